From an optimization exercise on the open Yosys and OpenROAD flow, aimed at small area; shortcuts taken in it are not production practice. Where RTL was checked, it was by simulation tests only, not by an equivalence proof against the original. Order is by start time. A run may have started before the one above it ended, and the first run may already hold edits. Some runs may be left out. An edit can pass the tests and still lose a function that they never use. Function not checked in run 3: the RTL went through the layout flow alone. Power and IR drop assume default switching activity.

===== flow/run.sh =====
#!/bin/bash
# synth_recipe.tcl (not shown) runs the flow's synth.tcl, then flattens the netlist and writes it again
# the make line also repeats each setting of config.mk as NAME=value (left out here)
make -C /OpenROAD-flow-scripts/flow DESIGN_CONFIG=/design/flow/config.mk WORK_HOME=/design/flow/orfs CLKGATE_MAP_FILE= SYNTH_SCRIPT=/design/flow/synth_recipe.tcl finish

===== flow/config.mk =====
export PLATFORM = sky130hd
export DESIGN_NAME = cpu
export DESIGN_NICKNAME = cpu
export VERILOG_FILES = /design/flow/design.v
export SDC_FILE = /design/flow/constraint.sdc
export NUM_CORES = 4
export LEC_CHECK = 0
export CAP_MARGIN = 20
export CORE_MARGIN = 2
export CORE_UTILIZATION = 40
export SLEW_MARGIN = 20

===== flow/constraint.sdc =====
create_clock -name core_clock -period 20.0 [get_ports {clk}]
set_input_delay 4.0000 -clock core_clock [delete_from_list [all_inputs] [get_ports {clk}]]
set_output_delay 4.0000 -clock core_clock [all_outputs]
set_load 0.01 [all_outputs]

===== flow/design.v =====
module Registrador (
  input  wire        Clk,
  input  wire        Reset,
  input  wire        Load,
  input  wire [31:0] Entrada,
  output reg  [31:0] Saida
);
  always @(posedge Clk) begin
    if (Reset)
      Saida <= 32'b0;
    else if (Load)
      Saida <= Entrada;
  end
endmodule
module Instr_Reg (
  input  wire        Clk,
  input  wire        Reset,
  input  wire        Load_ir,
  input  wire [31:0] Entrada,
  output reg  [5:0]  Instr31_26,
  output reg  [4:0]  Instr25_21,
  output reg  [4:0]  Instr20_16,
  output reg  [15:0] Instr15_0
);
  always @(posedge Clk) begin
    if (Reset) begin
      Instr31_26 <= 6'b0;
      Instr25_21 <= 5'b0;
      Instr20_16 <= 5'b0;
      Instr15_0  <= 16'b0;
    end else if (Load_ir) begin
      Instr31_26 <= Entrada[31:26];
      Instr25_21 <= Entrada[25:21];
      Instr20_16 <= Entrada[20:16];
      Instr15_0  <= Entrada[15:0];
    end
  end
endmodule
module Banco_reg (
  input  wire        Clk,
  input  wire        Reset,
  input  wire        RegWrite,
  input  wire [4:0]  ReadReg1,
  input  wire [4:0]  ReadReg2,
  input  wire [4:0]  WriteReg,
  input  wire [31:0] WriteData,
  output wire [31:0] ReadData1,
  output wire [31:0] ReadData2
);
  reg [31:0] Cluster [0:31];
  integer i;
  assign ReadData1 = Cluster[ReadReg1];
  assign ReadData2 = Cluster[ReadReg2];
  always @(posedge Clk) begin
    if (Reset) begin
      for (i = 0; i < 32; i = i + 1)
        Cluster[i] <= 32'b0;
    end else if (RegWrite) begin
      Cluster[WriteReg] <= WriteData;
    end
  end
endmodule
module RegDesloc (
  input  wire        Clk,
  input  wire        Reset,
  input  wire [2:0]  Shift,
  input  wire [4:0]  N,
  input  wire [31:0] Entrada,
  output wire [31:0] Saida
);
  reg [31:0] temp;
  reg [4:0]  n_shift;
  assign Saida = temp;
  always @(posedge Clk) begin
    if (Reset) begin
      temp <= 32'b0;
    end else begin
      case (Shift)
        3'b001: begin
          temp    <= Entrada;
          n_shift <= N;
        end
        3'b010: temp <= temp << n_shift;
        3'b011: temp <= temp >> n_shift;
        3'b100: temp <= $signed(temp) >>> n_shift;
        3'b101: temp <= (temp >> n_shift) | (temp << (6'd32 - {1'b0, n_shift}));
        3'b110: temp <= (temp << n_shift) | (temp >> (6'd32 - {1'b0, n_shift}));
        default: temp <= temp;
      endcase
    end
  end
endmodule
module ula32 (
  input  wire [31:0] A,
  input  wire [31:0] B,
  input  wire [2:0]  Seletor,
  output wire [31:0] S,
  output wire        Overflow,
  output wire        Negativo,
  output wire        z,
  output wire        Igual,
  output wire        Maior,
  output wire        Menor
);
  reg  [31:0] s_temp;
  reg  [31:0] novo_B;
  wire [31:0] soma_temp;
  wire [31:0] carry_temp;
  wire        igual_temp;
  wire        overflow_temp;
  always @(*) begin
    case (Seletor)
      3'b000:  s_temp = A;
      3'b001:  s_temp = soma_temp;
      3'b010:  s_temp = soma_temp;
      3'b011:  s_temp = A & B;
      3'b110:  s_temp = A ^ B;
      3'b101:  s_temp = ~A;
      3'b100:  s_temp = soma_temp;
      default: s_temp = 32'b0;
    endcase
  end
  always @(*) begin
    case (Seletor)
      3'b001:  novo_B = B;
      3'b100:  novo_B = 32'd1;
      default: novo_B = ~B;
    endcase
  end
  assign S        = s_temp;
  assign Negativo = s_temp[31];
  assign z        = (s_temp == 32'b0);
  assign soma_temp[0]  = A[0] ^ novo_B[0] ^ Seletor[1];
  assign carry_temp[0] = (Seletor[1] & (A[0] | novo_B[0])) | (A[0] & novo_B[0]);
  genvar k;
  generate
    for (k = 1; k < 32; k = k + 1) begin : rc
      assign soma_temp[k]  = A[k] ^ novo_B[k] ^ carry_temp[k-1];
      assign carry_temp[k] = (carry_temp[k-1] & (A[k] | novo_B[k])) | (A[k] & novo_B[k]);
    end
  endgenerate
  assign overflow_temp = carry_temp[31] ^ carry_temp[30];
  assign Overflow      = overflow_temp;
  assign igual_temp = (soma_temp == 32'b0) ? ~overflow_temp : 1'b0;
  assign Igual      = igual_temp;
  assign Maior      = ((~soma_temp[31] & ~overflow_temp) | (overflow_temp & ~A[31])) & ~igual_temp;
  assign Menor      = (soma_temp[31] & ~overflow_temp) | (overflow_temp & A[31]);
endmodule
module mult(
    input wire [31:0] q,
    input wire [31:0] m,
    input wire clk,
    input wire start,
    input wire reset,
    output reg [31:0] hi,
    output reg [31:0] lo
);
    reg [31:0] a;
    reg regqcomparativo;
    reg [31:0] multiplicando;
    reg [31:0] multiplicador;
    reg [5:0] contador;
    reg status;
    reg [31:0] hi_v;
    reg [31:0] lo_v;
    always @ (posedge clk)
            begin
        hi_v = hi; lo_v = lo;
                if (reset == 1'b1) begin
                status = 1'b0;
                end
                if (start == 1'b1) begin
                a = 32'b0;
                regqcomparativo = 1'b0;
                multiplicando = q;
                multiplicador = m;
                contador = 6'd32;
                hi_v = 32'b0;
                lo_v = 32'b0;
                status = 1'b1;
                end
                if (reset == 1'b1 && status == 1'b1)begin
                    a = 32'b0;
                    regqcomparativo = 1'b0;
                    multiplicando = q;
                    multiplicador = m;
                    contador = 6'd32;
                    hi_v = 32'b0;
                    lo_v = 32'b0;
                end
                else if (contador != 0 && status == 1'b1) begin
                if (multiplicando[0] == 1'b1 && regqcomparativo == 1'b0)  
                begin
                    a = a - multiplicador;
                end
                else if (multiplicando[0] == 1'b0 && regqcomparativo == 1'b1)  
                begin
                    a = a+multiplicador;
                end
                {a, multiplicando, regqcomparativo} = {a, multiplicando, regqcomparativo} >> 1'b1;
                if(a[30] == 1'b1)begin
                    a[31] = 1'b1;
                end
                contador = contador - 1'b1;
            if (contador == 6'b0) begin
                hi_v = a;
                lo_v = multiplicando;
                status = 1'b0;
            end
        end
        hi <= hi_v; lo <= lo_v;
    end
endmodule
module div(
    input wire [31:0] b,
    input wire [31:0] q,
    input wire clk,
    input wire start,
    input wire reset,
    output reg divzero,
    output reg [31:0] hi,
    output reg [31:0] lo
);
    reg [31:0] a;
    reg [31:0] divisor;
    reg [31:0] dividendo;
    reg [5:0] contador;
    reg status;
    reg sinalDivisor;
    reg sinalDividendo;
    reg divzero_v;
    reg [31:0] hi_v;
    reg [31:0] lo_v;
    always @(posedge clk) begin
        divzero_v = divzero; hi_v = hi; lo_v = lo;
        if (reset == 1'b1) begin
          status = 1'b0;
          divzero_v = 1'b0;
        end
        if (divzero_v == 1'b1) begin
          status = 1'b0;
          divzero_v = 1'b0;
        end
        if (start == 1'b1) begin
                a = 32'b0;
                dividendo = q;
                divisor = b;
                contador = 6'd32;
                hi_v = 32'b0;
                lo_v = 32'b0;
                status = 1'b1;
                divzero_v = 1'b0;
                sinalDivisor = divisor[31];   
                sinalDividendo = dividendo[31]; 
                if (divisor[31] == 1'b1) begin
                  divisor = ~(divisor) + 1'b1;
                end
                if (dividendo[31] == 1'b1) begin
                  dividendo = ~(dividendo) + 1'b1;
                end
        end
        if (reset == 1'b1 && status == 1'b1)begin
                    a = 32'b0;
                    dividendo = q;
                    divisor = b;
                    contador = 6'd32;
                    hi_v = 32'b0;
                    lo_v = 32'b0;
                    divzero_v = 1'b0;
                    sinalDivisor = divisor[31];   
                    sinalDividendo = dividendo[31]; 
        end
        else if (contador != 0 && status == 1'b1) begin
            if(divisor == 32'b0) begin
                divzero_v = 1'b1;
                contador = 6'b0;
            end
            else begin
            {a,dividendo} = {a, dividendo} << 1'b1;
            a = a - divisor;
            if (a[31] == 1'b1)begin
                a = a + divisor;
            end
            else begin
                dividendo[0] = 1'b1;
            end
            contador = contador - 1'b1;
            end
        end
        if (contador == 6'b0 && divzero_v == 1'b0 && status == 1'b1) begin
          if (sinalDividendo == 1'b1) begin
            dividendo = ~dividendo + 1'b1;
          end
          if (sinalDivisor == 1'b1) begin
            dividendo = ~dividendo + 1'b1;
          end
                hi_v = a;
                lo_v = dividendo;
                status = 1'b0;
        end
        divzero <= divzero_v; hi <= hi_v; lo <= lo_v;
    end
endmodule
module load_size_control(
    input wire [1:0] load_size,
    input wire [31:0] load_input,
    output wire [23:0] out
);
    assign out = (load_size == 2'b00) ? load_input [7:0]:
                 (load_size == 2'b01) ? load_input [15:0]:
                 (load_size == 2'b10) ? load_input [31:16]:
                 load_input [31:8];
endmodule
module store_size_control(
  input wire store_size,  
  input wire [31:0] store_input,  
  input wire [23:0] byte_junction_input,  
  output wire [31:0] out  
);
  assign out = (store_size == 0) ? {{byte_junction_input}, {store_input[7:0]}} :
               {{byte_junction_input[15:0]}, store_input[15:0]};
endmodule
module mux_HILO (
  input HiLoSrc,
  input wire [31:0] inFromDiv,
  input wire [31:0] inFromMult,
  output wire [31:0] out
);
  assign out = (HiLoSrc == 0) ? inFromDiv : inFromMult;
endmodule
module mux_IorD (
  input wire [2:0] IorD,
  input wire [31:0] inFromPC,
  input wire [31:0] inFromALU,
  output wire [31:0] out
);
  assign out = (IorD == 0) ? 253 :
               (IorD == 1) ? 254 :
               (IorD == 2) ? 255 :
               (IorD == 3) ? inFromPC :
               inFromALU;
endmodule
module mux_PcSrc (
  input wire [1:0] sel,
  input wire [31:0] inFromALU, 
  input wire [31:0] inFromShiftL2,
  input wire [31:0] inFromLoadSizeControl,
  input wire [31:0] inFromEPC,
  output wire [31:0] out
);
  assign out =  (sel == 0) ? inFromALU :
                (sel == 1) ? inFromShiftL2:
                (sel == 2) ? inFromLoadSizeControl:
                inFromEPC;
endmodule
module mux_SRInput (
  input wire SrInputSrc,
  input wire [31:0] inFromB,
  input wire [31:0] inFromA,
  output wire [31:0] out
);
  assign out = (SrInputSrc == 0) ? inFromB : inFromA;
endmodule
module mux_SRN (
  input wire [1:0] SrNSrc,
  input wire [4:0] inFromShamt,
  input wire [4:0] inFromMem,
  input wire [4:0] inFromA,
  input wire [4:0] inFromB,
  output wire [4:0] out
);
  assign out =  (SrNSrc == 0) ? inFromShamt:
                (SrNSrc == 1) ? inFromMem:
                (SrNSrc == 2) ? inFromA:
                inFromB;
endmodule
module mux_conSrc (
  input wire [1:0] conSrc,
  input wire equalTo,
  input wire notEqualTo,
  input wire lessThanOrEq,
  input wire moreThan,
  output wire out
);
  assign out =  (conSrc == 0) ? equalTo :
                (conSrc == 1) ? notEqualTo:
                (conSrc == 2) ? lessThanOrEq:
                moreThan;
endmodule
module mux_ulaA (
  input wire sel,
  input wire [31:0] inFromPC,
  input wire [31:0] inFromReg,
  output wire [31:0] out
);
  assign out = (sel == 0) ? inFromPC : inFromReg;
endmodule
module mux_ulaB (
  input wire [1:0] sel,
  input wire [31:0] inFromReg,
  input wire [31:0] inFromSignExt,
  input wire [31:0] inFromShiftL2,
  output wire [31:0] out
);
  assign out =  (sel == 0) ? inFromReg :
                (sel == 1) ? 4:
                (sel == 2) ? inFromSignExt:
                inFromShiftL2;
endmodule
module mux_wrDataReg (
  input wire [3:0] sel,
  input wire [31:0] inFromAluResult,
  input wire [31:0] inFromMemData,
  input wire [31:0] inFromHI,
  input wire [31:0] inFromLO,
  input wire [31:0] inFromLoadSizeCtrl,
  input wire [31:0] inFromShiftReg,
  input wire [31:0] inFromB,
  input wire [31:0] inFromShift16,
  input wire [31:0] inFromA,
  input wire [31:0] inFromExtend,
  output wire [31:0] out
);
  assign out =  (sel == 0)  ? inFromAluResult:    
                (sel == 1)  ? inFromMemData:      
                (sel == 2)  ? inFromHI:           
                (sel == 3)  ? inFromLO:           
                (sel == 4)  ? 227:                 
                (sel == 5)  ? inFromLoadSizeCtrl: 
                (sel == 6)  ? inFromShiftReg:     
                (sel == 7)  ? inFromB:            
                (sel == 8)  ? inFromShift16:      
                (sel == 9)  ? inFromA:
                inFromExtend;
endmodule
module mux_wrReg (
  input wire [2:0] sel,
  input wire [4:0] inFromRT,
  input wire [4:0] inFromRD,
  input wire [4:0] inFromRS,
  output wire [4:0] out
);
  assign out =  (sel == 0) ? inFromRT :
                (sel == 1) ? inFromRD:
                (sel == 2) ? 31:
                (sel == 3) ? 29:
                inFromRS;
endmodule
module mux_writeDataMemSrc (
  input wire WriteDataSrc,
  input wire [31:0] inFromB,
  input wire [31:0] inFromStoreSizeControl,
  output wire [31:0] out
);
  assign out = (WriteDataSrc == 0) ? inFromB : inFromStoreSizeControl;
endmodule
module shift_16 (
  input wire [15:0] in,
  output wire [31:0] out
);
  assign out = {in, {16{1'b0}}};
endmodule
module shift_left_2(
    input wire [31:0] in,
    output wire [31:0] out
);
    assign out = in << 2;  
endmodule
module sign_extend (
  input wire [15:0] in,
  output wire [31:0] out
);
  assign out = (in[15]) ? {{16{1'b1}}, in} : {{16{1'b0}}, in};
endmodule
module control_unit (
  input wire clk,
  input wire reset,
  input wire Overflow,  
  input wire Negativo,  
  input wire Zero,   
  input wire Igual,  
  input wire Maior,  
  input wire Menor,  
  input wire invalid_opcode,
  input wire divzero,
  input wire [5:0] OPCODE,
  input wire [5:0] FUNCT,
  input wire conSrc_out,
    output reg PC_write,
    output reg A_write,
    output reg B_write,
    output reg EPC_write,
    output reg HI_write,
    output reg LO_write,
    output reg FlagRegWrite,
    output reg IRWrite,
    output reg RegWrite,
    output reg MemWrite,
    output reg [2:0] ShiftOP,
    output reg [2:0] Seletor,
    output reg mult_start,
    output reg div_start,
    output reg [1:0] load_size,
    output reg store_size,
    output reg writeCondition,
      output reg seletor_ulaA,
      output reg [1:0] seletor_ulaB,
      output reg [2:0] RegDst,
      output reg [3:0] MemtoReg,
      output reg SrInputSrc,
      output reg [1:0] SrNSrc,
      output reg SrctoMem,   
      output reg [2:0] IorD,
      output reg [1:0] PCSource,
      output reg [1:0] conSrc,
      output reg HiLoSrc,
  output reg reset_out
);
  reg [5:0] STATE;
  reg [5:0] COUNTER;
  reg CAN_OVERFLOW;
  parameter ST_r = 6'b0;
  parameter ST_add   = 6'b000110;
  parameter ST_and   = 6'b000111;
  parameter ST_div   = 6'b001000;
  parameter ST_mult  = 6'b001001;
  parameter ST_jr    = 6'b001010;
  parameter ST_mfhi  = 6'b001011;
  parameter ST_mflo  = 6'b001100;
  parameter ST_sll   = 6'b001101;
  parameter ST_sllv  = 6'b001110;
  parameter ST_slt   = 6'b001111;
  parameter ST_sra   = 6'b010000;
  parameter ST_srav  = 6'b010001;
  parameter ST_srl   = 6'b010010;
  parameter ST_sub   = 6'b010011;
  parameter ST_break = 6'b010100;
  parameter ST_rte   = 6'b010101;
  parameter ST_xchg  = 6'b010110;
  parameter ST_addi  = 6'b010111;
  parameter ST_addiu = 6'b011000;
  parameter ST_beq   = 6'b011001;
  parameter ST_bne   = 6'b011010;
  parameter ST_ble   = 6'b011011;
  parameter ST_bgt   = 6'b011100;
  parameter ST_sram  = 6'b011101;
  parameter ST_lb    = 6'b011110;
  parameter ST_lh    = 6'b011111;
  parameter ST_lui   = 6'b100000;
  parameter ST_lw    = 6'b100001;
  parameter ST_sb    = 6'b100010;
  parameter ST_sh    = 6'b100011;
  parameter ST_slti  = 6'b100100;
  parameter ST_sw    = 6'b100101;
  parameter ST_j = 6'b100110;
  parameter ST_jal = 6'b100111;
  parameter opcode_r = 6'b000000;
  parameter funct_add   = 6'b100000;
  parameter funct_and   = 6'b100100;
  parameter funct_div   = 6'b011010;
  parameter funct_mult  = 6'b011000;
  parameter funct_jr    = 6'b001000;
  parameter funct_mfhi  = 6'b010000;
  parameter funct_mflo  = 6'b010010;
  parameter funct_sll   = 6'b000000;
  parameter funct_sllv  = 6'b000100;
  parameter funct_slt   = 6'b101010;
  parameter funct_sra   = 6'b000011;
  parameter funct_srav  = 6'b000111;
  parameter funct_srl   = 6'b000010;
  parameter funct_sub   = 6'b100010;
  parameter funct_break = 6'b001101;
  parameter funct_rte   = 6'b010011;
  parameter funct_xchg  = 6'b000101;
  parameter opcode_addi  = 6'b001000;
  parameter opcode_addiu = 6'b001001; 
  parameter opcode_beq   = 6'b000100; 
  parameter opcode_bne   = 6'b000101; 
  parameter opcode_ble   = 6'b000110; 
  parameter opcode_bgt   = 6'b000111; 
  parameter opcode_sram  = 6'b000001; 
  parameter opcode_lb    = 6'b100000; 
  parameter opcode_lh    = 6'b100001; 
  parameter opcode_lui   = 6'b001111; 
  parameter opcode_lw    = 6'b100011; 
  parameter opcode_sb    = 6'b101000; 
  parameter opcode_sh    = 6'b101001; 
  parameter opcode_slti  = 6'b001010; 
  parameter opcode_sw    = 6'b101011; 
  parameter opcode_j = 6'b000010;
  parameter opcode_jal = 6'b000011;
  parameter ST_reset = 6'b111111;
  parameter ST_fetch = 6'b000001;
  parameter ST_decode = 6'b000010;     
  parameter ST_shift_end = 6'b101100;
  parameter ST_conditional_branch = 6'b101101;
  parameter ST_calculateOverflow = 6'b101110;
  parameter ST_invalid_opcode = 6'b000011;
  parameter ST_overflow = 6'b000100;
  parameter ST_divzero = 6'b000101;
  always @ (posedge clk) begin
    if (reset == 1'b1 || reset_out == 1'b1) begin
      if (reset == 1'b1 || STATE != ST_reset) begin     
        STATE = ST_reset;
        PC_write <= 0;    
        writeCondition <= 0;
        A_write <= 0;     
        B_write <= 0;     
        EPC_write <= 0;   
        HI_write <= 0;    
        LO_write <= 0;    
        FlagRegWrite <= 0;
        IRWrite <= 0;     
        RegWrite <= 0;    
        MemWrite <= 0;    
        ShiftOP <= 0;     
        Seletor <= 0;     
        mult_start <= 0; 
        div_start <= 0;  
        load_size <= 0;
        store_size <= 0;
        seletor_ulaA <= 0;
        seletor_ulaB <= 0;
        RegDst <= 0;   
        MemtoReg <= 0; 
        SrInputSrc <= 0;
        SrNSrc <= 0;
        SrctoMem <= 0;
        IorD <= 0;     
        PCSource <= 0; 
        conSrc <= 0;   
        HiLoSrc <= 0;
        reset_out <= 1;
        COUNTER = 0;
      end else begin       
        STATE = ST_fetch;
        PC_write <= 0;    
        writeCondition <= 0;
        A_write <= 0;     
        B_write <= 0;     
        EPC_write <= 0;   
        HI_write <= 0;    
        LO_write <= 0;    
        FlagRegWrite <= 0;
        IRWrite <= 0;     
        RegWrite <= 1'b1;    
        MemWrite <= 0;    
        ShiftOP <= 0;     
        Seletor <= 0;     
        mult_start <= 0; 
        div_start <= 0;  
        load_size <= 0;
        store_size <= 0;
        seletor_ulaA <= 0;
        seletor_ulaB <= 0;
        RegDst <= 3'b011;   
        MemtoReg <= 4'b0100; 
        SrInputSrc <= 0;
        SrNSrc <= 0;
        SrctoMem <= 0;
        IorD <= 0;     
        PCSource <= 0; 
        conSrc <= 0;   
        HiLoSrc <= 0;
        reset_out <= 0;  
        COUNTER = 0;
      end
    end
    else begin
      case (STATE)
        ST_fetch: begin
          if(COUNTER <= 6'b000001) begin  
            STATE = ST_fetch;  
            PC_write <= 1'b0;    
            writeCondition <= 0;
            A_write <= 1'b0;     
            B_write <= 1'b0;     
            EPC_write <= 1'b0;   
            HI_write <= 1'b0;    
            LO_write <= 1'b0;    
            FlagRegWrite <= 1'b0;
            IRWrite <= 1'b0;     
            RegWrite <= 1'b0;    
            MemWrite <= 1'b0;  
            ShiftOP <= 0;     
            Seletor <= 3'b000;     
            mult_start <= 1'b0; 
            div_start <= 1'b0;  
            load_size <= 2'b0;
            store_size <= 1'b0;
            seletor_ulaA <= 1'b0;
            seletor_ulaB <= 2'b0;
            RegDst <= 4'b0;   
            MemtoReg <= 4'b0; 
            SrInputSrc <= 1'b0;
            SrNSrc <= 3'b0;
            SrctoMem <= 0;
            IorD <= 3'b011;  
            PCSource <= 2'b0; 
            conSrc <= 0;   
            HiLoSrc <= 1'b0;
            reset_out <= 1'b0;  
            COUNTER = COUNTER + 1;
          end else if(COUNTER == 6'b000010)begin
            STATE = ST_fetch;
            PCSource <= 2'b00;  
            seletor_ulaA <= 1'b0;  
            seletor_ulaB <= 2'b01;  
            Seletor <= 3'b001;  
            PC_write <= 1'b1;  
            IRWrite <= 1'b1;  
            COUNTER = COUNTER + 1;
            CAN_OVERFLOW = 0;
          end
          else if(COUNTER == 6'b000011) begin
            STATE = ST_fetch;
            IRWrite <= 1'b0;  
            PC_write <= 1'b0;  
            A_write <= 1'b1;  
            B_write <= 1'b1;  
            COUNTER = COUNTER + 1;
          end
        else if(COUNTER == 6'b000100)begin
            A_write <= 1'b0;  
            B_write <= 1'b0;  
            COUNTER = 6'b0;
            case(OPCODE)
              opcode_r: begin
                case(FUNCT)
                  funct_add: begin
                    STATE = ST_add;
                  end
                  funct_and: begin
                    STATE = ST_and;
                  end
                  funct_div: begin
                    STATE = ST_div;
                  end
                  funct_mult: begin
                    STATE = ST_mult;
                  end
                  funct_jr: begin
                    STATE = ST_jr;
                  end
                  funct_mfhi: begin
                    STATE = ST_mfhi;
                  end
                  funct_mflo: begin
                    STATE = ST_mflo;
                  end
                  funct_sll: begin
                    STATE = ST_sll;
                  end
                  funct_sllv: begin
                    STATE = ST_sllv;
                  end
                  funct_slt: begin
                    STATE = ST_slt;
                  end
                  funct_sra: begin
                    STATE = ST_sra;
                  end
                  funct_srav: begin
                    STATE = ST_srav;
                  end
                  funct_srl: begin
                    STATE = ST_srl;
                  end
                  funct_sub: begin
                    STATE = ST_sub;
                  end
                  funct_break: begin
                    STATE = ST_break;
                  end
                  funct_rte: begin
                    STATE = ST_rte;
                  end
                  funct_xchg: begin
                    STATE = ST_xchg;
                  end
                  default: begin
                    STATE = ST_invalid_opcode;
                  end
                endcase
              end
            opcode_addi: begin
              STATE = ST_addi;
            end
            opcode_addiu: begin
              STATE = ST_addiu;
            end
            opcode_beq: begin
              STATE = ST_conditional_branch;
            end
            opcode_bne: begin
              STATE = ST_conditional_branch;
            end
            opcode_ble: begin
              STATE = ST_conditional_branch;
            end
            opcode_bgt: begin
              STATE = ST_conditional_branch;
            end
            opcode_sram: begin
              STATE = ST_sram;
            end
            opcode_lb: begin
              STATE = ST_lb;
            end
            opcode_lh: begin
              STATE = ST_lh;
            end
            opcode_lui: begin
              STATE = ST_lui;
            end
            opcode_lw: begin
              STATE = ST_lw;
            end
            opcode_sb: begin
              STATE = ST_sb;
            end
            opcode_sh: begin
              STATE = ST_sh;
            end
            opcode_slti: begin
              STATE = ST_slti;
            end
            opcode_sw: begin
              STATE = ST_sw;
            end
            opcode_j: begin
              STATE = ST_j;
            end
            opcode_jal: begin
              STATE = ST_jal;
            end
            default: begin
              STATE = ST_invalid_opcode;
            end
          endcase
          end
        end
        ST_add: begin
          PC_write <= 1'b0;  
          A_write <= 1'b0;     
          B_write <= 1'b0;     
          EPC_write <= 1'b0;   
          HI_write <= 1'b0;    
          LO_write <= 1'b0;    
          FlagRegWrite <= 1'b0;
          IRWrite <= 1'b0;     
          RegWrite <= 1'b1;   
          MemWrite <= 1'b0;   
          ShiftOP <= 0;     
          Seletor <= 3'b001;  
          mult_start <= 1'b0; 
          div_start <= 1'b0;  
          load_size <= 2'b0;
          store_size <= 1'b0;
          seletor_ulaA <= 1'b1;  
          seletor_ulaB <= 2'b00;  
          RegDst <= 3'b001;  
          MemtoReg <= 4'b0;  
          SrInputSrc <= 1'b0;
          SrNSrc <= 3'b0;
          SrctoMem <= 0;
          IorD <= 3'b000; 
          PCSource <= 2'b00;
          conSrc <= 0;   
          HiLoSrc <= 1'b0;
          reset_out <= 1'b0; 
          STATE = ST_calculateOverflow;
        end
        ST_and: begin
          PC_write <= 1'b0;    
          A_write <= 1'b0;     
          B_write <= 1'b0;     
          EPC_write <= 1'b0;   
          HI_write <= 1'b0;    
          LO_write <= 1'b0;    
          FlagRegWrite <= 1'b0;
          IRWrite <= 1'b0;     
          RegWrite <= 1'b1;  
          MemWrite <= 1'b0;   
          ShiftOP <= 0;     
          Seletor <= 3'b011;   
          mult_start <= 1'b0; 
          div_start <= 1'b0;  
          load_size <= 2'b0;
          store_size <= 1'b0;
          seletor_ulaA <= 1'b1;  
          seletor_ulaB <= 2'b00;  
          RegDst <= 3'b001;  
          MemtoReg <= 4'b0;  
          SrInputSrc <= 1'b0;
          SrNSrc <= 3'b0;
          SrctoMem <= 0;
          IorD <= 3'b000; 
          PCSource <= 2'b00;
          conSrc <= 0;   
          HiLoSrc <= 1'b0;
          reset_out <= 1'b0; 
          STATE = ST_fetch;
        end
        ST_div: begin
          if (COUNTER == 0) begin
            STATE = ST_div;
            PC_write <= 1'b0;
            A_write <= 1'b0;     
            B_write <= 1'b0;     
            EPC_write <= 1'b0;   
            HI_write <= 1'b0;    
            LO_write <= 1'b0;    
            FlagRegWrite <= 1'b0;
            IRWrite <= 1'b0;     
            RegWrite <= 1'b0;
            MemWrite <= 1'b0;   
            ShiftOP <= 0;     
            Seletor <= 3'b0;     
            mult_start <= 1'b0; 
            div_start <= 1'b1;   
            load_size <= 2'b0;
            store_size <= 1'b0;
            seletor_ulaA <= 1'b0;
            seletor_ulaB <= 2'b0;
            RegDst <= 3'b000;
            MemtoReg <= 4'b0; 
            SrInputSrc <= 1'b0;
            SrNSrc <= 3'b0;
            SrctoMem <= 0;
            IorD <= 3'b000; 
            PCSource <= 2'b01;
            conSrc <= 0;   
            HiLoSrc <= 1'b0;
            reset_out <= 1'b0; 
            COUNTER = COUNTER + 1;
          end else if (COUNTER < 32) begin
            STATE = ST_div;
            div_start <= 1'b0;   
            COUNTER = COUNTER + 1;
            if (divzero == 1) begin
              STATE = ST_divzero;
              COUNTER = 0;
            end
          end else begin
            STATE = ST_fetch;
            HiLoSrc <= 1'b0;
            HI_write <= 1'b1;
            LO_write <= 1'b1;
            COUNTER = 0;
          end
        end
        ST_mult: begin
          if (COUNTER == 0) begin
            STATE = ST_mult;
            PC_write <= 1'b0;
            A_write <= 1'b0;     
            B_write <= 1'b0;     
            EPC_write <= 1'b0;   
            HI_write <= 1'b0;    
            LO_write <= 1'b0;    
            FlagRegWrite <= 1'b0;
            IRWrite <= 1'b0;     
            RegWrite <= 1'b0;
            MemWrite <= 1'b0;   
            ShiftOP <= 0;     
            Seletor <= 3'b0;     
            mult_start <= 1'b1;  
            div_start <= 1'b0;  
            load_size <= 2'b0;
            store_size <= 1'b0;
            seletor_ulaA <= 1'b0;
            seletor_ulaB <= 2'b0;
            RegDst <= 3'b000;
            MemtoReg <= 4'b0; 
            SrInputSrc <= 1'b0;
            SrNSrc <= 3'b0;
            SrctoMem <= 0;
            IorD <= 3'b000; 
            PCSource <= 2'b00;
            conSrc <= 0;   
            HiLoSrc <= 1'b1;
            reset_out <= 1'b0; 
            COUNTER = COUNTER + 1;
          end else if (COUNTER < 32) begin
            STATE = ST_mult;
            mult_start <= 1'b0;  
            COUNTER = COUNTER + 1;
          end else begin
            STATE = ST_fetch;
            HiLoSrc <= 1'b1;
            HI_write <= 1'b1;
            LO_write <= 1'b1;
            COUNTER = 0;
          end
        end
        ST_jr: begin
          STATE = ST_fetch;
          PC_write <= 1'b1;      
          A_write <= 1'b0;     
          B_write <= 1'b0;     
          EPC_write <= 1'b0;   
          HI_write <= 1'b0;    
          LO_write <= 1'b0;    
          FlagRegWrite <= 1'b0;
          IRWrite <= 1'b0;     
          RegWrite <= 1'b0;    
          MemWrite <= 1'b0;
          ShiftOP <= 0;     
          Seletor <= 3'b000;       
          mult_start <= 1'b0; 
          div_start <= 1'b0;  
          load_size <= 2'b0;
          store_size <= 1'b0;
          seletor_ulaA <= 1'b1;   
          seletor_ulaB <= 2'b0;
          RegDst <= 4'b0;   
          MemtoReg <= 4'b0; 
          SrInputSrc <= 1'b0;
          SrNSrc <= 3'b0;
          SrctoMem <= 0;
          IorD <= 3'b011; 
          PCSource <= 2'b00;     
          conSrc <= 0;   
          HiLoSrc <= 1'b0;
          reset_out <= 1'b0;
        end
        ST_mfhi: begin
          PC_write <= 1'b0;    
          A_write <= 1'b0;     
          B_write <= 1'b0;     
          EPC_write <= 1'b0;   
          HI_write <= 1'b0;    
          LO_write <= 1'b0;    
          FlagRegWrite <= 1'b0;
          IRWrite <= 1'b0;     
          RegWrite <= 1'b1;  
          MemWrite <= 1'b0;   
          ShiftOP <= 0;     
          Seletor <= 3'b0;     
          mult_start <= 1'b0; 
          div_start <= 1'b0;  
          load_size <= 2'b0;
          store_size <= 1'b0;
          seletor_ulaA <= 1'b0;
          seletor_ulaB <= 2'b0;
          RegDst <= 3'b001;  
          MemtoReg <= 4'b0010;  
          SrInputSrc <= 1'b0;
          SrNSrc <= 3'b0;
          SrctoMem <= 0;
          IorD <= 3'b000; 
          PCSource <= 2'b0; 
          conSrc <= 0;   
          HiLoSrc <= 1'b0;
          reset_out <= 1'b0; 
          STATE = ST_fetch;
        end
        ST_mflo: begin
          PC_write <= 1'b0;   
          A_write <= 1'b0;     
          B_write <= 1'b0;     
          EPC_write <= 1'b0;   
          HI_write <= 1'b0;    
          LO_write <= 1'b0;    
          FlagRegWrite <= 1'b0;
          IRWrite <= 1'b0;     
          RegWrite <= 1'b1;  
          MemWrite <= 1'b0;   
          ShiftOP <= 0;     
          Seletor <= 3'b0;     
          mult_start <= 1'b0; 
          div_start <= 1'b0;  
          load_size <= 2'b0;
          store_size <= 1'b0;
          seletor_ulaA <= 1'b0;
          seletor_ulaB <= 2'b0;
          RegDst <= 3'b001;  
          MemtoReg <= 4'b0011;  
          SrInputSrc <= 1'b0;
          SrNSrc <= 3'b0;
          SrctoMem <= 0;
          IorD <= 3'b000; 
          PCSource <= 2'b00; 
          conSrc <= 0;   
          HiLoSrc <= 1'b0;
          reset_out <= 1'b0; 
          STATE = ST_fetch;
        end
        ST_sll: begin
        if(COUNTER == 6'b0)begin
          PC_write <= 1'b0;   
          A_write <= 1'b0;     
          B_write <= 1'b0;     
          EPC_write <= 1'b0;   
          HI_write <= 1'b0;    
          LO_write <= 1'b0;    
          FlagRegWrite <= 1'b0;
          IRWrite <= 1'b0;     
          RegWrite <= 1'b0; 
          MemWrite <= 1'b0;   
          ShiftOP <= 3'b001;  
          Seletor <= 3'b0;     
          mult_start <= 1'b0; 
          div_start <= 1'b0;  
          load_size <= 2'b0;
          store_size <= 1'b0;
          seletor_ulaA <= 1'b0;
          seletor_ulaB <= 2'b0;
          RegDst <= 3'b000;
          MemtoReg <= 4'b0000;
          SrInputSrc <= 1'b0;  
          SrNSrc <= 3'b000;  
          SrctoMem <= 0;
          IorD <= 3'b000; 
          PCSource <= 2'b00; 
          conSrc <= 0;   
          HiLoSrc <= 1'b0;
          reset_out <= 1'b0; 
          STATE = ST_sll;
          COUNTER = COUNTER + 1;
        end
        else begin
          PC_write <= 1'b0;   
          A_write <= 1'b0;     
          B_write <= 1'b0;     
          EPC_write <= 1'b0;   
          HI_write <= 1'b0;    
          LO_write <= 1'b0;    
          FlagRegWrite <= 1'b0;
          IRWrite <= 1'b0;     
          RegWrite <= 1'b0; 
          MemWrite <= 1'b0;   
          ShiftOP <= 3'b010;  
          Seletor <= 3'b0;     
          mult_start <= 1'b0; 
          div_start <= 1'b0;  
          load_size <= 2'b0;
          store_size <= 1'b0;
          seletor_ulaA <= 1'b0;
          seletor_ulaB <= 2'b0;
          RegDst <= 3'b000;
          MemtoReg <= 4'b0000;
          SrInputSrc <= 1'b0;
          SrNSrc <= 3'b000;
          SrctoMem <= 0;
          IorD <= 3'b000; 
          PCSource <= 2'b00; 
          conSrc <= 0;   
          HiLoSrc <= 1'b0;
          reset_out <= 1'b0; 
          STATE = ST_shift_end;      
        end
      end
        ST_sllv: begin
        if(COUNTER == 6'b0)begin
          PC_write <= 1'b0;   
          A_write <= 1'b0;     
          B_write <= 1'b0;     
          EPC_write <= 1'b0;   
          HI_write <= 1'b0;    
          LO_write <= 1'b0;    
          FlagRegWrite <= 1'b0;
          IRWrite <= 1'b0;     
          RegWrite <= 1'b0; 
          MemWrite <= 1'b0;   
          ShiftOP <= 3'b001;  
          Seletor <= 3'b0;     
          mult_start <= 1'b0; 
          div_start <= 1'b0;  
          load_size <= 2'b0;
          store_size <= 1'b0;
          seletor_ulaA <= 1'b0;
          seletor_ulaB <= 2'b0;
          RegDst <= 3'b000;
          MemtoReg <= 4'b0000;
          SrInputSrc <= 1'b1;  
          SrNSrc <= 3'b011;  
          SrctoMem <= 0;
          IorD <= 3'b000; 
          PCSource <= 2'b00; 
          conSrc <= 0;   
          HiLoSrc <= 1'b0;
          reset_out <= 1'b0; 
          STATE = ST_sllv;
          COUNTER = COUNTER + 1;
        end
        else begin
          PC_write <= 1'b0;   
          A_write <= 1'b0;     
          B_write <= 1'b0;     
          EPC_write <= 1'b0;   
          HI_write <= 1'b0;    
          LO_write <= 1'b0;    
          FlagRegWrite <= 1'b0;
          IRWrite <= 1'b0;     
          RegWrite <= 1'b0; 
          MemWrite <= 1'b0;   
          ShiftOP <= 3'b010;  
          Seletor <= 3'b0;     
          mult_start <= 1'b0; 
          div_start <= 1'b0;  
          load_size <= 2'b0;
          store_size <= 1'b0;
          seletor_ulaA <= 1'b0;
          seletor_ulaB <= 2'b0;
          RegDst <= 3'b000;
          MemtoReg <= 4'b0000;
          SrInputSrc <= 1'b0;
          SrNSrc <= 3'b000;
          SrctoMem <= 0;
          IorD <= 3'b000; 
          PCSource <= 2'b00; 
          conSrc <= 0;   
          HiLoSrc <= 1'b0;
          reset_out <= 1'b0; 
          STATE = ST_shift_end;      
        end
      end 
        ST_slt: begin
          PC_write <= 1'b0;    
          A_write <= 1'b0;     
          B_write <= 1'b0;     
          EPC_write <= 1'b0;   
          HI_write <= 1'b0;    
          LO_write <= 1'b0;    
          FlagRegWrite <= 1'b0;
          IRWrite <= 1'b0;     
          RegWrite <= 1'b1;  
          MemWrite <= 1'b0;   
          ShiftOP <= 0;     
          Seletor <= 3'b111;  
          mult_start <= 1'b0; 
          div_start <= 1'b0;  
          load_size <= 2'b0;
          store_size <= 1'b0;
          seletor_ulaA <= 1'b1;  
          seletor_ulaB <= 2'b00;  
          RegDst <= 3'b001;  
          MemtoReg <= 4'b1010;  
          SrInputSrc <= 1'b0;
          SrNSrc <= 3'b0;
          SrctoMem <= 0;
          IorD <= 3'b000; 
          PCSource <= 2'b00;
          conSrc <= 0;   
          HiLoSrc <= 1'b0;
          reset_out <= 1'b0; 
          STATE = ST_fetch;
        end
        ST_sra: begin
        if(COUNTER == 6'b0)begin
          PC_write <= 1'b0;   
          A_write <= 1'b0;     
          B_write <= 1'b0;     
          EPC_write <= 1'b0;   
          HI_write <= 1'b0;    
          LO_write <= 1'b0;    
          FlagRegWrite <= 1'b0;
          IRWrite <= 1'b0;     
          RegWrite <= 1'b0; 
          MemWrite <= 1'b0;   
          ShiftOP <= 3'b001;  
          Seletor <= 3'b0;     
          mult_start <= 1'b0; 
          div_start <= 1'b0;  
          load_size <= 2'b0;
          store_size <= 1'b0;
          seletor_ulaA <= 1'b0;
          seletor_ulaB <= 2'b0;
          RegDst <= 3'b000;
          MemtoReg <= 4'b0000;
          SrInputSrc <= 1'b0;  
          SrNSrc <= 3'b000;  
          SrctoMem <= 0;
          IorD <= 3'b000; 
          PCSource <= 2'b00; 
          conSrc <= 0;   
          HiLoSrc <= 1'b0;
          reset_out <= 1'b0; 
          STATE = ST_sra;
          COUNTER = COUNTER + 1;
        end
        else begin
          PC_write <= 1'b0;   
          A_write <= 1'b0;     
          B_write <= 1'b0;     
          EPC_write <= 1'b0;   
          HI_write <= 1'b0;    
          LO_write <= 1'b0;    
          FlagRegWrite <= 1'b0;
          IRWrite <= 1'b0;     
          RegWrite <= 1'b0; 
          MemWrite <= 1'b0;   
          ShiftOP <= 3'b100;  
          Seletor <= 3'b0;     
          mult_start <= 1'b0; 
          div_start <= 1'b0;  
          load_size <= 2'b0;
          store_size <= 1'b0;
          seletor_ulaA <= 1'b0;
          seletor_ulaB <= 2'b0;
          RegDst <= 3'b000;
          MemtoReg <= 4'b0000;
          SrInputSrc <= 1'b0;
          SrNSrc <= 3'b000;
          SrctoMem <= 0;
          IorD <= 3'b000; 
          PCSource <= 2'b00; 
          conSrc <= 0;   
          HiLoSrc <= 1'b0;
          reset_out <= 1'b0; 
          STATE = ST_shift_end;      
        end
      end
        ST_srav: begin
        if(COUNTER == 6'b0)begin
          PC_write <= 1'b0;   
          A_write <= 1'b0;     
          B_write <= 1'b0;     
          EPC_write <= 1'b0;   
          HI_write <= 1'b0;    
          LO_write <= 1'b0;    
          FlagRegWrite <= 1'b0;
          IRWrite <= 1'b0;     
          RegWrite <= 1'b0; 
          MemWrite <= 1'b0;   
          ShiftOP <= 3'b001;  
          Seletor <= 3'b0;     
          mult_start <= 1'b0; 
          div_start <= 1'b0;  
          load_size <= 2'b0;
          store_size <= 1'b0;
          seletor_ulaA <= 1'b0;
          seletor_ulaB <= 2'b0;
          RegDst <= 3'b000;
          MemtoReg <= 4'b0000;
          SrInputSrc <= 1'b1;  
          SrNSrc <= 3'b011;  
          SrctoMem <= 0;
          IorD <= 3'b000; 
          PCSource <= 2'b00; 
          conSrc <= 0;   
          HiLoSrc <= 1'b0;
          reset_out <= 1'b0; 
          STATE = ST_srav;
          COUNTER = COUNTER + 1;
        end
        else begin
          PC_write <= 1'b0;   
          A_write <= 1'b0;     
          B_write <= 1'b0;     
          EPC_write <= 1'b0;   
          HI_write <= 1'b0;    
          LO_write <= 1'b0;    
          FlagRegWrite <= 1'b0;
          IRWrite <= 1'b0;     
          RegWrite <= 1'b0; 
          MemWrite <= 1'b0;   
          ShiftOP <= 3'b100;  
          Seletor <= 3'b0;     
          mult_start <= 1'b0; 
          div_start <= 1'b0;  
          load_size <= 2'b0;
          store_size <= 1'b0;
          seletor_ulaA <= 1'b0;
          seletor_ulaB <= 2'b0;
          RegDst <= 3'b000;
          MemtoReg <= 4'b0000;
          SrInputSrc <= 1'b0;
          SrNSrc <= 3'b000;
          SrctoMem <= 0;
          IorD <= 3'b000; 
          PCSource <= 2'b00; 
          conSrc <= 0;   
          HiLoSrc <= 1'b0;
          reset_out <= 1'b0; 
          STATE = ST_shift_end;      
        end
      end
        ST_srl: begin
        if(COUNTER == 6'b0)begin
          PC_write <= 1'b0;   
          A_write <= 1'b0;     
          B_write <= 1'b0;     
          EPC_write <= 1'b0;   
          HI_write <= 1'b0;    
          LO_write <= 1'b0;    
          FlagRegWrite <= 1'b0;
          IRWrite <= 1'b0;     
          RegWrite <= 1'b0; 
          MemWrite <= 1'b0;   
          ShiftOP <= 3'b001;  
          Seletor <= 3'b0;     
          mult_start <= 1'b0; 
          div_start <= 1'b0;  
          load_size <= 2'b0;
          store_size <= 1'b0;
          seletor_ulaA <= 1'b0;
          seletor_ulaB <= 2'b0;
          RegDst <= 3'b000;
          MemtoReg <= 4'b0000;
          SrInputSrc <= 1'b0;  
          SrNSrc <= 3'b000;  
          SrctoMem <= 0;
          IorD <= 3'b000; 
          PCSource <= 2'b00; 
          conSrc <= 0;   
          HiLoSrc <= 1'b0;
          reset_out <= 1'b0; 
          STATE = ST_srl;
          COUNTER = COUNTER + 1;
        end
        else begin
          PC_write <= 1'b0;   
          A_write <= 1'b0;     
          B_write <= 1'b0;     
          EPC_write <= 1'b0;   
          HI_write <= 1'b0;    
          LO_write <= 1'b0;    
          FlagRegWrite <= 1'b0;
          IRWrite <= 1'b0;     
          RegWrite <= 1'b0; 
          MemWrite <= 1'b0;   
          ShiftOP <= 3'b011;  
          Seletor <= 3'b0;     
          mult_start <= 1'b0; 
          div_start <= 1'b0;  
          load_size <= 2'b0;
          store_size <= 1'b0;
          seletor_ulaA <= 1'b0;
          seletor_ulaB <= 2'b0;
          RegDst <= 3'b000;
          MemtoReg <= 4'b0000;
          SrInputSrc <= 1'b0;
          SrNSrc <= 3'b000;
          SrctoMem <= 0;
          IorD <= 3'b000; 
          PCSource <= 2'b00; 
          conSrc <= 0;   
          HiLoSrc <= 1'b0;
          reset_out <= 1'b0; 
          STATE = ST_shift_end;      
        end
      end
        ST_shift_end: begin
          PC_write <= 1'b0;   
          A_write <= 1'b0;     
          B_write <= 1'b0;     
          EPC_write <= 1'b0;   
          HI_write <= 1'b0;    
          LO_write <= 1'b0;    
          FlagRegWrite <= 1'b0;
          IRWrite <= 1'b0;     
          RegWrite <= 1'b1;   
          MemWrite <= 1'b0;   
          ShiftOP <= 0;     
          Seletor <= 3'b0;     
          mult_start <= 1'b0; 
          div_start <= 1'b0;  
          load_size <= 2'b0;
          store_size <= 1'b0;
          seletor_ulaA <= 1'b0;
          seletor_ulaB <= 2'b0;
          RegDst <= 3'b001;  
          MemtoReg <= 4'b0110;  
          SrInputSrc <= 1'b0;
          SrNSrc <= 3'b0;
          SrctoMem <= 0;
          IorD <= 3'b000; 
          PCSource <= 2'b00; 
          conSrc <= 0;   
          HiLoSrc <= 1'b0;
          reset_out <= 1'b0; 
          STATE = ST_fetch;
          COUNTER = 0;
      end
        ST_sub: begin
          PC_write <= 1'b0;  
          A_write <= 1'b0;     
          B_write <= 1'b0;     
          EPC_write <= 1'b0;   
          HI_write <= 1'b0;    
          LO_write <= 1'b0;    
          FlagRegWrite <= 1'b0;
          IRWrite <= 1'b0;     
          RegWrite <= 1'b1;   
          MemWrite <= 1'b0;   
          ShiftOP <= 0;     
          Seletor <= 3'b010;  
          mult_start <= 1'b0; 
          div_start <= 1'b0;  
          load_size <= 2'b0;
          store_size <= 1'b0;
          seletor_ulaA <= 1'b1;  
          seletor_ulaB <= 2'b00;  
          RegDst <= 3'b001;  
          MemtoReg <= 4'b0000;  
          SrInputSrc <= 1'b0;
          SrNSrc <= 3'b0;
          SrctoMem <= 0;
          IorD <= 3'b000; 
          PCSource <= 2'b00;
          conSrc <= 0;   
          HiLoSrc <= 1'b0;
          reset_out <= 1'b0; 
          STATE = ST_calculateOverflow;
        end
        ST_break: begin
          STATE = ST_fetch;
          PC_write <= 1'b1;      
          A_write <= 1'b0;     
          B_write <= 1'b0;     
          EPC_write <= 1'b0;   
          HI_write <= 1'b0;    
          LO_write <= 1'b0;    
          FlagRegWrite <= 1'b0;
          IRWrite <= 1'b0;     
          RegWrite <= 1'b0;    
          MemWrite <= 1'b0;
          ShiftOP <= 0;     
          Seletor <= 3'b010;     
          mult_start <= 1'b0; 
          div_start <= 1'b0;  
          load_size <= 2'b0;
          store_size <= 1'b0;
          seletor_ulaA <= 1'b0;  
          seletor_ulaB <= 2'b01; 
          RegDst <= 4'b0;   
          MemtoReg <= 4'b0; 
          SrInputSrc <= 1'b0;
          SrNSrc <= 3'b0;
          SrctoMem <= 0;
          IorD <= 3'b011; 
          PCSource <= 2'b0;      
          conSrc <= 0;   
          HiLoSrc <= 1'b0;
          reset_out <= 1'b0;
        end
        ST_rte: begin
          STATE = ST_fetch;
          PC_write <= 1'b1;      
          A_write <= 1'b0;     
          B_write <= 1'b0;     
          EPC_write <= 1'b0;   
          HI_write <= 1'b0;    
          LO_write <= 1'b0;    
          FlagRegWrite <= 1'b0;
          IRWrite <= 1'b0;     
          RegWrite <= 1'b0;    
          MemWrite <= 1'b0;
          ShiftOP <= 0;     
          Seletor <= 3'b000;
          mult_start <= 1'b0; 
          div_start <= 1'b0;  
          load_size <= 2'b0;
          store_size <= 1'b0;
          seletor_ulaA <= 1'b0;
          seletor_ulaB <= 2'b0;
          RegDst <= 4'b0;   
          MemtoReg <= 4'b0; 
          SrInputSrc <= 1'b0;
          SrNSrc <= 3'b0;
          SrctoMem <= 0;
          IorD <= 3'b011; 
          PCSource <= 2'b11;      
          conSrc <= 0;   
          HiLoSrc <= 1'b0;
          reset_out <= 1'b0;
        end
        ST_xchg: begin
          if (COUNTER == 1'b0)begin
            PC_write <= 1'b0;   
            A_write <= 1'b0;     
            B_write <= 1'b0;     
            EPC_write <= 1'b0;   
            HI_write <= 1'b0;    
            LO_write <= 1'b0;    
            FlagRegWrite <= 1'b0;
            IRWrite <= 1'b0;     
            RegWrite <= 1'b1;   
            MemWrite <= 1'b0;   
            ShiftOP <= 0;     
            Seletor <= 3'b0;     
            mult_start <= 1'b0; 
            div_start <= 1'b0;  
            load_size <= 2'b0;
            store_size <= 1'b0;
            seletor_ulaA <= 1'b0;
            seletor_ulaB <= 2'b0;
            RegDst <= 3'b000;  
            MemtoReg <= 4'b1001;  
            SrInputSrc <= 1'b0;
            SrNSrc <= 3'b0;
            SrctoMem <= 0;
            IorD <= 3'b000; 
            PCSource <= 2'b00;
            conSrc <= 0;   
            HiLoSrc <= 1'b0;
            reset_out <= 1'b0;
            COUNTER = COUNTER + 1;
            STATE = ST_xchg; 
          end else if (COUNTER == 1'b1) begin
            STATE = ST_fetch;
            RegDst <= 3'b100;  
            MemtoReg <= 4'b0111;  
            RegWrite <= 1'b1;   
            COUNTER = 0;
          end
        end
        ST_addi: begin
          PC_write <= 1'b0;  
          A_write <= 1'b0;     
          B_write <= 1'b0;     
          EPC_write <= 1'b0;   
          HI_write <= 1'b0;    
          LO_write <= 1'b0;    
          FlagRegWrite <= 1'b0;
          IRWrite <= 1'b0;     
          RegWrite <= 1'b1;   
          MemWrite <= 1'b0;   
          ShiftOP <= 0;     
          Seletor <= 3'b001;  
          mult_start <= 1'b0; 
          div_start <= 1'b0;  
          load_size <= 2'b0;
          store_size <= 1'b0;
          seletor_ulaA <= 1'b1;  
          seletor_ulaB <= 2'b10;  
          RegDst <= 3'b000;  
          MemtoReg <= 4'b0000;  
          SrInputSrc <= 1'b0;
          SrNSrc <= 3'b0;
          SrctoMem <= 0;
          IorD <= 3'b000; 
          PCSource <= 2'b00;
          conSrc <= 0;   
          HiLoSrc <= 1'b0;
          reset_out <= 1'b0; 
          STATE = ST_calculateOverflow;
        end
        ST_addiu: begin
          PC_write <= 1'b0;    
          A_write <= 1'b0;     
          B_write <= 1'b0;     
          EPC_write <= 1'b0;   
          HI_write <= 1'b0;    
          LO_write <= 1'b0;    
          FlagRegWrite <= 1'b0;
          IRWrite <= 1'b0;     
          RegWrite <= 1'b1;  
          MemWrite <= 1'b0;   
          ShiftOP <= 0;     
          Seletor <= 3'b001;  
          mult_start <= 1'b0; 
          div_start <= 1'b0;  
          load_size <= 2'b0;
          store_size <= 1'b0;
          seletor_ulaA <= 1'b1;  
          seletor_ulaB <= 2'b10; 
          RegDst <= 3'b000;  
          MemtoReg <= 4'b0;  
          SrInputSrc <= 1'b0;
          SrNSrc <= 3'b0;
          SrctoMem <= 0;
          IorD <= 3'b000; 
          PCSource <= 2'b00;
          conSrc <= 0;   
          HiLoSrc <= 1'b0;
          reset_out <= 1'b0; 
          STATE = ST_fetch;
        end
        ST_beq: begin
          PC_write <= 1'b0;  
          writeCondition <= 1;
          A_write <= 1'b0;     
          B_write <= 1'b0;     
          EPC_write <= 1'b0;   
          HI_write <= 1'b0;    
          LO_write <= 1'b0;    
          FlagRegWrite <= 1'b0;  
          IRWrite <= 1'b0;     
          RegWrite <= 1'b0; 
          MemWrite <= 1'b0;   
          ShiftOP <= 0;     
          Seletor <= 3'b001;  
          mult_start <= 1'b0; 
          div_start <= 1'b0;  
          load_size <= 2'b0;
          store_size <= 1'b0;
          seletor_ulaA <= 1'b0;  
          seletor_ulaB <= 2'b11;  
          RegDst <= 3'b000;
          MemtoReg <= 4'b0;
          SrInputSrc <= 1'b0;
          SrNSrc <= 3'b0;
          SrctoMem <= 0;
          IorD <= 3'b000; 
          PCSource <= 2'b00;  
          conSrc <= 2'b00;  
          HiLoSrc <= 1'b0;
          reset_out <= 1'b0; 
          STATE = ST_fetch;        
        end
        ST_bne: begin
          PC_write <= 0;  
          writeCondition <= 1;
          A_write <= 1'b0;     
          B_write <= 1'b0;     
          EPC_write <= 1'b0;   
          HI_write <= 1'b0;    
          LO_write <= 1'b0;    
          FlagRegWrite <= 1'b0;  
          IRWrite <= 1'b0;     
          RegWrite <= 1'b0; 
          MemWrite <= 1'b0;   
          ShiftOP <= 0;     
          Seletor <= 3'b001;  
          mult_start <= 1'b0; 
          div_start <= 1'b0;  
          load_size <= 2'b0;
          store_size <= 1'b0;
          seletor_ulaA <= 1'b0;  
          seletor_ulaB <= 2'b11;  
          RegDst <= 3'b000;
          MemtoReg <= 4'b0;
          SrInputSrc <= 1'b0;
          SrNSrc <= 3'b0;
          SrctoMem <= 0;
          IorD <= 3'b000; 
          PCSource <= 2'b00;  
          conSrc <= 2'b01;  
          HiLoSrc <= 1'b0;
          reset_out <= 1'b0; 
          STATE = ST_fetch;
        end
        ST_ble: begin
          PC_write <= 0;  
          writeCondition <= 1;
          A_write <= 1'b0;     
          B_write <= 1'b0;     
          EPC_write <= 1'b0;   
          HI_write <= 1'b0;    
          LO_write <= 1'b0;    
          FlagRegWrite <= 1'b0;  
          IRWrite <= 1'b0;     
          RegWrite <= 1'b0; 
          MemWrite <= 1'b0;   
          ShiftOP <= 0;     
          Seletor <= 3'b001;  
          mult_start <= 1'b0; 
          div_start <= 1'b0;  
          load_size <= 2'b0;
          store_size <= 1'b0;
          seletor_ulaA <= 1'b0;  
          seletor_ulaB <= 2'b11;  
          RegDst <= 3'b000;
          MemtoReg <= 4'b0;
          SrInputSrc <= 1'b0;
          SrNSrc <= 3'b0;
          SrctoMem <= 0;
          IorD <= 3'b000; 
          PCSource <= 2'b00;  
          conSrc <= 2'b10;  
          HiLoSrc <= 1'b0;
          reset_out <= 1'b0; 
          STATE = ST_fetch;
        end
        ST_bgt:begin
          PC_write <= 0;  
          writeCondition <= 1;
          A_write <= 1'b0;     
          B_write <= 1'b0;     
          EPC_write <= 1'b0;   
          HI_write <= 1'b0;    
          LO_write <= 1'b0;    
          FlagRegWrite <= 1'b0;  
          IRWrite <= 1'b0;     
          RegWrite <= 1'b0; 
          MemWrite <= 1'b0;   
          ShiftOP <= 0;     
          Seletor <= 3'b001;  
          mult_start <= 1'b0; 
          div_start <= 1'b0;  
          load_size <= 2'b0;
          store_size <= 1'b0;
          seletor_ulaA <= 1'b0;  
          seletor_ulaB <= 2'b11;  
          RegDst <= 3'b000;
          MemtoReg <= 4'b0;
          SrInputSrc <= 1'b0;
          SrNSrc <= 3'b0;
          SrctoMem <= 0;
          IorD <= 3'b000; 
          PCSource <= 2'b00;  
          conSrc <= 2'b11;  
          HiLoSrc <= 1'b0;
          reset_out <= 1'b0; 
          STATE = ST_fetch;    
        end
        ST_sram: begin
          if (COUNTER <= 1'b1)begin
            PC_write <= 1'b0;   
            A_write <= 1'b0;     
            B_write <= 1'b0;     
            EPC_write <= 1'b0;   
            HI_write <= 1'b0;    
            LO_write <= 1'b0;    
            FlagRegWrite <= 1'b0;
            IRWrite <= 1'b0;     
            RegWrite <= 1'b0;  
            MemWrite <= 1'b0;
            ShiftOP <= 0;     
            Seletor <= 3'b001;  
            mult_start <= 1'b0; 
            div_start <= 1'b0;  
            load_size <= 2'b0;
            store_size <= 1'b0;
            seletor_ulaA <= 1'b1;  
            seletor_ulaB <= 2'b10;  
            RegDst <= 3'b000;
            MemtoReg <= 4'b0000;
            SrInputSrc <= 1'b0;
            SrNSrc <= 3'b0;
            SrctoMem <= 0;
            IorD <= 3'b100;  
            PCSource <= 2'b00;
            conSrc <= 0;   
            HiLoSrc <= 1'b0;
            reset_out <= 1'b0;
            COUNTER = COUNTER + 1;
            STATE = ST_sram; 
          end else if (COUNTER == 2'b10) begin
            STATE = ST_sram;
            SrNSrc <= 3'b001;  
            SrInputSrc <= 1'b0;  
            ShiftOP <= 3'b001;  
            COUNTER = COUNTER + 1;
          end else if (COUNTER == 2'b11) begin
            STATE = ST_sram;
            ShiftOP <= 3'b100;  
            COUNTER = COUNTER + 1;
          end else if (COUNTER == 3'b100) begin
            STATE = ST_fetch;
            MemtoReg <= 3'b110;  
            RegDst <= 1'b0;  
            RegWrite <= 1'b1;  
            COUNTER = 0;
          end
        end
        ST_lb: begin
          if (COUNTER <= 1'b1)begin
            PC_write <= 1'b0;   
            A_write <= 1'b0;     
            B_write <= 1'b0;     
            EPC_write <= 1'b0;   
            HI_write <= 1'b0;    
            LO_write <= 1'b0;    
            FlagRegWrite <= 1'b0;
            IRWrite <= 1'b0;     
            RegWrite <= 1'b0;  
            MemWrite <= 1'b0;  
            ShiftOP <= 0;     
            Seletor <= 3'b001;  
            mult_start <= 1'b0; 
            div_start <= 1'b0;  
            load_size <= 2'b0;
            store_size <= 1'b0;
            seletor_ulaA <= 1'b1;  
            seletor_ulaB <= 2'b10;  
            RegDst <= 3'b000;
            MemtoReg <= 4'b0000;
            SrInputSrc <= 1'b0;
            SrNSrc <= 3'b0;
            SrctoMem <= 0;
            IorD <= 3'b100;  
            PCSource <= 2'b00;
            conSrc <= 0;   
            HiLoSrc <= 1'b0;
            reset_out <= 1'b0;
            COUNTER = COUNTER + 1;
            STATE = ST_lb; 
          end else if (COUNTER == 2'b10) begin
            STATE = ST_fetch;
            RegWrite <= 1'b1;   
            MemtoReg <= 4'b0101;  
            load_size <= 2'b00;  
            RegDst <= 1'b0;  
            COUNTER = 0;
          end
        end
        ST_lh: begin
          if (COUNTER <= 1'b1)begin
            PC_write <= 1'b0;   
            A_write <= 1'b0;     
            B_write <= 1'b0;     
            EPC_write <= 1'b0;   
            HI_write <= 1'b0;    
            LO_write <= 1'b0;    
            FlagRegWrite <= 1'b0;
            IRWrite <= 1'b0;     
            RegWrite <= 1'b0;  
            MemWrite <= 1'b0;  
            ShiftOP <= 0;     
            Seletor <= 3'b001;  
            mult_start <= 1'b0; 
            div_start <= 1'b0;  
            load_size <= 2'b0;
            store_size <= 1'b0;
            seletor_ulaA <= 1'b1;  
            seletor_ulaB <= 2'b10;  
            RegDst <= 3'b000;
            MemtoReg <= 4'b0000;
            SrInputSrc <= 1'b0;
            SrNSrc <= 3'b0;
            SrctoMem <= 0;
            IorD <= 3'b100;  
            PCSource <= 2'b00;
            conSrc <= 0;   
            HiLoSrc <= 1'b0;
            reset_out <= 1'b0;
            COUNTER = COUNTER + 1;
            STATE = ST_lh; 
          end else if (COUNTER == 2'b10) begin
            STATE = ST_fetch;
            RegWrite <= 1'b1;   
            MemtoReg <= 4'b0101;  
            load_size <= 2'b01;  
            RegDst <= 1'b0;  
            COUNTER = 0;
          end
        end
        ST_lui: begin
          PC_write <= 1'b0;   
          A_write <= 1'b0;     
          B_write <= 1'b0;     
          EPC_write <= 1'b0;   
          HI_write <= 1'b0;    
          LO_write <= 1'b0;    
          FlagRegWrite <= 1'b0;
          IRWrite <= 1'b0;     
          RegWrite <= 1'b1;     
          MemWrite <= 1'b0;   
          ShiftOP <= 0;     
          Seletor <= 3'b0;     
          mult_start <= 1'b0; 
          div_start <= 1'b0;  
          load_size <= 2'b0;
          store_size <= 1'b0;
          seletor_ulaA <= 1'b0;
          seletor_ulaB <= 2'b0;
          RegDst <= 3'b000; 
          MemtoReg <= 4'b1000;  
          SrInputSrc <= 1'b0;
          SrNSrc <= 3'b0;
          SrctoMem <= 0;
          IorD <= 3'b000; 
          PCSource <= 2'b00; 
          conSrc <= 0;   
          HiLoSrc <= 1'b0;
          reset_out <= 1'b0; 
          STATE = ST_fetch;
        end
        ST_lw: begin
          if (COUNTER <= 1'b1)begin
            PC_write <= 1'b0;   
            A_write <= 1'b0;     
            B_write <= 1'b0;     
            EPC_write <= 1'b0;   
            HI_write <= 1'b0;    
            LO_write <= 1'b0;    
            FlagRegWrite <= 1'b0;
            IRWrite <= 1'b0;     
            RegWrite <= 1'b0;  
            MemWrite <= 1'b0;  
            ShiftOP <= 0;     
            Seletor <= 3'b001;  
            mult_start <= 1'b0; 
            div_start <= 1'b0;  
            load_size <= 2'b0;
            store_size <= 1'b0;
            seletor_ulaA <= 1'b1;  
            seletor_ulaB <= 2'b10;  
            RegDst <= 3'b000;
            MemtoReg <= 4'b0000;
            SrInputSrc <= 1'b0;
            SrNSrc <= 3'b0;
            SrctoMem <= 0;
            IorD <= 3'b100;  
            PCSource <= 2'b00;
            conSrc <= 0;   
            HiLoSrc <= 1'b0;
            reset_out <= 1'b0;
            COUNTER = COUNTER + 1;
            STATE = ST_lw; 
          end else if (COUNTER == 2'b10) begin
            STATE = ST_fetch;
            RegWrite <= 1'b1;   
            MemtoReg <= 4'b0001;  
            RegDst <= 1'b0;  
            COUNTER = 0;
          end
        end
        ST_sb: begin
          if (COUNTER <= 1'b1)begin
            PC_write <= 1'b0;   
            A_write <= 1'b0;     
            B_write <= 1'b0;     
            EPC_write <= 1'b0;   
            HI_write <= 1'b0;    
            LO_write <= 1'b0;    
            FlagRegWrite <= 1'b0;
            IRWrite <= 1'b0;     
            RegWrite <= 1'b0;  
            MemWrite <= 1'b0;  
            ShiftOP <= 0;     
            Seletor <= 3'b001;  
            mult_start <= 1'b0; 
            div_start <= 1'b0;  
            load_size <= 2'b0;
            store_size <= 1'b0;
            seletor_ulaA <= 1'b1;  
            seletor_ulaB <= 2'b10;  
            RegDst <= 3'b000;
            MemtoReg <= 4'b0000;
            SrInputSrc <= 1'b0;
            SrNSrc <= 3'b0;
            SrctoMem <= 0;
            IorD <= 3'b100;  
            PCSource <= 2'b00;
            conSrc <= 0;   
            HiLoSrc <= 1'b0;
            reset_out <= 1'b0;
            COUNTER = COUNTER + 1;
            STATE = ST_sb; 
          end else if (COUNTER == 2'b10) begin
            STATE = ST_fetch;
            load_size <= 2'b11;  
            store_size <= 1'b0;  
            SrctoMem <= 1'b1;  
            MemWrite <= 1'b1;  
            COUNTER = 0;
          end
        end
        ST_sh: begin
          if (COUNTER <= 1'b1)begin
            PC_write <= 1'b0;   
            A_write <= 1'b0;     
            B_write <= 1'b0;     
            EPC_write <= 1'b0;   
            HI_write <= 1'b0;    
            LO_write <= 1'b0;    
            FlagRegWrite <= 1'b0;
            IRWrite <= 1'b0;     
            RegWrite <= 1'b0;  
            MemWrite <= 1'b0;  
            ShiftOP <= 0;     
            Seletor <= 3'b001;  
            mult_start <= 1'b0; 
            div_start <= 1'b0;  
            load_size <= 2'b0;
            store_size <= 1'b0;
            seletor_ulaA <= 1'b1;  
            seletor_ulaB <= 2'b10;  
            RegDst <= 3'b000;
            MemtoReg <= 4'b0000;
            SrInputSrc <= 1'b0;
            SrNSrc <= 3'b0;
            SrctoMem <= 0;
            IorD <= 3'b100;  
            PCSource <= 2'b00;
            conSrc <= 0;   
            HiLoSrc <= 1'b0;
            reset_out <= 1'b0;
            COUNTER = COUNTER + 1;
            STATE = ST_sh; 
          end else if (COUNTER == 2'b10) begin
            STATE = ST_fetch;
            load_size <= 2'b10;  
            store_size <= 1'b1;  
            SrctoMem <= 1'b1;  
            MemWrite <= 1'b1;  
            COUNTER = 0;
          end
        end
        ST_slti: begin
          PC_write <= 1'b0;    
          A_write <= 1'b0;     
          B_write <= 1'b0;     
          EPC_write <= 1'b0;   
          HI_write <= 1'b0;    
          LO_write <= 1'b0;    
          FlagRegWrite <= 1'b0;
          IRWrite <= 1'b0;     
          RegWrite <= 1'b1; 
          MemWrite <= 1'b0;   
          ShiftOP <= 0;     
          Seletor <= 3'b111;  
          mult_start <= 1'b0; 
          div_start <= 1'b0;  
          load_size <= 2'b0;
          store_size <= 1'b0;
          seletor_ulaA <= 1'b1;  
          seletor_ulaB <= 2'b10;  
          RegDst <= 3'b000;  
          MemtoReg <= 4'b1010;  
          SrInputSrc <= 1'b0;
          SrNSrc <= 3'b0;
          SrctoMem <= 0;
          IorD <= 3'b000; 
          PCSource <= 2'b00;
          conSrc <= 0;   
          HiLoSrc <= 1'b0;
          reset_out <= 1'b0; 
          STATE = ST_fetch;
        end
        ST_sw: begin
          STATE = ST_fetch;
          PC_write <= 1'b0;
          A_write <= 1'b0;     
          B_write <= 1'b0;     
          EPC_write <= 1'b0;   
          HI_write <= 1'b0;    
          LO_write <= 1'b0;    
          FlagRegWrite <= 1'b0;
          IRWrite <= 1'b0;     
          RegWrite <= 1'b0;    
          MemWrite <= 1'b1;        
          ShiftOP <= 0;     
          Seletor <= 3'b001;       
          mult_start <= 1'b0; 
          div_start <= 1'b0;  
          load_size <= 2'b0;
          store_size <= 1'b0;
          seletor_ulaA <= 1'b1;   
          seletor_ulaB <= 2'b10;   
          RegDst <= 4'b0;   
          MemtoReg <= 4'b0; 
          SrInputSrc <= 1'b0;
          SrNSrc <= 3'b0;
          SrctoMem <= 0;         
          IorD <= 3'b100;        
          PCSource <= 2'b00;
          conSrc <= 0;
          HiLoSrc <= 1'b0;
          reset_out <= 1'b0;
        end
        ST_j: begin 
          PC_write <= 1'b1;   
          A_write <= 1'b0;     
          B_write <= 1'b0;     
          EPC_write <= 1'b0;   
          HI_write <= 1'b0;    
          LO_write <= 1'b0;    
          FlagRegWrite <= 1'b0;
          IRWrite <= 1'b0;     
          RegWrite <= 1'b0;  
          MemWrite <= 1'b0;   
          ShiftOP <= 0;     
          Seletor <= 3'b0;     
          mult_start <= 1'b0; 
          div_start <= 1'b0;  
          load_size <= 2'b0;
          store_size <= 1'b0;
          seletor_ulaA <= 1'b0;
          seletor_ulaB <= 2'b0;
          RegDst <= 3'b0;
          MemtoReg <= 4'b0; 
          SrInputSrc <= 1'b0;
          SrNSrc <= 3'b0;
          SrctoMem <= 0;
          IorD <= 3'b000; 
          PCSource <= 2'b01;   
          conSrc <= 0;   
          HiLoSrc <= 1'b0;
          reset_out <= 1'b0; 
          STATE = ST_fetch;
        end
        ST_jal: begin
          PC_write <= 1'b1;  
          A_write <= 1'b0;     
          B_write <= 1'b0;     
          EPC_write <= 1'b0;   
          HI_write <= 1'b0;    
          LO_write <= 1'b0;    
          FlagRegWrite <= 1'b0;
          IRWrite <= 1'b0;     
          RegWrite <= 1'b1;   
          MemWrite <= 1'b0;   
          ShiftOP <= 0;     
          Seletor <= 3'b0;     
          mult_start <= 1'b0; 
          div_start <= 1'b0;  
          load_size <= 2'b0;
          store_size <= 1'b0;
          seletor_ulaA <= 1'b0;
          seletor_ulaB <= 2'b0;
          RegDst <= 3'b010;  
          MemtoReg <= 4'b0; 
          SrInputSrc <= 1'b0;
          SrNSrc <= 3'b0;
          SrctoMem <= 0;
          IorD <= 3'b000; 
          PCSource <= 2'b01;  
          conSrc <= 0;   
          HiLoSrc <= 1'b0;
          reset_out <= 1'b0; 
          STATE = ST_fetch;
        end
        ST_conditional_branch: begin
          PC_write <= 1'b0;    
          A_write <= 1'b0;     
          B_write <= 1'b0;     
          EPC_write <= 1'b0;   
          HI_write <= 1'b0;    
          LO_write <= 1'b0;    
          FlagRegWrite <= 1'b1;  
          IRWrite <= 1'b0;     
          RegWrite <= 1'b0; 
          MemWrite <= 1'b0;   
          ShiftOP <= 0;     
          Seletor <= 3'b111;  
          mult_start <= 1'b0; 
          div_start <= 1'b0;  
          load_size <= 2'b0;
          store_size <= 1'b0;
          seletor_ulaA <= 1'b1;  
          seletor_ulaB <= 2'b00;  
          RegDst <= 3'b000;
          MemtoReg <= 4'b0;
          SrInputSrc <= 1'b0;
          SrNSrc <= 3'b0;
          SrctoMem <= 0;
          IorD <= 3'b000; 
          PCSource <= 2'b00;
          conSrc <= 0;   
          HiLoSrc <= 1'b0;
          reset_out <= 1'b0;
          case(OPCODE)
            opcode_beq: begin
              STATE = ST_beq;
            end
            opcode_bne: begin
              STATE = ST_bne;
            end
            opcode_ble: begin
              STATE = ST_ble;
            end
            opcode_bgt:begin
              STATE = ST_bgt;
            end
          endcase
        end
        ST_invalid_opcode: begin
          if (COUNTER < 6'b000010) begin
            STATE = ST_invalid_opcode;  
            PC_write <= 1'b0;    
            A_write <= 1'b0;     
            B_write <= 1'b0;     
            EPC_write <= 1'b1;     
            HI_write <= 1'b0;    
            LO_write <= 1'b0;    
            FlagRegWrite <= 1'b0;
            IRWrite <= 1'b0;     
            RegWrite <= 1'b0;    
            MemWrite <= 1'b0;      
            ShiftOP <= 0;     
            Seletor <= 3'b010;     
            mult_start <= 1'b0; 
            div_start <= 1'b0;  
            load_size <= 2'b0;
            store_size <= 1'b0;
            seletor_ulaA <= 1'b0;  
            seletor_ulaB <= 2'b01; 
            RegDst <= 4'b0;   
            MemtoReg <= 4'b0; 
            SrInputSrc <= 1'b0;
            SrNSrc <= 3'b0;
            SrctoMem <= 0;
            IorD <= 3'b000;        
            PCSource <= 2'b0; 
            conSrc <= 0;   
            HiLoSrc <= 1'b0;
            reset_out <= 1'b0;
            COUNTER = COUNTER + 1;
          end else begin
            STATE = ST_fetch;  
            PC_write <= 1'b1;      
            A_write <= 1'b0;     
            B_write <= 1'b0;     
            EPC_write <= 1'b0;
            HI_write <= 1'b0;    
            LO_write <= 1'b0;    
            FlagRegWrite <= 1'b0;
            IRWrite <= 1'b0;     
            RegWrite <= 1'b0;    
            MemWrite <= 1'b0;
            ShiftOP <= 0;     
            Seletor <= 3'b000;
            mult_start <= 1'b0; 
            div_start <= 1'b0;  
            load_size <= 2'b0;     
            store_size <= 1'b0;
            seletor_ulaA <= 1'b0;
            seletor_ulaB <= 2'b01;
            RegDst <= 4'b0;   
            MemtoReg <= 4'b0; 
            SrInputSrc <= 1'b0;
            SrNSrc <= 3'b0;
            SrctoMem <= 0;
            IorD <= 3'b000;
            PCSource <= 2'b10;     
            conSrc <= 0;   
            HiLoSrc <= 1'b0;
            reset_out <= 1'b0;
            COUNTER = 0;
          end
        end
        ST_overflow: begin
          if (COUNTER < 6'b000010) begin
            STATE = ST_overflow;  
            PC_write <= 1'b0;    
            A_write <= 1'b0;     
            B_write <= 1'b0;     
            EPC_write <= 1'b1;     
            HI_write <= 1'b0;    
            LO_write <= 1'b0;    
            FlagRegWrite <= 1'b0;
            IRWrite <= 1'b0;     
            RegWrite <= 1'b0;    
            MemWrite <= 1'b0;      
            ShiftOP <= 0;     
            Seletor <= 3'b010;     
            mult_start <= 1'b0; 
            div_start <= 1'b0;  
            load_size <= 2'b0;
            store_size <= 1'b0;
            seletor_ulaA <= 1'b0;  
            seletor_ulaB <= 2'b01; 
            RegDst <= 4'b0;   
            MemtoReg <= 4'b0; 
            SrInputSrc <= 1'b0;
            SrNSrc <= 3'b0;
            SrctoMem <= 0;
            IorD <= 3'b001;        
            PCSource <= 2'b0; 
            conSrc <= 0;   
            HiLoSrc <= 1'b0;
            reset_out <= 1'b0;
            COUNTER = COUNTER + 1;
          end else begin
            STATE = ST_fetch;  
            PC_write <= 1'b1;      
            A_write <= 1'b0;     
            B_write <= 1'b0;     
            EPC_write <= 1'b0;
            HI_write <= 1'b0;    
            LO_write <= 1'b0;    
            FlagRegWrite <= 1'b0;
            IRWrite <= 1'b0;     
            RegWrite <= 1'b0;    
            MemWrite <= 1'b0;
            ShiftOP <= 0;     
            Seletor <= 3'b000;
            mult_start <= 1'b0; 
            div_start <= 1'b0;  
            load_size <= 2'b0;     
            store_size <= 1'b0;
            seletor_ulaA <= 1'b0;
            seletor_ulaB <= 2'b01;
            RegDst <= 4'b0;   
            MemtoReg <= 4'b0; 
            SrInputSrc <= 1'b0;
            SrNSrc <= 3'b0;
            SrctoMem <= 0;
            IorD <= 3'b000;
            PCSource <= 2'b10;     
            conSrc <= 0;   
            HiLoSrc <= 1'b0;
            reset_out <= 1'b0;
            COUNTER = 0;
          end
        end
        ST_divzero: begin
          if (COUNTER < 6'b000010) begin
            STATE = ST_divzero;  
            PC_write <= 1'b0;    
            A_write <= 1'b0;     
            B_write <= 1'b0;     
            EPC_write <= 1'b1;     
            HI_write <= 1'b0;    
            LO_write <= 1'b0;    
            FlagRegWrite <= 1'b0;
            IRWrite <= 1'b0;     
            RegWrite <= 1'b0;    
            MemWrite <= 1'b0;      
            ShiftOP <= 0;     
            Seletor <= 3'b010;     
            mult_start <= 1'b0; 
            div_start <= 1'b0;  
            load_size <= 2'b0;
            store_size <= 1'b0;
            seletor_ulaA <= 1'b0;  
            seletor_ulaB <= 2'b01; 
            RegDst <= 4'b0;   
            MemtoReg <= 4'b0; 
            SrInputSrc <= 1'b0;
            SrNSrc <= 3'b0;
            SrctoMem <= 0;
            IorD <= 3'b010;        
            PCSource <= 2'b0; 
            conSrc <= 0;   
            HiLoSrc <= 1'b0;
            reset_out <= 1'b0;
            COUNTER = COUNTER + 1;
          end else begin
            STATE = ST_fetch;  
            PC_write <= 1'b1;      
            A_write <= 1'b0;     
            B_write <= 1'b0;     
            EPC_write <= 1'b0;
            HI_write <= 1'b0;    
            LO_write <= 1'b0;    
            FlagRegWrite <= 1'b0;
            IRWrite <= 1'b0;     
            RegWrite <= 1'b0;    
            MemWrite <= 1'b0;
            ShiftOP <= 0;     
            Seletor <= 3'b000;
            mult_start <= 1'b0; 
            div_start <= 1'b0;  
            load_size <= 2'b0;     
            store_size <= 1'b0;
            seletor_ulaA <= 1'b0;
            seletor_ulaB <= 2'b01;
            RegDst <= 4'b0;   
            MemtoReg <= 4'b0; 
            SrInputSrc <= 1'b0;
            SrNSrc <= 3'b0;
            SrctoMem <= 0;
            IorD <= 3'b000;
            PCSource <= 2'b10;     
            conSrc <= 0;   
            HiLoSrc <= 1'b0;
            reset_out <= 1'b0;
            COUNTER = 0;
          end
        end
        ST_calculateOverflow: begin
          if (Overflow == 1'b1) begin
            STATE = ST_overflow;
          end
          else begin
            STATE = ST_fetch;
          end
        end
      endcase
    end
  end
endmodule
module cpu (
  input wire clk,
  input wire reset,
  input wire [31:0] mem_rdata,
  output wire [31:0] mem_addr,
  output wire [31:0] mem_wdata,
  output wire mem_we
);
  wire reset_out;
  wire rst;
  assign rst = reset | reset_out;
  wire invalid_opcode;
  assign invalid_opcode = 1'b0;
  wire [31:0] PC_in;
  wire [31:0] PC_out;
  wire [31:0] A_in;
  wire [31:0] A_out;
  wire [31:0] B_in;
  wire [31:0] B_out;
  wire [31:0] EPC_in;
  wire [31:0] EPC_out;
  wire [31:0] HI_in;
  wire [31:0] HI_out;
  wire [31:0] LO_in;
  wire [31:0] LO_out;
  wire [31:0] FLAG_REG_in;     
  wire [31:0] FLAG_REG_out;
  wire [31:0] IR_in;
  wire [5:0] IR_opcode;
  wire [4:0] IR_rs;
  wire [4:0] IR_rt;
  wire [15:0] IR_im;       
  wire [4:0] ReadReg1;
  wire [4:0] ReadReg2;
  wire [4:0] WriteReg;
  wire [31:0] WriteDataReg;
  wire [31:0] ReadData1;
  wire [31:0] ReadData2;
  wire [31:0] Address;
  wire [31:0] WriteDataMem;
  wire [31:0] MemData;
  wire [4:0] SRN;
  wire [31:0] SRInput;
  wire [31:0] SROut;
  wire [31:0] ula_A_in;
  wire [31:0] ula_B_in;
  wire [31:0] ULA_out;
  wire [31:0] sign_extend_out;
  wire [31:0] shift_left_2_mux_ula_b_out;
  wire [31:0] shift_left_2_IR_out;
  wire [31:0] shift_16_out;
  wire [23:0] load_size_control_out;
  wire [31:0] store_size_control_out;
  wire conSrc_out;
  wire [31:0] mult_hi_out;
  wire [31:0] mult_lo_out;
  wire [31:0] div_hi_out;
  wire [31:0] div_lo_out;
  wire PC_write;
  wire A_write;
  wire B_write;
  wire EPC_write;
  wire HI_write;
  wire LO_write;
  wire FlagRegWrite;
  wire IRWrite;
  wire RegWrite;
  wire MemWrite;
  wire [2:0] ShiftOP;
  wire [2:0] Seletor;
  wire mult_start;
  wire div_start;
  wire seletor_ulaA;
  wire [1:0] seletor_ulaB;
  wire [2:0] RegDst;
  wire [3:0] MemtoReg;
  wire SrInputSrc;
  wire [1:0] SrNSrc;
  wire [1:0] load_size;
  wire store_size;
  wire SrctoMem;   
  wire [2:0] IorD;
  wire [1:0] PCSource;
  wire [1:0] conSrc;
  wire HiLoSrc;
  wire writeCondition;
  wire Overflow;  
  wire Negativo;  
  wire Zero;   
  wire Igual;  
  wire Maior;  
  wire Menor;  
  wire divzero;  
    Registrador PC_(
      clk,
      rst,
      PC_write | (writeCondition & conSrc_out),
      PC_in,
      PC_out
    );
    Registrador A_(
      clk,
      rst,
      A_write,
      A_in,
      A_out
    );
    Registrador B_(
      clk,
      rst,
      B_write,
      B_in,
      B_out
    );
    Registrador EPC_(
      clk,
      rst,
      EPC_write,
      ULA_out,
      EPC_out
    );
    Registrador HI_(
      clk,
      rst,
      HI_write,
      HI_in,
      HI_out
    );
    Registrador LO_(
      clk,
      rst,
      LO_write,
      LO_in,
      LO_out
    );
    Registrador FLAG_REG_(
      clk,
      rst,
      FlagRegWrite,
      {29'b0, Igual, Menor, Maior},
      FLAG_REG_out
    );
    Instr_Reg IR_(
      clk,
      rst,
      IRWrite,
      MemData,
      IR_opcode,
      IR_rs,
      IR_rt,
      IR_im
    );
    Banco_reg BANCO_REG_(
      clk,
      rst,
      RegWrite,
      IR_rs,
      IR_rt,
      WriteReg,
      WriteDataReg,
      A_in,
      B_in
    );
    RegDesloc SR_(
      clk,
      rst,
      ShiftOP,
      SRN,
      SRInput,
      SROut
    );
  assign mem_addr = Address;
  assign mem_wdata = WriteDataMem;
  assign mem_we = MemWrite;
  assign MemData = mem_rdata;
  ula32 ULA_(
    ula_A_in,
    ula_B_in,
    Seletor,
    ULA_out,
    Overflow,
    Negativo,
    Zero,
    Igual,
    Maior,
    Menor
  );
    mux_ulaA MUX_ULA_A_(
      seletor_ulaA,
      PC_out,
      A_out,
      ula_A_in
    );
    mux_ulaB MUX_ULA_B_(
      seletor_ulaB,
      B_out,
      sign_extend_out,
      shift_left_2_mux_ula_b_out,
      ula_B_in
    );
    mux_wrReg MUX_WRREG_(
      RegDst,
      IR_rt,
      IR_im[15:11],
      IR_rs,
      WriteReg
    );
    mux_wrDataReg MUX_WRDATADATAREG_(
      MemtoReg,
      ULA_out,
      MemData,
      HI_out,
      LO_out,
      {{8'b0}, load_size_control_out},
      SROut,
      B_out,
      shift_16_out,
      A_out,
      {{31'b0}, {Menor}},
      WriteDataReg
    );
    mux_writeDataMemSrc MUX_WRITEDATAMEMSRC_(
      SrctoMem,
      B_out,
      store_size_control_out,
      WriteDataMem
    );
    mux_SRInput MUX_SRINPUT_(
      SrInputSrc,
      B_out,
      A_out,
      SRInput
    );
    mux_SRN MUX_SRN_(
      SrNSrc,
      IR_im[10:6],
      MemData[4:0],
      A_out[4:0],
      B_out[4:0],
      SRN
    );
    mux_IorD MUX_IORD_(
      IorD,
      PC_out,
      ULA_out,
      Address
    );
    mux_PcSrc MUX_PCSRC_(
      PCSource,
      ULA_out,
      {{PC_out[31:28]}, {shift_left_2_IR_out[27:0]}},
      {{8'b0}, load_size_control_out},
      EPC_out,
      PC_in
    );
    mux_conSrc MUX_CONSRC_(
      conSrc,
      FLAG_REG_out[2],
      ~FLAG_REG_out[2],
      FLAG_REG_out[2] | FLAG_REG_out[1],
      FLAG_REG_out[0],
      conSrc_out
    );
    mux_HILO MUX_HI_(
      HiLoSrc,
      div_hi_out,
      mult_hi_out,
      HI_in
    );
    mux_HILO MUX_LO_(
      HiLoSrc,
      div_lo_out,
      mult_lo_out,
      LO_in
    );
  sign_extend SIGN_EXTEND_(
    IR_im,
    sign_extend_out
  );
  shift_left_2 SHIFT_LEFT_2_MUX_ULA_B_(
    sign_extend_out,
    shift_left_2_mux_ula_b_out
  );
  shift_left_2 SHIFT_LEFT_2_IR_(
    {6'b0, IR_rs, IR_rt, IR_im},
    shift_left_2_IR_out
  );
  shift_16 SHIFT_16_(
    IR_im,
    shift_16_out
  );
  load_size_control LOAD_SIZE_CONTROL_(
    load_size,
    MemData,
    load_size_control_out
  );
  store_size_control STORE_SIZE_CONTROL_(
    store_size,
    B_out,
    load_size_control_out,
    store_size_control_out
  );
  mult MULT_(
    A_out,
    B_out,
    clk,
    mult_start,
    rst,
    mult_hi_out,
    mult_lo_out
  );
  div DIV_(
    B_out,
    A_out,
    clk,
    div_start,
    rst,
    divzero,
    div_hi_out,
    div_lo_out
  );
  control_unit CTRL_UNIT_(
    .clk(clk),
    .reset(reset),
    .Overflow(Overflow),  
    .Negativo(Negativo),  
    .Zero(Zero),   
    .Igual(Igual),  
    .Maior(Maior),  
    .Menor(Menor),  
    .invalid_opcode(invalid_opcode),
    .divzero(divzero),
    .OPCODE(IR_opcode),
    .FUNCT(IR_im[5:0]),
    .conSrc_out(conSrc_out),
    .PC_write(PC_write),     
    .A_write(A_write),      
    .B_write(B_write),      
    .EPC_write(EPC_write),    
    .HI_write(HI_write),     
    .LO_write(LO_write),     
    .FlagRegWrite(FlagRegWrite), 
    .IRWrite(IRWrite),      
    .RegWrite(RegWrite),
    .MemWrite(MemWrite),
    .ShiftOP(ShiftOP),
    .Seletor(Seletor),
    .mult_start(mult_start), 
    .div_start(div_start),  
    .load_size(load_size),
    .store_size(store_size),
    .writeCondition(writeCondition),
    .seletor_ulaA(seletor_ulaA),
    .seletor_ulaB(seletor_ulaB),
    .RegDst(RegDst),   
    .MemtoReg(MemtoReg), 
    .SrInputSrc(SrInputSrc),
    .SrNSrc(SrNSrc),
    .SrctoMem(SrctoMem),
    .IorD(IorD),     
    .PCSource(PCSource), 
    .conSrc(conSrc),   
    .HiLoSrc(HiLoSrc),
   .reset_out(reset_out) 
  );
endmodule

==> results of run 1 <==
-- Yosys cell counts, types with 62 or more instances --
master    number  area (um^2)
mux4_2       685        15430
buf_1        151        566.8
a21o_1        89        668.1
a211oi_1     250         1877
ha_1         175         2190
xor2_1        76        665.6
a21oi_1      689         3448
nor2_1      2002         7515
a22o_1        62        543.0
o22ai_1       79        494.2
a31oi_1       89        556.8
mux2_2        94         1059
a22oi_1      115        863.3
clkbuf_1     813         3052
mux2i_1      447         4474
nand2_1      763         2864
dfxtp_1      578        11570
nand3_1      132        660.6
o21ai_0      468         2342
xnor2_1      100        875.8
inv_1        186        698.2
edfxtp_1    1108        33270
nor2b_1      141        882.1
nor3_1       121        605.6
-- flip-flops by register name, indices dropped and copies added (netlist names), 16 cells and up, named ones only --
name / cells
MULT_.hi: 32
HI_.Saida: 32
IR_.Instr15_0: 16
PC_.Saida: 32
DIV_.divisor: 32
EPC_.Saida: 32
DIV_.hi: 32
DIV_.a: 32
DIV_.lo: 32
MULT_.multiplicador: 32
SR_.temp: 32
B_.Saida: 32
MULT_.multiplicando: 32
MULT_.lo: 32
A_.Saida: 32
BANCO_REG_.Cluster: 1024
MULT_.a: 32
DIV_.dividendo: 32
LO_.Saida: 32
-- layout make-up --
| type | count | area [um^2] |
|---|---|---|
| diodes | 17 | 42.54 |
| clock buffers | 244 | 5266 |
| clock inverters | 114 | 1149 |
| fillers | 24491 | 145100 |
| inverters | 192 | 723.2 |
| multi-input cells | 7496 | 56390 |
| flip-flops and latches | 1686 | 44910 |
| well taps | 3515 | 4398 |
| repair buffers | 461 | 3806 |
-- logic make-up after synthesis --
kind of cell               count (synthesis)
adders and majority gates                211
AOI/OAI and AO/OA                       2352
DFF                                     1686
muxes                                   1227
xor gates and xnor gates                 176
and+or+nand+nor                         3530
buffers and inverters                   1183
-- what timing repair did --
item,in CTS,in global routing
gates resized for setup,0,2
endpoints found under the hold margin,0,0
endpoints found under the setup margin,0,1
-- worst max-delay path: cells and delay by family, from the launching register on --
family	cells	cell delay (ns)
mux	2	0.25
buf+inv	4	0.80
fa+ha+maj	32	11.93
simple gates	3	0.44
compound gates	5	0.92
flops	1	0.42
-- layer usage --
layer / part of all wire [%] / vias to the layer above / track usage (%) / routed length (um)
met5: 0.030 / - / 0 / 138
met4: 7.4 / 20 / 21.39 / 34330
met3: 11 / 1318 / 8.801 / 53230
met2: 44 / 5930 / 51.70 / 203300
met1: 37 / 44819 / 43.52 / 174000
li1: - / 37863 / - / -
-- power groups by stage --
stage                     combinational (mW)  sequential (mW)  clock (mW)
after detailed placement                6.48             4.86           0
after CTS                               6.51             4.79        3.67
after global routing                    7.19             4.87        3.80
after floorplan                         4.52             4.73           0
final                                   6.71             4.79        3.64
after global placement                  6.40             4.80           0
-- path summary, 6_finish.rpt --
| check | startpoint | to | slack (ns) | cells after the start |
|---|---|---|---|---|
| min | CTRL_UNIT_.IRWrite$_SDFFE_PN0P_ | CTRL_UNIT_.IRWrite$_SDFFE_PN0P_ | 0.45 | 2 |
| max reg2reg | IR_.Instr15_0[0]$_SDFFE_PN0P_ | BANCO_REG_.Cluster[24][0]$_SDFFCE_PN0P_ | 4.69 | 52 |
| min reg2reg | CTRL_UNIT_.IRWrite$_SDFFE_PN0P_ | CTRL_UNIT_.IRWrite$_SDFFE_PN0P_ | 0.45 | 2 |
| max | IR_.Instr15_0[0]$_SDFFE_PN0P_ | mem_addr[31] | 0.39 | 46 |
-- through the flow --
step	total power [mW]	worst slack, ns	util (%)
6_report	15.15	0.3853	44.57
5_1_grt	15.85	-0.002753	44.56
4_1_cts	14.97	0.1839	44.50
3_5_place_dp	11.34	1.167	42.05
3_3_place_gp	11.20	1.027	42.05
2_1_floorplan	9.246	2.355	-
==> run_results.csv, run 1 <==
group,metric,value,unit
detailed_routing,drtIter0Drc,12824,
power,leakage,41.04,nW
logic_synthesis,yosys.area_share.simple,14.35,%
logic_synthesis,synth_cell_type_count,107,
clock_tree,ctsHtreeMaxLevel,4,
critical_path,path_max_fanout,5,
power,p_switching,6.264,mW
power,swShare,41.36,%
detailed_routing,num_vias,89950,
critical_path,crit_path_max_incr_delay,0.56,ns
detailed_routing,wl_per_cell,33.88,um
power,max-vdd-ir-drop,0.1295,mV
sta,timing.hold.ws,0.4549,ns
critical_path,cp.arrival,15.61,ns
sta,slew_viol_final,0,
power,power_frac_seq,31.6,%
finish,final_common_cell,"nor2_1",
clock_tree,ctsRootBufferMaster,"clkbuf_16",
logic_synthesis,yosysSeqAreaShare,42.70,%
sta,finalHoldViolCount,0,
logic_synthesis,synth-edff-count,1108,
detailed_routing,dr.pass1.iters,8,
logic_synthesis,ys.flop_type,"edfxtp_1",
sta,fin_crit_sh,98.07,%
detailed_routing,ant_nets,0,
die,dieArea,266700,um^2
grt,antenna_found_initial,37,
logic_synthesis,syn_area_per_cell,10.13,um^2
critical_path,worstPathRequired,16.00,ns
clock_tree,cts.sinks,1686,
clock_tree,clock_latency,0.88,ns
finish,final_area,116700,um^2
placed_design,place_inst,13346,
sta,finalSetupViolCount,0,
logic_synthesis,yosysWarnings,8,
grt,grt_max_degree,108,
logic_synthesis,synth.mux.area_fraction,19.97,%
clock_tree,cts_setup_buffers,0,
finish,area_growth_syn_to_layout,11.09,%
logic_synthesis,synth_top_family_by_area,"multiplexers",
die,core.rowCount,188,
grt,grt_pass1_wl,650.1,mm
logic_synthesis,async_flop_share,0,%
critical_path,cp_slowest_cell,"clkdlybuf4s50_1",
power,power.internal,8.882,mW
placed_design,gp_congestion,1.012,
critical_path,path_class,"reg2out",
finish,final_cell_mix,"1,988 x nor2_1, 1,108 x edfxtp_1, 694 x nand2_1, 685 x mux4_2, 675 x a21oi_1",
critical_path,cp_common_cell,"fa_1",
sta,period_needed,19.61,ns
detailed_routing,vias_per_cell,6.554,
grt,grt_usage,34.14,%
die,die_x,516.4,um
power,p_clk_share,24.1,%
die,core-area,261800,um^2
die,ios,99,
logic_synthesis,synthAdderAreaFrac,2.771,%
finish,drive_gt1_share,16.46,%
clock_tree,tritoncts,"built",
clock_tree,path_clk_slew,0.06,ns
logic_synthesis,synth_seq_cells,1686,
flow_run,max-cap-violations,0,
sta,fmax,50.98,MHz
grt,grt.overflow.total,0,
finish,fin_nets,10273,
logic_synthesis,synthXorXnorAreaFrac,1.468,%
sta,setup_tns,0,ns
placed_design,hpwlAfterDp,312.8,mm
status,status,"timing/DRC/antenna clean",
die,initial_core_util,40.12,%
critical_path,critPathLaunchType,"flip-flop",
finish,fin_cells,13725,
grt,grt_pass1_vias,86311,
critical_path,endpoint_kind,"output pin",
sta,finClkSkew,0.07701,ns
detailed_routing,drc,0,
power,p_per_area,129.8,nW/um^2
clock_tree,cts_hold_buf,0,
detailed_routing,totalWireLength,465.0,mm
clock_tree,cts_made_buffers,191,
placed_design,place_area,110100,um^2
sta,tightest_slew,1.167,ns
logic_synthesis,syn-cell-area,105000,um^2
placed_design,port-buffer-count,98,
min_path,hold_path_class,"reg2reg",
die,die_h,516.4,um
logic_synthesis,syn_nets,10610,
clock_tree,clk_path_buf_depth,3,
logic_synthesis,synth_compound_area_share,14.44,%
sta,max-slew-margin-rel,19.98,%
power,p_comb_share,44.3,%
logic_synthesis,syn_inst,10365,
==> run 2: changes to the inputs <==
==> flow/design.v (replaced) <==
module cpu (
  input  wire        clk,
  input  wire        reset,
  input  wire [31:0] mem_rdata,
  output wire [31:0] mem_addr,
  output wire [31:0] mem_wdata,
  output wire        mem_we
);
  localparam [4:0]
    S_RST  = 5'd0,  S_RST2 = 5'd1,
    S_F1   = 5'd2,  S_F2   = 5'd3,  S_F3  = 5'd4,  S_F4  = 5'd5,
    S_I0   = 5'd6,
    S_AD1  = 5'd7,  S_AD2  = 5'd8,  S_PREX = 5'd9,
    S_EXA  = 5'd10, S_EXB  = 5'd11, S_EXC = 5'd12,
    S_W1   = 5'd13, S_P1   = 5'd14,
    S_XC1  = 5'd15, S_XC2  = 5'd16,
    S_SH1  = 5'd17, S_SH2  = 5'd18, S_SH3 = 5'd19,
    S_MD   = 5'd20, S_MDL  = 5'd21,
    S_CB1  = 5'd22, S_CB2  = 5'd23,
    S_L1   = 5'd24, S_L2   = 5'd25, S_L3  = 5'd26,
    S_SW1  = 5'd27, S_SR4  = 5'd28, S_SR5 = 5'd29;
  reg  [4:0]  state;
  reg  [4:0]  cnt;
  reg  [1:0]  exv;        
  reg         taken;      
  reg         bq;         
  reg  [31:0] PC, EPC, IR, B, HI, LO;
  wire rst = reset | (state == S_RST);
  wire [5:0] op = IR[31:26];
  wire [5:0] fn = IR[5:0];
  wire [4:0] rs = IR[25:21];
  wire [4:0] rt = IR[20:16];
  wire [4:0] rd = IR[15:11];
  wire       r  = (op == 6'h00);
  wire i_add   = r & (fn == 6'h20);
  wire i_and   = r & (fn == 6'h24);
  wire i_div   = r & (fn == 6'h1a);
  wire i_mult  = r & (fn == 6'h18);
  wire i_jr    = r & (fn == 6'h08);
  wire i_mfhi  = r & (fn == 6'h10);
  wire i_mflo  = r & (fn == 6'h12);
  wire i_sll   = r & (fn == 6'h00);
  wire i_sllv  = r & (fn == 6'h04);
  wire i_slt   = r & (fn == 6'h2a);
  wire i_sra   = r & (fn == 6'h03);
  wire i_srav  = r & (fn == 6'h07);
  wire i_srl   = r & (fn == 6'h02);
  wire i_sub   = r & (fn == 6'h22);
  wire i_break = r & (fn == 6'h0d);
  wire i_rte   = r & (fn == 6'h13);
  wire i_xchg  = r & (fn == 6'h05);
  wire i_addi  = (op == 6'h08);
  wire i_addiu = (op == 6'h09);
  wire i_br    = (op[5:2] == 4'b0001);           
  wire i_sram  = (op == 6'h01);
  wire i_lb    = (op == 6'h20);
  wire i_lh    = (op == 6'h21);
  wire i_lui   = (op == 6'h0f);
  wire i_lw    = (op == 6'h23);
  wire i_sb    = (op == 6'h28);
  wire i_sh    = (op == 6'h29);
  wire i_slti  = (op == 6'h0a);
  wire i_sw    = (op == 6'h2b);
  wire i_j     = (op == 6'h02);
  wire i_jal   = (op == 6'h03);
  wire d_ad  = i_add | i_sub | i_addi;
  wire d_w1  = i_and | i_slt | i_mfhi | i_mflo | i_addiu | i_slti | i_lui | i_j | i_jal;
  wire d_md  = i_div | i_mult;
  wire d_p1  = i_jr | i_break | i_rte;
  wire d_sh  = i_sll | i_sllv | i_sra | i_srav | i_srl;
  wire d_mem = i_sram | i_lb | i_lh | i_lw | i_sb | i_sh;
  reg  [31:0] rf [0:31];
  wire [4:0]  raddr = (state == S_F4) ? rt : rs;
  reg  [31:0] A;
  integer ri;
  always @(*) begin
    A = 32'b0;
    for (ri = 0; ri < 32; ri = ri + 1)
      A = A | (rf[ri] & {32{raddr == ri}});
  end
  wire is_div = fn[1];                  
  wire sA = A[31];
  wire sB = B[31];
  wire b_zero = (B == 32'b0);
  wire md_en  = ~(is_div & b_zero);
  wire booth_sub = LO[0] & ~bq;
  wire booth_add = ~LO[0] & bq;
  reg  [2:0] asel;    
  reg  [2:0] bsel;    
  reg        inv, cin, andop, b227;
  wire [31:0] sext  = {{16{IR[15]}}, IR[15:0]};
  reg  [31:0] ain, bin;
  always @(*) begin
    case (asel)
      3'd1:    ain = A;
      3'd2:    ain = PC;
      3'd3:    ain = HI;
      3'd4:    ain = {HI[30:0], LO[31] ^ sA};
      default: ain = 32'b0;
    endcase
    case (bsel)
      3'd1:    bin = B;
      3'd2:    bin = 32'd4;
      3'd3:    bin = sext;
      3'd4:    bin = {sext[29:0], 2'b00};
      3'd5:    bin = LO;
      3'd6:    bin = HI;
      3'd7:    bin = {IR[15:0], 16'b0};
      default: bin = {24'b0, b227, b227, b227, 3'b000, b227, b227};
    endcase
  end
  wire [31:0] bx  = bin ^ {32{inv}};
  wire [31:0] sum = ain + bx + {31'b0, cin};
  wire [31:0] alu = andop ? (ain & bin) : sum;
  wire ov = (ain[31] == bx[31]) & (sum[31] != ain[31]);
  wire lt = sum[31] ^ ov;
  wire eq = (sum == 32'b0);
  always @(*) begin
    asel = 3'd1; bsel = 3'd3; inv = 1'b0; cin = 1'b0; andop = 1'b0; b227 = 1'b0;
    case (state)
      S_F1, S_F2, S_F3, S_F4, S_EXA, S_EXB: begin
        asel = 3'd2; bsel = 3'd2;
        inv = (state == S_EXA) | (state == S_EXB);
        cin = inv;
      end
      S_I0: begin
        bsel = 3'd0; inv = i_div & sA;
      end
      S_AD1: begin
        bsel = r ? 3'd1 : 3'd3; inv = r & fn[1]; cin = r & fn[1];
      end
      S_W1: begin
        if (i_and | i_slt) bsel = 3'd1;
        if (i_slt | i_slti) begin inv = 1'b1; cin = 1'b1; end
        andop = i_and;
        if (i_jal) begin asel = 3'd2; bsel = 3'd0; end
        if (i_mfhi) begin asel = 3'd0; bsel = 3'd6; end
        if (i_mflo) begin asel = 3'd0; bsel = 3'd5; end
        if (i_lui)  begin asel = 3'd0; bsel = 3'd7; end
      end
      S_P1: begin
        if (i_break) begin asel = 3'd2; bsel = 3'd2; inv = 1'b1; cin = 1'b1; end
        else bsel = 3'd0;
      end
      S_XC1: bsel = 3'd0;
      S_XC2: begin asel = 3'd0; bsel = 3'd1; end
      S_MD: begin
        if (is_div) begin
          asel = 3'd4; bsel = 3'd1; inv = ~sB; cin = ~sB;
        end else begin
          asel = 3'd3; bsel = (booth_sub | booth_add) ? 3'd1 : 3'd0;
          inv = booth_sub; cin = booth_sub;
        end
      end
      S_MDL: begin
        asel = 3'd0; bsel = 3'd5; inv = is_div & (sA ^ sB); cin = inv;
      end
      S_CB1: begin bsel = 3'd1; inv = 1'b1; cin = 1'b1; end
      S_CB2: begin asel = 3'd2; bsel = 3'd4; end
      S_RST2: begin asel = 3'd0; bsel = 3'd0; b227 = 1'b1; end
      default: ;
    endcase
  end
  wire        sh_v   = (state == S_SH3) & fn[2];        
  wire [31:0] sh_src = sh_v ? A : B;
  wire [4:0]  sh_amt = (state == S_SR5) ? mem_rdata[4:0] : (fn[2] ? B[4:0] : IR[10:6]);
  wire        sh_left  = (state == S_SH3) & ~fn[1];
  wire        sh_arith = (state == S_SR5) | fn[0];
  reg  [31:0] sh_x, sh_out;
  wire [31:0] sh_y;
  integer k;
  always @(*) begin
    for (k = 0; k < 32; k = k + 1)
      sh_x[k] = sh_left ? sh_src[31-k] : sh_src[k];
  end
  assign sh_y = $signed({sh_arith & ~sh_left & sh_src[31], sh_x}) >>> sh_amt;
  always @(*) begin
    for (k = 0; k < 32; k = k + 1)
      sh_out[k] = sh_left ? sh_y[31-k] : sh_y[k];
  end
  wire w1_write = (state == S_W1) & ~i_j;
  wire ld_write = (state == S_L3) & ~op[3] & op[5];       
  wire rf_we = (state == S_RST2) | (state == S_AD1) | w1_write | (state == S_XC1) |
               (state == S_XC2) | (state == S_SH3) | ld_write | (state == S_SR5);
  wire [4:0] waddr = (state == S_RST2) ? 5'd29 :
                     ((state == S_W1) & i_jal) ? 5'd31 :
                     (state == S_XC2) ? rs :
                     (r & (state != S_XC1)) ? rd : rt;
  wire [31:0] ld_data = {op[1] ? mem_rdata[31:16] : 16'b0,
                         op[0] ? mem_rdata[15:8]  : 8'b0,
                         mem_rdata[7:0]};
  wire [31:0] wdata = ((state == S_SH3) | (state == S_SR5)) ? sh_out :
                      (state == S_L3) ? ld_data :
                      ((state == S_W1) & (i_slt | i_slti)) ? {31'b0, lt} :
                      alu;
  wire [31:0] wdata_r = wdata & {32{~rst}};
  integer i;
  always @(posedge clk) begin
    for (i = 0; i < 32; i = i + 1)
      if (rst | (rf_we & (waddr == i)))
        rf[i] <= wdata_r;
  end
  wire addr_pc  = (state == S_F1) | (state == S_F2) | (state == S_F3) | (state == S_F4) |
                  (state == S_I0) | (state == S_P1);
  wire addr_alu = (state == S_L1) | (state == S_L2) | (state == S_L3) | (state == S_SW1) |
                  (state == S_SR4) | (state == S_SR5);
  wire exab = (state == S_EXA) | (state == S_EXB);
  assign mem_addr = addr_pc  ? PC :
                    addr_alu ? alu :
                    {24'b0, 6'b111111, exab ? exv : 2'b01};
  assign mem_we = (state == S_SW1) | ((state == S_L3) & op[3]);
  assign mem_wdata = {(state == S_SW1) ? B[31:16] : mem_rdata[31:16],
                      ((state == S_SW1) | op[0]) ? B[15:8] : mem_rdata[15:8],
                      B[7:0]};
  always @(posedge clk) begin
    if (state == S_F3) IR <= mem_rdata;
    if (state == S_F4) B  <= A;
    if (state == S_CB1)
      taken <= (op[1:0] == 2'b00) ? eq :
               (op[1:0] == 2'b01) ? ~eq :
               (op[1:0] == 2'b10) ? (eq | lt) : (~eq & ~lt);
  end
  always @(posedge clk) begin
    if (rst) begin
      PC <= 32'b0;
    end else begin
      case (state)
        S_F3: PC <= alu;
        S_P1: PC <= i_rte ? EPC : alu;
        S_W1: if (i_j | i_jal) PC <= {PC[31:28], IR[25:0], 2'b00};
        S_CB2: if (taken) PC <= alu;
        S_EXC: PC <= {24'b0, mem_rdata[7:0]};
        default: ;
      endcase
    end
  end
  always @(posedge clk) begin
    if (rst) EPC <= 32'b0;
    else if (state == S_EXA) EPC <= alu;
  end
  always @(posedge clk) begin
    if (rst) begin
      HI <= 32'b0;
      LO <= 32'b0;
    end else begin
      if (state == S_I0 && d_md && md_en) begin
        HI <= 32'b0;
        LO <= alu;
      end
      if (state == S_MD && md_en) begin
        if (is_div) begin
          HI <= sum[31] ? ain : sum;
          LO <= {LO[30:0], ~sum[31]};
        end else begin
          HI <= {sum[31], sum[31:1]};
          LO <= {sum[0], LO[31:1]};
        end
      end
      if (state == S_MDL) LO <= alu;
    end
  end
  always @(posedge clk) begin
    if (state == S_I0) bq <= 1'b0;
    else if (state == S_MD) bq <= LO[0];
  end
  always @(posedge clk) begin
    if (reset) begin
      state <= S_RST;
    end else begin
      case (state)
        S_RST:  state <= S_RST2;
        S_RST2: state <= S_F1;
        S_F1:   state <= S_F2;
        S_F2:   state <= S_F3;
        S_F3:   state <= S_F4;
        S_F4:   state <= S_I0;
        S_I0: begin
          cnt <= 5'd0;
          if (d_ad)       state <= S_AD1;
          else if (d_w1)  state <= S_W1;
          else if (d_md)  state <= S_MD;
          else if (d_p1)  state <= S_P1;
          else if (d_sh)  state <= S_SH1;
          else if (i_xchg) state <= S_XC1;
          else if (i_br)  state <= S_CB1;
          else if (d_mem) state <= S_L1;
          else if (i_sw)  state <= S_SW1;
          else begin
            state <= S_EXA;
            exv <= 2'b01;
          end
        end
        S_AD1: begin
          if (ov) begin
            state <= S_PREX;
            exv <= 2'b10;
          end else
            state <= S_AD2;
        end
        S_AD2:  state <= S_F1;
        S_PREX: state <= S_EXA;
        S_EXA:  state <= S_EXB;
        S_EXB:  state <= S_EXC;
        S_EXC:  state <= S_F1;
        S_W1:   state <= S_F1;
        S_P1:   state <= S_F1;
        S_XC1:  state <= S_XC2;
        S_XC2:  state <= S_F1;
        S_SH1:  state <= S_SH2;
        S_SH2:  state <= S_SH3;
        S_SH3:  state <= S_F1;
        S_MD: begin
          cnt <= cnt + 5'd1;
          if (cnt == 5'd1 && is_div && b_zero) begin
            state <= S_PREX;
            exv <= 2'b11;
          end else if (cnt == 5'd31)
            state <= S_MDL;
        end
        S_MDL:  state <= S_F1;
        S_CB1:  state <= S_CB2;
        S_CB2:  state <= S_F1;
        S_L1:   state <= S_L2;
        S_L2:   state <= S_L3;
        S_L3:   state <= op[5] ? S_F1 : S_SR4;
        S_SW1:  state <= S_F1;
        S_SR4:  state <= S_SR5;
        S_SR5:  state <= S_F1;
        default: state <= S_RST;
      endcase
    end
  end
endmodule
==> run_results.csv, run 2 <==
group,metric,value,unit
sta,tightest_slew,1.280,ns
sta,finClkSkew,0.05145,ns
logic_synthesis,yosysWarnings,2,
critical_path,crit_start,"state[0]$_SDFFE_PP0P_",
logic_synthesis,synth-edff-count,1096,
logic_synthesis,async_flop_share,0,%
sta,max-slew-margin-rel,14.43,%
detailed_routing,totalWireLength,263.7,mm
grt,grt_pass1_vias,46659,
logic_synthesis,ys.flop_type,"edfxtp_1",
critical_path,path_max_fanout,54,
logic_synthesis,yosys-top-cells-count,"1,096 x edfxtp_1, 804 x o21ai_0, 390 x nand2_1",
critical_path,cp_common_cell,"buf_4",
logic_synthesis,syn_inst,5397,
min_path,worstHoldStart,"bq$_SDFFE_PP0P_",
clock_tree,clock_latency,0.79,ns
finish,final_common_cell,"edfxtp_1",
sta,slew_viol_final,0,
sta,rsz0062_at_grt,"false",
sta,fmax,61.00,MHz
min_path,worstHoldPathCells,2,
detailed_routing,num_vias,51334,
clock_tree,tritoncts,"built",
clock_tree,clk_path_buf_depth,3,
critical_path,cp_slowest_cell,"a2111oi_0",
critical_path,r2r-start,"state[0]$_SDFFE_PP0P_",
critical_path,crit_buf_inv,5,
status,status,"timing/DRC/antenna clean",
detailed_routing,dr.pass1.iters,7,
critical_path,critPathLaunchType,"flip-flop",
clock_tree,ctsRootBufferMaster,"clkbuf_16",
critical_path,cp.arrival,12.39,ns
finish,drive_gt1_share,13.05,%
die,die_x,392.8,um
die,dieArea,154300,um^2
placed_design,gp_congestion,1.043,
sta,period_needed,16.39,ns
logic_synthesis,synth_cell_type_count,108,
clock_tree,ctsHtreeMaxLevel,4,
logic_synthesis,synth_seq_cells,1230,
clock_tree,cts_made_buffers,134,
logic_synthesis,syn_nets,5469,
logic_synthesis,synth.most_common_cell,"edfxtp_1",
placed_design,place_area,65080,um^2
clock_tree,cts.sinks,1230,
logic_synthesis,syn_area_per_cell,11.21,um^2
logic_synthesis,synth_top_area_share,54.42,%
detailed_routing,wl_per_cell,34.97,um
die,ios,99,
grt,grt.overflow.total,0,
grt,grt_pass1_wl,365.7,mm
placed_design,pre_cts_ws,4.767,ns
logic_synthesis,yosysSeqAreaShare,58.86,%
power,leakage,24.18,nW
critical_path,crit_path_max_incr_delay,0.86,ns
finish,area_growth_syn_to_layout,14.81,%
critical_path,r2r.worst_path.cells,37,
flow_run,max-cap-violations,0,
grt,antenna_found_initial,17,
sta,setup_tns,0,ns
logic_synthesis,syn-cell-area,60470,um^2
critical_path,endpoint_kind,"output pin",
min_path,min_to,"bq$_SDFFE_PP0P_",
detailed_routing,drtIter0Drc,8628,
min_path,hold_path_class,"reg2reg",
critical_path,critical_path.top_delay_family,"compound AO/OA/AOI/OAI gates",
critical_path,rr_endpoint,"taken$_DFFE_PP_",
clock_tree,cts_resized,0,
die,core.rowCount,142,
die,die_h,392.8,um
grt,grt_max_degree,76,
finish,final_cell_mix,"1,096 x edfxtp_1, 770 x o21ai_0, 390 x nand2_1, 334 x nor2_1, 315 x a21oi_1",
sta,finalHoldViolCount,0,
logic_synthesis,synth_area_leaders,"edfxtp_1 54%, o21ai_0 6.7%, dfxtp_1 4.4%",
power,max-vdd-ir-drop,0.08865,mV
logic_synthesis,yosysTopAreaCell,"edfxtp_1",
power,fin_total_pwr,7.169,mW
clock_tree,cts_hold_buf,0,
sta,fin_crit_sh,81.97,%
grt,grt_usage,33.35,%
die,initial_core_util,40.33,%
critical_path,worstPathRequired,16.00,ns
die,core-area,150000,um^2
finish,largest_register,"rf",
sta,setup_ws,3.605,ns
placed_design,port-buffer-count,98,
critical_path,r2r_slack,5.63,ns
power,p_per_area,103.2,nW/um^2
clock_tree,path_clk_slew,0.06,ns
finish,fin_cells,7541,
sta,finalSetupViolCount,0,
finish,fin_nets,5492,
detailed_routing,vias_per_cell,6.807,
placed_design,hpwlAfterDp,170.3,mm
finish,final_area,69430,um^2
placed_design,place_inst,7300,
clock_tree,cts_setup_buffers,0,
finish,largest_reg_flops,1024,
detailed_routing,ant_nets,0,
detailed_routing,drc,0,
critical_path,worst-path-stages,29,
critical_path,path_class,"reg2out",
run 2: cell types whose count changed after synthesis, sizes merged, moves of 330 or more:
| cell | delta |
|---|---|
| a21oi | -355 |
| clkbuf | -464 |
| dfxtp | -444 |
| nor2 | -1663 |
| mux2i | -330 |
| o21ai | +333 |
| mux4 | -684 |
| nand2 | -373 |
run 2: area by class of cell:
cell class	count	area [um^2]
antenna	7	17.52
clock buffer	173	3656
clock inverter	61	658.1
fill	13611	80520
inverter	65	244.0
multi-input combinational	3644	23900
sequential	1230	35600
tap	2016	2522
timing repair buffer	345	2835
run 2: cells by family (layout without fill, tap and decap cells):
group,Yosys count,after routing,synth area share [%]
compound gates,2082,2082,22.15
flops,1230,1230,58.86
xor+xnor,70,70,1.014
simple gates,1266,1266,10.31
mux,188,188,3.281
fa+ha+maj,38,38,0.8235
other cells,0,7,0
buf+inv,523,644,3.555
run 2: metal layers:
metal | vias up | track usage [%] | routed length, um
met5 | - | 0 | 64
met4 | 8 | 22.04 | 20670
met3 | 776 | 8.774 | 34630
met2 | 4115 | 48.33 | 110900
met1 | 25317 | 43.88 | 97470
li1 | 21118 | - | -
run 2: where the power goes:
group          total, mW  internal, mW  switching [mW]  leakage [nW]
registers           3.45          3.33           0.115          13.1
logic               1.24         0.306           0.935          8.97
clock network       2.48          1.42            1.06          2.11
total               7.17          5.06            2.11          24.2
run 2: worst max path at each step:
stage          slack [ns]           end
2_1_floorplan        8.66  mem_addr[31]
3_3_place_gp         4.73  mem_addr[31]
3_5_place_dp         4.77  mem_addr[31]
4_1_cts              3.88  mem_addr[31]
5_1_grt              3.43  mem_addr[31]
6_report             3.61  mem_addr[31]
run 2: metrics by stage:
stage | util (%) | hold WS (ns)
2_1_floorplan | - | 0.4332
4_1_cts | 46.28 | 0.4625
5_1_grt | 46.29 | 0.4950
3_5_place_dp | 43.40 | 0.4529
3_3_place_gp | 43.38 | 0.4415
6_report | 46.30 | 0.4606
run 2: tightest hold or removal path: cells and delay by family (launching register included):
kind / cells / cell delay (ns)
simple gates: 1 / 0.05
flops: 1 / 0.31
compound gates: 1 / 0.06
==> run 3: changes to the inputs <==
--- a/flow/design.v
+++ b/flow/design.v
@@ -19,5 +19,5 @@
     S_CB1  = 5'd22, S_CB2  = 5'd23,
     S_L1   = 5'd24, S_L2   = 5'd25, S_L3  = 5'd26,
-    S_SW1  = 5'd27, S_SR4  = 5'd28, S_SR5 = 5'd29;
+    S_SW1  = 5'd27, S_SR4  = 5'd28, S_SR5 = 5'd29, S_F1S = 5'd30;
   reg  [4:0]  state;
   reg  [4:0]  cnt;
@@ -71,5 +71,6 @@
   wire d_mem = i_sram | i_lb | i_lh | i_lw | i_sb | i_sh;
   reg  [31:0] rf [0:31];
-  wire [4:0]  raddr = (state == S_F4) ? rt : rs;
+  wire        i_shv = i_sllv | i_srav;
+  wire [4:0]  raddr = (((state == S_F4) & ~i_shv) | ((state == S_SH3) & i_shv)) ? rt : rs;
   reg  [31:0] A;
   integer ri;
@@ -100,10 +101,9 @@
     endcase
     case (bsel)
-      3'd1:    bin = B;
+      3'd1:    bin = Bsh;
       3'd2:    bin = 32'd4;
       3'd3:    bin = sext;
       3'd4:    bin = {sext[29:0], 2'b00};
       3'd5:    bin = LO;
-      3'd6:    bin = HI;
       3'd7:    bin = {IR[15:0], 16'b0};
       default: bin = {24'b0, b227, b227, b227, 3'b000, b227, b227};
@@ -135,5 +135,5 @@
         andop = i_and;
         if (i_jal) begin asel = 3'd2; bsel = 3'd0; end
-        if (i_mfhi) begin asel = 3'd0; bsel = 3'd6; end
+        if (i_mfhi) begin asel = 3'd3; bsel = 3'd0; end
         if (i_mflo) begin asel = 3'd0; bsel = 3'd5; end
         if (i_lui)  begin asel = 3'd0; bsel = 3'd7; end
@@ -159,28 +159,30 @@
       S_CB2: begin asel = 3'd2; bsel = 3'd4; end
       S_RST2: begin asel = 3'd0; bsel = 3'd0; b227 = 1'b1; end
+      S_SH3, S_F1S: begin asel = 3'd0; bsel = 3'd1; end
       default: ;
     endcase
   end
-  wire        sh_v   = (state == S_SH3) & fn[2];        
-  wire [31:0] sh_src = sh_v ? A : B;
-  wire [4:0]  sh_amt = (state == S_SR5) ? mem_rdata[4:0] : (fn[2] ? B[4:0] : IR[10:6]);
+  wire        sh_on    = (state == S_SH3) | (state == S_F1S);
+  wire [4:0]  sh_amt   = ~sh_on ? 5'd0 :
+                         (state == S_F1S) ? mem_rdata[4:0] :
+                         fn[2] ? A[4:0] : IR[10:6];
   wire        sh_left  = (state == S_SH3) & ~fn[1];
-  wire        sh_arith = (state == S_SR5) | fn[0];
-  reg  [31:0] sh_x, sh_out;
-  wire [31:0] sh_y;
+  wire        sh_fill  = ((state == S_F1S) | fn[0]) & ~sh_left & B[31];
+  wire [4:0]  rot = sh_left ? (5'd0 - sh_amt) : sh_amt;
+  wire [31:0] r0 = rot[0] ? {B[0], B[31:1]} : B;
+  wire [31:0] r1 = rot[1] ? {r0[1:0], r0[31:2]} : r0;
+  wire [31:0] r2 = rot[2] ? {r1[3:0], r1[31:4]} : r1;
+  wire [31:0] r3 = rot[3] ? {r2[7:0], r2[31:8]} : r2;
+  wire [31:0] r4 = rot[4] ? {r3[15:0], r3[31:16]} : r3;
+  reg  [31:0] Bsh;
   integer k;
   always @(*) begin
     for (k = 0; k < 32; k = k + 1)
-      sh_x[k] = sh_left ? sh_src[31-k] : sh_src[k];
-  end
-  assign sh_y = $signed({sh_arith & ~sh_left & sh_src[31], sh_x}) >>> sh_amt;
-  always @(*) begin
-    for (k = 0; k < 32; k = k + 1)
-      sh_out[k] = sh_left ? sh_y[31-k] : sh_y[k];
+      Bsh[k] = (sh_left ? (k >= sh_amt) : ({1'b0, sh_amt} <= 6'd31 - k)) ? r4[k] : sh_fill;
   end
   wire w1_write = (state == S_W1) & ~i_j;
   wire ld_write = (state == S_L3) & ~op[3] & op[5];       
   wire rf_we = (state == S_RST2) | (state == S_AD1) | w1_write | (state == S_XC1) |
-               (state == S_XC2) | (state == S_SH3) | ld_write | (state == S_SR5);
+               (state == S_XC2) | (state == S_SH3) | ld_write | (state == S_F1S);
   wire [4:0] waddr = (state == S_RST2) ? 5'd29 :
                      ((state == S_W1) & i_jal) ? 5'd31 :
@@ -190,6 +192,5 @@
                          op[0] ? mem_rdata[15:8]  : 8'b0,
                          mem_rdata[7:0]};
-  wire [31:0] wdata = ((state == S_SH3) | (state == S_SR5)) ? sh_out :
-                      (state == S_L3) ? ld_data :
+  wire [31:0] wdata = (state == S_L3) ? ld_data :
                       ((state == S_W1) & (i_slt | i_slti)) ? {31'b0, lt} :
                       alu;
@@ -201,5 +202,5 @@
         rf[i] <= wdata_r;
   end
-  wire addr_pc  = (state == S_F1) | (state == S_F2) | (state == S_F3) | (state == S_F4) |
+  wire addr_pc  = (state == S_F1) | (state == S_F1S) | (state == S_F2) | (state == S_F3) | (state == S_F4) |
                   (state == S_I0) | (state == S_P1);
   wire addr_alu = (state == S_L1) | (state == S_L2) | (state == S_L3) | (state == S_SW1) |
@@ -326,5 +327,6 @@
         S_SW1:  state <= S_F1;
         S_SR4:  state <= S_SR5;
-        S_SR5:  state <= S_F1;
+        S_SR5:  state <= S_F1S;
+        S_F1S:  state <= S_F2;
         default: state <= S_RST;
       endcase
--- a/flow/config.mk
+++ b/flow/config.mk
@@ -6,6 +6,7 @@
 export NUM_CORES = 4
 export LEC_CHECK = 0
-export CAP_MARGIN = 20
+export CAP_MARGIN = 0
 export CORE_MARGIN = 2
-export CORE_UTILIZATION = 40
-export SLEW_MARGIN = 20
+export CORE_UTILIZATION = 70
+export GPL_TIMING_DRIVEN = 0
+export SLEW_MARGIN = 0
==> run_results.csv, run 3 <==
group,metric,value,unit
die,core.rowCount,105,
logic_synthesis,synth_area_leaders,"edfxtp_1 57%, dfxtp_1 4.6%, mux2i_1 3.6%",
placed_design,port-buffer-count,97,
die,die_h,291.9,um
logic_synthesis,synth.most_common_cell,"edfxtp_1",
logic_synthesis,yosysSeqAreaShare,61.36,%
grt,grt.overflow.total,5,
clock_tree,ctsRootBufferMaster,"clkbuf_16",
grt,grt_usage,74.24,%
clock_tree,cts.sinks,1230,
die,die_x,291.9,um
placed_design,gp_congestion,1.193,
logic_synthesis,syn-cell-area,58010,um^2
logic_synthesis,synth_seq_cells,1230,
clock_tree,cts_made_buffers,113,
die,initial_core_util,70.65,%
grt,grt_pass1_vias,58481,
grt,grt_pass1_wl,440.0,mm
status,status,"aborted with a tool error",
clock_tree,ctsHtreeMaxLevel,3,
placed_design,place_inst,6031,
status,tool.error,"[ERROR GRT-0116] Global routing finished with congestion. Check the congestion regions in the DRC Viewer.",
logic_synthesis,synth-edff-count,1096,
logic_synthesis,synth_cell_type_count,113,
grt,grt_max_degree,42,
logic_synthesis,syn_nets,4873,
logic_synthesis,yosysTopAreaCell,"edfxtp_1",
logic_synthesis,yosys-top-cells-count,"1,096 x edfxtp_1, 426 x nand2_1, 275 x o21ai_0",
logic_synthesis,syn_inst,4795,
placed_design,pre_cts_ws,-0.7849,ns
logic_synthesis,ys.flop_type,"edfxtp_1",
placed_design,hpwlAfterDp,189.1,mm
clock_tree,clk_path_buf_depth,3,
logic_synthesis,yosysWarnings,2,
logic_synthesis,syn_area_per_cell,12.10,um^2
die,ios,99,
logic_synthesis,synth_top_area_share,56.73,%
status,lastStage,"global routing (5_1_grt)",
logic_synthesis,async_flop_share,0,%
[run 3: cell types whose count changed after synthesis, moves of 71 or more]
cell	change
nand3_1	+71
a222oi_1	+89
a21oi_1	-82
a22oi_1	+139
mux2i_1	+94
o21a_1	-89
o21ai_0	-529
clkbuf_1	-89
nor2_1	-95
[run 3: through the flow]
stage	hold WS, ns	cell area, um^2	utilization, %
floorplan	0.4363	58010	-
global placement	0.4450	60320	73.47
CTS	0.4662	65800	80.13
detailed placement	0.4555	62100	75.63
[run 3: cell families after synthesis]
kind of cell	after synthesis	share of synthesized area [%]
compound gates	1544	18.80
simple gates	1247	10.41
flops	1230	61.36
buf+inv	409	2.957
mux	254	4.475
xor+xnor	66	0.9964
fa+ha+maj	45	1.005
[run 3: worst max path at each step]
| stage | from | endpoint | depth (start not counted) |
|---|---|---|---|
| floorplan | mem_rdata[0] | mem_addr[31] | 37 |
| global placement | mem_rdata[0] | mem_addr[31] | 39 |
| detailed placement | mem_rdata[0] | mem_addr[31] | 39 |
| CTS | mem_rdata[0] | mem_addr[31] | 39 |
[run 3: power groups by stage]
stage	sequential, mW	combinational, mW	clock, mW
after floorplan	3.80	0.743	0
after global placement	3.87	1.35	0
after detailed placement	3.90	1.53	0
after CTS	3.94	1.60	2.23
[run 3: layer usage]
metal	GRT overflow	GRT usage (%)
met1	0	75.97
met2	2	88.53
met3	0	61.21
met4	3	69.59
met5	0	34.26
[run 3: repair_timing]
| item | in CTS |
|---|---|
| pin swaps | 1 |
| setup endpoints to repair | 4 |
| gates resized for setup | 8 |
| buffers inserted | 1 |
| hold buffers | 0 |
==> run 4: changes to the inputs <==
--- a/flow/design.v
+++ b/flow/design.v
@@ -72,5 +72,10 @@
   reg  [31:0] rf [0:31];
   wire        i_shv = i_sllv | i_srav;
-  wire [4:0]  raddr = (((state == S_F4) & ~i_shv) | ((state == S_SH3) & i_shv)) ? rt : rs;
+  wire        nx_shv = (mem_rdata[31:26] == 6'h00) &
+                       ((mem_rdata[5:0] == 6'h04) | (mem_rdata[5:0] == 6'h07));
+  reg         rd_rt;
+  always @(posedge clk)
+    rd_rt <= (state == S_F3) ? ~nx_shv : ((state == S_I0) & i_shv);
+  wire [4:0]  raddr = rd_rt ? rt : rs;
   reg  [31:0] A;
   integer ri;
@@ -163,11 +168,22 @@
     endcase
   end
-  wire        sh_on    = (state == S_SH3) | (state == S_F1S);
-  wire [4:0]  sh_amt   = ~sh_on ? 5'd0 :
-                         (state == S_F1S) ? mem_rdata[4:0] :
-                         fn[2] ? A[4:0] : IR[10:6];
+  reg  [4:0]  samt, srot;
+  wire [4:0]  n_sh = fn[2] ? A[4:0] : IR[10:6];
+  always @(posedge clk) begin
+    if (rst | (state == S_SH3) | (state == S_F1S)) begin
+      samt <= 5'd0;
+      srot <= 5'd0;
+    end else if (state == S_SH1) begin
+      samt <= n_sh;
+      srot <= fn[1] ? n_sh : (5'd0 - n_sh);
+    end else if (state == S_SR5) begin
+      samt <= mem_rdata[4:0];
+      srot <= mem_rdata[4:0];
+    end
+  end
+  wire [4:0]  sh_amt   = samt;
   wire        sh_left  = (state == S_SH3) & ~fn[1];
   wire        sh_fill  = ((state == S_F1S) | fn[0]) & ~sh_left & B[31];
-  wire [4:0]  rot = sh_left ? (5'd0 - sh_amt) : sh_amt;
+  wire [4:0]  rot = srot;
   wire [31:0] r0 = rot[0] ? {B[0], B[31:1]} : B;
   wire [31:0] r1 = rot[1] ? {r0[1:0], r0[31:2]} : r0;
==> flow/flow/run.sh (new file) <==
#!/bin/bash
# Own layout flow: the standard ORFS flow (standard.sh) with these changes to how the
# layout is made:
#  1. after the standard synthesis, its combinational cells are mapped again (for area, then
#     buffered and sized by ABC for the clock period) by
#     Yosys/ABC (flow/resyn.tcl); the flip-flops, their names and cell types are kept
#  2. CTS with larger sink clusters and without dummy loads
#  3. the port buffers are sky130_fd_sc_hd__buf_1
#  4. a fanout limit of 16 for the placement repair (flow/pre_resize.tcl)
# Each tool's full output goes to its own log in this folder (ORFS steps: orfs/logs/).
set -euo pipefail
PLAT=${FLOW_PLATFORM:-sky130hd}
TOP=${FLOW_TOP:-cpu}
R=orfs/results/$PLAT/cpu/base
LIB=$FLOW_HOME/platforms/$PLAT/lib/sky130_fd_sc_hd__tt_025C_1v80.lib
export CTS_ARGS="-sink_clustering_enable -repair_clock_nets -dont_use_dummy_load -sink_clustering_size 20 -sink_clustering_max_diameter 100"
export BUFFER_PORTS_ARGS="-buffer_cell sky130_fd_sc_hd__buf_1"
export PRE_RESIZE_TCL="$PWD/flow/pre_resize.tcl"

# 1. standard synthesis
bash standard.sh "$PWD/$R/1_2_yosys.v" > make_synth.log 2>&1
cp "$R/1_2_yosys.v" standard_1_2_yosys.v

# 2. area re-mapping of the combinational logic
printf "set_driving_cell sky130_fd_sc_hd__buf_1\nset_load 5\n" > abc.constr
python3 flow/genmodels.py "$LIB" cell_models.v > genmodels.log 2>&1
DONT_USE=$(python3 - "$FLOW_HOME/platforms/$PLAT/config.mk" <<'PY'
import re, sys
t = open(sys.argv[1]).read()
i = t.index('DONT_USE_CELLS')
print(' '.join(re.findall(r'sky130_fd_sc_hd__\w+', t[i:t.index('\n#', i)])))
PY
)
YOSYS=$(command -v yosys || echo "$FLOW_HOME/../tools/install/yosys/bin/yosys")
RESYN_LIB="$LIB" RESYN_DONT_USE="$DONT_USE" RESYN_MODELS=cell_models.v \
RESYN_IN=standard_1_2_yosys.v RESYN_TOP="$TOP" RESYN_STAT=resyn_stat.txt RESYN_OUT=resyn_1_2_yosys.v \
RESYN_ABC="+strash;&get -n;&deepsyn -T 60;&dch -f;&nf -R 1000;&put;topo;stime -c;buffer -c -N 16;upsize -c;dnsize -c;" \
RESYN_ABC_EXTRA="-D 20000 -constr $PWD/abc.constr" \
  "$YOSYS" -c flow/resyn.tcl > resyn.log 2>&1
cp resyn_1_2_yosys.v "$R/1_2_yosys.v"
touch "$R/1_2_yosys.v"

# 3. the rest of the standard flow, from the re-mapped netlist
bash standard.sh > make_finish.log 2>&1
==> flow/flow/genmodels.py (new file) <==
#!/usr/bin/env python3
"""Write Verilog models of the single-output combinational cells of a liberty file.
usage: genmodels.py LIB OUT.v"""
import re, sys
lib = open(sys.argv[1]).read()
out = []
def conv(f):
    f = f.replace('!', '~').replace('+', '|').replace('*', '&')
    f = re.sub(r'\)\s*\(', ') & (', f)
    # implicit AND by space between operands: "A B" -> "A & B"
    f = re.sub(r'([A-Za-z0-9_\)])\s+(?=[A-Za-z0-9_\(~])', r'\1 & ', f)
    return f
for m in re.finditer(r'\n\s*cell\s*\(\s*"?(\w+)"?\s*\)\s*\{', lib):
    name = m.group(1)
    start = m.end()
    depth = 1; i = start
    while depth:
        c = lib[i]
        if c == '{': depth += 1
        elif c == '}': depth -= 1
        i += 1
    body = lib[start:i]
    if re.search(r'\b(ff|latch|statetable)\s*\(', body):
        continue
    pins = re.findall(r'\n\s*pin\s*\(\s*"?(\w+)"?\s*\)\s*\{(.*?)\n\s{8}\}', body, re.S)
    if not pins:
        continue
    ins, outs = [], []
    for pn, pb in pins:
        d = re.search(r'direction\s*:\s*"?(\w+)"?', pb)
        if not d: continue
        if d.group(1) == 'input': ins.append(pn)
        elif d.group(1) == 'output':
            f = re.search(r'function\s*:\s*"([^"]*)"', pb)
            outs.append((pn, f.group(1) if f else None))
    if len(outs) != 1 or outs[0][1] is None:
        continue
    on, f = outs[0]
    ports = ', '.join(['input ' + p for p in ins] + ['output ' + on])
    out.append(f'module {name}({ports});\n  assign {on} = {conv(f)};\nendmodule\n')
open(sys.argv[2], 'w').write('\n'.join(out))
print(len(out), 'models')
==> flow/flow/pre_resize.tcl (new file) <==
# Before the placement repair (repair_design): a fanout limit, so that the long high-fanout
# nets (the register file's write enables and data) are split into small buffer trees.
set_max_fanout 16 [current_design]
==> flow/flow/resyn.tcl (new file) <==
# Re-map the combinational logic of the standard synthesis netlist for area.
# The flip-flops (and the ha/fa and tie cells) are kept as they are, with their names;
# every other cell is read as its function and mapped again by ABC.
yosys -import
set lib $::env(RESYN_LIB)
set du {}
foreach c $::env(RESYN_DONT_USE) { lappend du -dont_use $c }
read_verilog $::env(RESYN_MODELS)
read_liberty -lib -ignore_redef $lib
read_verilog $::env(RESYN_IN)
hierarchy -check -top $::env(RESYN_TOP)
flatten
opt -purge
techmap
opt -fast
abc -liberty $lib {*}$du -script $::env(RESYN_ABC) {*}$::env(RESYN_ABC_EXTRA)
setundef -zero
splitnets
opt_clean -purge
hilomap -singleton -hicell sky130_fd_sc_hd__conb_1 HI -locell sky130_fd_sc_hd__conb_1 LO
insbuf -buf sky130_fd_sc_hd__buf_4 A X
tee -o $::env(RESYN_STAT) stat -liberty $lib
write_verilog -noattr -nohex -nodec $::env(RESYN_OUT)
==> flow/standard.sh (new file) <==
#!/bin/bash
# synth_recipe.tcl (not shown) runs the flow's synth.tcl, then flattens the netlist and writes it again
# the make line also repeats each setting of config.mk as NAME=value (left out here)
make -C /OpenROAD-flow-scripts/flow DESIGN_CONFIG=/design/flow/config.mk WORK_HOME=/design/flow/orfs CLKGATE_MAP_FILE= SYNTH_SCRIPT=/design/flow/synth_recipe.tcl "${@:-finish}"
--- a/flow/config.mk
+++ b/flow/config.mk
@@ -6,7 +6,8 @@
 export NUM_CORES = 4
 export LEC_CHECK = 0
-export CAP_MARGIN = 0
+export CAP_MARGIN = 10
 export CORE_MARGIN = 2
-export CORE_UTILIZATION = 70
+export CORE_UTILIZATION = 60
 export GPL_TIMING_DRIVEN = 0
-export SLEW_MARGIN = 0
+export SETUP_SLACK_MARGIN = 1.0
+export SLEW_MARGIN = 10
removed: flow/run.sh
==> run_results.csv, run 4 <==
group,metric,value,unit
status,status,"complete, but fails checks",
status,so_faults,"max-capacitance violations, max-slew violations",
grt,grt.overflow.total,0,
clock_tree,cts_resized,0,
placed_design,port-buffer-count,97,
power,p_switching,2.359,mW
clock_tree,cts_made_buffers,74,
power,leakage,20.80,nW
finish,drive_gt1_share,6.946,%
die,die_x,297.4,um
critical_path,path_max_fanout,16,
logic_synthesis,syn-cell-area,51640,um^2
logic_synthesis,syn_area_per_cell,13.64,um^2
critical_path,r2r.worst_path.cells,63,
clock_tree,clock_latency,0.76,ns
critical_path,cp_slowest_cell,"o21ai_0",
finish,nFillCells,5455,
sta,slew_viol_final,84,
power,power.internal,4.659,mW
finish,final_common_cell,"edfxtp_1",
placed_design,place_inst,5270,
power,max-vdd-ir-drop,0.1083,mV
critical_path,r2r_slack,3.26,ns
clock_tree,tritoncts,"built",
finish,largest_reg_flops,1024,
sta,finClkSkew,0.1427,ns
die,ios,99,
detailed_routing,drtIter0Drc,10510,
detailed_routing,num_vias,44611,
power,p_comb_share,21.6,%
finish,area_growth_syn_to_layout,12.63,%
finish,fin_cells,5362,
min_path,min_to,"EPC[20]$_SDFFE_PP0P_",
placed_design,hpwlAfterDp,158.9,mm
finish,largest_register,"rf",
min_path,worstHoldStart,"EPC[20]$_SDFFE_PP0P_",
die,core-area,85280,um^2
logic_synthesis,syn_inst,3786,
sta,max-slew-margin-rel,-7.191,%
finish,final_cell_mix,"1,096 x edfxtp_1, 429 x nand2_1, 287 x a222oi_1, 244 x nor2_1, 200 x o21ai_0",
placed_design,gp_congestion,1.043,
critical_path,critPathLaunchType,"flip-flop",
grt,grt_usage,52.46,%
power,p_clk_share,22.3,%
die,initial_core_util,60.56,%
logic_synthesis,syn_nets,3859,
min_path,hold_path_class,"reg2reg",
grt,grt_pass1_wl,325.2,mm
critical_path,rr_endpoint,"taken$_DFFE_PP_",
flow_run,max-cap-violations,7,
die,core.rowCount,107,
detailed_routing,ant_nets,0,
die,dieArea,88440,um^2
grt,grt_pass1_vias,41836,
sta,fin_crit_sh,93.69,%
detailed_routing,dr.pass1.iters,14,
die,die_h,297.4,um
sta,period_needed,18.74,ns
critical_path,worstPathRequired,16.00,ns
power,power_frac_seq,56.1,%
sta,finalHoldViolCount,0,
sta,rsz0062_at_grt,"false",
critical_path,path_class,"reg2out",
clock_tree,ctsHtreeMaxLevel,3,
critical_path,crit_path_max_incr_delay,0.93,ns
critical_path,cp_common_cell,"o21bai_1",
detailed_routing,vias_per_cell,8.320,
power,swShare,33.62,%
logic_synthesis,yosysWarnings,2,
sta,tightest_slew,1.608,ns
clock_tree,clk_path_buf_depth,3,
critical_path,crit_buf_inv,4,
clock_tree,ctsRootBufferMaster,"clkbuf_16",
clock_tree,path_clk_slew,0.10,ns
clock_tree,cts_hold_buf,0,
critical_path,r2r-start,"IR[22]$_DFFE_PP_",
power,p_per_area,120.7,nW/um^2
grt,antenna_found_initial,14,
critical_path,cp.arrival,14.74,ns
sta,setup_tns,0,ns
min_path,worstHoldPathCells,2,
sta,finalSetupViolCount,0,
grt,grt_max_degree,21,
critical_path,critical_path.top_delay_family,"compound AO/OA/AOI/OAI gates",
critical_path,endpoint_kind,"output pin",
clock_tree,cts.sinks,1240,
sta,fmax,53.37,MHz
clock_tree,cts_setup_buffers,0,
detailed_routing,drc,0,
detailed_routing,totalWireLength,240.5,mm
detailed_routing,wl_per_cell,44.86,um
finish,fin_nets,4279,
[run 4: area by class of cell]
class | count | area, um^2 | area share, %
diodes | 14 | 35.03 | 0.06023
plain buffers | 157 | 649.4 | 1.116
clock buffers | 74 | 1852 | 3.184
inverters | 50 | 187.7 | 0.3227
multi-input cells | 2339 | 15090 | 25.94
flip-flops and latches | 1240 | 35790 | 61.54
well taps | 1144 | 1431 | 2.461
repair buffers | 344 | 3128 | 5.378
[run 4: worst min-delay path: stages, from the launching register on]
cell	delay (ns)
dfxtp_1	0.33
nand2_1	0.05
o21ai_0	0.06
[run 4: worst max-delay path by stage]
stage / slack, ns / cells after the start / from / to
floorplan: 6.41 / 55 / rd_rt$_DFF_P_ / mem_addr[31]
global placement: 2.58 / 55 / IR[22]$_DFFE_PP_ / mem_addr[31]
detailed placement: 2.80 / 57 / rd_rt$_DFF_P_ / mem_addr[31]
CTS: 2.07 / 55 / IR[22]$_DFFE_PP_ / mem_addr[31]
global route: 1.06 / 55 / IR[22]$_DFFE_PP_ / mem_addr[31]
finish: 1.26 / 55 / IR[22]$_DFFE_PP_ / mem_addr[31]
[run 4: stage by stage]
stage | power, mW | setup WS (ns) | area [um^2] | utilization (%) | hold WS [ns]
after CTS | 6.757 | 2.072 | 58070 | 68.09 | 0.4569
after global routing | 7.025 | 1.062 | 58140 | 68.17 | 0.4779
after global placement | 4.990 | 2.581 | 53440 | 62.66 | 0.4293
final | 7.018 | 1.262 | 58170 | 68.21 | 0.4583
after floorplan | 4.425 | 6.413 | 51640 | - | 0.4196
after detailed placement | 5.251 | 2.803 | 56210 | 65.92 | 0.4401
[run 4: power groups by stage]
stage / Sequential [mW] / Combinational [mW] / Clock [mW]
detailed placement: 3.90 / 1.35 / 0
global placement: 3.88 / 1.11 / 0
global route: 3.96 / 1.49 / 1.58
CTS: 3.89 / 1.38 / 1.49
finish: 3.94 / 1.51 / 1.57
floorplan: 3.82 / 0.604 / 0
[run 4: per-layer routing]
layer	vias up	GRT usage, %	part of all wire (%)
met5	-	0.4329	0.089
met4	12	46.38	13
met3	1802	20.59	17
met2	5778	78.37	42
met1	20701	58.44	28
li1	16318	-	-
==> run 5: changes to the inputs <==
--- a/flow/flow/run.sh
+++ b/flow/flow/run.sh
@@ -5,5 +5,5 @@
 #     buffered and sized by ABC for the clock period) by
 #     Yosys/ABC (flow/resyn.tcl); the flip-flops, their names and cell types are kept
-#  2. CTS with larger sink clusters and without dummy loads
+#  2. CTS without dummy loads
 #  3. the port buffers are sky130_fd_sc_hd__buf_1
 #  4. a fanout limit of 16 for the placement repair (flow/pre_resize.tcl)
@@ -14,5 +14,5 @@
 R=orfs/results/$PLAT/cpu/base
 LIB=$FLOW_HOME/platforms/$PLAT/lib/sky130_fd_sc_hd__tt_025C_1v80.lib
-export CTS_ARGS="-sink_clustering_enable -repair_clock_nets -dont_use_dummy_load -sink_clustering_size 20 -sink_clustering_max_diameter 100"
+export CTS_ARGS="-sink_clustering_enable -repair_clock_nets -dont_use_dummy_load"
 export BUFFER_PORTS_ARGS="-buffer_cell sky130_fd_sc_hd__buf_1"
 export PRE_RESIZE_TCL="$PWD/flow/pre_resize.tcl"
==> flow/config.mk (replaced) <==
export PLATFORM = sky130hd
export DESIGN_NAME = cpu
export DESIGN_NICKNAME = cpu
export VERILOG_FILES = /design/flow/design.v
export SDC_FILE = /design/flow/constraint.sdc
export NUM_CORES = 4
export LEC_CHECK = 0
export CAP_MARGIN = 15
export CORE_MARGIN = 2
export CORE_UTILIZATION = 55
export GPL_TIMING_DRIVEN = 0
export SETUP_SLACK_MARGIN = 1.5
export SLEW_MARGIN = 15
==> run_results.csv, run 5 <==
group,metric,value,unit
sta,fin_crit_sh,90.51,%
critical_path,cp_common_cell,"o21bai_1",
power,power.internal,4.864,mW
finish,largest_register,"rf",
sta,tightest_slew,1.390,ns
detailed_routing,drtIter0Drc,11073,
critical_path,path_class,"reg2out",
sta,finalHoldViolCount,0,
min_path,hold_path_class,"reg2reg",
clock_tree,ctsRootBufferMaster,"clkbuf_16",
status,status,"timing/DRC/antenna clean",
placed_design,pre_cts_ws,2.543,ns
detailed_routing,vias_per_cell,8.068,
grt,grt_pass1_vias,40801,
grt,grt.overflow.total,0,
power,p_switching,2.158,mW
critical_path,path_max_fanout,16,
critical_path,endpoint_kind,"output pin",
clock_tree,clk_path_buf_depth,3,
die,core-area,93470,um^2
grt,antenna_found_initial,23,
sta,setup_tns,0,ns
logic_synthesis,syn_nets,3893,
placed_design,gp_congestion,1.015,
logic_synthesis,yosysWarnings,2,
die,initial_core_util,55.57,%
finish,final_cell_mix,"1,096 x edfxtp_1, 396 x nand2_1, 257 x nor2_1, 232 x a222oi_1, 153 x a22oi_1",
sta,slew_viol_final,0,
clock_tree,cts_made_buffers,118,
clock_tree,clock_latency,0.76,ns
grt,grt_usage,50.15,%
die,dieArea,96910,um^2
finish,utilization,62.70,%
finish,drive_gt1_share,9.233,%
finish,largest_reg_flops,1024,
critical_path,endpoint,"mem_addr[31]",
sta,timing.hold.ws,0.4128,ns
critical_path,crit_start,"rd_rt$_DFF_P_",
critical_path,r2r.worst_path.cells,63,
sta,max-slew-margin-rel,6.371,%
grt,grt_pass1_wl,333.8,mm
critical_path,cp_slowest_cell,"clkdlybuf4s15_1",
flow_run,max-cap-violations,0,
die,die_h,311.3,um
power,swShare,30.73,%
logic_synthesis,syn_inst,3820,
die,ios,99,
critical_path,r2r_slack,3.39,ns
power,p_clk_share,27.5,%
logic_synthesis,syn-cell-area,51940,um^2
critical_path,crit_path_max_incr_delay,0.75,ns
placed_design,port-buffer-count,97,
sta,finalSetupViolCount,0,
critical_path,critPathLaunchType,"flip-flop",
power,leakage,21.28,nW
finish,fin_nets,4288,
finish,area_growth_syn_to_layout,12.83,%
logic_synthesis,syn_area_per_cell,13.60,um^2
clock_tree,tritoncts,"built",
detailed_routing,num_vias,44183,
clock_tree,path_clk_slew,0.06,ns
sta,period_needed,18.10,ns
critical_path,r2r-start,"rd_rt$_DFF_P_",
critical_path,rr_endpoint,"taken$_DFFE_PP_",
sta,setup_ws,1.897,ns
placed_design,hpwlAfterDp,168.8,mm
power,p_comb_share,18.8,%
clock_tree,cts.sinks,1240,
detailed_routing,ant_nets,0,
critical_path,worstPathRequired,16.00,ns
die,die_x,311.3,um
power,p_per_area,119.8,nW/um^2
detailed_routing,drc,0,
grt,grt_max_degree,19,
power,max-vdd-ir-drop,0.1164,mV
sta,finClkSkew,0.1173,ns
detailed_routing,wl_per_cell,45.38,um
detailed_routing,totalWireLength,248.5,mm
finish,final_common_cell,"edfxtp_1",
die,core.rowCount,112,
critical_path,cp.arrival,14.10,ns
sta,fmax,55.24,MHz
power,power_frac_seq,53.7,%
clock_tree,ctsHtreeMaxLevel,3,
detailed_routing,dr.pass1.iters,13,
sta,rsz0062_at_grt,"false",
==> run 5: cell count changes in the layout (fill, tap and decap cells not counted), moves of 23 or more <==
cell | previous run | this run
buf_2 | 35 | 117
a22oi_1 | 122 | 153
a221o_1 | 12 | 35
buf_8 | 55 | 6
nand2_1 | 429 | 396
or4_1 | 5 | 34
a222oi_1 | 287 | 232
clkbuf_16 | 74 | 118
clkdlybuf4s50_1 | 130 | 68
o21ai_0 | 200 | 141
buf_1 | 156 | 127
==> run 5: timing repair <==
| action | 4_1_cts | 5_1_grt |
|---|---|---|
| setup buffers | 0 | 0 |
| endpoints found under the setup margin | 0 | 3 |
| hold endpoints to repair | 0 | 0 |
| gates resized for setup | 0 | 18 |
| hold buffers | 0 | 0 |
==> run 5: critical path, delay by kind of cell, from the launching register on <==
family	cells	cell delay (ns)
xor gates and xnor gates	2	0.32
DFF	1	0.33
adders and majority gates	2	0.79
AOI/OAI and AO/OA	36	7.20
buffers and inverters	8	3.57
and+or+nand+nor	5	1.16
==> run 5: cell type report <==
class,count,area [um^2]
buffer,160,735.7
timing repair buffer,275,1894
fill,6834,34860
inverter,70,262.8
multi-input combinational,2350,15370
sequential,1240,35790
clock buffer,118,2953
antenna,9,22.52
tap,1254,1569
==> run 5: layer usage <==
metal  global-route usage [%]  vias up  part of all wire (%)
li1                         -    16374                     -
met3                    22.40     1291                    19
met4                    32.69       16                   8.7
met1                    66.12    21224                    33
met5                        0        -                 0.049
met2                    66.81     5278                    39
==> run 5: metrics by stage <==
| stage | cell area, um^2 | total power [mW] | instances |
|---|---|---|---|
| detailed placement | 55560 | 4.985 | 5347 |
| floorplan | 51940 | 4.277 | 3820 |
| global placement | 53870 | 4.847 | 5171 |
| CTS | 58510 | 6.857 | 5465 |
| finish | 58610 | 7.022 | 5476 |
| global route | 58580 | 7.074 | 5468 |
==> run 5: worst min path at each step <==
stage | startpoint | to | slack [ns] | cells past startpoint
6_report | LO[24]$_SDFFE_PP0P_ | LO[23]$_SDFFE_PP0P_ | 0.41 | 2
5_1_grt | LO[24]$_SDFFE_PP0P_ | LO[23]$_SDFFE_PP0P_ | 0.42 | 2
4_1_cts | LO[24]$_SDFFE_PP0P_ | LO[23]$_SDFFE_PP0P_ | 0.41 | 2
3_5_place_dp | EPC[18]$_SDFFE_PP0P_ | EPC[18]$_SDFFE_PP0P_ | 0.44 | 2
3_3_place_gp | EPC[7]$_SDFFE_PP0P_ | EPC[7]$_SDFFE_PP0P_ | 0.44 | 2
2_1_floorplan | EPC[12]$_SDFFE_PP0P_ | EPC[12]$_SDFFE_PP0P_ | 0.43 | 2
==> run 5: power by group through the flow <==
| stage | registers, mW | logic [mW] | clock network, mW |
|---|---|---|---|
| final | 3.77 | 1.32 | 1.93 |
| after global routing | 3.80 | 1.29 | 1.98 |
| after CTS | 3.76 | 1.20 | 1.90 |
| after detailed placement | 3.79 | 1.19 | 0 |
| after global placement | 3.81 | 1.04 | 0 |
| after floorplan | 3.74 | 0.541 | 0 |
==> run 6: changes to the inputs <==
--- a/flow/flow/run.sh
+++ b/flow/flow/run.sh
@@ -5,5 +5,5 @@
 #     buffered and sized by ABC for the clock period) by
 #     Yosys/ABC (flow/resyn.tcl); the flip-flops, their names and cell types are kept
-#  2. CTS without dummy loads
+#  2. CTS with larger sink clusters and without dummy loads
 #  3. the port buffers are sky130_fd_sc_hd__buf_1
 #  4. a fanout limit of 16 for the placement repair (flow/pre_resize.tcl)
@@ -14,5 +14,5 @@
 R=orfs/results/$PLAT/cpu/base
 LIB=$FLOW_HOME/platforms/$PLAT/lib/sky130_fd_sc_hd__tt_025C_1v80.lib
-export CTS_ARGS="-sink_clustering_enable -repair_clock_nets -dont_use_dummy_load"
+export CTS_ARGS="-sink_clustering_enable -repair_clock_nets -dont_use_dummy_load -sink_clustering_size 20 -sink_clustering_max_diameter 100"
 export BUFFER_PORTS_ARGS="-buffer_cell sky130_fd_sc_hd__buf_1"
 export PRE_RESIZE_TCL="$PWD/flow/pre_resize.tcl"
--- a/flow/config.mk
+++ b/flow/config.mk
@@ -6,8 +6,8 @@
 export NUM_CORES = 4
 export LEC_CHECK = 0
-export CAP_MARGIN = 15
+export CAP_MARGIN = 30
 export CORE_MARGIN = 2
 export CORE_UTILIZATION = 55
 export GPL_TIMING_DRIVEN = 0
-export SETUP_SLACK_MARGIN = 1.5
-export SLEW_MARGIN = 15
+export SETUP_SLACK_MARGIN = 1.0
+export SLEW_MARGIN = 30
==> run_results.csv, run 6 <==
group,metric,value,unit
status,status,"timing/DRC/antenna clean",
clock_tree,clk_path_buf_depth,3,
flow_run,max-cap-violations,0,
die,die_h,310.8,um
finish,final_common_cell,"edfxtp_1",
finish,area_growth_syn_to_layout,11.26,%
logic_synthesis,yosysWarnings,2,
min_path,min_to,"HI[18]$_SDFFE_PP0P_",
detailed_routing,ant_nets,0,
sta,finalHoldViolCount,0,
critical_path,r2r-start,"IR[23]$_DFFE_PP_",
clock_tree,cts_hold_buf,0,
placed_design,pre_cts_ws,3.004,ns
die,core-area,93330,um^2
grt,grt.overflow.total,0,
die,core.rowCount,112,
clock_tree,ctsRootBufferMaster,"clkbuf_16",
detailed_routing,dr.pass1.iters,13,
grt,grt_pass1_vias,38468,
placed_design,port-buffer-count,97,
sta,tightest_slew,1.128,ns
min_path,worstHoldPathCells,2,
die,ios,99,
placed_design,gp_congestion,1.033,
grt,grt_usage,44.26,%
critical_path,path_max_fanout,16,
critical_path,cp.arrival,14.02,ns
finish,utilization,61.73,%
detailed_routing,num_vias,40904,
power,fin_total_pwr,6.591,mW
finish,nFillCells,7010,
finish,fin_nets,4238,
sta,fmax,55.49,MHz
power,max-vdd-ir-drop,0.1020,mV
die,initial_core_util,55.48,%
detailed_routing,drtIter0Drc,8527,
clock_tree,cts_setup_buffers,0,
sta,finalSetupViolCount,0,
sta,rsz0062_at_grt,"false",
min_path,worstHoldStart,"HI[18]$_SDFFE_PP0P_",
finish,drive_gt1_share,9.272,%
critical_path,cp_slowest_cell,"edfxtp_1",
sta,fin_crit_sh,90.11,%
critical_path,r2r.worst_path.cells,65,
clock_tree,ctsHtreeMaxLevel,3,
die,die_x,310.8,um
power,leakage,20.84,nW
finish,largest_register,"rf",
clock_tree,cts_resized,0,
finish,final_area,57610,um^2
min_path,hold_path_class,"reg2reg",
detailed_routing,vias_per_cell,7.539,
placed_design,place_area,55660,um^2
placed_design,hpwlAfterDp,152.8,mm
critical_path,critPathLaunchType,"flip-flop",
sta,finClkSkew,0.07845,ns
finish,largest_reg_flops,1024,
detailed_routing,drc,0,
sta,setup_tns,0,ns
sta,period_needed,18.02,ns
critical_path,worstPathRequired,16.00,ns
critical_path,path_class,"reg2out",
detailed_routing,totalWireLength,218.7,mm
critical_path,endpoint_kind,"output pin",
grt,antenna_found_initial,15,
finish,final_cell_mix,"1,096 x edfxtp_1, 433 x nand2_1, 274 x a222oi_1, 223 x nor2_1, 144 x dfxtp_1",
clock_tree,cts.sinks,1240,
logic_synthesis,syn_area_per_cell,13.68,um^2
clock_tree,cts_made_buffers,75,
grt,grt_max_degree,21,
logic_synthesis,syn_nets,3857,
grt,grt_pass1_wl,299.4,mm
critical_path,r2r_slack,3.29,ns
sta,max-slew-margin-rel,24.21,%
detailed_routing,wl_per_cell,40.31,um
critical_path,crit_path_max_incr_delay,0.79,ns
sta,slew_viol_final,0,
critical_path,rr_endpoint,"taken$_DFFE_PP_",
clock_tree,path_clk_slew,0.09,ns
logic_synthesis,syn_inst,3784,
die,dieArea,96610,um^2
power,p_per_area,114.4,nW/um^2
logic_synthesis,syn-cell-area,51780,um^2
clock_tree,tritoncts,"built",
sta,setup_ws,1.977,ns
clock_tree,clock_latency,0.70,ns
run 6: worst max path at each step:
stage / from / to / slack [ns] / depth (start not counted)
floorplan: IR[28]$_DFFE_PP_ / mem_addr[31] / 6.69 / 48
global placement: IR[23]$_DFFE_PP_ / mem_addr[30] / 2.53 / 52
detailed placement: IR[28]$_DFFE_PP_ / mem_addr[31] / 3.00 / 51
CTS: IR[28]$_DFFE_PP_ / mem_addr[31] / 2.24 / 51
global route: state[3]$_SDFFE_PP0P_ / mem_addr[31] / 1.54 / 51
finish: IR[23]$_DFFE_PP_ / mem_addr[30] / 1.98 / 54
run 6: worst max-delay path, delay by kind of cell, from the launching register on:
kind                       cells  cell delay (ns)
and+or+nand+nor                9             1.61
xor gates and xnor gates       3             0.94
buffers and inverters          8             2.55
AOI/OAI and AO/OA             33             7.07
DFF                            1             0.79
adders and majority gates      1             0.34
run 6: per-stage QoR:
stage,instances,hold slack [ns]
after CTS,5415,0.4596
after global routing,5419,0.4787
after floorplan,3784,0.4160
final,5426,0.4596
after global placement,5135,0.4333
after detailed placement,5340,0.4385
run 6: cell type report:
type / count / area (um^2) / area share (%)
Timing Repair Buffer: 304 / 2076 / 3.603
Tap cell: 1254 / 1569 / 2.724
Inverter: 41 / 153.9 / 0.2671
Antenna cell: 9 / 22.52 / 0.03909
Multi-Input combinational cell: 2341 / 15380 / 26.69
Buffer: 162 / 738.2 / 1.281
Clock buffer: 75 / 1877 / 3.258
Sequential cell: 1240 / 35790 / 62.13
run 6: layer usage:
metal | part of all wire, % | track usage [%] | vias to the layer above
met3 | 14 | 11.65 | 875
met5 | 0.020 | 0 | -
li1 | - | - | 16261
met4 | 9.3 | 33.30 | 6
met1 | 32 | 53.12 | 19807
met2 | 45 | 68.93 | 3955
run 6: report_power, final:
| part | total (mW) | switching (mW) | internal [mW] |
|---|---|---|---|
| registers | 3.77 | 0.187 | 3.58 |
| logic | 1.34 | 1.03 | 0.306 |
| clock network | 1.48 | 0.816 | 0.667 |
==> run 7: changes to the inputs <==
--- a/flow/config.mk
+++ b/flow/config.mk
@@ -6,8 +6,8 @@
 export NUM_CORES = 4
 export LEC_CHECK = 0
-export CAP_MARGIN = 30
+export CAP_MARGIN = 15
 export CORE_MARGIN = 2
 export CORE_UTILIZATION = 55
 export GPL_TIMING_DRIVEN = 0
-export SETUP_SLACK_MARGIN = 1.0
-export SLEW_MARGIN = 30
+export SETUP_SLACK_MARGIN = 1.5
+export SLEW_MARGIN = 15
==> run_results.csv, run 7 <==
group,metric,value,unit
critical_path,path_class,"reg2out",
finish,final_cell_mix,"1,096 x edfxtp_1, 396 x nand2_1, 257 x nor2_1, 232 x a222oi_1, 154 x a22oi_1",
clock_tree,tritoncts,"built",
clock_tree,clock_latency,0.69,ns
sta,finalSetupViolCount,0,
clock_tree,cts_hold_buf,0,
critical_path,cp_slowest_cell,"clkdlybuf4s15_1",
logic_synthesis,syn_area_per_cell,13.60,um^2
detailed_routing,ant_nets,0,
die,initial_core_util,55.57,%
placed_design,hpwlAfterDp,168.8,mm
grt,grt_pass1_wl,328.5,mm
clock_tree,cts_made_buffers,75,
critical_path,critPathLaunchType,"flip-flop",
die,core.rowCount,112,
detailed_routing,dr.pass1.iters,14,
logic_synthesis,syn-cell-area,51940,um^2
sta,setup_tns,0,ns
die,core-area,93470,um^2
detailed_routing,num_vias,43294,
finish,area_growth_syn_to_layout,10.79,%
min_path,hold_path_class,"reg2reg",
critical_path,endpoint_kind,"output pin",
sta,slew_viol_final,0,
finish,largest_reg_flops,1024,
placed_design,place_area,55560,um^2
clock_tree,clk_path_buf_depth,3,
grt,antenna_found_initial,18,
sta,rsz0062_at_grt,"false",
flow_run,max-cap-violations,0,
placed_design,place_inst,5347,
clock_tree,cts_setup_buffers,0,
power,p_per_area,113.7,nW/um^2
sta,finalHoldViolCount,0,
status,status,"timing/DRC/antenna clean",
clock_tree,ctsHtreeMaxLevel,3,
finish,drive_gt1_share,8.271,%
clock_tree,path_clk_slew,0.09,ns
detailed_routing,drtIter0Drc,10434,
detailed_routing,wl_per_cell,44.95,um
logic_synthesis,yosysWarnings,2,
clock_tree,cts_resized,0,
finish,final_common_cell,"edfxtp_1",
sta,finClkSkew,0.1171,ns
sta,period_needed,18.01,ns
die,ios,99,
critical_path,cp.arrival,14.01,ns
logic_synthesis,syn_nets,3893,
sta,fmax,55.53,MHz
die,die_x,311.3,um
detailed_routing,drc,0,
clock_tree,ctsRootBufferMaster,"clkbuf_16",
critical_path,worstPathRequired,16.00,ns
finish,fin_nets,4246,
critical_path,cp_common_cell,"o21bai_1",
power,leakage,20.76,nW
finish,utilization,61.57,%
sta,max-slew-margin-rel,7.757,%
grt,grt_pass1_vias,39952,
clock_tree,cts.sinks,1240,
sta,fin_crit_sh,90.04,%
finish,fin_cells,5436,
grt,grt.overflow.total,0,
grt,grt_usage,49.31,%
critical_path,crit_path_max_incr_delay,0.73,ns
sta,tightest_slew,1.374,ns
placed_design,gp_congestion,1.015,
logic_synthesis,syn_inst,3820,
placed_design,port-buffer-count,97,
die,die_h,311.3,um
grt,grt_max_degree,21,
die,dieArea,96910,um^2
finish,largest_register,"rf",
finish,final_area,57550,um^2
detailed_routing,totalWireLength,244.3,mm
detailed_routing,vias_per_cell,7.964,
power,max-vdd-ir-drop,0.09906,mV
critical_path,path_max_fanout,16,
run 7: cell count changes in the layout (fill, tap and decap cells not counted), sizes merged, moves of 15 or more:
cell,previous run,this run
a221o,15,35
a222oi,274,232
o21ai,183,164
nand2,433,396
nor2,235,265
inv,39,67
buf,315,294
nor3,75,60
or4,7,34
a22oi,120,154
nand3,98,114
run 7: path summary, 6_finish.rpt:
path	from	endpoint	slack, ns	depth (start not counted)
setup / recovery	rd_rt$_DFF_P_	mem_addr[31]	1.99	53
setup reg to reg	rd_rt$_DFF_P_	taken$_DFFE_PP_	3.49	63
hold / removal	EPC[0]$_SDFFE_PP0P_	EPC[0]$_SDFFE_PP0P_	0.47	2
hold reg to reg	EPC[0]$_SDFFE_PP0P_	EPC[0]$_SDFFE_PP0P_	0.47	2
run 7: cell type report:
type	instances	area, um^2
fill	7011	35920
sequential	1240	35790
multi-input combinational	2350	15360
timing repair buffer	276	1922
clock buffer	75	1877
tap	1254	1569
buffer	160	729.5
inverter	70	262.8
antenna	11	27.53
run 7: where the power goes:
part	total [mW]	leakage [nW]	internal, mW	switching [mW]
clock	1.48	0.924	0.667	0.818
sequential	3.75	13.1	3.56	0.190
combinational	1.31	6.71	0.269	1.04
run 7: metal layers:
metal	up-vias	track usage, %	routed length [um]
met2	4933	66.31	96000
met5	-	0	114
met1	20886	65.21	81680
met4	15	30.35	20060
li1	16274	-	-
met3	1186	22.03	46490
run 7: worst max-delay path, delay by kind of cell (launching register included):
family / cells / cell delay, ns
DFF: 1 / 0.34
and+or+nand+nor: 5 / 1.15
buffers and inverters: 8 / 3.63
xor gates and xnor gates: 2 / 0.34
AOI/OAI and AO/OA: 36 / 7.28
adders and majority gates: 2 / 0.57
run 7: metrics by stage:
| step | worst slack, ns | hold WS, ns | total power [mW] |
|---|---|---|---|
| 4_1_cts | 1.944 | 0.4662 | 6.396 |
| 6_report | 1.991 | 0.4729 | 6.545 |
| 2_1_floorplan | 6.565 | 0.4254 | 4.277 |
| 5_1_grt | 1.508 | 0.4902 | 6.602 |
| 3_3_place_gp | 2.119 | 0.4418 | 4.847 |
| 3_5_place_dp | 2.543 | 0.4448 | 4.985 |

==> static timing again, ports no longer ideal <==
How much do the figures lean on ideal ports? The routed layouts below were timed once more, with nothing changed but the port constraints. Step 1, drivers: a clkbuf_16 drives clk and a buf_2 each remaining input, both assumed. Step 2 moves the port delays by t, midway between the first and last clock arrival at a register: inputs arrive t later, outputs are due t later. That takes back most of the time a late clock gives input paths. Slacks: ideal / step 1 / step 2; pairs: ideal / step 1.
| run | t, ns | setup WS [ns] | cell pins on the clock port's net |
|---|---|---|---|
| run 1 | 0.931 | 0.385 / 0.294 / 1.225 | 1 |
| run 2 | 0.841 | 3.605 / 3.527 / 4.368 | 1 |
| run 4 | 0.764 | 1.262 / 1.185 / 1.949 | 1 |
| run 5 | 0.777 | 1.897 / 1.823 / 2.600 | 1 |
| run 6 | 0.732 | 1.977 / 1.902 / 2.634 | 1 |
| run 7 | 0.711 | 1.991 / 1.913 / 2.623 | 1 |
